This design comes from an exercise in tuning for small area and a short achievable clock period on the open sky130 flow, not from production work.
Where RTL was checked, it was by simulation tests only, not by an equivalence proof against the original.
Runs are listed by start time; runs that overlapped did not see each other's results, and the first one shown may already differ from the original design.
Some runs may be left out. An edit can pass the tests and still lose a function that they never use.
No functional check of the RTL was part of runs 1 to 4.

==> design.v <==
module mac9 #(
  parameter PIX_W  = 8,
  parameter COEF_W = 16,
  parameter ACC_W  = 32
)(
  input  logic                clk,
  input  logic                rstn,
  input  logic [PIX_W-1:0]    px0, px1, px2,
  input  logic [PIX_W-1:0]    px3, px4, px5,
  input  logic [PIX_W-1:0]    px6, px7, px8,
  input  logic signed [COEF_W-1:0] k0,k1,k2,k3,k4,k5,k6,k7,k8,
  output logic signed [ACC_W-1:0] acc_out
);
  logic signed [COEF_W+PIX_W-1:0] p0,p1,p2,p3,p4,p5,p6,p7,p8;
  always_ff @(posedge clk) begin
    if (!rstn) begin
      p0 <= '0; p1 <= '0; p2 <= '0;
      p3 <= '0; p4 <= '0; p5 <= '0;
      p6 <= '0; p7 <= '0; p8 <= '0;
      acc_out <= '0;
    end else begin
      p0 <= $signed({{(COEF_W){1'b0}}, px0}) * k0;
      p1 <= $signed({{(COEF_W){1'b0}}, px1}) * k1;
      p2 <= $signed({{(COEF_W){1'b0}}, px2}) * k2;
      p3 <= $signed({{(COEF_W){1'b0}}, px3}) * k3;
      p4 <= $signed({{(COEF_W){1'b0}}, px4}) * k4;
      p5 <= $signed({{(COEF_W){1'b0}}, px5}) * k5;
      p6 <= $signed({{(COEF_W){1'b0}}, px6}) * k6;
      p7 <= $signed({{(COEF_W){1'b0}}, px7}) * k7;
      p8 <= $signed({{(COEF_W){1'b0}}, px8}) * k8;
      acc_out <= p0 + p1 + p2 + p3 + p4 + p5 + p6 + p7 + p8;
    end
  end
endmodule
module linebuffer_3x3 #(
  parameter PIX_W = 8,
  parameter IMG_W = 128
)(
  input  logic                 clk,
  input  logic                 rstn,
  input  logic                 valid_in,
  input  logic [PIX_W-1:0]     px_in,
  output logic [PIX_W-1:0] w00, w01, w02,
  output logic [PIX_W-1:0] w10, w11, w12,
  output logic [PIX_W-1:0] w20, w21, w22,
  output logic                 valid_out
);
  logic [PIX_W-1:0] line0 [0:IMG_W-1];  
  logic [PIX_W-1:0] line1 [0:IMG_W-1];  
  logic [PIX_W-1:0] sreg0, sreg1;
  integer col;
  integer row;
  integer c0, c1, c2;
  logic first_rows_filled;
  logic [$clog2(IMG_W)-1:0] wcol;
  assign wcol = (col >= 2) ? col - 2 : col + IMG_W - 2;
  always_ff @(posedge clk) begin
    if (!rstn) begin
      col <= 0;
      row <= 0;
      first_rows_filled <= 1'b0;
      valid_out <= 1'b0;
    end else begin
      if (valid_in) begin
        sreg1 <= sreg0;
        sreg0 <= px_in;
        w20 <= line1[col];  
        line0[wcol] <= line1[wcol];
        line1[wcol] <= sreg1;
        if (col == IMG_W-1) begin
          col <= 0;
          row <= row + 1;
          if (row >= 1) first_rows_filled <= 1'b1;
        end else begin
          col <= col + 1;
        end
        c0 = (col >= 2) ? (col-2) : -1;
        c1 = (col >= 1) ? (col-1) : -1;
        c2 = col;
        if (c0 == -1) w00 <= 0; else w00 <= line0[c0];
        if (c1 == -1) w01 <= 0; else w01 <= line0[c1];
        w02 <= line0[c2];
        if (c0 == -1) w10 <= 0; else w10 <= line1[c0];
        if (c1 == -1) w11 <= 0; else w11 <= line1[c1];
        w12 <= line1[c2];
        w20 <= (c0 == -1) ? 0 :   ( (c0 == col) ? px_in : (c0 == col-1 ? sreg0 : sreg1) );
        w21 <= (c1 == -1) ? 0 : ( (c1 == col) ? px_in : (c1 == col-1 ? sreg0 : sreg1) );
        w22 <= ( (c2 == col) ? px_in : (c2 == col-1 ? sreg0 : sreg1) );
        if (first_rows_filled && col >= 2) valid_out <= 1'b1;
        else valid_out <= 1'b0;
      end else begin
        valid_out <= 1'b0;
      end
    end
  end
endmodule
module conv_top #(
  parameter PIX_W   = 8,     
  parameter COEF_W  = 16,    
  parameter ACC_W   = 32,    
  parameter IMG_W   = 64,    
  parameter USE_ABS = 1,   
  parameter SHIFT = 2
)(
  input  logic                 clk,
  input  logic                 rstn,
  input  logic                 valid_in,
  input  logic [PIX_W-1:0]     px_in,
  input  logic                 kernel_wr,
  input  logic [3:0]           kernel_addr,  
  input  logic signed [COEF_W-1:0] kernel_data,
  output logic                 valid_out,
  output logic [PIX_W-1:0]     px_out
);
  logic signed [COEF_W-1:0] kernel [0:8];
  integer i;
  always_ff @(posedge clk) begin
    if (!rstn) begin
      for (i=0;i<9;i=i+1) kernel[i] <= '0;
    end else begin
      if (kernel_wr) kernel[kernel_addr] <= kernel_data;
    end
  end
  logic [PIX_W-1:0] w00, w01, w02;
  logic [PIX_W-1:0] w10, w11, w12;
  logic [PIX_W-1:0] w20, w21, w22;
  logic window_valid;
  linebuffer_3x3 #(.PIX_W(PIX_W), .IMG_W(IMG_W)) lb (
    .clk(clk), .rstn(rstn),
    .valid_in(valid_in), .px_in(px_in),
    .w00(w00), .w01(w01), .w02(w02),
    .w10(w10), .w11(w11), .w12(w12),
    .w20(w20), .w21(w21), .w22(w22),
    .valid_out(window_valid)
  );
  logic signed [ACC_W-1:0] acc_out;
  mac9 #(.PIX_W(PIX_W), .COEF_W(COEF_W), .ACC_W(ACC_W)) mac (
    .clk(clk), .rstn(rstn),
    .px0(w00), .px1(w01), .px2(w02),
    .px3(w10), .px4(w11), .px5(w12),
    .px6(w20), .px7(w21), .px8(w22),
    .k0(kernel[0]), .k1(kernel[1]), .k2(kernel[2]),
    .k3(kernel[3]), .k4(kernel[4]), .k5(kernel[5]),
    .k6(kernel[6]), .k7(kernel[7]), .k8(kernel[8]),
    .acc_out(acc_out)
  );
  logic signed [ACC_W-1:0] acc_proc;
  logic signed [ACC_W-1:0] acc_shifted;
  logic signed [ACC_W-1:0] acc_abs;
  logic signed [ACC_W-1:0] acc_norm;
  always_comb begin
    if (USE_ABS && acc_out[ACC_W-1])
      acc_abs = -acc_out;
    else
      acc_abs = acc_out;
    acc_norm = acc_abs >>> SHIFT;
  end
  logic window_valid_d1, window_valid_d2;
  always_ff @(posedge clk) begin
    if (!rstn) begin
      window_valid_d1 <= 1'b0;
      window_valid_d2 <= 1'b0;
    end else begin
      window_valid_d1 <= window_valid;
      window_valid_d2 <= window_valid_d1;
    end
  end
  always_ff @(posedge clk) begin
  if (!rstn) begin
    px_out    <= '0;
    valid_out <= 1'b0;
  end else begin
    if (window_valid_d2) begin
      if (acc_norm <= 0)
        px_out <= '0;
      else if (acc_norm >= (1<<PIX_W)-1)
        px_out <= {(PIX_W){1'b1}};
      else
        px_out <= acc_norm[PIX_W-1:0];
      valid_out <= 1'b1;
    end else begin
      valid_out <= 1'b0;
    end
  end
end
endmodule
==> run.sh <==
#!/bin/bash
# synth_recipe.tcl (not shown) runs the flow's synth.tcl, then flattens the netlist and writes it again
# the make line also repeats each setting of config.mk as NAME=value (left out here)
make -C /OpenROAD-flow-scripts/flow DESIGN_CONFIG=/design/flow/config.mk WORK_HOME=/design/flow/orfs CLKGATE_MAP_FILE= SYNTH_SCRIPT=/design/flow/synth_recipe.tcl finish
==> config.mk <==
export PLATFORM = sky130hd
export DESIGN_NAME = conv_top
export DESIGN_NICKNAME = conv_top
export VERILOG_FILES = /design/flow/design.v
export SDC_FILE = /design/flow/constraint.sdc
export NUM_CORES = 4
export LEC_CHECK = 0
export CAP_MARGIN = 20
export CORE_MARGIN = 2
export CORE_UTILIZATION = 40
export PLACE_DENSITY = 0.6
export SLEW_MARGIN = 20
==> constraint.sdc <==
create_clock -name core_clock -period 8.0 [get_ports {clk}]
set_input_delay 1.6000 -clock core_clock [delete_from_list [all_inputs] [get_ports {clk}]]
set_output_delay 1.6000 -clock core_clock [all_outputs]
set_load 0.01 [all_outputs]
==> metrics.cfg, run 1 <==
[status]
status = finished clean

[sta]
max_freq_mhz = 137.2
fin_skew_ns = 0.1082
period_minus_slack_ns = 7.286
rsz0062_at_grt = false
hold_violations = 0
slew_headroom_pct = 7.170
min_period_over_period_pct = 91.08
tightest_slew_ns = 1.390
setup_tns_ns = 0
final-setup-viol-count = 0
slew_violations = 0

[logic_synthesis]
netlist_area_sq_um = 126200
synth_top_area_cell = edfxtp_1
ys_types = 103
synth_async_sr_flop_share_pct = 0
synth_area_leaders = edfxtp_1 30%, fa_1 17%, mux4_2 6.2%, dfxtp_1 5.2%, ha_1 4.8%
synthMostInstantiatedCell = inv_1
avgSynthCellArea_sq_um = 10.54
yosysSeqAreaShare_pct = 34.84
synthTopCellsByCount = 1,445 x inv_1, 1,248 x edfxtp_1, 1,210 x nand2_1
synth_cells = 11980
ys.flop_type = edfxtp_1
ys_warn_count = 3
syn_nets = 13550
synth_edf_count = 1248
ys_seq_elements = 1573
synth_top_area_share_pct = 29.69

[worst_setup_path]
cp.buffers_inverters = 3
r2r_slack_ns = 0.71
worst_setup_path_start_kind = register
cp_max_fo = 4
critPathArrivalTime_ns = 8.00
end_kind = register
crit_slowest_cell = o41ai_1
required_ns = 8.72
critPathTopFamily = compound AO/OA/AOI/OAI gates
path_class = reg -> reg
max_stage_delay_ns = 0.54
cpMostUsedCell = fa_1

[cts]
post_cts_resized = 0
clockBufferDepth = 4
clock_sinks = 1573
cts_tree = built
hold_buffers = 0
post_cts_buffers = 0
insertion_delay_ns = 0.91
cts_root_buf = clkbuf_16
clk_pin_slew_ns = 0.07
cts_made_buffers = 188
htreeDepth = 4

[floorplanning]
initial_utilization_pct = 40.14
io_pins = 41
rows = 206
dieArea_sq_um = 320100
die_y_microns = 565.8
dieWidth_microns = 565.8
core_sq_um = 314500

[drt]
avgRoutedWirePerCell_microns = 29.63
drcViolationCount = 0
wl_mm = 480.8
drt_iter0_drc = 13900
via_per_inst = 6.073
vias = 98550
drtAntennaViolNets = 0
dr.pass1.iters = 7

[placement]
hpwl_mm = 329.9
place.gp.congestion = 1.014
port_buffers = 40

[layout]
synthToLayoutAreaGrowth_pct = 10.04
final_nets = 13420
drive_gt1_share_pct = 10.77

[grt]
grt_use_total_pct = 29.91
grt_pass1_vias = 94830
grt_pass1_wl_mm = 691.1
antenna_found_initial = 73
grt_max_degree = 142
grt_overflow = 0

[job]
maxCapViolations = 0

[hold_path]
hold_path_class = reg -> reg

==> layout make-up <==
| cell class | count | area (sq um) |
|---|---|---|
| diodes | 74 | 185.2 |
| clock buffers | 215 | 4995 |
| clock inverters | 122 | 1316 |
| fillers | 29580 | 175500 |
| inverters | 1452 | 5464 |
| multi-input cells | 8314 | 74930 |
| flip-flops and latches | 1573 | 44000 |
| well taps | 4160 | 5205 |
| repair buffers | 317 | 2811 |
==> metal layers <==
metal / up-vias / GRT usage [%] / wire length [microns]
met2: 6610 / 44.41 / 205600
met3: 1762 / 9.075 / 59010
met5: - / 0 / 290
met1: 48680 / 37.29 / 175300
li1: 41450 / - / -
met4: 44 / 20.80 / 40580
==> worst paths after layout <==
path                                               from                    endpoint  cells past startpoint
worst max register to register     mac.p1[0]$_SDFF_PN0_  mac.acc_out[28]$_SDFF_PN0_                     27
worst min register to register  lb.valid_out$_SDFF_PN0_  window_valid_d1$_SDFF_PN0_                      1
worst max-delay path               mac.p1[0]$_SDFF_PN0_  mac.acc_out[28]$_SDFF_PN0_                     27
worst min-delay path            lb.valid_out$_SDFF_PN0_  window_valid_d1$_SDFF_PN0_                      1
==> through the flow <==
| stage | utilization (%) | instances | cell area (sq um) | setup slack (ns) | hold WS, ns |
|---|---|---|---|---|---|
| after floorplan | - | 11980 | 126200 | 1.550 | 0.4119 |
| after global placement | 42.07 | 15810 | 132300 | 0.6912 | 0.4441 |
| after detailed placement | 42.07 | 15810 | 132300 | 0.7594 | 0.4512 |
| after CTS | 44.08 | 16150 | 138600 | 0.7005 | 0.4766 |
| after global routing | 44.13 | 16170 | 138800 | 0.2610 | 0.4935 |
| final | 44.17 | 16230 | 138900 | 0.7139 | 0.4651 |
==> sequential cells by signal, summed over array words and instances (netlist names), 24 cells and up <==
register,count
lb.line1,512
kernel,144
mac.p8,24
mac.p5,24
mac.p6,24
mac.acc_out,32
mac.p1,24
lb.col,32
lb.line0,512
mac.p0,24
mac.p3,24
mac.p4,24
mac.p2,24
mac.p7,24
lb.row,32
==> logic make-up (layout without fill, tap and decap cells) <==
kind of cell / Yosys count / count (layout) / share of synthesized area (%)
other: 0 / 74 / 0
AOI/OAI and AO/OA: 1844 / 1844 / 9.497
and+or+nand+nor: 3681 / 3681 / 14.44
buffers and inverters: 2090 / 2106 / 6.463
muxes: 940 / 940 / 11.08
DFF: 1573 / 1573 / 34.84
xor gates and xnor gates: 307 / 307 / 2.130
adders and majority gates: 1542 / 1542 / 21.55
==> cells in the final DEF, fill, tap and decap left out, types with 319 or more instances in the layout <==
master,Yosys,final
dfxtp_1,325,319
a21oi_1,503,501
and2_1,969,968
mux2i_1,434,434
inv_1,1445,1444
o21ai_0,337,321
edfxtp_1,1248,1248
nor2_1,549,471
fa_1,1053,1053
ha_1,489,487
mux4_2,350,350
nand2_1,1210,1204
Power of run 1 is not shown: the default activity estimate is doubtful for this run.
--- run 2: outline of the changes from run 1 ---
design.v: 186 -> 4797 lines; modules unchanged: 0
  mac9: edited, 34 -> 4691 lines, shown in part
  linebuffer_3x3: edited, 62 -> 47 lines
  conv_top: edited, 90 -> 59 lines
==> module mac9, changes in run 2, first 57 of 4722 lines <==
@@ -1,34 +1,4691 @@
-module mac9 #(
-  parameter PIX_W  = 8,
-  parameter COEF_W = 16,
-  parameter ACC_W  = 32
-)(
-  input  logic                clk,
-  input  logic                rstn,
-  input  logic [PIX_W-1:0]    px0, px1, px2,
-  input  logic [PIX_W-1:0]    px3, px4, px5,
-  input  logic [PIX_W-1:0]    px6, px7, px8,
-  input  logic signed [COEF_W-1:0] k0,k1,k2,k3,k4,k5,k6,k7,k8,
-  output logic signed [ACC_W-1:0] acc_out
+module mac9 (
+  input  logic               clk,
+  input  logic [7:0]         px0, px1, px2, px3, px4, px5, px6, px7, px8,
+  input  logic signed [15:0] k0, k1, k2, k3, k4, k5, k6, k7, k8,
+  output logic [7:0]         r
 );
-  logic signed [COEF_W+PIX_W-1:0] p0,p1,p2,p3,p4,p5,p6,p7,p8;
+  logic signed [16:0] ps01, ps23, ps45, ps67;
   always_ff @(posedge clk) begin
-    if (!rstn) begin
-      p0 <= '0; p1 <= '0; p2 <= '0;
-      p3 <= '0; p4 <= '0; p5 <= '0;
-      p6 <= '0; p7 <= '0; p8 <= '0;
-      acc_out <= '0;
-    end else begin
-      p0 <= $signed({{(COEF_W){1'b0}}, px0}) * k0;
-      p1 <= $signed({{(COEF_W){1'b0}}, px1}) * k1;
-      p2 <= $signed({{(COEF_W){1'b0}}, px2}) * k2;
-      p3 <= $signed({{(COEF_W){1'b0}}, px3}) * k3;
-      p4 <= $signed({{(COEF_W){1'b0}}, px4}) * k4;
-      p5 <= $signed({{(COEF_W){1'b0}}, px5}) * k5;
-      p6 <= $signed({{(COEF_W){1'b0}}, px6}) * k6;
-      p7 <= $signed({{(COEF_W){1'b0}}, px7}) * k7;
-      p8 <= $signed({{(COEF_W){1'b0}}, px8}) * k8;
-      acc_out <= p0 + p1 + p2 + p3 + p4 + p5 + p6 + p7 + p8;
-    end
+    ps01 <= k0 + k1;
+    ps23 <= k2 + k3;
+    ps45 <= k4 + k5;
+    ps67 <= k6 + k7;
   end
+  logic e1;
+  logic e2;
+  logic e3;
+  logic p4;
+  logic p5;
+  logic p6;
+  logic p7;
+  logic p8;
+  logic p9;
+  logic p10;
+  logic p11;
+  logic p12;
+  logic p13;
==> module linebuffer_3x3 as of run 2 <==
module linebuffer_3x3 #(
  parameter IMG_W = 64
)(
  input  logic       clk,
  input  logic       rstn,
  input  logic       valid_in,
  input  logic [7:0] px_in,
  output logic [7:0] w00, w01, w02,
  output logic [7:0] w10, w11, w12,
  output logic [7:0] w20, w21, w22,
  output logic       valid_out     
);
  localparam N = 2*IMG_W + 3;
  logic       v_q;
  logic [7:0] px_q;
  always_ff @(posedge clk) begin
    v_q  <= rstn & valid_in;
    px_q <= px_in;
  end
  logic [8*N-1:0] chain;
  always_ff @(posedge clk)
    if (v_q) chain <= {chain[8*N-9:0], px_q};
  logic [$clog2(IMG_W)-1:0] col;
  logic [1:0]               row;    
  always_ff @(posedge clk) begin
    if (!rstn) begin
      col <= '0;
      row <= '0;
      valid_out <= 1'b0;
    end else begin
      valid_out <= v_q && row[1] && col >= 2;
      if (v_q) begin
        col <= col + 1'b1;
        if (col == IMG_W-1 && !row[1]) row <= row + 1'b1;
      end
    end
  end
  assign w22 = chain[8*0   +: 8];
  assign w21 = chain[8*1   +: 8];
  assign w20 = chain[8*2   +: 8];
  assign w12 = chain[8*IMG_W     +: 8];
  assign w11 = chain[8*(IMG_W+1) +: 8];
  assign w10 = chain[8*(IMG_W+2) +: 8];
  assign w02 = chain[8*(2*IMG_W)   +: 8];
  assign w01 = chain[8*(2*IMG_W+1) +: 8];
  assign w00 = chain[8*(2*IMG_W+2) +: 8];
endmodule
==> module conv_top as of run 2 <==
module conv_top (
  input  logic               clk,
  input  logic               rstn,
  input  logic               valid_in,
  input  logic [7:0]         px_in,
  input  logic               kernel_wr,
  input  logic [3:0]         kernel_addr,
  input  logic signed [15:0] kernel_data,
  output logic               valid_out,
  output logic [7:0]         px_out
);
  localparam MAC_LAT = 2;    
  logic rst_q;
  always_ff @(posedge clk) rst_q <= ~rstn;
  logic signed [15:0] kernel [0:8];
  genvar gi;
  generate
    for (gi = 0; gi < 9; gi = gi + 1) begin : g_k
      always_ff @(posedge clk) begin
        if (rstn && kernel_wr && kernel_addr == gi)
          kernel[gi] <= kernel_data;
        else if (rst_q)
          kernel[gi] <= '0;
      end
    end
  endgenerate
  logic [7:0] w00, w01, w02, w10, w11, w12, w20, w21, w22;
  logic       window_valid;
  linebuffer_3x3 lb (
    .clk(clk), .rstn(rstn),
    .valid_in(valid_in), .px_in(px_in),
    .w00(w00), .w01(w01), .w02(w02),
    .w10(w10), .w11(w11), .w12(w12),
    .w20(w20), .w21(w21), .w22(w22),
    .valid_out(window_valid)
  );
  logic [7:0] r;
  mac9 mac (
    .clk(clk),
    .px0(w00), .px1(w01), .px2(w02),
    .px3(w10), .px4(w11), .px5(w12),
    .px6(w20), .px7(w21), .px8(w22),
    .k0(kernel[0]), .k1(kernel[1]), .k2(kernel[2]),
    .k3(kernel[3]), .k4(kernel[4]), .k5(kernel[5]),
    .k6(kernel[6]), .k7(kernel[7]), .k8(kernel[8]),
    .r(r)
  );
  logic [MAC_LAT:0] vpipe;
  assign vpipe[0] = window_valid;
  generate
    for (gi = 1; gi <= MAC_LAT; gi = gi + 1) begin : g_v
      always_ff @(posedge clk) vpipe[gi] <= rstn & vpipe[gi-1];
    end
  endgenerate
  always_ff @(posedge clk) begin
    valid_out <= rstn & vpipe[MAC_LAT];
    px_out    <= r;
  end
endmodule
--- a/config.mk
+++ b/config.mk
@@ -5,8 +5,10 @@
 export SDC_FILE = /design/flow/constraint.sdc
 export NUM_CORES = 4
 export LEC_CHECK = 0
+export ABC_CLOCK_PERIOD_IN_PS = 2500
 export CAP_MARGIN = 20
 export CORE_MARGIN = 2
 export CORE_UTILIZATION = 40
 export PLACE_DENSITY = 0.6
+export SETUP_SLACK_MARGIN = 5
 export SLEW_MARGIN = 20
==> run 2 against run 1 <==
Sequential share of layout area up 15 points. Count of clock-buffer cells in the layout down 1. Largest cell class is now flip-flops and latches. Maximum frequency up 100%. Final area down 34%. Synthesized cell count down 56%. Global-route usage down 4.6 points. Clock skew down 0.047 ns. Via count down 53%.
==> metrics.cfg, run 2 <==
[status]
status = finished clean

[worst_setup_path]
cpMostUsedCell = fa_2
r2r-start = lb.chain[522]$_DFFE_PP_
critPathArrivalTime_ns = 4.41  ; -3.59 ns
crit_path_cell_trace = buf_6, buf_12, buf_6, mux2_4, a22oi_2, fa_1, inv_2, fa_2, fa_2, inv_2, fa_2
worst_setup_path_start_kind = register
cp_max_fo = 5  ; +1
required_ns = 8.76  ; +0.04 ns
r2r_slack_ns = 4.35  ; +3.64 ns
end_kind = register
path_class = reg -> reg
rr_worst_depth = 11  ; -59%
cp.buffers_inverters = 5  ; +2
critPathTopFamily = adder cells
max_stage_delay_ns = 0.54  ; about the same
crit_slowest_cell = fa_2
timing.rr.end = mac.r1826$_DFF_P_

[layout]
final_cell_mix = 1,192 x edfxtp_1, 471 x inv_1, 431 x mux2_2
final_nets = 6475  ; -52%
regMostFlops = lb.chain
fin_util_pct = 48.59  ; +4.4 points
drive_gt1_share_pct = 32.80  ; +22 points
synthToLayoutAreaGrowth_pct = 20.34
top_regs = lb.chain x1048, kernel x144
final_common_cell = edfxtp_1
largest_register_ffs = 1048

[floorplanning]
dieWidth_microns = 439.8  ; -22%
dieArea_sq_um = 193500  ; -40%
initial_utilization_pct = 40.37  ; +0.23 points
core_sq_um = 188200  ; -40%
io_pins = 41  ; unchanged
die_y_microns = 439.8  ; -22%
rows = 159  ; -23%

[hold_path]
hold_depth = 0  ; -1
hp-start = lb.chain[70]$_DFFE_PP_
hold_path_class = reg -> reg
worstHoldEndpoint = lb.chain[78]$_DFFE_PP_

[cts]
clk_pin_slew_ns = 0.06  ; about the same
hold_buffers = 0  ; unchanged
clock_sinks = 1546  ; -1.7%
cts_tree = built
insertion_delay_ns = 0.84  ; -0.07 ns
cts_root_buf = clkbuf_16
htreeDepth = 4  ; unchanged
clockBufferDepth = 3  ; -1
cts_made_buffers = 166  ; -12%

[sta]
setup_tns_ns = 0  ; unchanged
min_period_over_period_pct = 45.62  ; -45 points
holdWs_ns = 0.3834  ; -0.08179 ns
slew_headroom_pct = 32.92  ; +26 points
final-setup-viol-count = 0  ; unchanged
rsz0062_at_grt = true
period_minus_slack_ns = 3.649  ; -3.637 ns
max_freq_mhz = 274.0  ; +100%
hold_violations = 0  ; unchanged
fin_skew_ns = 0.06149  ; -0.04675 ns
tightest_slew_ns = 1.006  ; -0.3840 ns
slew_violations = 0  ; unchanged

[logic_synthesis]
synth_top_area_share_pct = 47.11  ; +17 points
synth_cells = 5281  ; -56%
synth_top_area_cell = edfxtp_1
yosysSeqAreaShare_pct = 56.44  ; +22 points
synthTopCellsByCount = 1,192 x edfxtp_1, 627 x inv_1, 625 x fa_1
ys_types = 84  ; -18%
netlist_area_sq_um = 75980  ; -40%
ys_warn_count = 5  ; +2
synth_edf_count = 1192  ; -4.5%
ys_seq_elements = 1546  ; -1.7%
ys.flop_type = edfxtp_1
synth_async_sr_flop_share_pct = 0  ; unchanged
synthMostInstantiatedCell = edfxtp_1
synth_area_leaders = edfxtp_1 47%, fa_1 16%, dfxtp_1 9.3%, mux2_2 6.6%, a22oi_1 3.4%
syn_nets = 6063  ; -55%
avgSynthCellArea_sq_um = 14.39  ; +37%

[drt]
drt_iter0_drc = 5728  ; -59%
drtAntennaViolNets = 0  ; unchanged
drcViolationCount = 0  ; unchanged
wl_mm = 246.6  ; -49%
via_per_inst = 5.529  ; -9.0%
avgRoutedWirePerCell_microns = 29.52  ; -0.37%
vias = 46180  ; -53%
dr.pass1.iters = 9  ; +2

[grt]
grt_pass1_vias = 46100  ; -51%
grt_use_total_pct = 25.32  ; -4.6 points
grt_max_degree = 168  ; +18%
grt_pass1_wl_mm = 345.0  ; -50%
antenna_found_initial = 23  ; -68%
grt_overflow = 0  ; unchanged

[placement]
hpwl_mm = 167.8  ; -49%
place.gp.congestion = 1.062  ; +4.8%
port_buffers = 40  ; unchanged

[job]
maxCapViolations = 0  ; unchanged

[run 2: cell types whose count changed after synthesis, sizes merged, moves of 350 or more]
cell   change
a21oi    -459
fa       -428
mux2i    -432
nor2     -462
nand2    -956
and2     -742
ha       -364
mux4     -350
inv      -821
[run 2: worst max-delay path by stage]
stage	from	to	slack, ns	depth (start not counted)
floorplan	lb.v_q$_DFF_P_	lb.row[0]$_SDFFE_PN0P_	-0.28	5
global placement	rstn	kernel[3][9]$_SDFFCE_PN0P_	3.28	5
detailed placement	lb.chain[1028]$_DFFE_PP_	mac.r1800$_DFF_P_	3.50	7
CTS	lb.chain[1027]$_DFFE_PP_	mac.r1896$_DFF_P_	4.41	11
global route	lb.chain[1027]$_DFFE_PP_	mac.r1896$_DFF_P_	4.33	11
finish	lb.chain[522]$_DFFE_PP_	mac.r1826$_DFF_P_	4.35	11
[run 2: through the flow]
step	instance area [sq um]	worst slack [ns]	std cells
final	91440	4.351	8353
after global placement	79070	3.280	7601
after detailed placement	79080	3.496	7601
after floorplan	76180	-0.2791	5281
after CTS	89650	4.415	8243
after global routing	91390	4.326	8332
[run 2: kinds of logic after synthesis]
kind of cell / after synthesis / share of synthesized area, %
AO/OA/AOI/OAI: 777 / 7.822
XOR/XNOR: 78 / 0.8991
adder cells (fa/ha/maj): 750 / 18.53
buffers and inverters: 921 / 4.563
flip-flops: 1546 / 56.44
multiplexers: 450 / 6.666
AND/OR/NAND/NOR: 759 / 5.088
[run 2: layer usage]
metal  up-vias  share of wire (%)  track usage [%]  wire length (microns)
met5         -              0.011                0                     27
met4         4                6.4            13.48                  15690
met3       630                 11            7.971                  26040
met2      2444                 42            36.06                 103200
met1     23720                 41            34.51                 101600
li1      19390                  -                -                      -
[run 2: what timing repair did]
action                                 4_1_cts  5_1_grt
pin swaps                                  192      180
endpoints found under the hold margin        0        0
buffers inserted                           311       78
cloned                                      24        6
resized for setup                          681      325
setup endpoints to repair                  337      280
[run 2: final cells by class]
type | instances | area, sq um
Timing Repair Buffer | 530 | 5493
Clock buffer | 214 | 4528
Fill cell | 16240 | 96760
Multi-Input combinational cell | 2820 | 31890
Tap cell | 2495 | 3122
Antenna cell | 26 | 65.06
Inverter | 629 | 2416
Sequential cell | 1546 | 42890
Clock inverter | 93 | 1027
Power of run 2 is not shown: the default activity estimate is doubtful for this run.
--- run 3: outline of the changes from run 2 ---
design.v: 4797 -> 4241 lines; modules unchanged: 1
  mac9: edited, 4691 -> 4117 lines, shown in part
  fa_cell: new, 4 lines
  ha_cell: new, 4 lines
  sel3n: new, 3 lines
  conv_top: edited, 59 -> 66 lines
==> module mac9, changes in run 3, first 121 of 5607 lines <==
@@ -31,10 +31,10 @@
   logic p18;
   logic p19;
   logic p20;
-  logic e21;
+  logic pn21;
   logic e22;
   logic e23;
-  logic p24;
+  logic e24;
   logic p25;
   logic p26;
   logic p27;
@@ -51,11 +51,11 @@
   logic p38;
   logic p39;
   logic p40;
-  logic e41;
-  logic e42;
+  logic p41;
+  logic pn42;
   logic e43;
-  logic p44;
-  logic p45;
+  logic e44;
+  logic e45;
   logic p46;
   logic p47;
   logic p48;
@@ -71,12 +71,12 @@
   logic p58;
   logic p59;
   logic p60;
-  logic e61;
-  logic e62;
-  logic e63;
-  logic p64;
-  logic p65;
-  logic p66;
+  logic p61;
+  logic p62;
+  logic pn63;
+  logic e64;
+  logic e65;
+  logic e66;
   logic p67;
   logic p68;
   logic p69;
@@ -91,13 +91,13 @@
   logic p78;
   logic p79;
   logic p80;
-  logic e81;
-  logic e82;
-  logic e83;
-  logic p84;
-  logic p85;
-  logic p86;
-  logic p87;
+  logic p81;
+  logic p82;
+  logic p83;
+  logic pn84;
+  logic e85;
+  logic e86;
+  logic e87;
   logic p88;
   logic p89;
   logic p90;
@@ -111,14 +111,14 @@
   logic p98;
   logic p99;
   logic p100;
-  logic e101;
-  logic e102;
-  logic e103;
+  logic p101;
+  logic p102;
+  logic p103;
   logic p104;
-  logic p105;
-  logic p106;
-  logic p107;
-  logic p108;
+  logic pn105;
+  logic e106;
+  logic e107;
+  logic e108;
   logic p109;
   logic p110;
   logic p111;
@@ -131,15 +131,15 @@
   logic p118;
   logic p119;
   logic p120;
-  logic e121;
-  logic e122;
-  logic e123;
+  logic p121;
+  logic p122;
+  logic p123;
   logic p124;
   logic p125;
-  logic p126;
-  logic p127;
-  logic p128;
-  logic p129;
+  logic pn126;
+  logic e127;
+  logic e128;
+  logic e129;
   logic p130;
   logic p131;
   logic p132;
@@ -151,16 +151,16 @@
   logic p138;
   logic p139;
   logic p140;
-  logic e141;
-  logic e142;
-  logic e143;
==> module fa_cell as of run 3 <==
module fa_cell (input logic a, b, c, output logic s, co);
  assign s  = a ^ b ^ c;
  assign co = (a & b) | (a & c) | (b & c);
endmodule
==> module ha_cell as of run 3 <==
module ha_cell (input logic a, b, output logic s, co);
  assign s  = a ^ b;
  assign co = a & b;
endmodule
==> module sel3n as of run 3 <==
module sel3n (input logic e0, a, e1, b, e2, c, output logic y);
  assign y = ~((e0 & a) | (e1 & b) | (e2 & c));
endmodule
==> module conv_top, changes in run 3 <==
@@ -10,17 +10,24 @@
   output logic [7:0]         px_out
 );
   localparam MAC_LAT = 2;    
-  logic rst_q;
-  always_ff @(posedge clk) rst_q <= ~rstn;
+  logic               rst_q, kw_q;
+  logic [3:0]         ka_q;
+  logic signed [15:0] kd_q;
+  always_ff @(posedge clk) begin
+    rst_q <= ~rstn;
+    kw_q  <= rstn & kernel_wr;
+    ka_q  <= kernel_addr;
+    kd_q  <= kernel_data;
+  end
   logic signed [15:0] kernel [0:8];
   genvar gi;
   generate
     for (gi = 0; gi < 9; gi = gi + 1) begin : g_k
       always_ff @(posedge clk) begin
-        if (rstn && kernel_wr && kernel_addr == gi)
-          kernel[gi] <= kernel_data;
-        else if (rst_q)
+        if (rst_q)
           kernel[gi] <= '0;
+        else if (kw_q && ka_q == gi)
+          kernel[gi] <= kd_q;
       end
     end
   endgenerate
--- a/config.mk
+++ b/config.mk
@@ -8,7 +8,9 @@
 export ABC_CLOCK_PERIOD_IN_PS = 2500
 export CAP_MARGIN = 20
 export CORE_MARGIN = 2
-export CORE_UTILIZATION = 40
-export PLACE_DENSITY = 0.6
+export CORE_UTILIZATION = 50
+export PLACE_DENSITY = 0.65
 export SETUP_SLACK_MARGIN = 5
 export SLEW_MARGIN = 20
+export SYNTH_HIERARCHICAL = 1
+export SYNTH_MINIMUM_KEEP_SIZE = 0
==> run 3 against run 2 <==
Via count is 7.7% lower. Clock skew is 0.0048 ns lower. Setup slack better by 0.33 ns. Count of clock-buffer cells in the layout is 10 lower. Non-clock buffer count is 205 lower. Sequential share of layout area is 4.5 points higher. Utilization is 10 points higher. Critical path type unchanged. First-iteration DRC count is 61% higher. Critical endpoint is now mac.r1751$_DFF_P_. Critical path depth is 5 lower.
==> metrics.cfg, run 3 <==
[layout]
multi_input_area_sq_um = 28170  ; -12%
regMostFlops = lb.chain
ff_latch_area_sq_um = 42140  ; -1.8%
drive_gt1_share_pct = 20.93  ; -12 points
top_regs = lb.chain x1048, kernel x144
synthToLayoutAreaGrowth_pct = 17.05
final_common_cell = edfxtp_1
fin_cells = 6593  ; -21%
final_cell_mix = 1,048 x edfxtp_1, 544 x a222oi_1, 483 x dfxtp_1
largest_register_ffs = 1048  ; unchanged
final_nets = 5357  ; -17%
nFillCells = 10550  ; -35%

[logic_synthesis]
yosysSeqAreaShare_pct = 60.07  ; +3.6 points
synth_top_area_cell = edfxtp_1
netlist_area_sq_um = 69990  ; -7.9%
synth_cells = 4223  ; -20%
synth_top_area_share_pct = 44.96  ; -2.1 points
ys.flop_type = edfxtp_1
synth_edf_count = 1048  ; -12%
synthTopCellsByCount = 1,048 x edfxtp_1, 623 x fa_1, 544 x a222oi_1
synthMostInstantiatedCell = edfxtp_1
ys_types = 82  ; -2.4%
syn_nets = 5002  ; -17%
ys_seq_elements = 1576  ; +1.9%
synth_async_sr_flop_share_pct = 0  ; unchanged
ys_warn_count = 11  ; +6
avgSynthCellArea_sq_um = 16.57  ; +15%
synth_area_leaders = edfxtp_1 45%, fa_1 18%, dfxtp_1 15%, a222oi_1 7.8%, ha_1 2.2%

[grt]
antenna_found_initial = 10  ; -57%
grt_pass1_vias = 41750  ; -9.5%
grt_overflow = 0  ; unchanged
grt_use_total_pct = 28.60  ; +3.3 points
grt_pass1_wl_mm = 292.5  ; -15%
grt_max_degree = 203  ; +21%

[sta]
holdWs_ns = 0.3261  ; -0.05723 ns
fin_skew_ns = 0.05670  ; -0.004784 ns
tightest_slew_ns = 1.118  ; +0.1114 ns
rsz0062_at_grt = true
slew_headroom_pct = 25.49  ; -7.4 points
period_minus_slack_ns = 3.320  ; -0.3292 ns
final-setup-viol-count = 0  ; unchanged
hold_violations = 0  ; unchanged
max_freq_mhz = 301.2  ; +9.9%
slew_violations = 0  ; unchanged
min_period_over_period_pct = 41.50  ; -4.1 points

[floorplanning]
io_pins = 41  ; unchanged
dieArea_sq_um = 143000  ; -26%
rows = 137  ; -14%
dieWidth_microns = 378.1  ; -14%
core_sq_um = 139200  ; -26%
initial_utilization_pct = 50.28  ; +9.9 points
die_y_microns = 378.1  ; -14%

[drt]
drt_iter0_drc = 9221  ; +61%
wl_mm = 209.0  ; -15%
via_per_inst = 6.469  ; +17%
drtAntennaViolNets = 0  ; unchanged
drcViolationCount = 0  ; unchanged
avgRoutedWirePerCell_microns = 31.70  ; +7.4%
dr.pass1.iters = 20  ; +11
vias = 42650  ; -7.7%

[worst_setup_path]
critPathArrivalTime_ns = 3.96  ; -0.45 ns
path_class = reg -> reg
crit_slowest_cell = fa_1
worst_setup_path_start_kind = register
critPathTopFamily = adder cells
max_stage_delay_ns = 0.61  ; +0.07 ns
cp.buffers_inverters = 1  ; -4
required_ns = 8.64  ; -0.12 ns
end_kind = register
crit_path_cell_trace = buf_6, and2_4, a222oi_1, fa_1, fa_2, fa_2
cpMostUsedCell = fa_2
cp_max_fo = 5  ; unchanged

[cts]
cts_tree = built
cts_root_buf = clkbuf_16
insertion_delay_ns = 0.81  ; -0.03 ns
clockBufferDepth = 3  ; unchanged
cts_made_buffers = 160  ; -3.6%
htreeDepth = 4  ; unchanged
clk_pin_slew_ns = 0.07  ; about the same
clock_sinks = 1576  ; +1.9%

[placement]
port_buffers = 40  ; unchanged
dp_cells = 6063  ; -20%
hpwl_mm = 144.9  ; -14%
place.gp.congestion = 1.031  ; -3.0%

[status]
status = finished clean

[hold_path]
hold_path_class = reg -> reg

[job]
maxCapViolations = 0  ; unchanged

run 3: per-module statistics from Yosys, one instance, submodules excluded:
| module | area (sq um) | cells inside | flops+latches | copies in the design |
|---|---|---|---|---|
| ha_cell | 12.51 | 1 | 0 | 17 |
| sel3n | 10.01 | 1 | 0 | 544 |
| fa_cell | 20.02 | 1 | 0 | 619 |
| mac9 | 12970 | 1326 | 333 | 1 |
| linebuffer_3x3 | 32600 | 1173 | 1066 | 1 |
| conv_top | 6374 | 544 | 177 | 1 |
run 3: cell type report:
| class | count | share of cell area, % |
|---|---|---|
| Clock buffer | 204 | 5.339 |
| Timing Repair Buffer | 325 | 3.959 |
| Clock inverter | 95 | 1.428 |
| Antenna cell | 2 | 0.006109 |
| Sequential cell | 1576 | 51.44 |
| Inverter | 126 | 0.5773 |
| Multi-Input combinational cell | 2389 | 34.39 |
| Tap cell | 1876 | 2.865 |
run 3: stage by stage:
stage,util (%),TNS [ns],setup WS [ns],cell area (sq um)
after floorplan,-,-6.203,-0.8651,70240
after global placement,52.22,0,4.253,72690
after detailed placement,52.23,0,4.181,72700
after CTS,57.83,0,4.719,80490
after global routing,58.86,0,4.578,81920
final,58.86,0,4.680,81930
run 3: layer usage:
metal / GRT usage [%] / wire, microns / vias up
met5: 0 / 22 / -
met4: 15.50 / 14150 / 4
met3: 10.47 / 27870 / 755
met2: 40.86 / 87620 / 2975
met1: 38.03 / 79320 / 21610
li1: - / - / 17300
run 3: worst reg2reg max path, delay by kind of cell (launching register included):
kind | cells | cell delay (ns)
buf+inv | 1 | 0.22
compound gates | 1 | 0.58
simple gates | 1 | 0.19
fa+ha+maj | 3 | 1.61
flops | 1 | 0.56
run 3: final timing paths:
kind | slack, ns | cells past startpoint | endpoint | from
max | 4.68 | 6 | mac.r1751$_DFF_P_ | lb.chain[1036]$_DFFE_PP_
min | 0.33 | 0 | mac.r2312$_DFF_P_ | mac.r1739$_DFF_P_
max reg2reg | 4.68 | 6 | mac.r1751$_DFF_P_ | lb.chain[1036]$_DFFE_PP_
min reg2reg | 0.33 | 0 | mac.r2312$_DFF_P_ | mac.r1739$_DFF_P_
run 3: cells by family after synthesis:
group	count (synthesis)	share of synthesized area, %
AO/OA/AOI/OAI	749	9.746
XOR/XNOR	86	1.076
adder cells (fa/ha/maj)	747	20.04
buffers and inverters	269	1.932
flip-flops	1576	60.07
multiplexers	147	2.102
AND/OR/NAND/NOR	649	5.041
run 3: repair_timing:
item	4_1_cts	5_1_grt
pin swaps	293	258
setup buffers	142	61
hold buffers	0	0
resized for setup	356	240
cloned	9	17
hold endpoints to repair	0	0
setup endpoints to repair	244	194
Power of run 3 is not shown: the default activity estimate is doubtful for this run.
==> run 4, diff against run 3 <==
--- a/design.v
+++ b/design.v
@@ -2273,54 +2273,54 @@
   logic c2260;
   logic s2261;
   logic c2262;
-  logic s2263;
-  logic c2264;
-  logic s2265;
-  logic c2266;
-  logic s2267;
-  logic c2268;
-  logic s2269;
-  logic c2270;
-  logic s2271;
-  logic c2272;
-  logic s2273;
-  logic c2274;
-  logic s2275;
-  logic c2276;
-  logic s2277;
-  logic c2278;
-  logic s2279;
-  logic c2280;
-  logic s2281;
-  logic c2282;
-  logic s2283;
-  logic c2284;
-  logic s2285;
-  logic c2286;
-  logic s2287;
-  logic c2288;
-  logic s2289;
-  logic c2290;
-  logic s2291;
-  logic c2292;
-  logic s2293;
-  logic c2294;
-  logic s2295;
-  logic c2296;
-  logic s2297;
-  logic c2298;
-  logic s2299;
-  logic c2300;
-  logic s2301;
-  logic c2302;
-  logic s2303;
-  logic c2304;
-  logic s2305;
-  logic c2306;
-  logic s2307;
-  logic c2308;
-  logic s2309;
-  logic c2310;
+  logic r2263;
+  logic r2264;
+  logic r2265;
+  logic r2266;
+  logic r2267;
+  logic r2268;
+  logic r2269;
+  logic r2270;
+  logic r2271;
+  logic r2272;
+  logic r2273;
+  logic r2274;
+  logic r2275;
+  logic r2276;
+  logic r2277;
+  logic r2278;
+  logic r2279;
+  logic r2280;
+  logic r2281;
+  logic r2282;
+  logic r2283;
+  logic r2284;
+  logic r2285;
+  logic r2286;
+  logic r2287;
+  logic r2288;
+  logic r2289;
+  logic r2290;
+  logic r2291;
+  logic r2292;
+  logic r2293;
+  logic r2294;
+  logic r2295;
+  logic r2296;
+  logic r2297;
+  logic r2298;
+  logic r2299;
+  logic r2300;
+  logic r2301;
+  logic r2302;
+  logic r2303;
+  logic r2304;
+  logic r2305;
+  logic r2306;
+  logic r2307;
+  logic r2308;
+  logic r2309;
+  logic r2310;
   logic r2311;
   logic r2312;
   logic r2313;
@@ -2346,34 +2346,54 @@
   logic r2333;
   logic r2334;
   logic r2335;
-  logic r2336;
-  logic r2337;
-  logic r2338;
-  logic r2339;
-  logic r2340;
-  logic r2341;
-  logic r2342;
-  logic r2343;
-  logic r2344;
-  logic r2345;
-  logic r2346;
-  logic r2347;
-  logic r2348;
-  logic r2349;
-  logic r2350;
-  logic r2351;
-  logic r2352;
-  logic r2353;
-  logic r2354;
-  logic r2355;
-  logic r2356;
-  logic r2357;
-  logic r2358;
-  logic r2359;
-  logic r2360;
-  logic r2361;
-  logic r2362;
-  logic r2363;
+  logic s2336;
+  logic c2337;
+  logic s2338;
+  logic c2339;
+  logic s2340;
+  logic c2341;
+  logic s2342;
+  logic c2343;
+  logic s2344;
+  logic c2345;
+  logic s2346;
+  logic c2347;
+  logic s2348;
+  logic c2349;
+  logic s2350;
+  logic c2351;
+  logic s2352;
+  logic c2353;
+  logic s2354;
+  logic c2355;
+  logic s2356;
+  logic c2357;
+  logic s2358;
+  logic c2359;
+  logic s2360;
+  logic c2361;
+  logic s2362;
+  logic c2363;
+  logic s2364;
+  logic c2365;
+  logic s2366;
+  logic c2367;
+  logic s2368;
+  logic c2369;
+  logic s2370;
+  logic c2371;
+  logic s2372;
+  logic c2373;
+  logic s2374;
+  logic c2375;
+  logic s2376;
+  logic c2377;
+  logic s2378;
+  logic c2379;
+  logic s2380;
+  logic c2381;
+  logic s2382;
+  logic c2383;
   assign e1 = px0[0] & ~px1[0];
   assign e2 = ~px0[0] & px1[0];
   assign e3 = px0[0] & px1[0];
@@ -3809,33 +3829,33 @@
   fa_cell us2257 (.a(c2208), .b(c2210), .c(s2211), .s(s2257), .co(c2258));
   fa_cell us2259 (.a(c2212), .b(c2214), .c(s2215), .s(s2259), .co(c2260));
   ha_cell us2261 (.a(c2216), .b(r1948), .s(s2261), .co(c2262));
-  ha_cell us2263 (.a(r1740), .b(r1741), .s(s2263), .co(c2264));
-  fa_cell us2265 (.a(s2217), .b(r1745), .c(r1746), .s(s2265), .co(c2266));
-  assign s2267 = c2218 ^ s2219 ^ 1'b1;
-  assign c2268 = (c2218 & s2219) | (c2218 & 1'b1) | (s2219 & 1'b1);
-  fa_cell us2269 (.a(c2220), .b(s2221), .c(r1759), .s(s2269), .co(c2270));
-  fa_cell us2271 (.a(c2222), .b(s2223), .c(s2145), .s(s2271), .co(c2272));
-  fa_cell us2273 (.a(c2224), .b(s2225), .c(s2149), .s(s2273), .co(c2274));
-  fa_cell us2275 (.a(c2226), .b(s2227), .c(s2153), .s(s2275), .co(c2276));
-  fa_cell us2277 (.a(c2228), .b(s2229), .c(s2157), .s(s2277), .co(c2278));
-  fa_cell us2279 (.a(c2230), .b(s2231), .c(s2161), .s(s2279), .co(c2280));
-  fa_cell us2281 (.a(c2232), .b(s2233), .c(s2165), .s(s2281), .co(c2282));
-  fa_cell us2283 (.a(c2234), .b(s2235), .c(s2169), .s(s2283), .co(c2284));
-  fa_cell us2285 (.a(c2236), .b(s2237), .c(s2173), .s(s2285), .co(c2286));
-  fa_cell us2287 (.a(c2238), .b(s2239), .c(s2177), .s(s2287), .co(c2288));
-  fa_cell us2289 (.a(c2240), .b(s2241), .c(s2181), .s(s2289), .co(c2290));
-  fa_cell us2291 (.a(c2242), .b(s2243), .c(s2185), .s(s2291), .co(c2292));
-  fa_cell us2293 (.a(c2244), .b(s2245), .c(s2189), .s(s2293), .co(c2294));
-  fa_cell us2295 (.a(c2246), .b(s2247), .c(s2193), .s(s2295), .co(c2296));
-  fa_cell us2297 (.a(c2248), .b(s2249), .c(s2197), .s(s2297), .co(c2298));
-  fa_cell us2299 (.a(c2250), .b(s2251), .c(s2201), .s(s2299), .co(c2300));
-  fa_cell us2301 (.a(c2252), .b(s2253), .c(s2205), .s(s2301), .co(c2302));
-  fa_cell us2303 (.a(c2254), .b(s2255), .c(s2209), .s(s2303), .co(c2304));
-  fa_cell us2305 (.a(c2256), .b(s2257), .c(s2213), .s(s2305), .co(c2306));
-  assign s2307 = c2258 ^ s2259 ^ 1'b1;
-  assign c2308 = (c2258 & s2259) | (c2258 & 1'b1) | (s2259 & 1'b1);
-  assign s2309 = c2260 ^ s2261 ^ 1'b1;
-  assign c2310 = (c2260 & s2261) | (c2260 & 1'b1) | (s2261 & 1'b1);
+  ha_cell us2336 (.a(r2266), .b(r2267), .s(s2336), .co(c2337));
+  fa_cell us2338 (.a(r2269), .b(r2270), .c(r2271), .s(s2338), .co(c2339));
+  assign s2340 = r2272 ^ r2273 ^ 1'b1;
+  assign c2341 = (r2272 & r2273) | (r2272 & 1'b1) | (r2273 & 1'b1);
+  fa_cell us2342 (.a(r2274), .b(r2275), .c(r2276), .s(s2342), .co(c2343));
+  fa_cell us2344 (.a(r2277), .b(r2278), .c(r2279), .s(s2344), .co(c2345));
+  fa_cell us2346 (.a(r2280), .b(r2281), .c(r2282), .s(s2346), .co(c2347));
+  fa_cell us2348 (.a(r2283), .b(r2284), .c(r2285), .s(s2348), .co(c2349));
+  fa_cell us2350 (.a(r2286), .b(r2287), .c(r2288), .s(s2350), .co(c2351));
+  fa_cell us2352 (.a(r2289), .b(r2290), .c(r2291), .s(s2352), .co(c2353));
+  fa_cell us2354 (.a(r2292), .b(r2293), .c(r2294), .s(s2354), .co(c2355));
+  fa_cell us2356 (.a(r2295), .b(r2296), .c(r2297), .s(s2356), .co(c2357));
+  fa_cell us2358 (.a(r2298), .b(r2299), .c(r2300), .s(s2358), .co(c2359));
+  fa_cell us2360 (.a(r2301), .b(r2302), .c(r2303), .s(s2360), .co(c2361));
+  fa_cell us2362 (.a(r2304), .b(r2305), .c(r2306), .s(s2362), .co(c2363));
+  fa_cell us2364 (.a(r2307), .b(r2308), .c(r2309), .s(s2364), .co(c2365));
+  fa_cell us2366 (.a(r2310), .b(r2311), .c(r2312), .s(s2366), .co(c2367));
+  fa_cell us2368 (.a(r2313), .b(r2314), .c(r2315), .s(s2368), .co(c2369));
+  fa_cell us2370 (.a(r2316), .b(r2317), .c(r2318), .s(s2370), .co(c2371));
+  fa_cell us2372 (.a(r2319), .b(r2320), .c(r2321), .s(s2372), .co(c2373));
+  fa_cell us2374 (.a(r2322), .b(r2323), .c(r2324), .s(s2374), .co(c2375));
+  fa_cell us2376 (.a(r2325), .b(r2326), .c(r2327), .s(s2376), .co(c2377));
+  fa_cell us2378 (.a(r2328), .b(r2329), .c(r2330), .s(s2378), .co(c2379));
+  assign s2380 = r2331 ^ r2332 ^ 1'b1;
+  assign c2381 = (r2331 & r2332) | (r2331 & 1'b1) | (r2332 & 1'b1);
+  assign s2382 = r2333 ^ r2334 ^ 1'b1;
+  assign c2383 = (r2333 & r2334) | (r2333 & 1'b1) | (r2334 & 1'b1);
   always_ff @(posedge clk) begin
     r1737 <= s801;
     r1738 <= s803;
@@ -4049,71 +4069,106 @@
     r1946 <= c1734;
     r1947 <= s1735;
     r1948 <= c1736;
-    r2311 <= r1737;
-    r2312 <= r1739;
-    r2313 <= s2263;
-    r2314 <= c2264;
-    r2315 <= c2266;
-    r2316 <= c2268;
-    r2317 <= c2270;
-    r2318 <= c2272;
-    r2319 <= c2274;
-    r2320 <= c2276;
-    r2321 <= c2278;
-    r2322 <= c2280;
-    r2323 <= c2282;
-    r2324 <= c2284;
-    r2325 <= c2286;
-    r2326 <= c2288;
-    r2327 <= c2290;
-    r2328 <= c2292;
-    r2329 <= c2294;
-    r2330 <= c2296;
-    r2331 <= c2298;
-    r2332 <= c2300;
-    r2333 <= c2302;
-    r2334 <= c2304;
-    r2335 <= c2306;
-    r2336 <= c2308;
-    r2337 <= c2310;
-    r2338 <= r1738;
-    r2339 <= r1742;
-    r2340 <= s2265;
-    r2341 <= s2267;
-    r2342 <= s2269;
-    r2343 <= s2271;
-    r2344 <= s2273;
-    r2345 <= s2275;
-    r2346 <= s2277;
-    r2347 <= s2279;
-    r2348 <= s2281;
-    r2349 <= s2283;
-    r2350 <= s2285;
-    r2351 <= s2287;
-    r2352 <= s2289;
-    r2353 <= s2291;
-    r2354 <= s2293;
-    r2355 <= s2295;
-    r2356 <= s2297;
-    r2357 <= s2299;
-    r2358 <= s2301;
-    r2359 <= s2303;
-    r2360 <= s2305;
-    r2361 <= s2307;
-    r2362 <= s2309;
-    r2363 <= c2262;
+    r2263 <= r1737;
+    r2264 <= r1738;
+    r2265 <= r1739;
+    r2266 <= r1740;
+    r2267 <= r1741;
+    r2268 <= r1742;
+    r2269 <= s2217;
+    r2270 <= r1745;
+    r2271 <= r1746;
+    r2272 <= c2218;
+    r2273 <= s2219;
+    r2274 <= c2220;
+    r2275 <= s2221;
+    r2276 <= r1759;
+    r2277 <= c2222;
+    r2278 <= s2223;
+    r2279 <= s2145;
+    r2280 <= c2224;
+    r2281 <= s2225;
+    r2282 <= s2149;
+    r2283 <= c2226;
+    r2284 <= s2227;
+    r2285 <= s2153;
+    r2286 <= c2228;
+    r2287 <= s2229;
+    r2288 <= s2157;
+    r2289 <= c2230;
+    r2290 <= s2231;
+    r2291 <= s2161;
+    r2292 <= c2232;
+    r2293 <= s2233;
+    r2294 <= s2165;
+    r2295 <= c2234;
+    r2296 <= s2235;
+    r2297 <= s2169;
+    r2298 <= c2236;
+    r2299 <= s2237;
+    r2300 <= s2173;
+    r2301 <= c2238;
+    r2302 <= s2239;
+    r2303 <= s2177;
+    r2304 <= c2240;
+    r2305 <= s2241;
+    r2306 <= s2181;
+    r2307 <= c2242;
+    r2308 <= s2243;
+    r2309 <= s2185;
+    r2310 <= c2244;
+    r2311 <= s2245;
+    r2312 <= s2189;
+    r2313 <= c2246;
+    r2314 <= s2247;
+    r2315 <= s2193;
+    r2316 <= c2248;
+    r2317 <= s2249;
+    r2318 <= s2197;
+    r2319 <= c2250;
+    r2320 <= s2251;
+    r2321 <= s2201;
+    r2322 <= c2252;
+    r2323 <= s2253;
+    r2324 <= s2205;
+    r2325 <= c2254;
+    r2326 <= s2255;
+    r2327 <= s2209;
+    r2328 <= c2256;
+    r2329 <= s2257;
+    r2330 <= s2213;
+    r2331 <= c2258;
+    r2332 <= s2259;
+    r2333 <= c2260;
+    r2334 <= s2261;
+    r2335 <= c2262;
   end
   logic [27:0] ra, rb, t, m;
-  assign ra = {1'b1, r2337, r2336, r2335, r2334, r2333, r2332, r2331, r2330, r2329, r2328, r2327, r2326, r2325, r2324, r2323, r2322, r2321, r2320, r2319, r2318, r2317, r2316, r2315, r2314, r2313, r2312, r2311};
-  assign rb = {1'b0, r2363, r2362, r2361, r2360, r2359, r2358, r2357, r2356, r2355, r2354, r2353, r2352, r2351, r2350, r2349, r2348, r2347, r2346, r2345, r2344, r2343, r2342, r2341, r2340, r2339, 1'b0, r2338};
-  assign t = ra + rb;
-  logic neg, sat;
-  logic [10:0] a;
-  assign neg = t[27];
-  assign m = t ^ {28{neg}};
-  assign a = {1'b0, m[9:0]} + {10'd0, neg};    
-  assign sat = (|m[26:10]) | (a >= 11'd1020);
-  assign r = sat ? 8'hff : a[9:2];
+  assign ra = {1'b1, c2383, c2381, c2379, c2377, c2375, c2373, c2371, c2369, c2367, c2365, c2363, c2361, c2359, c2357, c2355, c2353, c2351, c2349, c2347, c2345, c2343, c2341, c2339, c2337, s2336, r2265, r2263};
+  assign rb = {1'b0, r2335, s2382, s2380, s2378, s2376, s2374, s2372, s2370, s2368, s2366, s2364, s2362, s2360, s2358, s2356, s2354, s2352, s2350, s2348, s2346, s2344, s2342, s2340, s2338, r2268, 1'b0, r2264};
+  logic [10:0] lo;
+  logic [17:0] ux, uo, un;
+  logic zr, onr, isz, iso;
+  logic [9:0] nl;
+  logic [10:0] np1;
+  assign lo  = {1'b0, ra[9:0]} + {1'b0, rb[9:0]};
+  assign ux  = ra[27:10] ^ rb[27:10];
+  assign uo  = ra[26:10] | rb[26:10];
+  assign un  = ra[26:10] & rb[26:10];
+  assign zr  = &(~(ux[17:1] ^ uo[16:0]));
+  assign onr = &(ux[17:1] ^ un[16:0]);
+  assign isz = zr & (ux[0] == lo[10]);     
+  assign iso = onr & (ux[0] != lo[10]);    
+  assign nl  = ~lo[9:0];                   
+  assign np1 = {1'b0, nl} + 11'd1;
+  always_comb begin
+    if (isz)
+      r = (lo[9:0] >= 10'd1020) ? 8'hff : lo[9:2];
+    else if (iso)
+      r = (nl >= 10'd1019) ? 8'hff : np1[9:2];
+    else
+      r = 8'hff;
+  end
 endmodule
 module fa_cell (input logic a, b, c, output logic s, co);
   assign s  = a ^ b ^ c;
--- a/config.mk
+++ b/config.mk
@@ -8,8 +8,9 @@
 export ABC_CLOCK_PERIOD_IN_PS = 2500
 export CAP_MARGIN = 20
 export CORE_MARGIN = 2
-export CORE_UTILIZATION = 50
-export PLACE_DENSITY = 0.65
+export CORE_UTILIZATION = 40
+export CTS_CLUSTER_SIZE = 24
+export PLACE_DENSITY = 0.6
 export SETUP_SLACK_MARGIN = 5
 export SLEW_MARGIN = 20
 export SYNTH_HIERARCHICAL = 1
==> run 4 against run 3 <==
Critical path depth unchanged. Sequential share of layout area increased by 0.29 points. First-iteration DRC count down 5.7%. Maximum frequency is 4.4% lower. Final cell count is 6.1% higher. Die area is 25% higher. Routed wire length rose by 1.7%. Setup slack lost 0.15 ns. Utilization decreased by 12 points. Via count is 2.8% lower. Sequential cell count up 20. Synthesized cell count fell by 1.1%. Highest routed layer unchanged.
==> metrics.cfg, run 4 <==
[cts]
htreeDepth = 4  ; unchanged
clockBufferDepth = 3  ; unchanged
clock_sinks = 1596  ; +1.3%
cts_tree = built
cts_root_buf = clkbuf_16
insertion_delay_ns = 0.84  ; +0.03 ns
hold_buffers = 0  ; unchanged
clk_pin_slew_ns = 0.06  ; about the same
cts_made_buffers = 166  ; +3.8%

[layout]
largest_register_ffs = 1048  ; unchanged
regMostFlops = lb.chain
nFillCells = 14720  ; +40%
final_nets = 5320  ; -0.69%
top_regs = lb.chain x1048, kernel x144
multi_input_area_sq_um = 27390  ; -2.8%
drive_gt1_share_pct = 18.92  ; -2.0 points
synthToLayoutAreaGrowth_pct = 17.04  ; about the same
ff_latch_area_sq_um = 42480  ; +0.81%
final_cell_mix = 1,048 x edfxtp_1, 544 x a222oi_1, 527 x dfxtp_1
final_common_cell = edfxtp_1

[worst_setup_path]
crit_slowest_cell = a222oi_1
path_class = reg -> reg
required_ns = 8.68  ; +0.04 ns
end_kind = register
cp_max_fo = 4  ; -1
cp-startpoint = lb.chain[12]$_DFFE_PP_
critPathArrivalTime_ns = 4.15  ; +0.19 ns
r2r-start = lb.chain[12]$_DFFE_PP_
cpMostUsedCell = fa_2
max_stage_delay_ns = 0.77  ; +0.16 ns
crit_path_cell_trace = and2_4, buf_12, a222oi_1, fa_2, fa_2, fa_2
worst_setup_path_start_kind = register

[hold_path]
hold_path_class = reg -> reg
hp-start = mac.r1740$_DFF_P_

[logic_synthesis]
synth_async_sr_flop_share_pct = 0  ; unchanged
synth_top_area_share_pct = 44.85  ; -0.11 points
netlist_area_sq_um = 70160  ; +0.25%
synthMostInstantiatedCell = edfxtp_1
synthTopCellsByCount = 1,048 x edfxtp_1, 623 x fa_1, 548 x dfxtp_1
synth_top_area_cell = edfxtp_1
avgSynthCellArea_sq_um = 16.80  ; +1.4%
ys.flop_type = edfxtp_1
synth_edf_count = 1048  ; unchanged
yosysSeqAreaShare_pct = 60.49  ; +0.42 points
synth_cells = 4176  ; -1.1%
synth_area_leaders = edfxtp_1 45%, fa_1 18%, dfxtp_1 16%, a222oi_1 7.8%, ha_1 2.5%
ys_types = 79  ; -3.7%
ys_warn_count = 11  ; unchanged
ys_seq_elements = 1596  ; +1.3%
syn_nets = 4971  ; -0.62%

[floorplanning]
die_y_microns = 422.8  ; +12%
io_pins = 41  ; unchanged
rows = 153  ; +12%
core_sq_um = 174000  ; +25%
initial_utilization_pct = 40.32  ; -10 points
dieWidth_microns = 422.8  ; +12%
dieArea_sq_um = 178800  ; +25%

[sta]
holdWs_ns = 0.3301  ; +0.003932 ns
tightest_slew_ns = 1.178  ; +0.06053 ns
min_period_over_period_pct = 43.39  ; +1.9 points
rsz0062_at_grt = true
slew_violations = 0  ; unchanged
period_minus_slack_ns = 3.471  ; +0.1511 ns
setup_tns_ns = 0  ; unchanged
worst_slack_ns = 4.529  ; -0.1511 ns
hold_violations = 0  ; unchanged
slew_headroom_pct = 21.46  ; -4.0 points
final-setup-viol-count = 0  ; unchanged
fin_skew_ns = 0.07215  ; +0.01544 ns
max_freq_mhz = 288.1  ; -4.4%

[drt]
drcViolationCount = 0  ; unchanged
drtAntennaViolNets = 0  ; unchanged
dr.pass1.iters = 17  ; -15%
wl_mm = 212.5  ; +1.7%
avgRoutedWirePerCell_microns = 30.38  ; -4.2%
vias = 41450  ; -2.8%
via_per_inst = 5.926  ; -8.4%
drt_iter0_drc = 8694  ; -5.7%

[placement]
hpwl_mm = 151.1  ; +4.2%
port_buffers = 40  ; unchanged
pre_cts_ws_ns = 4.429  ; +0.2480 ns
place.gp.congestion = 1.009  ; -2.1%

[grt]
antenna_found_initial = 7  ; -3
grt_use_total_pct = 23.35  ; -5.2 points
grt_pass1_wl_mm = 300.8  ; +2.8%
grt_max_degree = 189  ; -6.9%
grt_overflow = 0  ; unchanged
grt_pass1_vias = 41630  ; -0.27%

[status]
status = finished clean

[job]
maxCapViolations = 0  ; unchanged

==> run 4: worst max-delay path, delay by kind of cell, from the launching register on <==
family	cells	cell delay, ns
AND/OR/NAND/NOR	1	0.20
adder cells (fa/ha/maj)	3	1.77
flip-flops	1	0.43
AO/OA/AOI/OAI	1	0.77
buffers and inverters	1	0.14
==> run 4: cell type report <==
| type | instances | share of cell area (%) |
|---|---|---|
| well taps | 2325 | 3.542 |
| clock buffers | 206 | 5.432 |
| flip-flops and latches | 1596 | 51.73 |
| clock inverters | 103 | 1.373 |
| inverters | 140 | 0.6399 |
| multi-input cells | 2302 | 33.35 |
| diodes | 4 | 0.01219 |
| repair buffers | 319 | 3.922 |
==> run 4: cell families after synthesis <==
kind of cell	after synthesis	synth area share [%]
AOI/OAI and AO/OA	720	9.444
DFF	1596	60.49
xor gates and xnor gates	87	1.086
muxes	147	2.097
and+or+nand+nor	581	4.619
adders and majority gates	763	20.27
buffers and inverters	282	1.995
==> run 4: path summary, 6_finish.rpt <==
check | endpoint | slack (ns) | cells after the start
worst max-delay path | mac.r1751$_DFF_P_ | 4.53 | 6
worst min-delay path | mac.r2266$_DFF_P_ | 0.33 | 0
worst max register to register | mac.r1751$_DFF_P_ | 4.53 | 6
worst min register to register | mac.r2266$_DFF_P_ | 0.33 | 0
==> run 4: repair_timing <==
item                       4_1_cts  5_1_grt
gates cloned                     7        4
resized for setup              339      180
setup buffers                  131       61
setup endpoints to repair      221      268
pin swaps                      269      188
==> run 4: metrics by stage <==
stage          std cells  instance area [sq um]  utilization, %
5_1_grt             6992                  82110           47.19
3_3_place_gp        6478                  73290           42.12
6_report            6995                  82120           47.19
2_1_floorplan       4176                  70170               -
3_5_place_dp        6479                  73320           42.13
4_1_cts             6926                  80980           46.53
==> run 4: layer usage <==
metal | vias to the layer above | global-route usage [%] | part of all wire [%]
li1 | 17090 | - | -
met1 | 21330 | 30.92 | 40
met2 | 2374 | 34.48 | 43
met3 | 647 | 7.346 | 11
met4 | 8 | 12.08 | 6.5
met5 | - | 0 | 0.021
==> run 4: per-module statistics from Yosys, one instance, submodules excluded <==
module          flip-flops and latches  cells  area, sq um
ha_cell                              0      1        12.51
conv_top                           177    544         6374
sel3n                                0      1        10.01
mac9                               353   1279        13140
fa_cell                              0      1        20.02
linebuffer_3x3                    1066   1173        32600
Power of run 4 is not shown: the default activity estimate is doubtful for this run.
--- run 5: outline of the changes from run 4 ---
design.v: 4296 -> 7287 lines; modules unchanged: 3
  mac9: edited, 4172 -> 7139 lines, shown in part
  nand2_cell: new, 3 lines
  nand3_cell: new, 3 lines
  and3_cell: new, 3 lines
  linebuffer_3x3: edited, 47 -> 59 lines
  conv_top: edited, 66 -> 69 lines
==> module mac9, changes in run 5, first 108 of 11112 lines <==
@@ -1,6 +1,8 @@
 module mac9 (
   input  logic               clk,
-  input  logic [7:0]         px0, px1, px2, px3, px4, px5, px6, px7, px8,
+  input  logic [7:0]         e0_01, e1_01, e2_01, e0_23, e1_23, e2_23,
+  input  logic [7:0]         e0_45, e1_45, e2_45, e0_67, e1_67, e2_67,
+  input  logic [7:0]         px8,
   input  logic signed [15:0] k0, k1, k2, k3, k4, k5, k6, k7, k8,
   output logic [7:0]         r
 );
@@ -11,4147 +13,7110 @@
     ps45 <= k4 + k5;
     ps67 <= k6 + k7;
   end
-  logic e1;
-  logic e2;
-  logic e3;
-  logic p4;
+  logic p1;
+  logic n2;
+  logic n3;
+  logic n4;
   logic p5;
-  logic p6;
-  logic p7;
-  logic p8;
+  logic n6;
+  logic n7;
+  logic n8;
   logic p9;
-  logic p10;
-  logic p11;
-  logic p12;
+  logic n10;
+  logic n11;
+  logic n12;
   logic p13;
-  logic p14;
-  logic p15;
-  logic p16;
+  logic n14;
+  logic n15;
+  logic n16;
   logic p17;
-  logic p18;
-  logic p19;
-  logic p20;
-  logic pn21;
-  logic e22;
-  logic e23;
-  logic e24;
+  logic n18;
+  logic n19;
+  logic n20;
+  logic p21;
+  logic n22;
+  logic n23;
+  logic n24;
   logic p25;
-  logic p26;
-  logic p27;
-  logic p28;
+  logic n26;
+  logic n27;
+  logic n28;
   logic p29;
-  logic p30;
-  logic p31;
-  logic p32;
+  logic n30;
+  logic n31;
+  logic n32;
   logic p33;
-  logic p34;
-  logic p35;
-  logic p36;
+  logic n34;
+  logic n35;
+  logic n36;
   logic p37;
-  logic p38;
-  logic p39;
-  logic p40;
+  logic n38;
+  logic n39;
+  logic n40;
   logic p41;
-  logic pn42;
-  logic e43;
-  logic e44;
-  logic e45;
-  logic p46;
-  logic p47;
-  logic p48;
+  logic n42;
+  logic n43;
+  logic n44;
+  logic p45;
+  logic n46;
+  logic n47;
+  logic n48;
   logic p49;
-  logic p50;
-  logic p51;
-  logic p52;
+  logic n50;
+  logic n51;
+  logic n52;
==> module nand2_cell as of run 5 <==
module nand2_cell (input logic a, b, output logic y);
  assign y = ~(a & b);
endmodule
==> module nand3_cell as of run 5 <==
module nand3_cell (input logic a, b, c, output logic y);
  assign y = ~(a & b & c);
endmodule
==> module and3_cell as of run 5 <==
module and3_cell (input logic a, b, c, output logic y);
  assign y = a & b & c;
endmodule
==> module linebuffer_3x3 as of run 5 <==
module linebuffer_3x3 #(
  parameter IMG_W = 64
)(
  input  logic       clk,
  input  logic       rstn,
  input  logic       valid_in,
  input  logic [7:0] px_in,
  output logic [7:0] w22,                      
  output logic [7:0] e0_01, e1_01, e2_01,      
  output logic [7:0] e0_23, e1_23, e2_23,      
  output logic [7:0] e0_45, e1_45, e2_45,      
  output logic [7:0] e0_67, e1_67, e2_67,      
  output logic       valid_out     
);
  localparam N = 2*IMG_W + 2;      
  logic       v_q;
  logic [7:0] px_q;
  always_ff @(posedge clk) begin
    v_q  <= rstn & valid_in;
    px_q <= px_in;
  end
  logic [8*N-1:0] chain;
  always_ff @(posedge clk)
    if (v_q) chain <= {chain[8*N-9:0], px_q};
  function automatic logic [7:0] nxt(input integer i);
    nxt = (i == 0) ? px_q : chain[8*(i-1) +: 8];
  endfunction
  always_ff @(posedge clk)
    if (v_q) begin
      e0_01 <= nxt(2*IMG_W+2) & ~nxt(2*IMG_W+1);
      e1_01 <= ~nxt(2*IMG_W+2) & nxt(2*IMG_W+1);
      e2_01 <= nxt(2*IMG_W+2) & nxt(2*IMG_W+1);
      e0_23 <= nxt(2*IMG_W) & ~nxt(IMG_W+2);
      e1_23 <= ~nxt(2*IMG_W) & nxt(IMG_W+2);
      e2_23 <= nxt(2*IMG_W) & nxt(IMG_W+2);
      e0_45 <= nxt(IMG_W+1) & ~nxt(IMG_W);
      e1_45 <= ~nxt(IMG_W+1) & nxt(IMG_W);
      e2_45 <= nxt(IMG_W+1) & nxt(IMG_W);
      e0_67 <= nxt(2) & ~nxt(1);
      e1_67 <= ~nxt(2) & nxt(1);
      e2_67 <= nxt(2) & nxt(1);
    end
  logic [$clog2(IMG_W)-1:0] col;
  logic [1:0]               row;    
  always_ff @(posedge clk) begin
    if (!rstn) begin
      col <= '0;
      row <= '0;
      valid_out <= 1'b0;
    end else begin
      valid_out <= v_q && row[1] && col >= 2;
      if (v_q) begin
        col <= col + 1'b1;
        if (col == IMG_W-1 && !row[1]) row <= row + 1'b1;
      end
    end
  end
  assign w22 = chain[8*0 +: 8];
endmodule
==> module conv_top as of run 5 <==
module conv_top (
  input  logic               clk,
  input  logic               rstn,
  input  logic               valid_in,
  input  logic [7:0]         px_in,
  input  logic               kernel_wr,
  input  logic [3:0]         kernel_addr,
  input  logic signed [15:0] kernel_data,
  output logic               valid_out,
  output logic [7:0]         px_out
);
  localparam MAC_LAT = 2;    
  logic               rst_q, kw_q;
  logic [3:0]         ka_q;
  logic signed [15:0] kd_q;
  always_ff @(posedge clk) begin
    rst_q <= ~rstn;
    kw_q  <= rstn & kernel_wr;
    ka_q  <= kernel_addr;
    kd_q  <= rstn ? kernel_data : 16'sd0;
  end
  logic signed [15:0] kernel [0:8];
  genvar gi;
  generate
    for (gi = 0; gi < 9; gi = gi + 1) begin : g_k
      always_ff @(posedge clk)
        if (rst_q || (kw_q && ka_q == gi))
          kernel[gi] <= kd_q;
    end
  endgenerate
  logic [7:0] w22;
  logic [7:0] e0_01, e1_01, e2_01, e0_23, e1_23, e2_23;
  logic [7:0] e0_45, e1_45, e2_45, e0_67, e1_67, e2_67;
  logic       window_valid;
  linebuffer_3x3 lb (
    .clk(clk), .rstn(rstn),
    .valid_in(valid_in), .px_in(px_in),
    .w22(w22),
    .e0_01(e0_01), .e1_01(e1_01), .e2_01(e2_01),
    .e0_23(e0_23), .e1_23(e1_23), .e2_23(e2_23),
    .e0_45(e0_45), .e1_45(e1_45), .e2_45(e2_45),
    .e0_67(e0_67), .e1_67(e1_67), .e2_67(e2_67),
    .valid_out(window_valid)
  );
  logic [7:0] r;
  mac9 mac (
    .clk(clk),
    .e0_01(e0_01), .e1_01(e1_01), .e2_01(e2_01),
    .e0_23(e0_23), .e1_23(e1_23), .e2_23(e2_23),
    .e0_45(e0_45), .e1_45(e1_45), .e2_45(e2_45),
    .e0_67(e0_67), .e1_67(e1_67), .e2_67(e2_67),
    .px8(w22),
    .k0(kernel[0]), .k1(kernel[1]), .k2(kernel[2]),
    .k3(kernel[3]), .k4(kernel[4]), .k5(kernel[5]),
    .k6(kernel[6]), .k7(kernel[7]), .k8(kernel[8]),
    .r(r)
  );
  logic [MAC_LAT:0] vpipe;
  assign vpipe[0] = window_valid;
  generate
    for (gi = 1; gi <= MAC_LAT; gi = gi + 1) begin : g_v
      always_ff @(posedge clk) vpipe[gi] <= rstn & vpipe[gi-1];
    end
  endgenerate
  always_ff @(posedge clk) begin
    valid_out <= rstn & vpipe[MAC_LAT];
    px_out    <= r;
  end
endmodule
--- a/config.mk
+++ b/config.mk
@@ -9,7 +9,6 @@
 export CAP_MARGIN = 20
 export CORE_MARGIN = 2
 export CORE_UTILIZATION = 40
-export CTS_CLUSTER_SIZE = 24
 export PLACE_DENSITY = 0.6
 export SETUP_SLACK_MARGIN = 5
 export SLEW_MARGIN = 20
==> run 5 against run 4 <==
Still clean. Via count is 9.7% higher. Utilization down 0.38 points. Area after synthesis is 6.8% higher. Sequential share of layout area up 1.8 points. Register-to-register slack improved by 0.42 ns. Largest cell class unchanged. Highest routed layer unchanged.
==> metrics.cfg, run 5 <==
[status]
status = finished clean

[grt]
grt_max_degree = 196  ; +3.7%
grt_pass1_vias = 43310  ; +4.0%
grt_use_total_pct = 22.75  ; -0.60 points
antenna_found_initial = 10  ; +3
grt_overflow = 0  ; unchanged
grt_pass1_wl_mm = 314.0  ; +4.4%

[layout]
final_cell_mix = 1,662 x nand2_1, 1,280 x edfxtp_1, 625 x fa_1
synthToLayoutAreaGrowth_pct = 16.04
final_nets = 6703  ; +26%
regMostFlops = lb.chain
final_common_cell = nand2_1
nFillCells = 16200  ; +10%
largest_register_ffs = 1040  ; -0.76%
multi_input_area_sq_um = 28100  ; +2.6%
fin_cells = 8532  ; +22%
ff_latch_area_sq_um = 46560  ; +9.6%
top_regs = lb.chain x1040, kernel x144
drive_gt1_share_pct = 8.999  ; -9.9 points

[worst_setup_path]
cp_max_fo = 5  ; +1
cpMostUsedCell = o2111a_1
path_class = reg -> reg
crit_path_cell_trace = fa_1, inv_2, ha_4, nor2_4, o31a_1, o2111a_1, nor3_4, buf_4, buf_6, nand2_4, o2111a_1, o311ai_2
worst_setup_path_start_kind = register
cp.buffers_inverters = 3  ; +2
critPathArrivalTime_ns = 3.73  ; -0.42 ns
critPathTopFamily = compound AO/OA/AOI/OAI gates
crit_slowest_cell = fa_1
required_ns = 8.68  ; about the same
max_stage_delay_ns = 0.58  ; -0.19 ns
end_kind = register

[cts]
htreeDepth = 4  ; unchanged
clock_sinks = 1685  ; +5.6%
hold_buffers = 0  ; unchanged
insertion_delay_ns = 0.81  ; -0.03 ns
clk_pin_slew_ns = 0.06  ; about the same
cts_made_buffers = 166  ; unchanged
clockBufferDepth = 3  ; unchanged
cts_root_buf = clkbuf_16
cts_tree = built

[sta]
final-setup-viol-count = 0  ; unchanged
tightest_slew_ns = 1.207  ; +0.02912 ns
period_minus_slack_ns = 3.052  ; -0.4187 ns
setup_tns_ns = 0  ; unchanged
hold_violations = 0  ; unchanged
fin_skew_ns = 0.04510  ; -0.02705 ns
max_freq_mhz = 327.6  ; +14%
slew_headroom_pct = 19.41  ; -2.1 points
slew_violations = 0  ; unchanged
rsz0062_at_grt = true
min_period_over_period_pct = 38.16  ; -5.2 points

[job]
maxCapViolations = 0  ; unchanged

[drt]
wl_met3_mm = 21.05  ; -7.1%
met1_length_mm = 92.36  ; +8.8%
wl_mm = 219.1  ; +3.1%
via_per_inst = 5.329  ; -10%
drcViolationCount = 0  ; unchanged
dr.pass1.iters = 6  ; -11
avgRoutedWirePerCell_microns = 25.68  ; -15%
wl_met2_mm = 95.17  ; +4.4%
highest_layer = met5
vias = 45470  ; +9.7%
drtAntennaViolNets = 0  ; unchanged
drt_iter0_drc = 5766  ; -34%

[logic_synthesis]
ys_seq_elements = 1685  ; +5.6%
syn_nets = 6293  ; +27%
ys.flop_type = edfxtp_1
avgSynthCellArea_sq_um = 13.64  ; -19%
synth_area_leaders = edfxtp_1 51%, fa_1 17%, dfxtp_1 11%, nand2_1 8.3%, nand3_1 3.6%
synth_edf_count = 1280  ; +22%
yosysSeqAreaShare_pct = 62.09  ; +1.6 points
synth_top_area_cell = edfxtp_1
netlist_area_sq_um = 74960  ; +6.8%
synthTopCellsByCount = 1,664 x nand2_1, 1,280 x edfxtp_1, 625 x fa_1
ys_warn_count = 11  ; unchanged
synth_async_sr_flop_share_pct = 0  ; unchanged
synth_top_area_share_pct = 51.27  ; +6.4 points
synth_cells = 5496  ; +32%
synthMostInstantiatedCell = nand2_1
ys_types = 65  ; -18%

[floorplanning]
io_pins = 41  ; unchanged
dieArea_sq_um = 190900  ; +6.8%
dieWidth_microns = 436.9  ; +3.3%
initial_utilization_pct = 40.34  ; about the same
die_y_microns = 436.9  ; +3.3%
core_sq_um = 185800  ; +6.8%
rows = 158  ; +3.3%

[placement]
dp_cells = 8016  ; +24%
place.gp.congestion = 0.9761  ; -3.2%
hpwl_mm = 151.8  ; +0.53%
port_buffers = 40  ; unchanged

[hold_path]
hold_path_class = reg -> reg

[run 5: cell types whose count changed after synthesis, sizes merged, moves of 83 or more]
cell | before | now
nand2 | 136 | 1664
dfxtp | 548 | 405
nand2b | 167 | 5
nand3 | 14 | 535
a222oi | 544 | 0
and2 | 62 | 180
buf | 94 | 11
mux2i | 147 | 9
edfxtp | 1048 | 1280
[run 5: worst paths after layout]
kind	from	endpoint	slack [ns]	depth (start not counted)
setup / recovery	mac.r3747$_DFF_P_	px_out[7]$_DFF_P_	4.95	12
hold / removal	mac.r3231$_DFF_P_	mac.r3743$_DFF_P_	0.32	0
setup reg to reg	mac.r3747$_DFF_P_	px_out[7]$_DFF_P_	4.95	12
hold reg to reg	mac.r3231$_DFF_P_	mac.r3743$_DFF_P_	0.32	0
[run 5: metal layers]
| layer | up-vias | global-route usage (%) |
|---|---|---|
| li1 | 19790 | - |
| met1 | 22980 | 32.38 |
| met2 | 2269 | 33.36 |
| met3 | 430 | 5.542 |
| met4 | 2 | 9.405 |
| met5 | - | 0 |
[run 5: cells by family after synthesis]
kind of cell | Yosys count | synth area share, %
simple gates | 2613 | 15.21
mux | 9 | 0.1202
compound gates | 196 | 1.758
xor+xnor | 91 | 1.063
fa+ha+maj | 765 | 19.03
buf+inv | 137 | 0.7311
flops | 1685 | 62.09
[run 5: metrics by stage]
| step | cell area (sq um) | hold slack [ns] | utilization [%] | setup WS [ns] |
|---|---|---|---|---|
| finish | 86990 | 0.3250 | 46.81 | 4.948 |
| global route | 86970 | 0.3301 | 46.80 | 4.831 |
| CTS | 85730 | 0.3258 | 46.13 | 4.966 |
| detailed placement | 78600 | 0.3121 | 42.30 | 4.682 |
| floorplan | 74980 | 0.3096 | - | -1.460 |
| global placement | 78600 | 0.3138 | 42.30 | 4.745 |
[run 5: modules after synthesis (local to each module, per instance), a selection]
module      area [sq um]  flops+latches
conv_top            5240            177
fa_cell            20.02              0
ha_cell            12.51              0
and3_cell          6.256              0
nand3_cell         5.005              0
mac9               12930            354
nand2_cell         3.754              0
[run 5: layout make-up]
| type | count | area share (%) |
|---|---|---|
| multi-input combinational | 3674 | 32.30 |
| antenna | 7 | 0.02014 |
| inverter | 115 | 0.4962 |
| clock inverter | 103 | 1.361 |
| timing repair buffer | 264 | 3.510 |
| sequential | 1685 | 53.53 |
| clock buffer | 204 | 5.216 |
| tap | 2480 | 3.567 |
[run 5: what timing repair did]
item,in CTS,in global routing
pin swaps,12,11
resized for setup,37,22
setup endpoints to repair,46,77
setup buffers,117,85
Power of run 5 is not shown: the default activity estimate is doubtful for this run.
## Run 6: large edit since run 5, in outline
design.v: 7287 -> 7459 lines; modules unchanged: 6
  mac9: edited, 7139 -> 7329 lines, shown in part
  linebuffer_3x3: edited, 59 -> 47 lines
  conv_top: edited, 69 -> 63 lines
==> module mac9, changes in run 6, first 108 of 10191 lines <==
@@ -1,8 +1,6 @@
 module mac9 (
   input  logic               clk,
-  input  logic [7:0]         e0_01, e1_01, e2_01, e0_23, e1_23, e2_23,
-  input  logic [7:0]         e0_45, e1_45, e2_45, e0_67, e1_67, e2_67,
-  input  logic [7:0]         px8,
+  input  logic [7:0]         px0, px1, px2, px3, px4, px5, px6, px7, px8,
   input  logic signed [15:0] k0, k1, k2, k3, k4, k5, k6, k7, k8,
   output logic [7:0]         r
 );
@@ -13,222 +11,222 @@
     ps45 <= k4 + k5;
     ps67 <= k6 + k7;
   end
-  logic p1;
-  logic n2;
-  logic n3;
-  logic n4;
-  logic p5;
+  logic e1;
+  logic e2;
+  logic e3;
+  logic p4;
+  logic n5;
   logic n6;
   logic n7;
-  logic n8;
-  logic p9;
+  logic p8;
+  logic n9;
   logic n10;
   logic n11;
-  logic n12;
-  logic p13;
+  logic p12;
+  logic n13;
   logic n14;
   logic n15;
-  logic n16;
-  logic p17;
+  logic p16;
+  logic n17;
   logic n18;
   logic n19;
-  logic n20;
-  logic p21;
+  logic p20;
+  logic n21;
   logic n22;
   logic n23;
-  logic n24;
-  logic p25;
+  logic p24;
+  logic n25;
   logic n26;
   logic n27;
-  logic n28;
-  logic p29;
+  logic p28;
+  logic n29;
   logic n30;
   logic n31;
-  logic n32;
-  logic p33;
+  logic p32;
+  logic n33;
   logic n34;
   logic n35;
-  logic n36;
-  logic p37;
+  logic p36;
+  logic n37;
   logic n38;
   logic n39;
-  logic n40;
-  logic p41;
+  logic p40;
+  logic n41;
   logic n42;
   logic n43;
-  logic n44;
-  logic p45;
+  logic p44;
+  logic n45;
   logic n46;
   logic n47;
-  logic n48;
-  logic p49;
+  logic p48;
+  logic n49;
   logic n50;
   logic n51;
-  logic n52;
-  logic p53;
+  logic p52;
+  logic n53;
   logic n54;
   logic n55;
-  logic n56;
-  logic p57;
+  logic p56;
+  logic n57;
   logic n58;
   logic n59;
-  logic n60;
-  logic p61;
+  logic p60;
+  logic n61;
==> module linebuffer_3x3 as of run 6 <==
module linebuffer_3x3 #(
  parameter IMG_W = 64
)(
  input  logic       clk,
  input  logic       rstn,
  input  logic       valid_in,
  input  logic [7:0] px_in,
  output logic [7:0] w00, w01, w02,
  output logic [7:0] w10, w11, w12,
  output logic [7:0] w20, w21, w22,
  output logic       valid_out     
);
  localparam N = 2*IMG_W + 3;
  logic       v_q;
  logic [7:0] px_q;
  always_ff @(posedge clk) begin
    v_q  <= rstn & valid_in;
    px_q <= px_in;
  end
  logic [8*N-1:0] chain;
  always_ff @(posedge clk)
    if (v_q) chain <= {chain[8*N-9:0], px_q};
  logic [$clog2(IMG_W)-1:0] col;
  logic [1:0]               row;    
  always_ff @(posedge clk) begin
    if (!rstn) begin
      col <= '0;
      row <= '0;
      valid_out <= 1'b0;
    end else begin
      valid_out <= v_q && row[1] && col >= 2;
      if (v_q) begin
        col <= col + 1'b1;
        if (col == IMG_W-1 && !row[1]) row <= row + 1'b1;
      end
    end
  end
  assign w22 = chain[8*0   +: 8];
  assign w21 = chain[8*1   +: 8];
  assign w20 = chain[8*2   +: 8];
  assign w12 = chain[8*IMG_W     +: 8];
  assign w11 = chain[8*(IMG_W+1) +: 8];
  assign w10 = chain[8*(IMG_W+2) +: 8];
  assign w02 = chain[8*(2*IMG_W)   +: 8];
  assign w01 = chain[8*(2*IMG_W+1) +: 8];
  assign w00 = chain[8*(2*IMG_W+2) +: 8];
endmodule
==> module conv_top, changes in run 6 <==
@@ -28,28 +28,22 @@
           kernel[gi] <= kd_q;
     end
   endgenerate
-  logic [7:0] w22;
-  logic [7:0] e0_01, e1_01, e2_01, e0_23, e1_23, e2_23;
-  logic [7:0] e0_45, e1_45, e2_45, e0_67, e1_67, e2_67;
+  logic [7:0] w00, w01, w02, w10, w11, w12, w20, w21, w22;
   logic       window_valid;
   linebuffer_3x3 lb (
     .clk(clk), .rstn(rstn),
     .valid_in(valid_in), .px_in(px_in),
-    .w22(w22),
-    .e0_01(e0_01), .e1_01(e1_01), .e2_01(e2_01),
-    .e0_23(e0_23), .e1_23(e1_23), .e2_23(e2_23),
-    .e0_45(e0_45), .e1_45(e1_45), .e2_45(e2_45),
-    .e0_67(e0_67), .e1_67(e1_67), .e2_67(e2_67),
+    .w00(w00), .w01(w01), .w02(w02),
+    .w10(w10), .w11(w11), .w12(w12),
+    .w20(w20), .w21(w21), .w22(w22),
     .valid_out(window_valid)
   );
   logic [7:0] r;
   mac9 mac (
     .clk(clk),
-    .e0_01(e0_01), .e1_01(e1_01), .e2_01(e2_01),
-    .e0_23(e0_23), .e1_23(e1_23), .e2_23(e2_23),
-    .e0_45(e0_45), .e1_45(e1_45), .e2_45(e2_45),
-    .e0_67(e0_67), .e1_67(e1_67), .e2_67(e2_67),
-    .px8(w22),
+    .px0(w00), .px1(w01), .px2(w02),
+    .px3(w10), .px4(w11), .px5(w12),
+    .px6(w20), .px7(w21), .px8(w22),
     .k0(kernel[0]), .k1(kernel[1]), .k2(kernel[2]),
     .k3(kernel[3]), .k4(kernel[4]), .k5(kernel[5]),
     .k6(kernel[6]), .k7(kernel[7]), .k8(kernel[8]),
==> run 6 against run 5 <==
Now fails the layout checks on antenna rules. Final cell count shrank 2.8%. Clock skew grew 0.031 ns. Utilization is essentially flat. Highest routed layer unchanged.
==> metrics.cfg, run 6 <==
[job]
maxCapViolations = 0  ; unchanged

[worst_setup_path]
cp_max_fo = 8  ; +3
worst_setup_path_start_kind = register
path_class = reg -> reg
rr_worst_depth = 8  ; -4
critPathArrivalTime_ns = 3.75  ; +0.02 ns
end_kind = register
required_ns = 8.68  ; about the same

[drt]
wl_met3_mm = 24.73  ; +18%
drt_iter0_drc = 6220  ; +7.9%
drcViolationCount = 0  ; unchanged
wl_mm = 236.4  ; +7.9%
drtAntennaViolNets = 1  ; +1
highest_layer = met5
met1_length_mm = 98.55  ; +6.7%
avgRoutedWirePerCell_microns = 28.50  ; +11%
vias = 45120  ; -0.76%
dr.pass1.iters = 9  ; +3
via_per_inst = 5.440  ; +2.1%
wl_met2_mm = 99.92  ; +5.0%

[sta]
slew_violations = 0  ; unchanged
tightest_slew_ns = 1.192  ; -0.01535 ns
rsz0062_at_grt = true
setup_tns_ns = 0  ; unchanged
hold_violations = 0  ; unchanged
period_minus_slack_ns = 3.075  ; +0.02213 ns
fin_skew_ns = 0.07645  ; +0.03134 ns
max_freq_mhz = 325.2  ; -0.72%
slew_headroom_pct = 20.54  ; +1.1 points
min_period_over_period_pct = 38.43  ; +0.28 points
final-setup-viol-count = 0  ; unchanged

[logic_synthesis]
synth_top_area_cell = edfxtp_1
ys_types = 65  ; unchanged
ys_warn_count = 11  ; unchanged
synth_top_area_share_pct = 49.38  ; -1.9 points
avgSynthCellArea_sq_um = 13.40  ; -1.8%
synth_cells = 5410  ; -1.6%
synth_edf_count = 1192  ; -6.9%
synthTopCellsByCount = 1,666 x nand2_1, 1,192 x edfxtp_1, 625 x fa_1
yosysSeqAreaShare_pct = 60.57  ; -1.5 points
synthMostInstantiatedCell = nand2_1
ys.flop_type = edfxtp_1
netlist_area_sq_um = 72480  ; -3.3%
syn_nets = 6207  ; -1.4%
synth_async_sr_flop_share_pct = 0  ; unchanged
ys_seq_elements = 1597  ; -5.2%
synth_area_leaders = edfxtp_1 49%, fa_1 17%, dfxtp_1 11%, nand2_1 8.6%, nand3_1 3.6%

[cts]
htreeDepth = 4  ; unchanged
clock_sinks = 1597  ; -5.2%
insertion_delay_ns = 0.85  ; +0.04 ns
cts_root_buf = clkbuf_16
clk_pin_slew_ns = 0.06  ; about the same
clockBufferDepth = 3  ; unchanged
cts_tree = built
cts_made_buffers = 168  ; +1.2%

[floorplanning]
dieWidth_microns = 429.7  ; -1.7%
rows = 156  ; -1.3%
io_pins = 41  ; unchanged
initial_utilization_pct = 40.19  ; -0.15 points
die_y_microns = 429.7  ; -1.7%
dieArea_sq_um = 184600  ; -3.3%
core_sq_um = 180400  ; -2.9%

[status]
so.violations = antenna rules
status = complete, but fails checks

[layout]
largest_register_ffs = 1048  ; +0.77%
ff_latch_area_sq_um = 43920  ; -5.7%
final_nets = 6569  ; -2.0%
fin_util_pct = 46.78  ; about the same
regMostFlops = lb.chain
drive_gt1_share_pct = 12.53  ; +3.5 points
final_cell_mix = 1,665 x nand2_1, 1,192 x edfxtp_1, 542 x fa_1
synthToLayoutAreaGrowth_pct = 16.41
nFillCells = 15870  ; -2.1%
top_regs = lb.chain x1048, kernel x144
fin_cells = 8295  ; -2.8%
multi_input_area_sq_um = 28550  ; +1.6%
fin_area_sq_um = 84370  ; -3.0%
final_common_cell = nand2_1

[grt]
antenna_found_initial = 22  ; +12
grt_max_degree = 197  ; +0.51%
grt_overflow = 0  ; unchanged
grt_pass1_wl_mm = 329.0  ; +4.8%
grt_pass1_vias = 43430  ; +0.28%
grt_use_total_pct = 25.33  ; +2.6 points

[placement]
hpwl_mm = 168.4  ; +11%
place_area_sq_um = 75850  ; -3.5%
dp_cells = 7791  ; -2.8%
port_buffers = 40  ; unchanged
place.gp.congestion = 1.072  ; +9.9%

[hold_path]
hold_depth = 0  ; unchanged
hold_path_class = reg -> reg

==> run 6: cell families (layout without fill, tap and decap cells) <==
family	count (synthesis)	count (layout)	synth area share [%]
simple gates	2581	2583	15.48
xor+xnor	99	99	1.196
compound gates	177	178	1.659
buf+inv	186	689	1.348
flops	1597	1597	60.57
mux	5	5	0.06905
other cells	0	9	0
fa+ha+maj	765	765	19.68
==> run 6: stage by stage <==
step | setup slack [ns] | hold WS [ns]
3_5_place_dp | 4.277 | 0.3161
5_1_grt | 4.872 | 0.3227
6_report | 4.925 | 0.3123
3_3_place_gp | 4.159 | 0.3139
2_1_floorplan | -0.8651 | 0.3096
4_1_cts | 4.977 | 0.3058
==> run 6: path summary, 6_finish.rpt <==
path	startpoint	to	slack, ns
max	lb.chain[529]$_DFFE_PP_	mac.r3410$_DFF_P_	4.93
min	mac.r3348$_DFF_P_	mac.r3851$_DFF_P_	0.31
max reg2reg	lb.chain[529]$_DFFE_PP_	mac.r3410$_DFF_P_	4.93
min reg2reg	mac.r3348$_DFF_P_	mac.r3851$_DFF_P_	0.31
==> run 6: layer usage <==
metal	track usage (%)	vias to the layer above
li1	-	19230
met1	35.48	23040
met2	36.31	2327
met3	7.388	514
met4	11.76	16
met5	0	-
==> run 6: timing repair <==
item | CTS | global route
pin swaps | 25 | 35
resized for setup | 197 | 126
setup buffers | 105 | 67
hold buffers | 0 | 0
cloned | 1 | 7
endpoints found under the setup margin | 219 | 233
==> run 6: modules after synthesis, one instance, submodules excluded <==
module | times used | cells | area (sq um) | flip-flops and latches
ha_cell | 12 | 1 | 12.51 | 0
fa_cell | 619 | 1 | 20.02 | 0
mac9 | 1 | 1214 | 13210 | 354
and3_cell | 32 | 1 | 6.256 | 0
conv_top | 1 | 216 | 5240 | 177
nand3_cell | 512 | 1 | 5.005 | 0
nand2_cell | 1632 | 1 | 3.754 | 0
linebuffer_3x3 | 1 | 1173 | 32600 | 1066
==> run 6: layout make-up <==
type	count	area share (%)
Tap cell	2370	3.514
Multi-Input combinational cell	3630	33.84
Inverter	99	0.4464
Clock inverter	102	1.379
Sequential cell	1597	52.05
Timing Repair Buffer	276	3.433
Antenna cell	9	0.02669
Clock buffer	212	5.313
==> run 6: critical path, cell delays in order (launching register included) <==
cell,delay (ns)
edfxtp_1,0.37
buf_12,0.15
nor2b_4,0.29
buf_2,0.31
nand2_1,0.09
nand3_1,0.15
fa_2,0.48
fa_1,0.56
fa_1,0.49
Power of run 6 is not shown: the default activity estimate is doubtful for this run.
==> run 7, diff against run 6 <==
--- a/config.mk
+++ b/config.mk
@@ -8,8 +8,10 @@
 export ABC_CLOCK_PERIOD_IN_PS = 2500
 export CAP_MARGIN = 20
 export CORE_MARGIN = 2
-export CORE_UTILIZATION = 40
-export PLACE_DENSITY = 0.6
+export CORE_UTILIZATION = 45
+export CTS_CLUSTER_DIAMETER = 110
+export CTS_CLUSTER_SIZE = 20
+export PLACE_DENSITY = 0.65
 export SETUP_SLACK_MARGIN = 5
 export SLEW_MARGIN = 20
 export SYNTH_HIERARCHICAL = 1
==> run 7 against run 6 <==
Routed wire length decreased by 2.4%. First-iteration DRC count up 1.6%. Now clean on timing, DRC and antenna. Non-clock buffer count shrank 4. Register-to-register slack is essentially flat. Critical path type unchanged. Synthesized cell count unchanged. Highest routed layer unchanged. Count of clock-buffer cells in the layout is 61 lower. Setup slack lost 0.0066 ns. Die area is 11% lower. Utilization up 4.0 points.
==> metrics.cfg, run 7 <==
[hold_path]
hold_depth = 0  ; unchanged
hold_path_class = reg -> reg
hp-start = mac.r3335$_DFF_P_
worstHoldEndpoint = mac.r3845$_DFF_P_

[cts]
htreeDepth = 3  ; -1
cts_made_buffers = 94  ; -44%
cts_root_buf = clkbuf_16
clockBufferDepth = 3  ; unchanged
clk_pin_slew_ns = 0.09  ; +0.03 ns
insertion_delay_ns = 0.77  ; -0.08 ns
cts_tree = built
hold_buffers = 0  ; unchanged
clock_sinks = 1597  ; unchanged

[logic_synthesis]
netlist_area_sq_um = 72480  ; unchanged
ys_warn_count = 11  ; unchanged
synthMostInstantiatedCell = nand2_1
synth_top_area_cell = edfxtp_1
synth_top_area_share_pct = 49.38  ; unchanged
avgSynthCellArea_sq_um = 13.40  ; unchanged
ys.flop_type = edfxtp_1
synth_area_leaders = edfxtp_1 49%, fa_1 17%, dfxtp_1 11%, nand2_1 8.6%, nand3_1 3.6%
ys_types = 65  ; unchanged
yosysSeqAreaShare_pct = 60.57  ; unchanged
ys_seq_elements = 1597  ; unchanged
synth_async_sr_flop_share_pct = 0  ; unchanged
synthTopCellsByCount = 1,666 x nand2_1, 1,192 x edfxtp_1, 625 x fa_1
synth_edf_count = 1192  ; unchanged
synth_cells = 5410  ; unchanged
syn_nets = 6207  ; unchanged

[layout]
final_common_cell = nand2_1
top_regs = lb.chain x1048, kernel x144
final_nets = 6490  ; -1.2%
multi_input_area_sq_um = 28530  ; about the same
drive_gt1_share_pct = 10.16  ; -2.4 points
ff_latch_area_sq_um = 43910  ; about the same
nFillCells = 13420  ; -15%
synthToLayoutAreaGrowth_pct = 12.16
largest_register_ffs = 1048  ; unchanged
fin_util_pct = 50.74  ; +4.0 points
final_cell_mix = 1,666 x nand2_1, 1,192 x edfxtp_1, 549 x fa_1
regMostFlops = lb.chain

[worst_setup_path]
end_kind = register
path_class = reg -> reg
timing.rr.end = px_out[4]$_DFF_P_
r2r-start = mac.r3858$_DFF_P_
cp_max_fo = 5  ; -3
worst_setup_path_start_kind = register
critPathArrivalTime_ns = 3.72  ; -0.03 ns
rr_worst_depth = 9  ; +1
required_ns = 8.64  ; -0.04 ns
r2r_slack_ns = 4.92  ; about the same

[floorplanning]
dieArea_sq_um = 164300  ; -11%
io_pins = 41  ; unchanged
initial_utilization_pct = 45.24  ; +5.1 points
rows = 147  ; -5.8%
die_y_microns = 405.3  ; -5.7%
dieWidth_microns = 405.3  ; -5.7%
core_sq_um = 160200  ; -11%

[drt]
dr.pass1.iters = 8  ; -1
drtAntennaViolNets = 0  ; -1
avgRoutedWirePerCell_microns = 29.09  ; +2.1%
drt_iter0_drc = 6319  ; +1.6%
via_per_inst = 5.630  ; +3.5%
wl_mm = 230.8  ; -2.4%
vias = 44670  ; -1.0%
drcViolationCount = 0  ; unchanged

[sta]
period_minus_slack_ns = 3.081  ; +0.006570 ns
worst_slack_ns = 4.919  ; -0.006570 ns
max_freq_mhz = 324.6  ; -0.21%
rsz0062_at_grt = true
min_period_over_period_pct = 38.51  ; +0.082 points
hold_violations = 0  ; unchanged
fin_skew_ns = 0.05216  ; -0.02429 ns
final-setup-viol-count = 0  ; unchanged
tightest_slew_ns = 1.206  ; +0.01364 ns
slew_violations = 0  ; unchanged
slew_headroom_pct = 19.52  ; -1.0 points

[status]
status = finished clean

[grt]
grt_use_total_pct = 28.14  ; +2.8 points
grt_overflow = 0  ; unchanged
grt_pass1_vias = 42450  ; -2.2%
antenna_found_initial = 16  ; -27%
grt_max_degree = 172  ; -13%
grt_pass1_wl_mm = 322.4  ; -2.0%

[placement]
port_buffers = 40  ; unchanged
pre_cts_ws_ns = 4.266  ; -0.01105 ns
place.gp.congestion = 1.043  ; -2.8%
hpwl_mm = 166.2  ; -1.3%

[job]
maxCapViolations = 0  ; unchanged

==> run 7: stage by stage <==
step	cell area, sq um	hold WS [ns]	instances	TNS [ns]
final	81290	0.3305	7934	0
after global routing	81270	0.3432	7926	0
after CTS	80200	0.3317	7856	0
after detailed placement	75550	0.3128	7571	0
after global placement	75540	0.3150	7571	0
after floorplan	72480	0.3096	5410	-6.203
==> run 7: worst max path at each step <==
| stage | from | endpoint | slack (ns) | depth (start not counted) |
|---|---|---|---|---|
| 2_1_floorplan | lb.v_q$_DFF_P_ | lb.row[0]$_SDFFE_PN0P_ | -0.87 | 4 |
| 3_3_place_gp | lb.chain[1024]$_DFFE_PP_ | mac.r3326$_DFF_P_ | 4.24 | 6 |
| 3_5_place_dp | lb.chain[1024]$_DFFE_PP_ | mac.r3449$_DFF_P_ | 4.27 | 6 |
| 4_1_cts | mac.r3860$_DFF_P_ | px_out[3]$_DFF_P_ | 4.95 | 9 |
| 5_1_grt | mac.r3858$_DFF_P_ | px_out[3]$_DFF_P_ | 4.83 | 9 |
| 6_report | mac.r3858$_DFF_P_ | px_out[4]$_DFF_P_ | 4.92 | 9 |
==> run 7: cells by family after synthesis <==
family,share of synthesized area (%)
flip-flops,60.57
adder cells (fa/ha/maj),19.68
buffers and inverters,1.348
AND/OR/NAND/NOR,15.48
AO/OA/AOI/OAI,1.659
XOR/XNOR,1.196
multiplexers,0.06905
==> run 7: area by class of cell <==
type	instances	area share (%)
diodes	8	0.02463
multi-input cells	3629	35.09
clock buffers	151	3.209
repair buffers	272	3.526
inverters	99	0.4602
clock inverters	18	0.3432
flip-flops and latches	1597	54.02
well taps	2160	3.325
==> run 7: repair_timing <==
action,CTS,global route
cloned,1,4
pin swaps,26,41
gates resized for setup,186,108
endpoints found under the setup margin,218,96
setup buffers,115,66
==> run 7: routing by layer <==
layer	GRT usage [%]	routed length [microns]	vias to the layer above
li1	-	-	18990
met1	39.42	94040	22680
met2	40.58	97760	2491
met3	8.082	25970	503
met4	13.02	13020	6
met5	0	42	-
==> run 7: modules after synthesis (local to each module, per instance) <==
module          cells  copies in the design
nand2_cell          1                  1632
conv_top          216                     1
and3_cell           1                    32
mac9             1214                     1
nand3_cell          1                   512
linebuffer_3x3   1173                     1
fa_cell             1                   619
ha_cell             1                    12
==> run 7: worst max-delay path, stage by stage, from the launching register on <==
cell      delay, ns
dfxtp_2        0.33
fa_1           0.56
inv_2          0.05
ha_4           0.29
inv_4          0.03
or4_4          0.54
a21oi_4        0.20
o21ai_4        0.08
a2111o_2       0.59
o22a_1         0.27
Power of run 7 is not shown: the default activity estimate is doubtful for this run.
==> run 8: too many edits to list; what changed since run 7 <==
design.v: 7459 -> 7295 lines; modules unchanged: 7
  mac9: edited, 7329 -> 7165 lines, shown in part
  conv_top: edited, 63 -> 63 lines
==> module mac9, changes in run 8, first 108 of 10242 lines <==
@@ -11,222 +11,242 @@
     ps45 <= k4 + k5;
     ps67 <= k6 + k7;
   end
-  logic e1;
-  logic e2;
-  logic e3;
-  logic p4;
-  logic n5;
+  logic [7:0] px8q;
+  logic [7:0] eq0_01, eq1_01, eq2_01;
+  logic [7:0] eq0_23, eq1_23, eq2_23;
+  logic [7:0] eq0_45, eq1_45, eq2_45;
+  logic [7:0] eq0_67, eq1_67, eq2_67;
+  always_ff @(posedge clk) begin
+    px8q <= px8;
+    eq0_01 <= px0 & ~px1;
+    eq1_01 <= ~px0 & px1;
+    eq2_01 <= px0 & px1;
+    eq0_23 <= px2 & ~px3;
+    eq1_23 <= ~px2 & px3;
+    eq2_23 <= px2 & px3;
+    eq0_45 <= px4 & ~px5;
+    eq1_45 <= ~px4 & px5;
+    eq2_45 <= px4 & px5;
+    eq0_67 <= px6 & ~px7;
+    eq1_67 <= ~px6 & px7;
+    eq2_67 <= px6 & px7;
+  end
+  logic p1;
+  logic n2;
+  logic n3;
+  logic n4;
+  logic p5;
   logic n6;
   logic n7;
-  logic p8;
-  logic n9;
+  logic n8;
+  logic p9;
   logic n10;
   logic n11;
-  logic p12;
-  logic n13;
+  logic n12;
+  logic p13;
   logic n14;
   logic n15;
-  logic p16;
-  logic n17;
+  logic n16;
+  logic p17;
   logic n18;
   logic n19;
-  logic p20;
-  logic n21;
+  logic n20;
+  logic p21;
   logic n22;
   logic n23;
-  logic p24;
-  logic n25;
+  logic n24;
+  logic p25;
   logic n26;
   logic n27;
-  logic p28;
-  logic n29;
+  logic n28;
+  logic p29;
   logic n30;
   logic n31;
-  logic p32;
-  logic n33;
+  logic n32;
+  logic p33;
   logic n34;
   logic n35;
-  logic p36;
-  logic n37;
+  logic n36;
+  logic p37;
   logic n38;
   logic n39;
-  logic p40;
-  logic n41;
+  logic n40;
+  logic p41;
   logic n42;
   logic n43;
-  logic p44;
-  logic n45;
+  logic n44;
+  logic p45;
   logic n46;
   logic n47;
-  logic p48;
-  logic n49;
+  logic n48;
+  logic p49;
   logic n50;
   logic n51;
-  logic p52;
-  logic n53;
+  logic n52;
+  logic p53;
   logic n54;
   logic n55;
==> module conv_top, changes in run 8 <==
@@ -9,7 +9,7 @@
   output logic               valid_out,
   output logic [7:0]         px_out
 );
-  localparam MAC_LAT = 2;    
+  localparam MAC_LAT = 4;    
   logic               rst_q, kw_q;
   logic [3:0]         ka_q;
   logic signed [15:0] kd_q;
==> run 8 against run 7 <==
Area after synthesis up 3.8%. Clock skew up 0.013 ns. Final area down 0.21%. Still clean on timing, DRC and antenna. Via count down 1.5%. Global-route usage down 3.3 points. Sequential share of layout area up 3.3 points. Largest cell class unchanged. Die area up 3.7%. Final cell count up 0.19%. Setup slack better by 0.045 ns. Utilization down 2.1 points.
==> metrics.cfg, run 8 <==
[status]
status = finished clean

[worst_setup_path]
timing.rr.end = mac.r3402$_DFF_P_
rr_worst_depth = 5  ; -4
max_stage_delay_ns = 0.89  ; +0.30 ns
crit_path_cell_trace = nand2_1, nand3_1, fa_1, fa_1, fa_1
cp_max_fo = 17  ; +12
critPathArrivalTime_ns = 3.69  ; -0.03 ns
r2r_slack_ns = 4.96  ; +0.05 ns
path_class = reg -> reg
cpMostUsedCell = fa_1
end_kind = register
worst_setup_path_start_kind = register
crit_slowest_cell = edfxtp_1
r2r-start = kernel[3][15]$_DFFE_PP_
required_ns = 8.65  ; about the same

[logic_synthesis]
synth_top_area_cell = edfxtp_1
ys.flop_type = edfxtp_1
synthMostInstantiatedCell = nand2_1
synth_area_leaders = edfxtp_1 48%, fa_1 17%, dfxtp_1 14%, nand2_1 8.4%, nand3_1 3.5%
synth_edf_count = 1192  ; unchanged
syn_nets = 6374  ; +2.7%
synth_async_sr_flop_share_pct = 0  ; unchanged
ys_types = 65  ; unchanged
netlist_area_sq_um = 75210  ; +3.8%
synth_cells = 5577  ; +3.1%
ys_seq_elements = 1725  ; +8.0%
ys_warn_count = 11  ; unchanged
synth_top_area_share_pct = 47.59  ; -1.8 points
synthTopCellsByCount = 1,684 x nand2_1, 1,192 x edfxtp_1, 625 x fa_1
yosysSeqAreaShare_pct = 61.78  ; +1.2 points
avgSynthCellArea_sq_um = 13.49  ; +0.66%

[layout]
final_nets = 6461  ; -0.45%
top_regs = lb.chain x1048, kernel x144
fin_cells = 7949  ; +0.19%
multi_input_area_sq_um = 27780  ; -2.6%
fin_util_pct = 48.68  ; -2.1 points
ff_latch_area_sq_um = 46520  ; +5.9%
final_cell_mix = 1,684 x nand2_1, 1,192 x edfxtp_1, 625 x fa_1
nFillCells = 14310  ; +6.7%
regMostFlops = lb.chain
fin_area_sq_um = 81120  ; -0.21%
synthToLayoutAreaGrowth_pct = 7.859
largest_register_ffs = 1048  ; unchanged
drive_gt1_share_pct = 3.675  ; -6.5 points
final_common_cell = nand2_1

[drt]
drcViolationCount = 0  ; unchanged
wl_met3_mm = 19.87  ; -23%
wl_mm = 211.7  ; -8.3%
via_per_inst = 5.536  ; -1.7%
drtAntennaViolNets = 0  ; unchanged
avgRoutedWirePerCell_microns = 26.64  ; -8.4%
dr.pass1.iters = 11  ; +3
highest_layer = met5
drt_iter0_drc = 6103  ; -3.4%
wl_met2_mm = 91.96  ; -5.9%
met1_length_mm = 85.32  ; -9.3%
vias = 44010  ; -1.5%

[sta]
min_period_over_period_pct = 37.95  ; -0.56 points
rsz0062_at_grt = false
slew_violations = 0  ; unchanged
period_minus_slack_ns = 3.036  ; -0.04503 ns
fin_skew_ns = 0.06544  ; +0.01329 ns
tightest_slew_ns = 1.157  ; -0.04897 ns
slew_headroom_pct = 22.79  ; +3.3 points
final-setup-viol-count = 0  ; unchanged
hold_violations = 0  ; unchanged
setup_tns_ns = 0  ; unchanged
max_freq_mhz = 329.4  ; +1.5%

[cts]
cts_tree = built
htreeDepth = 3  ; unchanged
clockBufferDepth = 3  ; unchanged
hold_buffers = 0  ; unchanged
clk_pin_slew_ns = 0.09  ; about the same
insertion_delay_ns = 0.78  ; about the same
cts_made_buffers = 97  ; +3.2%
clock_sinks = 1725  ; +8.0%
cts_root_buf = clkbuf_16

[placement]
dp_cells = 7755  ; +2.4%
place.gp.congestion = 1.025  ; -1.7%
place_area_sq_um = 77990  ; +3.2%
port_buffers = 40  ; unchanged
hpwl_mm = 151.3  ; -9.0%

[floorplanning]
initial_utilization_pct = 45.13  ; -0.11 points
dieArea_sq_um = 170400  ; +3.7%
io_pins = 41  ; unchanged
rows = 150  ; +2.0%
core_sq_um = 166700  ; +4.0%
dieWidth_microns = 412.8  ; +1.8%
die_y_microns = 412.8  ; +1.8%

[hold_path]
hold_depth = 0  ; unchanged
hold_path_class = reg -> reg
hp-start = mac.r3252$_DFF_P_
worstHoldEndpoint = mac.r3755$_DFF_P_

[grt]
antenna_found_initial = 8  ; -8
grt_max_degree = 214  ; +24%
grt_pass1_vias = 42380  ; -0.17%
grt_pass1_wl_mm = 302.4  ; -6.2%
grt_overflow = 0  ; unchanged
grt_use_total_pct = 24.82  ; -3.3 points

[job]
maxCapViolations = 0  ; unchanged

-- run 8: cell types whose count changed after synthesis, sizes merged, moves of 6 or more --
cell and delta:
nand2 +18, nand3 +10, dfxtp +128, a21oi +8
xor2 +6, o21ai +13, a22oi +7
-- run 8: cells by family after synthesis --
kind of cell / after synthesis / synth area share [%]
and+or+nand+nor: 2603 / 15.02
muxes: 1 / 0.01331
buffers and inverters: 187 / 1.299
AOI/OAI and AO/OA: 196 / 1.757
xor gates and xnor gates: 100 / 1.164
adders and majority gates: 765 / 18.96
DFF: 1725 / 61.78
-- run 8: how the worst max path moves through the flow --
stage	from	end	slack, ns	cells past startpoint
floorplan	lb.v_q$_DFF_P_	lb.row[0]$_SDFFE_PN0P_	-0.87	4
global placement	mac.eq0_01[0]$_DFF_P_	mac.r3264$_DFF_P_	4.83	5
detailed placement	mac.eq0_01[4]$_DFF_P_	mac.r3264$_DFF_P_	4.84	5
CTS	valid_out$_DFF_P_	valid_out	4.97	1
global route	px_out[4]$_DFF_P_	px_out[4]	5.01	1
finish	kernel[3][15]$_DFFE_PP_	mac.r3402$_DFF_P_	4.96	5
-- run 8: modules after synthesis (local to each module, per instance) --
module | flip-flops and latches | cells inside | times used | cell area (sq um)
nand2_cell | 0 | 1 | 1632 | 3.754
linebuffer_3x3 | 1066 | 1173 | 1 | 32600
nand3_cell | 0 | 1 | 512 | 5.005
fa_cell | 0 | 1 | 619 | 20.02
and3_cell | 0 | 1 | 32 | 6.256
ha_cell | 0 | 1 | 12 | 12.51
mac9 | 480 | 1377 | 1 | 15890
conv_top | 179 | 220 | 1 | 5295
-- run 8: layout make-up --
| class | count | area share, % |
|---|---|---|
| Clock inverter | 13 | 0.3023 |
| Multi-Input combinational cell | 3665 | 34.24 |
| Tap cell | 2204 | 3.399 |
| Clock buffer | 163 | 3.298 |
| Inverter | 98 | 0.4535 |
| Antenna cell | 4 | 0.01234 |
| Timing Repair Buffer | 77 | 0.9439 |
| Sequential cell | 1725 | 57.35 |
-- run 8: metal layers --
layer | GRT usage [%] | up-vias
li1 | - | 19090
met1 | 33.77 | 22080
met2 | 36.35 | 2293
met3 | 6.067 | 537
met4 | 14.51 | 8
met5 | 0 | -
-- run 8: through the flow --
step / setup WS, ns / hold slack, ns
6_report: 4.964 / 0.3252
5_1_grt: 5.005 / 0.3388
4_1_cts: 4.973 / 0.3275
3_5_place_dp: 4.843 / 0.3150
3_3_place_gp: 4.828 / 0.3121
2_1_floorplan: -0.8651 / 0.3096
-- run 8: critical path, delay by kind of cell, from the launching register on --
family	cells	cell delay, ns
adder cells (fa/ha/maj)	3	1.65
flip-flops	1	0.89
AND/OR/NAND/NOR	2	0.38
-- run 8: repair_timing --
| action | CTS | global route |
|---|---|---|
| pin swaps | 0 | 0 |
| buffers inserted | 0 | 13 |
| setup endpoints to repair | 24 | 227 |
| resized for setup | 27 | 28 |
| cloned | 0 | 0 |
Power of run 8 is not shown: the default activity estimate is doubtful for this run.
==> run 9, diff against run 8 <==
==> flow/run.sh (new file) <==
#!/bin/bash
# The standard layout, with the port buffers that buffer_ports inserts made
# plain buffers (sky130_fd_sc_hd__buf_4) instead of the default delay buffers.
# The full output of the run goes to standard.log in this folder; ORFS also
# keeps its per-step logs under orfs/logs.
set -euo pipefail
export BUFFER_PORTS_ARGS="-buffer_cell sky130_fd_sc_hd__buf_4"
bash standard.sh > standard.log 2>&1
==> standard.sh (new file) <==
#!/bin/bash
# synth_recipe.tcl (not shown) runs the flow's synth.tcl, then flattens the netlist and writes it again
# the make line also repeats each setting of config.mk as NAME=value (left out here)
make -C /OpenROAD-flow-scripts/flow DESIGN_CONFIG=/design/flow/config.mk WORK_HOME=/design/flow/orfs CLKGATE_MAP_FILE= SYNTH_SCRIPT=/design/flow/synth_recipe.tcl "${@:-finish}"
removed: run.sh
==> run 9 against run 8 <==
Critical path depth stayed put. Synthesized cell count stayed put. Final area is 0.14% higher. Final cell count hardly changed. Register-to-register slack hardly changed. Count of clock-buffer cells in the layout is 1 lower. Area after synthesis stayed put. Routed wire length is 0.20% higher. Utilization is 0.067 points higher. Worst hold slack better by 0.0054 ns. Non-clock buffer count is 2 higher.
==> metrics.cfg, run 9 <==
[logic_synthesis]
ys_warn_count = 11  ; unchanged
synth_compound_area_share_pct = 1.757  ; unchanged
muxShareOfSynthArea_pct = 0.01331  ; unchanged
netlist_area_sq_um = 75210  ; unchanged
synth_edf_count = 1192  ; unchanged
synth_xor_xnor_area_share_pct = 1.164  ; unchanged
ys_seq_elements = 1725  ; unchanged
synth_top_family_by_area = adder cells
synth_area_leaders = edfxtp_1 48%, fa_1 17%, dfxtp_1 14%, nand2_1 8.4%, nand3_1 3.5%
synth_async_sr_flop_share_pct = 0  ; unchanged
synth_adder_area_share_pct = 18.96  ; unchanged
syn_nets = 6374  ; unchanged
synth_top_area_share_pct = 47.59  ; unchanged
synthMostInstantiatedCell = nand2_1
ys_types = 65  ; unchanged
yosysSeqAreaShare_pct = 61.78  ; unchanged
ys.flop_type = edfxtp_1
synthTopCellsByCount = 1,684 x nand2_1, 1,192 x edfxtp_1, 625 x fa_1
synthSimpleGateAreaFrac_pct = 15.02  ; unchanged
avgSynthCellArea_sq_um = 13.49  ; unchanged
synth_top_area_cell = edfxtp_1
synth_cells = 5577  ; unchanged

[drt]
avgRoutedWirePerCell_microns = 26.67  ; +0.15%
dr.pass1.iters = 8  ; -3
drcViolationCount = 0  ; unchanged
via_per_inst = 5.499  ; -0.67%
vias = 43740  ; -0.62%
wl_mm = 212.1  ; +0.20%
drtAntennaViolNets = 0  ; unchanged
drt_iter0_drc = 5552  ; -9.0%

[layout]
final_nets = 6466  ; +0.077%
final_cell_mix = 1,684 x nand2_1, 1,192 x edfxtp_1, 625 x fa_1
drive_gt1_share_pct = 4.542  ; +0.87 points
multi_input_area_sq_um = 27790  ; about the same
regMostFlops = lb.chain
top_regs = lb.chain x1048, kernel x144
final_common_cell = nand2_1
ff_latch_area_sq_um = 46520  ; about the same
fin_util_pct = 48.74  ; +0.067 points
nFillCells = 14210  ; -0.75%
largest_register_ffs = 1048  ; unchanged
synthToLayoutAreaGrowth_pct = 8.007

[worst_setup_path]
required_ns = 8.62  ; -0.03 ns
worst_setup_path_start_kind = register
end_kind = register
r2r-start = mac.eq2_01[5]$_DFF_P_
critPathArrivalTime_ns = 3.64  ; -0.05 ns
timing.rr.end = mac.r3264$_DFF_P_
path_class = reg -> reg
rr_worst_depth = 5  ; unchanged
cp_max_fo = 17  ; unchanged
r2r_slack_ns = 4.98  ; about the same
cp-startpoint = mac.eq2_01[5]$_DFF_P_

[sta]
worst_slack_ns = 4.976  ; +0.01245 ns
rsz0062_at_grt = true
fin_skew_ns = 0.07001  ; +0.004566 ns
period_minus_slack_ns = 3.024  ; -0.01245 ns
min_period_over_period_pct = 37.80  ; -0.16 points
tightest_slew_ns = 1.196  ; +0.03939 ns
hold_violations = 0  ; unchanged
max_freq_mhz = 330.7  ; +0.41%
slew_violations = 0  ; unchanged
final-setup-viol-count = 0  ; unchanged
holdWs_ns = 0.3306  ; +0.005399 ns
slew_headroom_pct = 20.16  ; -2.6 points

[cts]
cts_tree = built
hold_buffers = 0  ; unchanged
clk_pin_slew_ns = 0.08  ; about the same
insertion_delay_ns = 0.80  ; +0.02 ns
cts_root_buf = clkbuf_16
clock_sinks = 1725  ; unchanged
clockBufferDepth = 3  ; unchanged
htreeDepth = 3  ; unchanged
cts_made_buffers = 100  ; +3.1%

[floorplanning]
die_y_microns = 412.8  ; unchanged
initial_utilization_pct = 45.13  ; unchanged
dieArea_sq_um = 170400  ; unchanged
core_sq_um = 166700  ; unchanged
io_pins = 41  ; unchanged
rows = 150  ; unchanged
dieWidth_microns = 412.8  ; unchanged

[hold_path]
hold_depth = 0  ; unchanged
worstHoldEndpoint = mac.lo_q[0]$_DFF_P_
hp-start = mac.r3741$_DFF_P_
hold_path_class = reg -> reg

[grt]
grt_use_total_pct = 24.91  ; +0.095 points
grt-busiest-layer = met2
grtUsageMet2_pct = 36.96  ; +0.62 points
grt_max_degree = 199  ; -7.0%
grt_overflow = 0  ; unchanged
gr-usage-met1_pct = 34.64  ; +0.87 points
antenna_found_initial = 7  ; -1
grtUsageMet3_pct = 5.549  ; -0.52 points
grt_pass1_wl_mm = 302.6  ; about the same
grt_pass1_vias = 42280  ; -0.23%

[placement]
port_buffers = 40  ; unchanged
place.gp.congestion = 1.019  ; -0.63%
hpwl_mm = 153.0  ; +1.1%
pre_cts_ws_ns = 4.936  ; +0.09267 ns

[status]
status = finished clean

[job]
maxCapViolations = 0  ; unchanged

run 9: cell counts after synthesis:
Identical to the previous run, type by type.
run 9: routing by layer:
metal / wire [microns] / share of wire [%]
met1: 87770 / 41
met2: 93000 / 44
met3: 18860 / 8.9
met4: 12480 / 5.9
met5: 40 / 0.019
run 9: metrics by stage:
| step | area, sq um | TNS [ns] | std cells |
|---|---|---|---|
| final | 81230 | 0 | 7953 |
| after global routing | 81230 | 0 | 7950 |
| after CTS | 81030 | 0 | 7938 |
| after detailed placement | 77900 | 0 | 7755 |
| after global placement | 77900 | 0 | 7755 |
| after floorplan | 75220 | -6.203 | 5577 |
run 9: what timing repair did:
item	4_1_cts	5_1_grt
gates resized for setup	8	36
pin swaps	0	0
endpoints found under the setup margin	6	38
setup buffers	4	12
run 9: worst max-delay path, stage by stage (launching register included):
cell	delay, ns
dfxtp_1	0.90
nand2_1	0.11
nand3_1	0.13
fa_1	0.51
fa_1	0.62
fa_1	0.61
run 9: area by class of cell:
| type | count | share of cell area (%) |
|---|---|---|
| clock buffer | 162 | 3.404 |
| inverter | 98 | 0.4528 |
| clock inverter | 17 | 0.3804 |
| sequential | 1725 | 57.27 |
| antenna | 3 | 0.009241 |
| multi-input combinational | 3665 | 34.21 |
| tap | 2204 | 3.395 |
| timing repair buffer | 79 | 0.8841 |
run 9: kinds of logic after synthesis:
| family | count (synthesis) |
|---|---|
| adder cells (fa/ha/maj) | 765 |
| AND/OR/NAND/NOR | 2603 |
| AO/OA/AOI/OAI | 196 |
| multiplexers | 1 |
| XOR/XNOR | 100 |
| buffers and inverters | 187 |
| flip-flops | 1725 |
run 9: worst max path at each step:
stage | endpoint | depth (start not counted)
global route | mac.r3264$_DFF_P_ | 5
finish | mac.r3264$_DFF_P_ | 5
CTS | mac.r3264$_DFF_P_ | 5
detailed placement | mac.r3288$_DFF_P_ | 5
floorplan | lb.row[0]$_SDFFE_PN0P_ | 4
global placement | mac.r3264$_DFF_P_ | 5
run 9: Yosys stat by module (local to each module, per instance):
module	copies in the design	flops+latches	cells
and3_cell	32	0	1
nand3_cell	512	0	1
linebuffer_3x3	1	1066	1173
ha_cell	12	0	1
mac9	1	480	1377
nand2_cell	1632	0	1
fa_cell	619	0	1
conv_top	1	179	220
Power of run 9 is not shown: the default activity estimate is doubtful for this run.
==> run 10, diff against run 9 <==
==> flow/run.sh (replaced) <==
#!/bin/bash
# The standard layout, with two changes to how it is optimised:
#  - the port buffers that buffer_ports inserts are plain buffers
#    (sky130_fd_sc_hd__buf_4) instead of the default delay buffers;
#  - ORFS's timing repair aims for a setup slack of 5.25 ns at the design's
#    clock period (SETUP_SLACK_MARGIN), so that it keeps improving paths
#    the global-route estimate already sees as meeting 3 ns.
# The clock period and constraints are the design's.  The full output of
# the run goes to standard.log in this folder; ORFS also keeps its per-step
# logs under orfs/logs.
set -euo pipefail
export BUFFER_PORTS_ARGS="-buffer_cell sky130_fd_sc_hd__buf_4"
export SETUP_SLACK_MARGIN=5.25
bash standard.sh > standard.log 2>&1
--- a/config.mk
+++ b/config.mk
@@ -12,7 +12,6 @@
 export CTS_CLUSTER_DIAMETER = 110
 export CTS_CLUSTER_SIZE = 20
 export PLACE_DENSITY = 0.65
-export SETUP_SLACK_MARGIN = 5
 export SLEW_MARGIN = 20
 export SYNTH_HIERARCHICAL = 1
 export SYNTH_MINIMUM_KEEP_SIZE = 0
==> run 10 against run 9 <==
Critical endpoint is now px_out[7]. Routed wire length grew 0.83%. Final area grew 1.9%. Synthesized cell count unchanged. Highest routed layer unchanged.
==> metrics.cfg, run 10 <==
[status]
status = finished clean

[worst_setup_path]
cp_max_fo = 1  ; -16
r2r-start = kernel[3][1]$_DFFE_PP_
cp-startpoint = px_out[7]$_DFF_P_
critPathTopFamily = flip-flops
path_class = reg -> out
worst_setup_path_start_kind = register
required_ns = 6.40  ; -2.22 ns
critPathArrivalTime_ns = 1.22  ; -2.42 ns
end_kind = primary output
crit_path_cell_trace = buf_6
cp.buffers_inverters = 1  ; +1
max_stage_delay_ns = 0.33  ; -0.57 ns
crit_slowest_cell = dfxtp_2

[cts]
cts_made_buffers = 100  ; unchanged
clk_pin_slew_ns = 0.08  ; about the same
cts_tree = built
insertion_delay_ns = 0.80  ; about the same
clockBufferDepth = 3  ; unchanged
htreeDepth = 3  ; unchanged
clock_sinks = 1725  ; unchanged
cts_root_buf = clkbuf_16

[logic_synthesis]
synthTopCellsByCount = 1,684 x nand2_1, 1,192 x edfxtp_1, 625 x fa_1
syn_nets = 6374  ; unchanged
netlist_area_sq_um = 75210  ; unchanged
avgSynthCellArea_sq_um = 13.49  ; unchanged
ys.flop_type = edfxtp_1
yosysSeqAreaShare_pct = 61.78  ; unchanged
synth_top_area_share_pct = 47.59  ; unchanged
synth_edf_count = 1192  ; unchanged
synthMostInstantiatedCell = nand2_1
ys_seq_elements = 1725  ; unchanged
ys_warn_count = 11  ; unchanged
ys_types = 65  ; unchanged
synth_area_leaders = edfxtp_1 48%, fa_1 17%, dfxtp_1 14%, nand2_1 8.4%, nand3_1 3.5%
synth_cells = 5577  ; unchanged
synth_async_sr_flop_share_pct = 0  ; unchanged
synth_top_area_cell = edfxtp_1

[layout]
top_regs = lb.chain x1048, kernel x144
fin_cells = 8109  ; +2.0%
final_common_cell = nand2_1
final_nets = 6615  ; +2.3%
fin_area_sq_um = 82740  ; +1.9%
final_cell_mix = 1,684 x nand2_1, 1,192 x edfxtp_1, 605 x fa_1
drive_gt1_share_pct = 8.617  ; +4.1 points
nFillCells = 14120  ; -0.60%
synthToLayoutAreaGrowth_pct = 10.01
regMostFlops = lb.chain
largest_register_ffs = 1048  ; unchanged

[floorplanning]
rows = 150  ; unchanged
core_sq_um = 166700  ; unchanged
io_pins = 41  ; unchanged
die_y_microns = 412.8  ; unchanged
dieArea_sq_um = 170400  ; unchanged
dieWidth_microns = 412.8  ; unchanged
initial_utilization_pct = 45.13  ; unchanged

[job]
maxCapViolations = 0  ; unchanged

[grt]
grt_pass1_wl_mm = 304.5  ; +0.62%
grt_overflow = 0  ; unchanged
grt_max_degree = 199  ; unchanged
antenna_found_initial = 7  ; unchanged
grt_pass1_vias = 42720  ; +1.0%
grt_use_total_pct = 25.04  ; +0.13 points

[sta]
rsz0062_at_grt = true
tightest_slew_ns = 1.221  ; +0.02492 ns
slew_headroom_pct = 18.50  ; -1.7 points
fin_skew_ns = 0.06836  ; -0.001648 ns
slew_violations = 0  ; unchanged
max_freq_mhz = 354.3  ; +7.1%
worst_slack_ns = 5.177  ; +0.2010 ns
period_minus_slack_ns = 2.823  ; -0.2010 ns
hold_violations = 0  ; unchanged
min_period_over_period_pct = 35.28  ; -2.5 points
final-setup-viol-count = 0  ; unchanged
setup_tns_ns = 0  ; unchanged

[hold_path]
hold_path_class = reg -> reg
hp-start = mac.r3741$_DFF_P_

[placement]
place.gp.congestion = 1.019  ; unchanged
hpwl_mm = 153.0  ; unchanged
place_area_sq_um = 77900  ; unchanged
dp_cells = 7755  ; unchanged
port_buffers = 40  ; unchanged
pre_cts_ws_ns = 4.936  ; unchanged

[drt]
drcViolationCount = 0  ; unchanged
vias = 44570  ; +1.9%
wl_mm = 213.9  ; +0.83%
drtAntennaViolNets = 0  ; unchanged
drt_iter0_drc = 5869  ; +5.7%
avgRoutedWirePerCell_microns = 26.38  ; -1.1%
dr.pass1.iters = 8  ; unchanged
via_per_inst = 5.496  ; about the same

==> run 10: timing repair <==
| action | 4_1_cts | 5_1_grt |
|---|---|---|
| setup endpoints to repair | 202 | 386 |
| resized for setup | 116 | 58 |
| hold buffers | 0 | 0 |
| pin swaps | 0 | 3 |
| setup buffers | 80 | 85 |
==> run 10: final timing paths <==
path                               to  slack (ns)  depth (start not counted)
setup / recovery            px_out[7]        5.18                          1
hold / removal    mac.lo_q[0]$_DFF_P_        0.33                          0
setup reg to reg    mac.r3230$_DFF_P_        5.22                          5
hold reg to reg   mac.lo_q[0]$_DFF_P_        0.33                          0
==> run 10: routing by layer <==
metal,track usage (%),up-vias,share of wire (%)
li1,-,19430,-
met5,0,-,0.014
met4,12.58,4,5.7
met3,5.755,445,8.9
met2,37.34,2048,44
met1,34.56,22640,41
==> run 10: layout make-up <==
class	instances	area [sq um]	share of cell area [%]
Inverter	98	367.9	0.4446
Antenna cell	10	25.02	0.03024
Clock buffer	162	2765	3.342
Sequential cell	1725	46650	56.38
Clock inverter	17	309.0	0.3735
Tap cell	2204	2758	3.333
Multi-Input combinational cell	3665	27900	33.71
Timing Repair Buffer	228	1973	2.385
==> run 10: logic make-up (layout without fill, tap and decap cells) <==
logic type / after synthesis / in the layout / share of synthesized area, %
other cells: 0 / 10 / 0
compound gates: 196 / 196 / 1.757
xor+xnor: 100 / 100 / 1.164
mux: 1 / 1 / 0.01331
simple gates: 2603 / 2603 / 15.02
fa+ha+maj: 765 / 765 / 18.96
buf+inv: 187 / 505 / 1.299
flops: 1725 / 1725 / 61.78
==> run 10: per-module statistics from Yosys (local to each module, per instance) <==
| module | times used | cells | cell area, sq um |
|---|---|---|---|
| nand3_cell | 512 | 1 | 5.005 |
| nand2_cell | 1632 | 1 | 3.754 |
| mac9 | 1 | 1377 | 15890 |
| and3_cell | 32 | 1 | 6.256 |
| conv_top | 1 | 220 | 5295 |
| ha_cell | 12 | 1 | 12.51 |
| fa_cell | 619 | 1 | 20.02 |
| linebuffer_3x3 | 1 | 1173 | 32600 |
==> run 10: stage by stage <==
step	utilization, %	hold WS, ns
after floorplan	-	0.3096
after global placement	46.74	0.3119
after detailed placement	46.74	0.3121
after CTS	49.14	0.3359
after global routing	49.63	0.3359
final	49.65	0.3310
Power of run 10 is not shown: the default activity estimate is doubtful for this run.
==> run 11, diff against run 10 <==
==> flow/run.sh (replaced) <==
#!/bin/bash
# The standard layout, with two changes to how it is optimised:
#  - the port buffers that buffer_ports inserts are plain buffers
#    (sky130_fd_sc_hd__buf_4) instead of the default delay buffers;
#  - ORFS's timing repair aims for a setup slack of 5.45 ns at the design's
#    clock period (SETUP_SLACK_MARGIN), so that it keeps improving paths
#    the global-route estimate already sees as meeting 3 ns.
# The clock period and constraints are the design's.  The full output of
# the run goes to standard.log in this folder; ORFS also keeps its per-step
# logs under orfs/logs.
set -euo pipefail
export BUFFER_PORTS_ARGS="-buffer_cell sky130_fd_sc_hd__buf_4"
export SETUP_SLACK_MARGIN=5.45
bash standard.sh > standard.log 2>&1
==> run 11 against run 10 <==
Critical path depth did not move. Final area rose by 4.0%. Worst hold slack got worse by 0.00062 ns. Non-clock buffer count rose by 160. Setup slack improved by 0.030 ns. Count of clock-buffer cells in the layout did not move. Final cell count rose by 1.9%. First-iteration DRC count fell by 0.44%. Sequential share of layout area fell by 2.0 points. Area after synthesis did not move. Routed wire length rose by 2.0%.
==> metrics.cfg, run 11 <==
[worst_setup_path]
crit_path_cell_trace = buf_6
critPathArrivalTime_ns = 1.19  ; -0.03 ns
cp-startpoint = valid_out$_DFF_P_
cp_max_fo = 1  ; unchanged
timing.rr.end = mac.r3317$_DFF_P_
r2r-start = kernel[2][8]$_DFFE_PP_
worst_setup_path_start_kind = register
critPathTopFamily = flip-flops
r2r_slack_ns = 5.27  ; +0.05 ns
end_kind = primary output
crit_slowest_cell = dfxtp_2
cp.buffers_inverters = 1  ; unchanged
max_stage_delay_ns = 0.32  ; about the same
rr_worst_depth = 6  ; +1
path_class = reg -> out
required_ns = 6.40  ; about the same

[placement]
hpwl_mm = 150.0  ; -2.0%
port_buffers = 40  ; unchanged
place.gp.congestion = 0.9955  ; -2.3%

[cts]
cts_root_buf = clkbuf_16
clock_sinks = 1725  ; unchanged
clk_pin_slew_ns = 0.08  ; about the same
clockBufferDepth = 3  ; unchanged
cts_tree = built
cts_made_buffers = 99  ; -1.0%
htreeDepth = 3  ; unchanged
insertion_delay_ns = 0.78  ; -0.02 ns

[floorplanning]
rows = 150  ; unchanged
io_pins = 41  ; unchanged
die_y_microns = 412.8  ; unchanged
initial_utilization_pct = 45.13  ; unchanged
core_sq_um = 166700  ; unchanged
dieWidth_microns = 412.8  ; unchanged
dieArea_sq_um = 170400  ; unchanged

[sta]
final-setup-viol-count = 0  ; unchanged
tightest_slew_ns = 1.207  ; -0.01383 ns
rsz0062_at_grt = true
slew_headroom_pct = 19.42  ; +0.92 points
slew_violations = 0  ; unchanged
hold_violations = 0  ; unchanged
min_period_over_period_pct = 34.90  ; -0.38 points
max_freq_mhz = 358.1  ; +1.1%
setup_tns_ns = 0  ; unchanged
fin_skew_ns = 0.06820  ; -0.0001632 ns
period_minus_slack_ns = 2.792  ; -0.03042 ns

[layout]
final_common_cell = nand2_1
final_cell_mix = 1,624 x nand2_1, 1,192 x edfxtp_1, 426 x fa_1
final_nets = 6774  ; +2.4%
drive_gt1_share_pct = 17.64  ; +9.0 points
synthToLayoutAreaGrowth_pct = 14.43
largest_register_ffs = 1048  ; unchanged
fin_util_pct = 51.64  ; +2.0 points
regMostFlops = lb.chain
top_regs = lb.chain x1048, kernel x144

[grt]
grt_overflow = 0  ; unchanged
grt_use_total_pct = 25.45  ; +0.41 points
grt_pass1_vias = 44320  ; +3.8%
grt_pass1_wl_mm = 310.7  ; +2.1%
grt_max_degree = 177  ; -11%
antenna_found_initial = 10  ; +3

[status]
status = finished clean

[drt]
dr.pass1.iters = 8  ; unchanged
vias = 45650  ; +2.4%
via_per_inst = 5.523  ; +0.50%
avgRoutedWirePerCell_microns = 26.40  ; about the same
drcViolationCount = 0  ; unchanged
drtAntennaViolNets = 0  ; unchanged
wl_mm = 218.2  ; +2.0%
drt_iter0_drc = 5843  ; -0.44%

[hold_path]
hp-start = mac.r3741$_DFF_P_
worstHoldEndpoint = mac.lo_q[0]$_DFF_P_
hold_path_class = reg -> reg
hold_depth = 0  ; unchanged

[logic_synthesis]
yosysSeqAreaShare_pct = 61.78  ; unchanged
synth_edf_count = 1192  ; unchanged
ys_seq_elements = 1725  ; unchanged
avgSynthCellArea_sq_um = 13.49  ; unchanged
ys.flop_type = edfxtp_1
synth_area_leaders = edfxtp_1 48%, fa_1 17%, dfxtp_1 14%, nand2_1 8.4%, nand3_1 3.5%
ys_types = 65  ; unchanged
syn_nets = 6374  ; unchanged
synth_async_sr_flop_share_pct = 0  ; unchanged
synth_cells = 5577  ; unchanged
netlist_area_sq_um = 75210  ; unchanged
synth_top_area_cell = edfxtp_1
ys_warn_count = 11  ; unchanged
synth_top_area_share_pct = 47.59  ; unchanged
synthMostInstantiatedCell = nand2_1
synthTopCellsByCount = 1,684 x nand2_1, 1,192 x edfxtp_1, 625 x fa_1

[job]
maxCapViolations = 0  ; unchanged

==> run 11: cell counts after synthesis <==
No cell type changed its count.
==> run 11: cell type report <==
type	instances	area, sq um
Clock buffer	162	2735
Antenna cell	5	12.51
Timing Repair Buffer	388	3566
Multi-Input combinational cell	3665	29480
Inverter	98	367.9
Clock inverter	17	301.5
Fill cell	13840	80590
Tap cell	2204	2758
Sequential cell	1725	46840
==> run 11: logic make-up (layout without fill, tap and decap cells) <==
kind of cell             after synthesis  count (layout)  synth area share (%)
AND/OR/NAND/NOR                     2603            2603                 15.02
flip-flops                          1725            1725                 61.78
adder cells (fa/ha/maj)              765             765                 18.96
AO/OA/AOI/OAI                        196             196                 1.757
buffers and inverters                187             665                 1.299
XOR/XNOR                             100             100                 1.164
multiplexers                           1               1               0.01331
other                                  0               5                     0
==> run 11: per-module statistics from Yosys, one instance, submodules excluded <==
module / times used / cells inside
ha_cell: 12 / 1
nand2_cell: 1632 / 1
mac9: 1 / 1377
linebuffer_3x3: 1 / 1173
conv_top: 1 / 220
and3_cell: 32 / 1
fa_cell: 619 / 1
nand3_cell: 512 / 1
==> run 11: repair_timing <==
item / in CTS / in global routing
hold buffers: 0 / 0
gates resized for setup: 492 / 290
cloned: 0 / 1
pin swaps: 149 / 169
setup endpoints to repair: 569 / 343
buffers inserted: 272 / 48
==> run 11: worst max path at each step <==
stage / endpoint / slack (ns) / cells after the start
2_1_floorplan: lb.row[0]$_SDFFE_PN0P_ / -0.87 / 4
3_3_place_gp: mac.r3264$_DFF_P_ / 4.79 / 5
3_5_place_dp: mac.r3264$_DFF_P_ / 4.79 / 5
4_1_cts: valid_out / 5.14 / 1
5_1_grt: px_out[4] / 5.14 / 1
6_report: valid_out / 5.21 / 1
==> run 11: stage by stage <==
stage / hold WS [ns] / instance area (sq um) / std cells / worst slack, ns
floorplan: 0.3096 / 75220 / 5577 / -0.8651
global placement: 0.3117 / 77920 / 7759 / 4.790
detailed placement: 0.3121 / 77920 / 7759 / 4.792
CTS: 0.3305 / 84570 / 8210 / 5.145
global route: 0.3386 / 86060 / 8260 / 5.145
finish: 0.3303 / 86070 / 8264 / 5.208
==> run 11: metal layers <==
| metal | wire length (microns) | vias to the layer above | GRT usage, % | part of all wire [%] |
|---|---|---|---|---|
| li1 | - | 19740 | - | - |
| met3 | 20760 | 541 | 5.816 | 9.5 |
| met5 | 0 | - | 0 | 0 |
| met1 | 86950 | 22950 | 34.72 | 40 |
| met4 | 13740 | 0 | 12.68 | 6.3 |
| met2 | 96750 | 2415 | 38.49 | 44 |
Power of run 11 is not shown: the default activity estimate is doubtful for this run.
--- run 12: outline of the changes from run 11 ---
design.v: 7295 -> 7479 lines; modules unchanged: 8
  mac9: edited, 7165 -> 7349 lines, shown in part
==> module mac9, changes in run 12, first 102 of 10210 lines <==
@@ -11,242 +11,234 @@
     ps45 <= k4 + k5;
     ps67 <= k6 + k7;
   end
-  logic [7:0] px8q;
-  logic [7:0] eq0_01, eq1_01, eq2_01;
-  logic [7:0] eq0_23, eq1_23, eq2_23;
-  logic [7:0] eq0_45, eq1_45, eq2_45;
-  logic [7:0] eq0_67, eq1_67, eq2_67;
+  logic [7:0] px0q, px1q, px2q, px3q, px4q, px5q, px6q, px7q, px8q;
   always_ff @(posedge clk) begin
+    px0q <= px0;
+    px1q <= px1;
+    px2q <= px2;
+    px3q <= px3;
+    px4q <= px4;
+    px5q <= px5;
+    px6q <= px6;
+    px7q <= px7;
     px8q <= px8;
-    eq0_01 <= px0 & ~px1;
-    eq1_01 <= ~px0 & px1;
-    eq2_01 <= px0 & px1;
-    eq0_23 <= px2 & ~px3;
-    eq1_23 <= ~px2 & px3;
-    eq2_23 <= px2 & px3;
-    eq0_45 <= px4 & ~px5;
-    eq1_45 <= ~px4 & px5;
-    eq2_45 <= px4 & px5;
-    eq0_67 <= px6 & ~px7;
-    eq1_67 <= ~px6 & px7;
-    eq2_67 <= px6 & px7;
   end
-  logic p1;
-  logic n2;
-  logic n3;
-  logic n4;
-  logic p5;
+  logic e1;
+  logic e2;
+  logic e3;
+  logic p4;
+  logic n5;
   logic n6;
   logic n7;
-  logic n8;
-  logic p9;
+  logic p8;
+  logic n9;
   logic n10;
   logic n11;
-  logic n12;
-  logic p13;
+  logic p12;
+  logic n13;
   logic n14;
   logic n15;
-  logic n16;
-  logic p17;
+  logic p16;
+  logic n17;
   logic n18;
   logic n19;
-  logic n20;
-  logic p21;
+  logic p20;
+  logic n21;
   logic n22;
   logic n23;
-  logic n24;
-  logic p25;
+  logic p24;
+  logic n25;
   logic n26;
   logic n27;
-  logic n28;
-  logic p29;
+  logic p28;
+  logic n29;
   logic n30;
   logic n31;
-  logic n32;
-  logic p33;
+  logic p32;
+  logic n33;
   logic n34;
   logic n35;
-  logic n36;
-  logic p37;
+  logic p36;
+  logic n37;
   logic n38;
   logic n39;
-  logic n40;
-  logic p41;
+  logic p40;
+  logic n41;
   logic n42;
   logic n43;
-  logic n44;
-  logic p45;
+  logic p44;
==> flow/run.sh (replaced) <==
#!/bin/bash
# The standard layout, with two changes to how it is optimised:
#  - the port buffers that buffer_ports inserts are plain buffers
#    (sky130_fd_sc_hd__buf_4) instead of the default delay buffers;
#  - ORFS's timing repair aims for a setup slack of 5.25 ns at the design's
#    clock period (SETUP_SLACK_MARGIN), so that it keeps improving paths
#    the global-route estimate already sees as meeting 3 ns.
# The clock period and constraints are the design's.  The full output of
# the run goes to standard.log in this folder; ORFS also keeps its per-step
# logs under orfs/logs.
set -euo pipefail
export BUFFER_PORTS_ARGS="-buffer_cell sky130_fd_sc_hd__buf_4"
export SETUP_SLACK_MARGIN=5.25
bash standard.sh > standard.log 2>&1
==> run 12 against run 11 <==
Still clean on timing, DRC and antenna. Sequential cell count fell by 32. Global-route usage up 1.6 points. Count of clock-buffer cells in the layout down 3. Synthesized cell count decreased by 0.57%. Utilization about the same. First-iteration DRC count is 14% higher. Die area is 0.84% lower. Final cell count down 0.40%. Sequential share of layout area shrank 0.46 points. Area after synthesis is 0.85% lower. Worst hold slack improved by 0.00054 ns. Maximum frequency decreased by 0.32%. Critical path type unchanged. Largest cell class unchanged.
==> metrics.cfg, run 12 <==
[logic_synthesis]
synth_cells = 5545  ; -0.57%
synth_async_sr_flop_share_pct = 0  ; unchanged
ys_types = 65  ; unchanged
ys.flop_type = edfxtp_1
syn_nets = 6342  ; -0.50%
synthMostInstantiatedCell = nand2_1
synth_area_leaders = edfxtp_1 48%, fa_1 17%, dfxtp_1 13%, nand2_1 8.5%, nand3_1 3.6%
synth_top_area_cell = edfxtp_1
ys_warn_count = 11  ; unchanged
synth_edf_count = 1192  ; unchanged
netlist_area_sq_um = 74570  ; -0.85%
synth_top_area_share_pct = 48.00  ; +0.41 points
yosysSeqAreaShare_pct = 61.45  ; -0.33 points
ys_seq_elements = 1693  ; -1.9%
synthTopCellsByCount = 1,684 x nand2_1, 1,192 x edfxtp_1, 625 x fa_1
avgSynthCellArea_sq_um = 13.45  ; -0.28%

[cts]
cts_root_buf = clkbuf_16
cts_made_buffers = 98  ; -1.0%
clk_pin_slew_ns = 0.08  ; about the same
insertion_delay_ns = 0.77  ; about the same
cts_tree = built
htreeDepth = 3  ; unchanged
clock_sinks = 1693  ; -1.9%
clockBufferDepth = 3  ; unchanged

[layout]
final_common_cell = nand2_1
nFillCells = 13780  ; -0.44%
fin_area_sq_um = 85130  ; -1.1%
final_nets = 6758  ; -0.24%
synthToLayoutAreaGrowth_pct = 14.15
drive_gt1_share_pct = 14.38  ; -3.3 points
top_regs = lb.chain x1048, kernel x144
largest_register_ffs = 1048  ; unchanged
final_cell_mix = 1,680 x nand2_1, 1,192 x edfxtp_1, 508 x fa_1
regMostFlops = lb.chain

[status]
status = finished clean

[grt]
grt_max_degree = 197  ; +11%
antenna_found_initial = 21  ; +11
grt_pass1_wl_mm = 322.5  ; +3.8%
grt_overflow = 0  ; unchanged
grt_pass1_vias = 43110  ; -2.7%
grt_use_total_pct = 27.05  ; +1.6 points

[sta]
tightest_slew_ns = 1.286  ; +0.07940 ns
rsz0062_at_grt = true
min_period_over_period_pct = 35.01  ; +0.11 points
hold_violations = 0  ; unchanged
period_minus_slack_ns = 2.801  ; +0.008930 ns
fin_skew_ns = 0.05789  ; -0.01031 ns
slew_headroom_pct = 14.12  ; -5.3 points
slew_violations = 0  ; unchanged
final-setup-viol-count = 0  ; unchanged
max_freq_mhz = 357.0  ; -0.32%

[drt]
drcViolationCount = 0  ; unchanged
wl_mm = 235.3  ; +7.8%
drt_iter0_drc = 6657  ; +14%
via_per_inst = 5.591  ; +1.2%
vias = 46020  ; +0.83%
drtAntennaViolNets = 0  ; unchanged
avgRoutedWirePerCell_microns = 28.59  ; +8.3%
dr.pass1.iters = 8  ; unchanged

[worst_setup_path]
cp.buffers_inverters = 1  ; unchanged
max_stage_delay_ns = 0.33  ; about the same
critPathTopFamily = flip-flops
critPathArrivalTime_ns = 1.20  ; about the same
crit_slowest_cell = dfxtp_2
cp_max_fo = 1  ; unchanged
required_ns = 6.40  ; about the same
crit_path_cell_trace = buf_6
path_class = reg -> out
worst_setup_path_start_kind = register
end_kind = primary output

[placement]
hpwl_mm = 163.1  ; +8.8%
place.gp.congestion = 1.012  ; +1.6%
place_area_sq_um = 77530  ; -0.50%
port_buffers = 40  ; unchanged

[floorplanning]
rows = 149  ; -0.67%
initial_utilization_pct = 45.25  ; +0.12 points
core_sq_um = 164800  ; -1.1%
dieWidth_microns = 411.1  ; -0.42%
io_pins = 41  ; unchanged
die_y_microns = 411.1  ; -0.42%
dieArea_sq_um = 169000  ; -0.84%

[hold_path]
hold_path_class = reg -> reg

[job]
maxCapViolations = 0  ; unchanged

run 12: cell types whose count changed after synthesis, sizes merged:
cell	previous run	this run
dfxtp	533	501
run 12: final timing paths:
path                            slack (ns)  cells past startpoint                start           endpoint
worst min register to register        0.33                      0    mac.r3325$_DFF_P_  mac.r3837$_DFF_P_
worst min-delay path                  0.33                      0    mac.r3325$_DFF_P_  mac.r3837$_DFF_P_
worst max register to register        5.21                      7  mac.px3q[7]$_DFF_P_  mac.r3462$_DFF_P_
worst max-delay path                  5.20                      1    valid_out$_DFF_P_          valid_out
run 12: stage by stage:
step	TNS (ns)	hold WS, ns	setup slack, ns	utilization (%)	instances
floorplan	-6.203	0.3096	-0.8651	-	5545
global placement	0	0.3117	4.544	47.04	7732
detailed placement	0	0.3121	4.594	47.05	7732
CTS	0	0.3303	5.143	50.71	8126
global route	0	0.3414	5.148	51.64	8224
finish	0	0.3309	5.199	51.65	8231
run 12: layout make-up:
| type | count | area [sq um] | area share [%] |
|---|---|---|---|
| clock inverter | 15 | 241.5 | 0.2837 |
| timing repair buffer | 393 | 4158 | 4.884 |
| sequential | 1693 | 45940 | 53.97 |
| antenna | 7 | 17.52 | 0.02058 |
| inverter | 98 | 367.9 | 0.4321 |
| tap | 2189 | 2739 | 3.217 |
| clock buffer | 159 | 2724 | 3.200 |
| multi-input combinational | 3677 | 28940 | 33.99 |
run 12: metal layers:
| metal | vias to the layer above | part of all wire, % | track usage (%) |
|---|---|---|---|
| li1 | 19700 | - | - |
| met1 | 23260 | 42 | 39.57 |
| met2 | 2505 | 43 | 39.45 |
| met3 | 548 | 9.4 | 4.989 |
| met4 | 10 | 5.4 | 12.06 |
| met5 | - | 0.026 | 0 |
run 12: logic make-up after synthesis:
family | synth area share [%]
DFF | 61.45
adders and majority gates | 19.13
xor gates and xnor gates | 1.174
buffers and inverters | 1.310
and+or+nand+nor | 15.15
AOI/OAI and AO/OA | 1.772
muxes | 0.01342
run 12: modules after synthesis (local to each module, per instance):
| module | cells inside | flip-flops and latches |
|---|---|---|
| nand3_cell | 1 | 0 |
| mac9 | 1345 | 448 |
| ha_cell | 1 | 0 |
| nand2_cell | 1 | 0 |
| fa_cell | 1 | 0 |
| linebuffer_3x3 | 1173 | 1066 |
| conv_top | 220 | 179 |
| and3_cell | 1 | 0 |
run 12: what timing repair did:
item,4_1_cts,5_1_grt
resized for setup,225,226
cloned,3,24
buffers inserted,217,74
hold buffers,0,0
setup endpoints to repair,343,111
pin swaps,16,62
Power of run 12 is not shown: the default activity estimate is doubtful for this run.
==> run 13, diff against run 12 <==
==> design.v: back to that of run 8 <==
--- a/config.mk
+++ b/config.mk
@@ -8,10 +8,10 @@
 export ABC_CLOCK_PERIOD_IN_PS = 2500
 export CAP_MARGIN = 20
 export CORE_MARGIN = 2
-export CORE_UTILIZATION = 45
+export CORE_UTILIZATION = 55
 export CTS_CLUSTER_DIAMETER = 110
 export CTS_CLUSTER_SIZE = 20
-export PLACE_DENSITY = 0.65
+export PLACE_DENSITY = 0.72
 export SLEW_MARGIN = 20
 export SYNTH_HIERARCHICAL = 1
 export SYNTH_MINIMUM_KEEP_SIZE = 0
==> run 13 against run 12 <==
Final area down 3.8%. Count of clock-buffer cells in the layout up 6. Worst hold slack worse by 0.0011 ns. Sequential share of layout area up 3.0 points. Die area down 17%. Synthesized cell count up 0.58%.
==> metrics.cfg, run 13 <==
[status]
status = finished clean

[floorplanning]
rows = 135  ; -9.4%
initial_utilization_pct = 55.45  ; +10 points
dieWidth_microns = 373.8  ; -9.1%
dieArea_sq_um = 139700  ; -17%
io_pins = 41  ; unchanged
die_y_microns = 373.8  ; -9.1%
core_sq_um = 135600  ; -18%

[layout]
largest_register_ffs = 1048  ; unchanged
regMostFlops = lb.chain
final_cell_mix = 1,684 x nand2_1, 1,192 x edfxtp_1, 616 x fa_1
drive_gt1_share_pct = 7.721  ; -6.7 points
synthToLayoutAreaGrowth_pct = 8.880
fin_util_pct = 60.38  ; +8.7 points
top_regs = lb.chain x1048, kernel x144
fin_area_sq_um = 81890  ; -3.8%
final_nets = 6574  ; -2.7%
final_common_cell = nand2_1

[cts]
cts_root_buf = clkbuf_16
clock_sinks = 1725  ; +1.9%
clk_pin_slew_ns = 0.08  ; about the same
insertion_delay_ns = 0.77  ; about the same
htreeDepth = 3  ; unchanged
clockBufferDepth = 3  ; unchanged
cts_made_buffers = 99  ; +1.0%
cts_tree = built

[drt]
drtAntennaViolNets = 0  ; unchanged
avgRoutedWirePerCell_microns = 27.78  ; -2.8%
wl_mm = 212.4  ; -9.7%
via_per_inst = 5.861  ; +4.8%
dr.pass1.iters = 8  ; unchanged
drcViolationCount = 0  ; unchanged
vias = 44800  ; -2.7%
drt_iter0_drc = 5781  ; -13%

[logic_synthesis]
synth_async_sr_flop_share_pct = 0  ; unchanged
syn_nets = 6374  ; +0.50%
synth_cells = 5577  ; +0.58%
synthTopCellsByCount = 1,684 x nand2_1, 1,192 x edfxtp_1, 625 x fa_1
ys.flop_type = edfxtp_1
synth_top_area_cell = edfxtp_1
yosysSeqAreaShare_pct = 61.78  ; +0.33 points
avgSynthCellArea_sq_um = 13.49  ; +0.28%
synthMostInstantiatedCell = nand2_1
synth_top_area_share_pct = 47.59  ; -0.41 points
synth_edf_count = 1192  ; unchanged
ys_types = 65  ; unchanged
ys_warn_count = 11  ; unchanged
netlist_area_sq_um = 75210  ; +0.86%
synth_area_leaders = edfxtp_1 48%, fa_1 17%, dfxtp_1 14%, nand2_1 8.4%, nand3_1 3.5%
ys_seq_elements = 1725  ; +1.9%

[placement]
place_area_sq_um = 77360  ; -0.23%
hpwl_mm = 150.3  ; -7.9%
place.gp.congestion = 1.045  ; +3.3%
port_buffers = 40  ; unchanged

[worst_setup_path]
max_stage_delay_ns = 0.33  ; about the same
cp_max_fo = 1  ; unchanged
required_ns = 6.40  ; about the same
critPathArrivalTime_ns = 1.21  ; about the same
end_kind = primary output
crit_slowest_cell = dfxtp_2
critPathTopFamily = flip-flops
crit_path_cell_trace = buf_6
path_class = reg -> out
cp.buffers_inverters = 1  ; unchanged
worst_setup_path_start_kind = register

[job]
maxCapViolations = 0  ; unchanged

[grt]
grt_use_total_pct = 30.31  ; +3.3 points
grt_max_degree = 205  ; +4.1%
grt_pass1_wl_mm = 302.5  ; -6.2%
grt_pass1_vias = 42720  ; -0.88%
antenna_found_initial = 9  ; -57%
grt_overflow = 0  ; unchanged

[sta]
slew_headroom_pct = 18.02  ; +3.9 points
rsz0062_at_grt = true
fin_skew_ns = 0.06744  ; +0.009550 ns
period_minus_slack_ns = 2.811  ; +0.009460 ns
final-setup-viol-count = 0  ; unchanged
slew_violations = 0  ; unchanged
hold_violations = 0  ; unchanged
tightest_slew_ns = 1.228  ; -0.05845 ns
min_period_over_period_pct = 35.13  ; +0.12 points
max_freq_mhz = 355.8  ; -0.34%

[hold_path]
hold_path_class = reg -> reg

-- run 13: per-stage QoR --
stage	std cells	worst slack [ns]	hold WS (ns)	setup TNS, ns
global route	7635	5.126	0.3360	0
detailed placement	7333	4.922	0.3121	0
CTS	7560	5.100	0.3319	0
floorplan	5577	-0.8651	0.3096	-6.203
finish	7644	5.189	0.3297	0
global placement	7333	4.949	0.3124	0
-- run 13: final cells by class --
type                            count  area, sq um
Tap cell                         1781         2228
Timing Repair Buffer              188         1737
Sequential cell                  1725        46630
Fill cell                       10300        53750
Clock buffer                      165         2768
Antenna cell                        9        22.52
Clock inverter                     13        250.2
Inverter                           98        367.9
Multi-Input combinational cell   3665        27880
-- run 13: routing by layer --
| layer | global-route usage, % | part of all wire, % | up-vias |
|---|---|---|---|
| met1 | 42.29 | 40 | 22560 |
| met4 | 15.45 | 6.4 | 2 |
| met3 | 6.301 | 9.2 | 499 |
| met5 | 0 | 0.0057 | - |
| li1 | - | - | 19330 |
| met2 | 45.50 | 44 | 2417 |
-- run 13: worst paths after layout --
| path | startpoint | endpoint | slack (ns) | cells past startpoint |
|---|---|---|---|---|
| worst min-delay path | mac.r3234$_DFF_P_ | mac.r3745$_DFF_P_ | 0.33 | 0 |
| worst min register to register | mac.r3234$_DFF_P_ | mac.r3745$_DFF_P_ | 0.33 | 0 |
| worst max register to register | kernel[0][2]$_DFFE_PP_ | mac.r3233$_DFF_P_ | 5.19 | 6 |
| worst max-delay path | valid_out$_DFF_P_ | valid_out | 5.19 | 1 |
-- run 13: cells by family (layout without fill, tap and decap cells) --
family / Yosys count / in the layout / share of synthesized area (%)
AND/OR/NAND/NOR: 2603 / 2603 / 15.02
AO/OA/AOI/OAI: 196 / 196 / 1.757
buffers and inverters: 187 / 464 / 1.299
other: 0 / 9 / 0
adder cells (fa/ha/maj): 765 / 765 / 18.96
flip-flops: 1725 / 1725 / 61.78
XOR/XNOR: 100 / 100 / 1.164
multiplexers: 1 / 1 / 0.01331
-- run 13: Yosys stat by module (local to each module, per instance) --
| module | times used | area [sq um] |
|---|---|---|
| linebuffer_3x3 | 1 | 32600 |
| nand3_cell | 512 | 5.005 |
| conv_top | 1 | 5295 |
| mac9 | 1 | 15890 |
| and3_cell | 32 | 6.256 |
| fa_cell | 619 | 20.02 |
| ha_cell | 12 | 12.51 |
| nand2_cell | 1632 | 3.754 |
-- run 13: repair_timing --
action / CTS / global route
hold buffers: 0 / 0
endpoints found under the hold margin: 0 / 0
setup buffers: 49 / 74
setup endpoints to repair: 323 / 428
pin swaps: 0 / 9
gates resized for setup: 112 / 45
gates cloned: 0 / 1
Power of run 13 is not shown: the default activity estimate is doubtful for this run.
==> run 14, diff against run 13 <==
--- a/config.mk
+++ b/config.mk
@@ -8,10 +8,11 @@
 export ABC_CLOCK_PERIOD_IN_PS = 2500
 export CAP_MARGIN = 20
 export CORE_MARGIN = 2
-export CORE_UTILIZATION = 55
+export CORE_UTILIZATION = 45
 export CTS_CLUSTER_DIAMETER = 110
 export CTS_CLUSTER_SIZE = 20
-export PLACE_DENSITY = 0.72
+export PLACE_DENSITY = 0.65
 export SLEW_MARGIN = 20
 export SYNTH_HIERARCHICAL = 1
 export SYNTH_MINIMUM_KEEP_SIZE = 0
+export TNS_END_PERCENT = 10
==> run 14 against run 13 <==
Utilization is 11 points lower. Count of clock-buffer cells in the layout down 3. Routed wire length increased by 0.32%. First-iteration DRC count decreased by 2.5%. Final cell count rose by 4.8%. Critical path depth rose by 4. Global-route usage fell by 5.3 points.
==> metrics.cfg, run 14 <==
[status]
status = finished clean

[worst_setup_path]
cp-startpoint = kernel[5][9]$_DFFE_PP_
end_kind = register
cp_max_fo = 9  ; +8
critPathArrivalTime_ns = 3.48  ; +2.27 ns
path_class = reg -> reg
required_ns = 8.60  ; +2.20 ns
worst_setup_path_start_kind = register
r2r-start = kernel[5][9]$_DFFE_PP_

[logic_synthesis]
ys_warn_count = 11  ; unchanged
yosysSeqAreaShare_pct = 61.78  ; unchanged
synth_top_area_cell = edfxtp_1
synthMostInstantiatedCell = nand2_1
netlist_area_sq_um = 75210  ; unchanged
avgSynthCellArea_sq_um = 13.49  ; unchanged
ys_seq_elements = 1725  ; unchanged
ys_types = 65  ; unchanged
synth_top_area_share_pct = 47.59  ; unchanged
synthTopCellsByCount = 1,684 x nand2_1, 1,192 x edfxtp_1, 625 x fa_1
syn_nets = 6374  ; unchanged
synth_cells = 5577  ; unchanged
ys.flop_type = edfxtp_1
synth_async_sr_flop_share_pct = 0  ; unchanged
synth_edf_count = 1192  ; unchanged
synth_area_leaders = edfxtp_1 48%, fa_1 17%, dfxtp_1 14%, nand2_1 8.4%, nand3_1 3.5%

[placement]
port_buffers = 40  ; unchanged
place.gp.congestion = 1.019  ; -2.5%
hpwl_mm = 153.0  ; +1.8%

[grt]
grt_pass1_wl_mm = 304.1  ; +0.52%
grt_pass1_vias = 42600  ; -0.30%
antenna_found_initial = 8  ; -1
grt_overflow = 0  ; unchanged
grt_use_total_pct = 25.01  ; -5.3 points
grt_max_degree = 199  ; -2.9%

[floorplanning]
dieWidth_microns = 412.8  ; +10%
initial_utilization_pct = 45.13  ; -10 points
io_pins = 41  ; unchanged
dieArea_sq_um = 170400  ; +22%
rows = 150  ; +11%
die_y_microns = 412.8  ; +10%
core_sq_um = 166700  ; +23%

[cts]
clockBufferDepth = 3  ; unchanged
htreeDepth = 3  ; unchanged
cts_tree = built
cts_made_buffers = 100  ; +1.0%
insertion_delay_ns = 0.79  ; +0.02 ns
cts_root_buf = clkbuf_16
clock_sinks = 1725  ; unchanged
hold_buffers = 0  ; unchanged
clk_pin_slew_ns = 0.08  ; about the same

[drt]
drtAntennaViolNets = 0  ; unchanged
drcViolationCount = 0  ; unchanged
avgRoutedWirePerCell_microns = 26.59  ; -4.3%
vias = 44070  ; -1.6%
drt_iter0_drc = 5637  ; -2.5%
via_per_inst = 5.501  ; -6.1%
dr.pass1.iters = 8  ; unchanged
wl_mm = 213.0  ; +0.32%

[hold_path]
hold_path_class = reg -> reg
hp-start = mac.r3741$_DFF_P_

[sta]
min_period_over_period_pct = 36.01  ; +0.87 points
tightest_slew_ns = 1.243  ; +0.01477 ns
fin_skew_ns = 0.06698  ; -0.0004603 ns
rsz0062_at_grt = true
period_minus_slack_ns = 2.881  ; +0.06995 ns
slew_headroom_pct = 17.04  ; -0.99 points
hold_violations = 0  ; unchanged
final-setup-viol-count = 0  ; unchanged
slew_violations = 0  ; unchanged
setup_tns_ns = 0  ; unchanged
max_freq_mhz = 347.2  ; -2.4%

[layout]
final_nets = 6521  ; -0.81%
regMostFlops = lb.chain
top_regs = lb.chain x1048, kernel x144
final_common_cell = nand2_1
largest_register_ffs = 1048  ; unchanged
nFillCells = 14160  ; +37%
synthToLayoutAreaGrowth_pct = 8.827  ; about the same
drive_gt1_share_pct = 6.533  ; -1.2 points
final_cell_mix = 1,684 x nand2_1, 1,192 x edfxtp_1, 623 x fa_1

[job]
maxCapViolations = 0  ; unchanged

run 14: cell types whose count changed in the layout (fill, tap and decap cells not counted), sizes merged:
cell | before | now
buf | 185 | 134
clkbuf | 168 | 162
inv | 101 | 106
clkinv | 10 | 8
diode | 9 | 6
bufinv | 0 | 1
run 14: path summary, 6_finish.rpt:
path                          to  slack (ns)  cells past startpoint
min reg2reg  mac.lo_q[0]$_DFF_P_        0.33                      0
max            mac.r3328$_DFF_P_        5.12                      5
max reg2reg    mac.r3328$_DFF_P_        5.12                      5
min          mac.lo_q[0]$_DFF_P_        0.33                      0
run 14: final cells by class:
class	instances	area (sq um)	share of cell area, %
Sequential cell	1725	46590	56.92
Tap cell	2204	2758	3.369
Timing Repair Buffer	134	1216	1.486
Clock inverter	17	309.0	0.3776
Multi-Input combinational cell	3665	27830	34.00
Inverter	98	367.9	0.4494
Antenna cell	6	15.01	0.01834
Clock buffer	162	2765	3.378
run 14: per-stage QoR:
stage	area, sq um	cells	util [%]	hold WS (ns)	worst slack [ns]
finish	81850	8011	49.11	0.3304	5.119
global route	81840	8005	49.10	0.3360	5.119
CTS	81670	7992	49.00	0.3359	5.110
detailed placement	77900	7755	46.74	0.3121	4.936
global placement	77900	7755	46.74	0.3119	4.945
floorplan	75220	5577	-	0.3096	-0.8651
run 14: kinds of logic (layout without fill, tap and decap cells):
family                     after synthesis  in the layout  synth area share (%)
other                                    0              6                     0
and+or+nand+nor                       2603           2603                 15.02
muxes                                    1              1               0.01331
DFF                                   1725           1725                 61.78
buffers and inverters                  187            411                 1.299
xor gates and xnor gates               100            100                 1.164
adders and majority gates              765            765                 18.96
AOI/OAI and AO/OA                      196            196                 1.757
run 14: Yosys stat by module, one instance, submodules excluded:
module | cell area [sq um] | copies in the design | flip-flops and latches
mac9 | 15890 | 1 | 480
fa_cell | 20.02 | 619 | 0
nand3_cell | 5.005 | 512 | 0
ha_cell | 12.51 | 12 | 0
linebuffer_3x3 | 32600 | 1 | 1066
nand2_cell | 3.754 | 1632 | 0
and3_cell | 6.256 | 32 | 0
conv_top | 5295 | 1 | 179
run 14: critical path, stage by stage, from the launching register on:
cell      delay (ns)
edfxtp_1        0.62
nand2_1         0.16
nand3_1         0.10
fa_1            0.58
fa_1            0.78
fa_1            0.49
run 14: metal layers:
metal / vias to the layer above / GRT usage (%) / wire (microns)
met5: - / 0 / 26
met3: 451 / 5.869 / 19430
met1: 22320 / 34.64 / 87480
met2: 2062 / 37.22 / 93600
met4: 4 / 12.26 / 12510
li1: 19240 / - / -
run 14: timing repair:
action / in CTS / in global routing
endpoints found under the setup margin: 202 / 430
buffers inserted: 58 / 13
pin swaps: 0 / 6
gates resized for setup: 96 / 18
Power of run 14 is not shown: the default activity estimate is doubtful for this run.

[afterwards: timing with drivers on the ports]
Ports are ideal in the flow. The routed layouts listed here were re-timed in OpenROAD. Step 1: set_driving_cell puts a clkbuf_16 on clk and a buf_2 on each other input, an assumption about the parent block. Step 2 adds t to the input delays and takes it off the output delays; t is the mean of the earliest and latest rising clock arrival at the registers after step 1. Input paths then give back, and output paths get back, about the clock's delay inside the block. a / b / c = ideal / step 1 / step 2; a / b = the first two.
| run | t (ns) | setup WS [ns] | pins driven straight from the clock port |
|---|---|---|---|
| run 1 | 0.965 | 0.714 / 0.714 / 0.714 | 1 |
| run 2 | 0.892 | 4.351 / 4.351 / 4.236 | 1 |
| run 3 | 0.856 | 4.680 / 4.680 / 4.680 | 1 |
| run 4 | 0.886 | 4.529 / 4.529 / 4.529 | 1 |
| run 5 | 0.867 | 4.948 / 4.948 / 4.948 | 1 |
| run 6 | 0.895 | 4.925 / 4.925 / 4.804 | 1 |
| run 7 | 0.834 | 4.919 / 4.919 / 4.802 | 1 |
| run 8 | 0.835 | 4.964 / 4.964 / 4.964 | 1 |
| run 9 | 0.847 | 4.976 / 4.976 / 4.976 | 1 |
| run 10 | 0.845 | 5.177 / 5.094 / 5.218 | 1 |
| run 11 | 0.847 | 5.208 / 5.110 / 5.274 | 1 |
| run 12 | 0.816 | 5.199 / 5.121 / 5.209 | 1 |
| run 13 | 0.816 | 5.189 / 5.112 / 5.193 | 1 |
| run 14 | 0.840 | 5.119 / 5.103 / 5.119 | 1 |
The setup slack of run 6, which loses most, moves by 0.000 ns with the drivers and by -0.121 ns with both steps.
